From an optimization exercise on the open Yosys and OpenROAD flow, aimed at small area; shortcuts taken in it are not production practice. RTL that was checked went through simulation tests only; none was proved equivalent to the original. The runs stand in the order in which they began. Some may have run side by side, so a run need not build on the results above it, and the first need not be the original design. Not every run is shown, and edits may drop behaviour that the tests do not exercise. No functional check of the RTL was part of run 1. Power figures rest on the tool's default switching activity, not on a simulated workload.

$ cat design.v
`timescale 1ns / 1ps
module NoteA4(
    input clk,
    input reset,
    output reg ClkRedu  
    );
	reg [24:0] conteo;  
	always @ (posedge clk, posedge reset)
		begin
		if(reset)
			begin
				conteo <= 0;
				ClkRedu <= 0;
			end
		else
			begin
				conteo <= conteo + 1;
			if(conteo == 25000000/440) 
				begin
					ClkRedu <= ClkRedu + 1;
					conteo <= 0;
				end
			end
		end
endmodule
`timescale 1ns / 1ps
module NoteA5(
    input clk,
    input reset,
    output reg ClkRedu  
    );
	reg [24:0] conteo;  
	always @ (posedge clk, posedge reset)
		begin
		if(reset)
			begin
				conteo <= 0;
				ClkRedu <= 0;
			end
		else
			begin
				conteo <= conteo + 1;
			if(conteo == 25000000/880) 
				begin
					ClkRedu <= ClkRedu + 1;
					conteo <= 0;
				end
			end
		end
endmodule
`timescale 1ns / 1ps
module NoteAS4(
    input clk,
    input reset,
    output reg ClkRedu  
    );
	reg [24:0] conteo;  
	always @ (posedge clk, posedge reset)
		begin
		if(reset)
			begin
				conteo <= 0;
				ClkRedu <= 0;
			end
		else
			begin
				conteo <= conteo + 1;
			if(conteo == 25000000/466) 
				begin
					ClkRedu <= ClkRedu + 1;
					conteo <= 0;
				end
			end
		end
endmodule
`timescale 1ns / 1ps
module NoteAS5(
    input clk,
    input reset,
    output reg ClkRedu  
    );
	reg [24:0] conteo;  
	always @ (posedge clk, posedge reset)
		begin
		if(reset)
			begin
				conteo <= 0;
				ClkRedu <= 0;
			end
		else
			begin
				conteo <= conteo + 1;
			if(conteo == 25000000/932) 
				begin
					ClkRedu <= ClkRedu + 1;
					conteo <= 0;
				end
			end
		end
endmodule
`timescale 1ns / 1ps
module NoteB4(
    input clk,
    input reset,
    output reg ClkRedu  
    );
	reg [24:0] conteo;  
	always @ (posedge clk, posedge reset)
		begin
		if(reset)
			begin
				conteo <= 0;
				ClkRedu <= 0;
			end
		else
			begin
				conteo <= conteo + 1;
			if(conteo == 25000000/494) 
				begin
					ClkRedu <= ClkRedu + 1;
					conteo <= 0;
				end
			end
		end
endmodule
`timescale 1ns / 1ps
module NoteB5(
    input clk,
    input reset,
    output reg ClkRedu  
    );
	reg [24:0] conteo;  
	always @ (posedge clk, posedge reset)
		begin
		if(reset)
			begin
				conteo <= 0;
				ClkRedu <= 0;
			end
		else
			begin
				conteo <= conteo + 1;
			if(conteo == 25000000/988) 
				begin
					ClkRedu <= ClkRedu + 1;
					conteo <= 0;
				end
			end
		end
endmodule
`timescale 1ns / 1ps
module NoteC4(
    input clk,
    input reset,
    output reg ClkRedu  
    );
	reg [24:0] conteo;  
	always @ (posedge clk, posedge reset)
		begin
		if(reset)
			begin
				conteo <= 0;
				ClkRedu <= 0;
			end
		else
			begin
				conteo <= conteo + 1;
			if(conteo == 25000000/262) 
				begin
					ClkRedu <= ClkRedu + 1;
					conteo <= 0;
				end
			end
		end
endmodule
`timescale 1ns / 1ps
module NoteC5(
    input clk,
    input reset,
    output reg ClkRedu  
    );
	reg [24:0] conteo;  
	always @ (posedge clk, posedge reset)
		begin
		if(reset)
			begin
				conteo <= 0;
				ClkRedu <= 0;
			end
		else
			begin
				conteo <= conteo + 1;
			if(conteo == 25000000/523) 
				begin
					ClkRedu <= ClkRedu + 1;
					conteo <= 0;
				end
			end
		end
endmodule
`timescale 1ns / 1ps
module NoteC6(
    input clk,
    input reset,
    output reg ClkRedu  
    );
	reg [24:0] conteo;  
	always @ (posedge clk, posedge reset)
		begin
		if(reset)
			begin
				conteo <= 0;
				ClkRedu <= 0;
			end
		else
			begin
				conteo <= conteo + 1;
			if(conteo == 25000000/1047) 
				begin
					ClkRedu <= ClkRedu + 1;
					conteo <= 0;
				end
			end
		end
endmodule
`timescale 1ns / 1ps
module NoteCS4(
    input clk,
    input reset,
    output reg ClkRedu  
    );
	reg [24:0] conteo;  
	always @ (posedge clk, posedge reset)
		begin
		if(reset)
			begin
				conteo <= 0;
				ClkRedu <= 0;
			end
		else
			begin
				conteo <= conteo + 1;
			if(conteo == 25000000/277) 
				begin
					ClkRedu <= ClkRedu + 1;
					conteo <= 0;
				end
			end
		end
endmodule
`timescale 1ns / 1ps
module NoteCS5(
    input clk,
    input reset,
    output reg ClkRedu  
    );
	reg [24:0] conteo;  
	always @ (posedge clk, posedge reset)
		begin
		if(reset)
			begin
				conteo <= 0;
				ClkRedu <= 0;
			end
		else
			begin
				conteo <= conteo + 1;
			if(conteo == 25000000/554) 
				begin
					ClkRedu <= ClkRedu + 1;
					conteo <= 0;
				end
			end
		end
endmodule
`timescale 1ns / 1ps
module NoteCS6(
    input clk,
    input reset,
    output reg ClkRedu  
    );
	reg [24:0] conteo;  
	always @ (posedge clk, posedge reset)
		begin
		if(reset)
			begin
				conteo <= 0;
				ClkRedu <= 0;
			end
		else
			begin
				conteo <= conteo + 1;
			if(conteo == 25000000/1109) 
				begin
					ClkRedu <= ClkRedu + 1;
					conteo <= 0;
				end
			end
		end
endmodule
`timescale 1ns / 1ps
module NoteD4(
    input clk,
    input reset,
    output reg ClkRedu  
    );
	reg [24:0] conteo;  
	always @ (posedge clk, posedge reset)
		begin
		if(reset)
			begin
				conteo <= 0;
				ClkRedu <= 0;
			end
		else
			begin
				conteo <= conteo + 1;
			if(conteo == 25000000/294) 
				begin
					ClkRedu <= ClkRedu + 1;
					conteo <= 0;
				end
			end
		end
endmodule
`timescale 1ns / 1ps
module NoteD5(
    input clk,
    input reset,
    output reg ClkRedu  
    );
	reg [24:0] conteo;  
	always @ (posedge clk, posedge reset)
		begin
		if(reset)
			begin
				conteo <= 0;
				ClkRedu <= 0;
			end
		else
			begin
				conteo <= conteo + 1;
			if(conteo == 25000000/587) 
				begin
					ClkRedu <= ClkRedu + 1;
					conteo <= 0;
				end
			end
		end
endmodule
`timescale 1ns / 1ps
module NoteD6(
    input clk,
    input reset,
    output reg ClkRedu  
    );
	reg [24:0] conteo;  
	always @ (posedge clk, posedge reset)
		begin
		if(reset)
			begin
				conteo <= 0;
				ClkRedu <= 0;
			end
		else
			begin
				conteo <= conteo + 1;
			if(conteo == 25000000/1175) 
				begin
					ClkRedu <= ClkRedu + 1;
					conteo <= 0;
				end
			end
		end
endmodule
`timescale 1ns / 1ps
module NoteDS4(
    input clk,
    input reset,
    output reg ClkRedu  
    );
	reg [24:0] conteo;  
	always @ (posedge clk, posedge reset)
		begin
		if(reset)
			begin
				conteo <= 0;
				ClkRedu <= 0;
			end
		else
			begin
				conteo <= conteo + 1;
			if(conteo == 25000000/311) 
				begin
					ClkRedu <= ClkRedu + 1;
					conteo <= 0;
				end
			end
		end
endmodule
`timescale 1ns / 1ps
module NoteDS5(
    input clk,
    input reset,
    output reg ClkRedu  
    );
	reg [24:0] conteo;  
	always @ (posedge clk, posedge reset)
		begin
		if(reset)
			begin
				conteo <= 0;
				ClkRedu <= 0;
			end
		else
			begin
				conteo <= conteo + 1;
			if(conteo == 25000000/622) 
				begin
					ClkRedu <= ClkRedu + 1;
					conteo <= 0;
				end
			end
		end
endmodule
`timescale 1ns / 1ps
module NoteDS6(
    input clk,
    input reset,
    output reg ClkRedu  
    );
	reg [24:0] conteo;  
	always @ (posedge clk, posedge reset)
		begin
		if(reset)
			begin
				conteo <= 0;
				ClkRedu <= 0;
			end
		else
			begin
				conteo <= conteo + 1;
			if(conteo == 25000000/1245) 
				begin
					ClkRedu <= ClkRedu + 1;
					conteo <= 0;
				end
			end
		end
endmodule
`timescale 1ns / 1ps
module NoteE4(
    input clk,
    input reset,
    output reg ClkRedu  
    );
	reg [24:0] conteo;  
	always @ (posedge clk, posedge reset)
		begin
		if(reset)
			begin
				conteo <= 0;
				ClkRedu <= 0;
			end
		else
			begin
				conteo <= conteo + 1;
			if(conteo == 25000000/330) 
				begin
					ClkRedu <= ClkRedu + 1;
					conteo <= 0;
				end
			end
		end
endmodule
`timescale 1ns / 1ps
module NoteE5(
    input clk,
    input reset,
    output reg ClkRedu  
    );
	reg [24:0] conteo;  
	always @ (posedge clk, posedge reset)
		begin
		if(reset)
			begin
				conteo <= 0;
				ClkRedu <= 0;
			end
		else
			begin
				conteo <= conteo + 1;
			if(conteo == 25000000/659) 
				begin
					ClkRedu <= ClkRedu + 1;
					conteo <= 0;
				end
			end
		end
endmodule
`timescale 1ns / 1ps
module NoteF4(
    input clk,
    input reset,
    output reg ClkRedu  
    );
	reg [24:0] conteo;  
	always @ (posedge clk, posedge reset)
		begin
		if(reset)
			begin
				conteo <= 0;
				ClkRedu <= 0;
			end
		else
			begin
				conteo <= conteo + 1;
			if(conteo == 25000000/349) 
				begin
					ClkRedu <= ClkRedu + 1;
					conteo <= 0;
				end
			end
		end
endmodule
`timescale 1ns / 1ps
module NoteF5(
    input clk,
    input reset,
    output reg ClkRedu  
    );
	reg [24:0] conteo;  
	always @ (posedge clk, posedge reset)
		begin
		if(reset)
			begin
				conteo <= 0;
				ClkRedu <= 0;
			end
		else
			begin
				conteo <= conteo + 1;
			if(conteo == 25000000/698) 
				begin
					ClkRedu <= ClkRedu + 1;
					conteo <= 0;
				end
			end
		end
endmodule
`timescale 1ns / 1ps
module NoteFS4(
    input clk,
    input reset,
    output reg ClkRedu  
    );
	reg [24:0] conteo;  
	always @ (posedge clk, posedge reset)
		begin
		if(reset)
			begin
				conteo <= 0;
				ClkRedu <= 0;
			end
		else
			begin
				conteo <= conteo + 1;
			if(conteo == 25000000/370) 
				begin
					ClkRedu <= ClkRedu + 1;
					conteo <= 0;
				end
			end
		end
endmodule
`timescale 1ns / 1ps
module NoteFS5(
    input clk,
    input reset,
    output reg ClkRedu  
    );
	reg [24:0] conteo;  
	always @ (posedge clk, posedge reset)
		begin
		if(reset)
			begin
				conteo <= 0;
				ClkRedu <= 0;
			end
		else
			begin
				conteo <= conteo + 1;
			if(conteo == 25000000/740) 
				begin
					ClkRedu <= ClkRedu + 1;
					conteo <= 0;
				end
			end
		end
endmodule
`timescale 1ns / 1ps
module NoteG4(
    input clk,
    input reset,
    output reg ClkRedu  
    );
	reg [24:0] conteo;  
	always @ (posedge clk, posedge reset)
		begin
		if(reset)
			begin
				conteo <= 0;
				ClkRedu <= 0;
			end
		else
			begin
				conteo <= conteo + 1;
			if(conteo == 25000000/392) 
				begin
					ClkRedu <= ClkRedu + 1;
					conteo <= 0;
				end
			end
		end
endmodule
`timescale 1ns / 1ps
module NoteG5(
    input clk,
    input reset,
    output reg ClkRedu  
    );
	reg [24:0] conteo;  
	always @ (posedge clk, posedge reset)
		begin
		if(reset)
			begin
				conteo <= 0;
				ClkRedu <= 0;
			end
		else
			begin
				conteo <= conteo + 1;
			if(conteo == 25000000/784) 
				begin
					ClkRedu <= ClkRedu + 1;
					conteo <= 0;
				end
			end
		end
endmodule
`timescale 1ns / 1ps
module NoteGS4(
    input clk,
    input reset,
    output reg ClkRedu  
    );
	reg [24:0] conteo;  
	always @ (posedge clk, posedge reset)
		begin
		if(reset)
			begin
				conteo <= 0;
				ClkRedu <= 0;
			end
		else
			begin
				conteo <= conteo + 1;
			if(conteo == 25000000/415) 
				begin
					ClkRedu <= ClkRedu + 1;
					conteo <= 0;
				end
			end
		end
endmodule
`timescale 1ns / 1ps
module NoteGS5(
    input clk,
    input reset,
    output reg ClkRedu  
    );
	reg [24:0] conteo;  
	always @ (posedge clk, posedge reset)
		begin
		if(reset)
			begin
				conteo <= 0;
				ClkRedu <= 0;
			end
		else
			begin
				conteo <= conteo + 1;
			if(conteo == 25000000/830) 
				begin
					ClkRedu <= ClkRedu + 1;
					conteo <= 0;
				end
			end
		end
endmodule
`timescale 1ns / 1ps
module Bus(
	input sw1,
	input sw2,
	input sw3,
	input sw4,
	input sw5,
	input sw6,
	input sw7,
   input btn1,
   input btn2,
   input btn3,
	input btn4,
	output [6:0] swBus,
   output [3:0] noteBus
   );
	assign swBus[0] = sw7;
	assign swBus[1] = sw6;
	assign swBus[2] = sw5;
	assign swBus[3] = sw4;
	assign swBus[4] = sw3;
	assign swBus[5] = sw2;
	assign swBus[6] = sw1;
	assign noteBus[0] = btn4;
	assign noteBus[1] = btn3;
	assign noteBus[2] = btn2;
	assign noteBus[3] = btn1;
endmodule
`timescale 1ns / 1ps
module Notes(
	input clk,
	input reset,
	input [6:0] swBus,
	input [3:0] noteBus,
	output clkNote
	);
	wire notaC4, notaC5, notaC6, notaCS4, notaCS5, notaCS6, notaD4, notaD5,
	notaD6, notaDS4, notaDS5, notaDS6, notaE4, notaE5, notaF4, notaF5, notaFS4,
	notaFS5, notaG4, notaG5, notaGS4, notaGS5, notaA4, notaA5, notaAS4, notaAS5,
	notaB4, notaB5;
	NoteC4	 	NoteC4	(.clk(clk),.reset(reset),.ClkRedu(	notaC4	));
	NoteC5	 	NoteC5	(.clk(clk),.reset(reset),.ClkRedu(	notaC5	));
	NoteC6	 	NoteC6	(.clk(clk),.reset(reset),.ClkRedu(	notaC6	));
	NoteCS4	 	NoteCS4	(.clk(clk),.reset(reset),.ClkRedu(	notaCS4	));
	NoteCS5	 	NoteCS5	(.clk(clk),.reset(reset),.ClkRedu(	notaCS5	));
	NoteCS6	 	NoteCS6	(.clk(clk),.reset(reset),.ClkRedu(	notaCS6	));
	NoteD4	 	NoteD4	(.clk(clk),.reset(reset),.ClkRedu(	notaD4	));
	NoteD5	 	NoteD5	(.clk(clk),.reset(reset),.ClkRedu(	notaD5	));
	NoteD6	 	NoteD6	(.clk(clk),.reset(reset),.ClkRedu(	notaD6	));
	NoteDS4	 	NoteDS4	(.clk(clk),.reset(reset),.ClkRedu(	notaDS4	));
	NoteDS5	 	NoteDS5	(.clk(clk),.reset(reset),.ClkRedu(	notaDS5	));
	NoteDS6	 	NoteDS6	(.clk(clk),.reset(reset),.ClkRedu(	notaDS6	));
	NoteE4	 	NoteE4	(.clk(clk),.reset(reset),.ClkRedu(	notaE4	));
	NoteE5	 	NoteE5	(.clk(clk),.reset(reset),.ClkRedu(	notaE5	));
	NoteF4	 	NoteF4	(.clk(clk),.reset(reset),.ClkRedu(	notaF4	));
	NoteF5	 	NoteF5	(.clk(clk),.reset(reset),.ClkRedu(	notaF5	));
	NoteFS4	 	NoteFS4	(.clk(clk),.reset(reset),.ClkRedu(	notaFS4	));
	NoteFS5	 	NoteFS5	(.clk(clk),.reset(reset),.ClkRedu(	notaFS5	));
	NoteG4	 	NoteG4	(.clk(clk),.reset(reset),.ClkRedu(	notaG4	));
	NoteG5	 	NoteG5	(.clk(clk),.reset(reset),.ClkRedu(	notaG5	));
	NoteGS4	 	NoteGS4	(.clk(clk),.reset(reset),.ClkRedu(	notaGS4	));
	NoteGS5	 	NoteGS5	(.clk(clk),.reset(reset),.ClkRedu(	notaGS5	));
	NoteA4	 	NoteA4	(.clk(clk),.reset(reset),.ClkRedu(	notaA4	));
	NoteA5	 	NoteA5	(.clk(clk),.reset(reset),.ClkRedu(	notaA5	));
	NoteAS4	 	NoteAS4	(.clk(clk),.reset(reset),.ClkRedu(	notaAS4	));
	NoteAS5	 	NoteAS5	(.clk(clk),.reset(reset),.ClkRedu(	notaAS5	));
	NoteB4	 	NoteB4	(.clk(clk),.reset(reset),.ClkRedu(	notaB4	));
	NoteB5	 	NoteB5	(.clk(clk),.reset(reset),.ClkRedu(	notaB5	));
	assign clkNote  =
	(swBus == 	1	 && noteBus == 	1	) ? 	notaDS6	:
	(swBus == 	1	 && noteBus == 	2	) ? 	notaD6	:
	(swBus == 	1	 && noteBus == 	4	) ? 	notaCS6	:
	(swBus == 	1	 && noteBus == 	8	) ? 	notaC6	:
	(swBus == 	2	 && noteBus == 	1	) ? 	notaB5	:
	(swBus == 	2	 && noteBus == 	2	) ? 	notaAS5	:
	(swBus == 	2	 && noteBus == 	4	) ? 	notaA5	:
	(swBus == 	2	 && noteBus == 	8	) ? 	notaGS5	:
	(swBus == 	4	 && noteBus == 	1	) ? 	notaG5	:
	(swBus == 	4	 && noteBus == 	2	) ? 	notaFS5	:
	(swBus == 	4	 && noteBus == 	4	) ? 	notaF5	:
	(swBus == 	4	 && noteBus == 	8	) ? 	notaE5	:
	(swBus == 	8	 && noteBus == 	1	) ? 	notaDS5	:
	(swBus == 	8	 && noteBus == 	2	) ? 	notaD5	:
	(swBus == 	8	 && noteBus == 	4	) ? 	notaCS5	:
	(swBus == 	8	 && noteBus == 	8	) ? 	notaC5	:
	(swBus == 	16	 && noteBus == 	1	) ? 	notaB4	:
	(swBus == 	16	 && noteBus == 	2	) ? 	notaAS4	:
	(swBus == 	16	 && noteBus == 	4	) ? 	notaA4	:
	(swBus == 	16	 && noteBus == 	8	) ? 	notaGS4	:
	(swBus == 	32	 && noteBus == 	1	) ? 	notaG4	:
	(swBus == 	32	 && noteBus == 	2	) ? 	notaFS4	:
	(swBus == 	32	 && noteBus == 	4	) ? 	notaF4	:
	(swBus == 	32	 && noteBus == 	8	) ? 	notaE4	:
	(swBus == 	64	 && noteBus == 	1	) ? 	notaDS4	:
	(swBus == 	64	 && noteBus == 	2	) ? 	notaD4	:
	(swBus == 	64	 && noteBus == 	4	) ? 	notaCS4	:
	(swBus == 	64	 && noteBus == 	8	) ? 	notaC4	:
															0			;
endmodule
`timescale 1ns / 1ps
module Piano(
	input clk,
	input reset,
	input sw1,
	input sw2,
	input sw3,
	input sw4,
	input sw5,
	input sw6,
	input sw7,
	input btn1,
	input btn2,
	input btn3,
	input btn4,
	output sound
	);
	wire [6:0] swBus;
	wire [3:0] noteBus;
	Bus Bus (.sw1(sw1),.sw2(sw2),.sw3(sw3),.sw4(sw4),.sw5(sw5),.sw6(sw6),.sw7(sw7),
		.btn1(btn1),.btn2(btn2),.btn3(btn3),.btn4(btn4),
		.swBus(swBus),.noteBus(noteBus));
	Notes Notes (.clk(clk),.reset(reset),.swBus(swBus),.noteBus(noteBus),.clkNote(sound));
endmodule
$ cat run.sh
#!/bin/bash
# synth_recipe.tcl (not shown) runs the flow's synth.tcl, then flattens the netlist and writes it again
# the make line also repeats each setting of config.mk as NAME=value (left out here)
make -C /OpenROAD-flow-scripts/flow DESIGN_CONFIG=/design/flow/config.mk WORK_HOME=/design/flow/orfs CLKGATE_MAP_FILE= SYNTH_SCRIPT=/design/flow/synth_recipe.tcl finish
$ cat config.mk
export PLATFORM = sky130hd
export DESIGN_NAME = Piano
export DESIGN_NICKNAME = Piano
export VERILOG_FILES = /design/flow/design.v
export SDC_FILE = /design/flow/constraint.sdc
export NUM_CORES = 4
export LEC_CHECK = 0
export CAP_MARGIN = 20
export CORE_MARGIN = 2
export CORE_UTILIZATION = 40
export SLEW_MARGIN = 20
$ cat constraint.sdc
create_clock -name core_clock -period 6.0 [get_ports {clk}]
set_input_delay 1.2000 -clock core_clock [delete_from_list [all_inputs] [get_ports {clk}]]
set_output_delay 1.2000 -clock core_clock [all_outputs]
set_load 0.01 [all_outputs]
==> impl_metrics.ini, run 1 <==
[worst_setup_path]
crit_family = buffers and inverters
critPathBufInv = 2
slowest_stage = clkdlybuf4s50_1
worst_ep_arrival_time_ns = 4.16
worstPathCellList = clkdlybuf4s50_1 -> or4_4 -> nor4b_1 -> o311ai_0 -> o311ai_0 -> o211ai_1 -> a2bb2oi_1 -> clkdlybuf4s50_1
required_ns = 4.80
crit_fanout = 6
cpPeakStageDelay_ns = 0.60
cp-start-kind = primary input
path_class = in -> out
crit_path_end_kind = output pin

[clock_network]
root_buffer = clkbuf_16
cts_num_sinks = 728
insertion_delay_ns = 0.63
postCtsSetupBuffers = 0
clkTransAtPathRegs_ns = 0.05
cts_tree = built
cts-resized-gates = 0
cts_buffer_depth = 3
htree_levels = 3
numCtsBuffers = 80
holdBufCountCts = 0

[timing]
fmax_ghz = 0.186
worst_clock_skew_ns = 0.0244
setup_viol = 0
rsz0062_at_grt = no
min_period_ns = 5.36
tightest_slew_ns = 1.05
slew_violations = 0
finalHoldViolCount = 0
worst_slew_margin_rel_pct = 29.9
period_share_pct = 89.4

[yosys]
synthMuxAreaShare_pct = 0.0963
synthDistinctLibCells = 63
netlist_instances = 3229
syn-num-nets = 3291
yosys.area.top_type = dfrtp_1
synth_fa_ha_area_share_pct = 1.82
syn_area_mm2 = 0.0338
synth_edf_count = 0
ys_ff_latch = 728
synth_area_leaders = dfrtp_1 54%, xnor2_1 9.2%, xor2_1 7.3%, nor2_1 4.8%, nand3_1 3.8%
yosys.area_share.xor_xnor_pct = 16.5
synth-simple-area-share_pct = 24.4
ys_seq_area_share_pct = 53.9
yosysWarnings = 28
synth_top_family_by_area = simple AND/OR/NAND/NOR gates
synth_compound_area_share_pct = 1.93
ys.flop_type = dfrtp_1
synthArstFlopShare_pct = 100
syn_avg_cell_area_um2 = 10.5
yosysTopAreaCellShare_pct = 53.9

[floorplanning]
initial_core_util_pct = 40.4
core_mm2 = 0.0837
fp.dieArea_mm2 = 0.0868
die_y_um = 295
die_w_um = 295
row_count = 106
ios = 14

[cells_and_area]
fin_util_pct = 45.6
final_cell_mix = 728 x dfrtp_1, 435 x nor2_1, 353 x xnor2_1
fill_cells = 7825
area_delta_synth_final_pct = 13.1
drive_gt1_share_pct = 5.52
final_common_cell = dfrtp_1
nNetsFinal = 3372
final_cell_count_no_fill = 4508
stdcell_area_mm2 = 0.0382

[routing]
num_vias = 22400
drtAntennaViolNets = 0
viasPerCell = 4.97
wl_um = 61100
wl_per_cell_um = 13.6
drtIter0Drc = 1342
first_pass_iters = 5
drc_errors = 0

[global_routing]
grt.overflow.total = 0
antenna_found_initial = 0
grtUsageTotal_pct = 14.5
grt_max_degree = 163
grt_pass1_vias = 22100
grt_first_pass_wirelength_um = 107000

[placed_design]
post-place-cells = 4361
placed_area_mm2 = 0.0355
numPortBuffers = 13
gp_congestion = 0.807
dpl.hpwl_um = 40300

[power]
vdd_drop_max_mv = 0.161
p_leak_uw = 0.0170
p_per_area_mw_per_mm2 = 263

[run]
maxCapViolations = 0

[status]
outcome = finished clean

[min_path]
min_path_type = reg -> reg
-- report_power, final --
part           internal [uW]  leakage, uW  switching [uW]
Sequential              4910      0.00977               0
Combinational           24.9      0.00595             115
Clock                   2980      0.00132            2020
Total                   7910       0.0170            2140
-- path summary, 6_finish.rpt --
path | depth (start not counted) | from | slack (ns) | end
hold / removal | 1 | Notes.NoteG5.conteo[24] | 0.46 | Notes.NoteG5.conteo[24]
max in group asynchronous | 3 | reset | 3.70 | Notes.NoteFS5.conteo[6]
setup / recovery | 8 | sw6 | 0.64 | sound
setup reg to reg | 8 | Notes.NoteAS4.conteo[0] | 3.48 | Notes.NoteAS4.conteo[15]
min in group asynchronous | 2 | reset | 1.02 | Notes.NoteCS4.conteo[13]
hold reg to reg | 1 | Notes.NoteG5.conteo[24] | 0.46 | Notes.NoteG5.conteo[24]
-- cells by family after synthesis --
kind of cell	count (synthesis)
compound gates	112
xor+xnor	635
fa+ha+maj	49
buf+inv	120
flops	728
mux	3
simple gates	1582
-- synthesized netlist by cell type (all sizes together) (41+ instances only) --
cell type	count
dfrtp	728
nor2	436
xnor2	353
xor2	282
nand2	266
nand3	256
nand4	147
and3	114
inv	77
nor4	71
nor3	67
o21ai	56
ha	49
and4	42
nor4b	41
-- per-layer routing --
metal	vias to the layer above	GRT usage (%)	wire length [um]
met5	-	0	0
met4	0	4.21	1210
met3	86	2.28	1920
met2	185	22.0	26300
met1	10900	21.3	31700
li1	11300	-	-
-- stage by stage --
stage | power [uW] | setup slack [ns] | hold slack (ns) | setup TNS (ns)
floorplan | 5100 | -5.17 | 0.425 | -3766.40
global placement | 5150 | 0.699 | 0.451 | 0
detailed placement | 5150 | 0.717 | 0.458 | 0
CTS | 10200 | 0.705 | 0.466 | 0
global route | 10400 | 0.525 | 0.475 | 0
finish | 10100 | 0.636 | 0.462 | 0
-- layout make-up --
cell class              count  area (um2)  area share, %
clock inverters            27         375          0.983
well taps                1134        1420           3.72
diodes                      2        5.00         0.0131
repair buffers             41         388           1.02
multi-input cells        2381       15200           39.7
clock buffers             117        2330           6.11
flip-flops and latches    728       18200           47.7
inverters                  78         297          0.776
==> run 2, diff against run 1 <==
==> design.v (replaced) <==
module Piano(
	input clk,
	input reset,
	input sw1,
	input sw2,
	input sw3,
	input sw4,
	input sw5,
	input sw6,
	input sw7,
	input btn1,
	input btn2,
	input btn3,
	input btn4,
	output sound
	);
	reg [4:0] bin;
	always @(posedge clk or posedge reset)
		if (reset) bin <= 0; else bin <= bin + 1'b1;
	wire tc2 = &bin[0:0];
	wire tc4 = &bin[1:0];
	wire tc8 = &bin[2:0];
	wire tc16 = &bin[3:0];
	wire tc32 = &bin[4:0];
	reg [1:0] q3;
	wire tc3 = q3[1];
	always @(posedge clk or posedge reset)
		if (reset) q3 <= 2'd0; else q3 <= {q3[0], ~(q3[1] ^ q3[0])};
	reg [2:0] q5;
	wire tc5 = ~q5[0] & q5[1];
	always @(posedge clk or posedge reset)
		if (reset) q5 <= 3'd4; else q5 <= {q5[1:0], q5[2] ^ q5[0] ^ tc5};
	reg [2:0] q7;
	wire tc7 = ~q7[0] & ~q7[2];
	always @(posedge clk or posedge reset)
		if (reset) q7 <= 3'd4; else q7 <= {q7[1:0], q7[2] ^ q7[0]};
	reg [3:0] q13;
	wire tc13 = ~q13[0] & q13[1] & ~q13[2];
	always @(posedge clk or posedge reset)
		if (reset) q13 <= 4'd4; else q13 <= {q13[2:0], ~(q13[3] ^ q13[0]) ^ tc13};
	reg [8:0] q331;
	wire tc331 = ~q331[0] & ~q331[1] & ~q331[2] & q331[3] & q331[4] & q331[5] & ~q331[7];
	always @(posedge clk or posedge reset)
		if (reset) q331 <= 9'd112; else q331 <= {q331[7:0], q331[8] ^ q331[3] ^ tc331};
	reg [8:0] q367;
	wire tc367 = ~q367[0] & ~q367[1] & ~q367[3] & ~q367[4] & q367[5] & q367[6] & ~q367[7];
	always @(posedge clk or posedge reset)
		if (reset) q367 <= 9'd192; else q367 <= {q367[7:0], ~(q367[8] ^ q367[4]) ^ tc367};
	reg [9:0] q947;
	wire tc947 = ~q947[0] & ~q947[1] & ~q947[2] & ~q947[3] & ~q947[4] & ~q947[5] & ~q947[6] & ~q947[7] & q947[8];
	always @(posedge clk or posedge reset)
		if (reset) q947 <= 10'd512; else q947 <= {q947[8:0], q947[9] ^ q947[2] ^ tc947};
	reg [10:0] q1993;
	wire tc1993 = q1993[0] & q1993[1] & ~q1993[2] & ~q1993[3] & q1993[4] & ~q1993[5] & ~q1993[6] & ~q1993[7] & q1993[8] & ~q1993[9];
	always @(posedge clk or posedge reset)
		if (reset) q1993 <= 11'd550; else q1993 <= {q1993[9:0], ~(q1993[10] ^ q1993[8]) ^ tc1993};
	reg [11:0] q3163;
	wire tc3163 = ~q3163[0] & ~q3163[1] & ~q3163[2] & ~q3163[3] & q3163[4] & ~q3163[5] & ~q3163[6] & ~q3163[7] & q3163[8] & ~q3163[9] & ~q3163[10];
	always @(posedge clk or posedge reset)
		if (reset) q3163 <= 12'd544; else q3163 <= {q3163[10:0], q3163[11] ^ q3163[0] ^ tc3163};
	reg [12:0] q4223;
	wire tc4223 = ~q4223[0] & ~q4223[1] & ~q4223[2] & ~q4223[3] & ~q4223[4] & ~q4223[6] & q4223[7] & ~q4223[8] & ~q4223[9] & ~q4223[10] & ~q4223[11];
	always @(posedge clk or posedge reset)
		if (reset) q4223 <= 13'd256; else q4223 <= {q4223[11:0], ~(q4223[12] ^ q4223[3]) ^ tc4223};
	reg [12:0] q4259;
	wire tc4259 = ~q4259[0] & q4259[1] & ~q4259[2] & q4259[3] & ~q4259[4] & ~q4259[5] & ~q4259[7] & ~q4259[8] & ~q4259[9] & ~q4259[10] & ~q4259[12];
	always @(posedge clk or posedge reset)
		if (reset) q4259 <= 13'd4244; else q4259 <= {q4259[11:0], ~(q4259[12] ^ q4259[2]) ^ tc4259};
	reg [12:0] q5669;
	wire tc5669 = ~q5669[0] & q5669[1] & ~q5669[2] & q5669[4] & ~q5669[5] & q5669[6] & ~q5669[7] & ~q5669[8] & ~q5669[9] & ~q5669[10] & ~q5669[12];
	always @(posedge clk or posedge reset)
		if (reset) q5669 <= 13'd180; else q5669 <= {q5669[11:0], ~(q5669[12] ^ q5669[8]) ^ tc5669};
	reg [12:0] q7967;
	wire tc7967 = q7967[0] & ~q7967[1] & ~q7967[2] & ~q7967[3] & q7967[4] & ~q7967[5] & ~q7967[6] & ~q7967[7] & ~q7967[8] & ~q7967[9] & ~q7967[10] & q7967[11];
	always @(posedge clk or posedge reset)
		if (reset) q7967 <= 13'd4130; else q7967 <= {q7967[11:0], ~(q7967[12] ^ q7967[2]) ^ tc7967};
	reg [13:0] q8117;
	wire tc8117 = ~q8117[0] & ~q8117[1] & q8117[2] & q8117[3] & ~q8117[4] & ~q8117[5] & q8117[6] & ~q8117[7] & ~q8117[8] & q8117[9] & ~q8117[10] & ~q8117[12];
	always @(posedge clk or posedge reset)
		if (reset) q8117 <= 14'd5272; else q8117 <= {q8117[12:0], q8117[13] ^ q8117[0] ^ tc8117};
	reg [14:0] q11939;
	wire tc11939 = q11939[0] & q11939[1] & q11939[2] & ~q11939[3] & ~q11939[5] & ~q11939[7] & ~q11939[8] & ~q11939[9] & ~q11939[10] & q11939[11] & ~q11939[13] & q11939[14];
	always @(posedge clk or posedge reset)
		if (reset) q11939 <= 15'd12430; else q11939 <= {q11939[13:0], q11939[14] ^ q11939[7] ^ tc11939};
	reg [14:0] q20081;
	wire tc20081 = ~q20081[0] & q20081[1] & q20081[2] & q20081[3] & ~q20081[5] & ~q20081[6] & ~q20081[7] & q20081[8] & ~q20081[9] & ~q20081[10] & ~q20081[11] & q20081[12] & q20081[13];
	always @(posedge clk or posedge reset)
		if (reset) q20081 <= 15'd25117; else q20081 <= {q20081[13:0], q20081[14] ^ q20081[3] ^ tc20081};
	reg [14:0] q21277;
	wire tc21277 = ~q21277[0] & ~q21277[1] & q21277[2] & ~q21277[3] & q21277[5] & ~q21277[6] & ~q21277[7] & q21277[8] & ~q21277[9] & ~q21277[10] & ~q21277[11] & ~q21277[12] & q21277[13];
	always @(posedge clk or posedge reset)
		if (reset) q21277 <= 15'd16969; else q21277 <= {q21277[13:0], ~(q21277[14] ^ q21277[13]) ^ tc21277};
	reg [14:0] q22543;
	wire tc22543 = q22543[0] & q22543[1] & ~q22543[2] & q22543[3] & q22543[4] & ~q22543[5] & ~q22543[6] & ~q22543[7] & ~q22543[8] & ~q22543[10] & ~q22543[11] & q22543[13] & q22543[14];
	always @(posedge clk or posedge reset)
		if (reset) q22543 <= 15'd17462; else q22543 <= {q22543[13:0], ~(q22543[14] ^ q22543[0]) ^ tc22543};
	reg [14:0] q26825;
	wire tc26825 = ~q26825[0] & ~q26825[1] & ~q26825[2] & ~q26825[3] & ~q26825[4] & ~q26825[5] & q26825[6] & q26825[7] & q26825[8] & ~q26825[9] & ~q26825[10] & ~q26825[11] & q26825[13];
	always @(posedge clk or posedge reset)
		if (reset) q26825 <= 15'd17281; else q26825 <= {q26825[13:0], ~(q26825[14] ^ q26825[3]) ^ tc26825};
	reg [15:0] q37879;
	wire tc37879 = ~q37879[0] & ~q37879[1] & ~q37879[2] & q37879[3] & ~q37879[4] & ~q37879[5] & ~q37879[6] & ~q37879[7] & q37879[8] & ~q37879[9] & ~q37879[10] & ~q37879[11] & ~q37879[13] & ~q37879[15];
	always @(posedge clk or posedge reset)
		if (reset) q37879 <= 16'd8721; else q37879 <= {q37879[14:0], q37879[15] ^ q37879[2] ^ tc37879};
	reg [15:0] q37937;
	wire tc37937 = q37937[0] & q37937[1] & ~q37937[2] & q37937[3] & q37937[4] & q37937[5] & q37937[6] & ~q37937[7] & ~q37937[8] & ~q37937[9] & q37937[10] & ~q37937[11] & ~q37937[13] & ~q37937[14];
	always @(posedge clk or posedge reset)
		if (reset) q37937 <= 16'd2294; else q37937 <= {q37937[14:0], q37937[15] ^ q37937[2] ^ tc37937};
	reg [15:0] q40193;
	wire tc40193 = q40193[0] & ~q40193[1] & ~q40193[2] & ~q40193[3] & q40193[4] & ~q40193[5] & q40193[6] & q40193[7] & ~q40193[8] & ~q40193[9] & q40193[11] & q40193[12] & ~q40193[13] & q40193[14];
	always @(posedge clk or posedge reset)
		if (reset) q40193 <= 16'd47522; else q40193 <= {q40193[14:0], q40193[15] ^ q40193[2] ^ tc40193};
	reg [15:0] q45127;
	wire tc45127 = ~q45127[0] & ~q45127[1] & q45127[2] & q45127[3] & ~q45127[4] & ~q45127[5] & q45127[6] & ~q45127[7] & q45127[8] & ~q45127[9] & q45127[10] & q45127[11] & ~q45127[12] & ~q45127[13] & q45127[14];
	always @(posedge clk or posedge reset)
		if (reset) q45127 <= 16'd39577; else q45127 <= {q45127[14:0], q45127[15] ^ q45127[2] ^ tc45127};
	reg [15:0] q53649;
	wire tc53649 = q53649[0] & ~q53649[1] & ~q53649[2] & q53649[3] & ~q53649[5] & q53649[6] & ~q53649[7] & q53649[8] & ~q53649[9] & ~q53649[10] & q53649[12] & q53649[13] & ~q53649[14] & q53649[15];
	always @(posedge clk or posedge reset)
		if (reset) q53649 <= 16'd29331; else q53649 <= {q53649[14:0], q53649[15] ^ q53649[6] ^ tc53649};
	reg [15:0] q60241;
	wire tc60241 = ~q60241[0] & q60241[1] & ~q60241[2] & q60241[3] & ~q60241[4] & q60241[5] & q60241[6] & ~q60241[7] & ~q60241[8] & ~q60241[9] & q60241[10] & ~q60241[11] & ~q60241[12] & q60241[13] & ~q60241[15];
	always @(posedge clk or posedge reset)
		if (reset) q60241 <= 16'd51412; else q60241 <= {q60241[14:0], q60241[15] ^ q60241[6] ^ tc60241};
	reg [16:0] q90253;
	wire tc90253 = ~q90253[0] & ~q90253[1] & ~q90253[2] & ~q90253[3] & ~q90253[5] & q90253[6] & ~q90253[7] & ~q90253[8] & q90253[9] & q90253[10] & ~q90253[11] & q90253[12] & ~q90253[13] & q90253[14] & ~q90253[15];
	always @(posedge clk or posedge reset)
		if (reset) q90253 <= 17'd44160; else q90253 <= {q90253[15:0], q90253[16] ^ q90253[13] ^ tc90253};
	reg wC4;  
	always @(posedge clk or posedge reset)
		if (reset) wC4 <= 1'b0; else if (tc4 & tc5 & tc13 & tc367) wC4 <= ~wC4;
	reg wCS4;  
	always @(posedge clk or posedge reset)
		if (reset) wCS4 <= 1'b0; else if (tc90253) wCS4 <= ~wCS4;
	reg wD4;  
	always @(posedge clk or posedge reset)
		if (reset) wD4 <= 1'b0; else if (tc3 & tc5 & tc5669) wD4 <= ~wD4;
	reg wDS4;  
	always @(posedge clk or posedge reset)
		if (reset) wDS4 <= 1'b0; else if (tc2 & tc40193) wDS4 <= ~wDS4;
	reg wE4;  
	always @(posedge clk or posedge reset)
		if (reset) wE4 <= 1'b0; else if (tc2 & tc37879) wE4 <= ~wE4;
	reg wF4;  
	always @(posedge clk or posedge reset)
		if (reset) wF4 <= 1'b0; else if (tc2 & tc3 & tc11939) wF4 <= ~wF4;
	reg wFS4;  
	always @(posedge clk or posedge reset)
		if (reset) wFS4 <= 1'b0; else if (tc16 & tc4223) wFS4 <= ~wFS4;
	reg wG4;  
	always @(posedge clk or posedge reset)
		if (reset) wG4 <= 1'b0; else if (tc32 & tc1993) wG4 <= ~wG4;
	reg wGS4;  
	always @(posedge clk or posedge reset)
		if (reset) wGS4 <= 1'b0; else if (tc60241) wGS4 <= ~wGS4;
	reg wA4;  
	always @(posedge clk or posedge reset)
		if (reset) wA4 <= 1'b0; else if (tc7 & tc8117) wA4 <= ~wA4;
	reg wAS4;  
	always @(posedge clk or posedge reset)
		if (reset) wAS4 <= 1'b0; else if (tc53649) wAS4 <= ~wAS4;
	reg wB4;  
	always @(posedge clk or posedge reset)
		if (reset) wB4 <= 1'b0; else if (tc16 & tc3163) wB4 <= ~wB4;
	reg wC5;  
	always @(posedge clk or posedge reset)
		if (reset) wC5 <= 1'b0; else if (tc2 & tc3 & tc7967) wC5 <= ~wC5;
	reg wCS5;  
	always @(posedge clk or posedge reset)
		if (reset) wCS5 <= 1'b0; else if (tc45127) wCS5 <= ~wCS5;
	reg wD5;  
	always @(posedge clk or posedge reset)
		if (reset) wD5 <= 1'b0; else if (tc2 & tc5 & tc4259) wD5 <= ~wD5;
	reg wDS5;  
	always @(posedge clk or posedge reset)
		if (reset) wDS5 <= 1'b0; else if (tc40193) wDS5 <= ~wDS5;
	reg wE5;  
	always @(posedge clk or posedge reset)
		if (reset) wE5 <= 1'b0; else if (tc37937) wE5 <= ~wE5;
	reg wF5;  
	always @(posedge clk or posedge reset)
		if (reset) wF5 <= 1'b0; else if (tc3 & tc11939) wF5 <= ~wF5;
	reg wFS5;  
	always @(posedge clk or posedge reset)
		if (reset) wFS5 <= 1'b0; else if (tc8 & tc4223) wFS5 <= ~wFS5;
	reg wG5;  
	always @(posedge clk or posedge reset)
		if (reset) wG5 <= 1'b0; else if (tc16 & tc1993) wG5 <= ~wG5;
	reg wGS5;  
	always @(posedge clk or posedge reset)
		if (reset) wGS5 <= 1'b0; else if (tc7 & tc13 & tc331) wGS5 <= ~wGS5;
	reg wA5;  
	always @(posedge clk or posedge reset)
		if (reset) wA5 <= 1'b0; else if (tc2 & tc3 & tc5 & tc947) wA5 <= ~wA5;
	reg wAS5;  
	always @(posedge clk or posedge reset)
		if (reset) wAS5 <= 1'b0; else if (tc26825) wAS5 <= ~wAS5;
	reg wB5;  
	always @(posedge clk or posedge reset)
		if (reset) wB5 <= 1'b0; else if (tc8 & tc3163) wB5 <= ~wB5;
	reg wC6;  
	always @(posedge clk or posedge reset)
		if (reset) wC6 <= 1'b0; else if (tc2 & tc11939) wC6 <= ~wC6;
	reg wCS6;  
	always @(posedge clk or posedge reset)
		if (reset) wCS6 <= 1'b0; else if (tc22543) wCS6 <= ~wCS6;
	reg wD6;  
	always @(posedge clk or posedge reset)
		if (reset) wD6 <= 1'b0; else if (tc21277) wD6 <= ~wD6;
	reg wDS6;  
	always @(posedge clk or posedge reset)
		if (reset) wDS6 <= 1'b0; else if (tc20081) wDS6 <= ~wDS6;
	wire [6:0] sw = {sw7, sw6, sw5, sw4, sw3, sw2, sw1};
	wire [3:0] btn = {btn4, btn3, btn2, btn1};
	wire sw_one = (sw != 7'd0) && ((sw & (sw - 7'd1)) == 7'd0);
	wire btn_one = (btn != 4'd0) && ((btn & (btn - 4'd1)) == 4'd0);
	assign sound = sw_one & btn_one & (
		(sw1 & ((btn1 & wC4) | (btn2 & wCS4) | (btn3 & wD4) | (btn4 & wDS4))) |
		(sw2 & ((btn1 & wE4) | (btn2 & wF4) | (btn3 & wFS4) | (btn4 & wG4))) |
		(sw3 & ((btn1 & wGS4) | (btn2 & wA4) | (btn3 & wAS4) | (btn4 & wB4))) |
		(sw4 & ((btn1 & wC5) | (btn2 & wCS5) | (btn3 & wD5) | (btn4 & wDS5))) |
		(sw5 & ((btn1 & wE5) | (btn2 & wF5) | (btn3 & wFS5) | (btn4 & wG5))) |
		(sw6 & ((btn1 & wGS5) | (btn2 & wA5) | (btn3 & wAS5) | (btn4 & wB5))) |
		(sw7 & ((btn1 & wC6) | (btn2 & wCS6) | (btn3 & wD6) | (btn4 & wDS6))));
endmodule
==> run 2 against run 1 <==
Still clean. Clock skew is 0.011 ns lower. Via count decreased by 78%. Area after synthesis fell by 68%. Count of clock-buffer cells in the layout is 66 lower. Sequential share of layout area up 24 points. Maximum frequency grew 17%. Register-to-register slack improved by 0.89 ns. Critical path type unchanged.
==> impl_metrics.ini, run 2 <==
[clock_network]
cts_buffer_depth = 3
cts-resized-gates = 0
holdBufCountCts = 0
cts_num_sinks = 350
clkTransAtPathRegs_ns = 0.06
htree_levels = 2
insertion_delay_ns = 0.50
postCtsSetupBuffers = 0
numCtsBuffers = 34
root_buffer = clkbuf_16
cts_tree = built

[global_routing]
antenna_found_initial = 3
grt.overflow.total = 0
grt_pass1_vias = 5352
grtUsageTotal_pct = 12.2
grt_first_pass_wirelength_um = 27900
grt_max_degree = 187

[power]
vdd_drop_max_mv = 0.261
p_per_area_mw_per_mm2 = 364
finalPower_uw = 4520
p_leak_uw = 0.00548

[yosys]
synthTopCellsByCount = 242 x dfrtp_1, 108 x dfstp_2, 47 x xnor2_1, 22 x xor2_1, 18 x nor4bb_1
ys_ff_latch = 350
syn_area_mm2 = 0.0107
yosysTopAreaCellShare_pct = 56.5
synthMostInstantiatedCell = dfrtp_1
netlist_instances = 597
ys.flop_type = dfrtp_1
syn_avg_cell_area_um2 = 18.0
yosysWarnings = 1
yosys.area.top_type = dfrtp_1
ys_seq_area_share_pct = 83.0
synthArstFlopShare_pct = 100
synthDistinctLibCells = 43
syn-num-nets = 614
synth_edf_count = 0
synth_area_leaders = dfrtp_1 56%, dfstp_2 26%, xnor2_1 3.8%, xor2_1 1.8%, nor4bb_1 1.7%

[timing]
worst_slew_margin_rel_pct = 37.4
finalSetupTns_ns = 0
min_period_ns = 4.57
slew_violations = 0
period_share_pct = 76.2
rsz0062_at_grt = no
fmax_ghz = 0.219
setup_viol = 0
tightest_slew_ns = 0.939
worst_clock_skew_ns = 0.0139
finalHoldViolCount = 0

[cells_and_area]
fill_cells = 2187
largest_register_ffs = 17
area_delta_synth_final_pct = 15.9
nNetsFinal = 662
drive_gt1_share_pct = 24.9
final_common_cell = dfrtp_1
final_cell_count_no_fill = 1007
multi_input_area_mm2 = 0.00178
final-seq-area_mm2 = 0.00889
fin_util_pct = 47.4
regMostFlops = q90253
final_cell_mix = 242 x dfrtp_1, 108 x dfstp_2, 47 x xnor2_1

[routing]
drtIter0Drc = 352
first_pass_iters = 5
wl_per_cell_um = 15.9
drtAntennaViolNets = 0
viasPerCell = 4.80
wl_um = 16000
drc_errors = 0
num_vias = 4832

[min_path]
min_path_type = reg -> reg
holdPathEnd = q22543[13]
hold_path_depth = 0
hp-start = q22543[12]

[status]
outcome = finished clean

[worst_setup_path]
cpPeakStageDelay_ns = 0.67
crit_fanout = 10
critPathBufInv = 2
slowest_stage = clkdlybuf4s50_1
worst_ep_arrival_time_ns = 3.37
crit_family = buffers and inverters
r2r_start = q1993[3]
r2r-end = wG4
worstPathCellList = clkdlybuf4s50_1 -> or3b_2 -> o21ai_0 -> o221ai_1 -> a211oi_1 -> clkdlybuf4s50_1
ff2ff_setup_slack_ns = 4.37
path_class = in -> out
cp-start-kind = primary input
cpMostUsedCell = clkdlybuf4s50_1
r2r_cells = 4
required_ns = 4.80
crit_path_end_kind = output pin

[placed_design]
dpl.hpwl_um = 9660
numPortBuffers = 13
post-place-cells = 944
gp_congestion = 0.825

[floorplanning]
die_w_um = 168
core_mm2 = 0.0262
fp.dieArea_mm2 = 0.0281
ios = 14
die_y_um = 168
initial_core_util_pct = 40.9
row_count = 59

[run]
maxCapViolations = 0
[run 2: cell count changes after synthesis, sizes merged, moves of 59 or more]
cell   previous run  this run
and3            114         3
dfrtp           728       242
dfstp             0       108
inv              77         7
nand2           266        17
nand3           256        11
nand4           147        10
nor2            436        10
nor3             67         8
xnor2           353        47
xor2            282        22
[run 2: final cells by class]
cell class / instances / area share (%)
flip-flops and latches: 350 / 71.6
multi-input cells: 236 / 14.4
diodes: 1 / 0.0202
well taps: 335 / 3.38
clock buffers: 51 / 8.12
clock inverters: 11 / 0.907
repair buffers: 16 / 1.36
inverters: 7 / 0.242
[run 2: worst max-delay path by stage]
stage | startpoint | endpoint | slack (ns) | cells after the start
after CTS | btn2 | sound | 1.41 | 6
after detailed placement | btn2 | sound | 1.42 | 6
after global routing | btn4 | sound | 1.20 | 6
after global placement | btn2 | sound | 1.48 | 6
final | btn2 | sound | 1.43 | 6
after floorplan | reset | bin[0] | 0.20 | 1
[run 2: metal layers]
layer  wire, um  share of wire [%]  track usage, %
met3        758                4.7            3.57
met1       7540                 47            17.4
met5         26               0.16               0
met4        374                2.3            4.46
met2       7340                 46            17.9
[run 2: power breakdown]
group / total [uW] / leakage (uW) / internal (uW) / switching (uW)
logic: 61.7 / 0.000668 / 12.4 / 49.3
clock network: 2100 / 0.000555 / 1260 / 840
registers: 2360 / 0.00426 / 2360 / 0
[run 2: through the flow]
| stage | hold WS (ns) | worst slack (ns) | cell area [um2] |
|---|---|---|---|
| final | 0.342 | 1.43 | 12400 |
| after global routing | 0.358 | 1.20 | 12400 |
| after CTS | 0.342 | 1.41 | 12400 |
| after detailed placement | 0.336 | 1.42 | 11300 |
| after global placement | 0.335 | 1.48 | 11300 |
| after floorplan | 0.331 | 0.202 | 10700 |
[run 2: kinds of logic (layout without fill, tap and decap cells)]
logic type	count (synthesis)	count (layout)	synth area share, %
AOI/OAI and AO/OA	29	29	2.00
xor gates and xnor gates	69	69	5.64
adders and majority gates	5	5	0.560
buffers and inverters	11	85	0.397
DFF	350	350	83.0
other	0	1	0
and+or+nand+nor	133	133	8.44
==> run 3, diff against run 2 <==
==> design.v (replaced) <==
module Piano(
	input clk,
	input reset,
	input sw1,
	input sw2,
	input sw3,
	input sw4,
	input sw5,
	input sw6,
	input sw7,
	input btn1,
	input btn2,
	input btn3,
	input btn4,
	output sound
	);
	reg run;
	always @(posedge clk or posedge reset)
		if (reset) run <= 1'b0; else run <= 1'b1;
	reg [4:0] bin;
	always @(posedge clk)
		if (!run) bin <= 5'd1; else bin <= bin + 1'b1;
	wire tc2 = &bin[0:0];
	wire tc4 = &bin[1:0];
	wire tc8 = &bin[2:0];
	wire tc16 = &bin[3:0];
	wire tc32 = &bin[4:0];
	reg [1:0] y3;
	wire [1:0] x3 = y3 ^ 2'd2;
	wire tc3 = ~x3[1];   
	wire fb3 = x3[1] ^ x3[0];
	always @(posedge clk)
		if (!run) y3 <= 2'd0; else y3 <= {x3[0:0], fb3} ^ 2'd2;
	reg [2:0] y5;
	wire [2:0] x5 = y5 ^ 3'd2;
	wire tc5 = ~x5[0] & x5[1];   
	wire fb5 = ~(x5[2] ^ (x5[1] & ~tc5));
	always @(posedge clk)
		if (!run) y5 <= 3'd2; else y5 <= {x5[1:0], fb5} ^ 3'd2;
	reg [2:0] y7;
	wire [2:0] x7 = y7 ^ 3'd2;
	wire tc7 = x7[1] & x7[2];   
	wire fb7 = ~(x7[2] ^ x7[1]);
	always @(posedge clk)
		if (!run) y7 <= 3'd0; else y7 <= {x7[1:0], fb7} ^ 3'd2;
	reg [3:0] y13;
	wire [3:0] x13 = y13 ^ 4'd10;
	wire tc13 = x13[0] & ~x13[1] & x13[2];   
	wire fb13 = x13[3] ^ (x13[2] & ~tc13);
	always @(posedge clk)
		if (!run) y13 <= 4'd13; else y13 <= {x13[2:0], fb13} ^ 4'd10;
	reg [8:0] y331;
	wire [8:0] x331 = y331 ^ 9'd170;
	wire tc331 = x331[0] & x331[1] & x331[2] & ~x331[3] & ~x331[4] & ~x331[5] & x331[7];   
	wire fb331 = ~(x331[8] ^ (x331[3] | tc331));
	always @(posedge clk)
		if (!run) y331 <= 9'd437; else y331 <= {x331[7:0], fb331} ^ 9'd170;
	reg [8:0] y367;
	wire [8:0] x367 = y367 ^ 9'd170;
	wire tc367 = ~x367[0] & ~x367[1] & ~x367[3] & ~x367[4] & x367[5] & x367[6] & ~x367[7];   
	wire fb367 = ~(x367[8] ^ (x367[4] | tc367));
	always @(posedge clk)
		if (!run) y367 <= 9'd299; else y367 <= {x367[7:0], fb367} ^ 9'd170;
	reg [9:0] y947;
	wire [9:0] x947 = y947 ^ 10'd682;
	wire tc947 = x947[1] & x947[2] & x947[3] & x947[4] & x947[5] & x947[6] & x947[7] & x947[8] & x947[9];   
	wire fb947 = ~(x947[9] ^ (x947[6] & ~tc947));
	always @(posedge clk)
		if (!run) y947 <= 10'd339; else y947 <= {x947[8:0], fb947} ^ 10'd682;
	reg [10:0] y1993;
	wire [10:0] x1993 = y1993 ^ 11'd682;
	wire tc1993 = x1993[0] & ~x1993[1] & x1993[2] & x1993[3] & x1993[4] & ~x1993[5] & x1993[6] & x1993[7] & ~x1993[8] & ~x1993[9];   
	wire fb1993 = x1993[10] ^ (x1993[1] | tc1993);
	always @(posedge clk)
		if (!run) y1993 <= 11'd479; else y1993 <= {x1993[9:0], fb1993} ^ 11'd682;
	reg [11:0] y3163;
	wire [11:0] x3163 = y3163 ^ 12'd2730;
	wire tc3163 = ~x3163[0] & ~x3163[1] & ~x3163[2] & ~x3163[3] & x3163[4] & ~x3163[5] & ~x3163[6] & ~x3163[7] & x3163[8] & ~x3163[9] & ~x3163[10];   
	wire fb3163 = x3163[11] ^ (x3163[0] | tc3163);
	always @(posedge clk)
		if (!run) y3163 <= 12'd3818; else y3163 <= {x3163[10:0], fb3163} ^ 12'd2730;
	reg [12:0] y4223;
	wire [12:0] x4223 = y4223 ^ 13'd2730;
	wire tc4223 = x4223[0] & ~x4223[1] & ~x4223[2] & x4223[3] & ~x4223[4] & ~x4223[5] & ~x4223[7] & x4223[8] & x4223[9] & ~x4223[10];   
	wire fb4223 = x4223[12] ^ (x4223[4] | tc4223);
	always @(posedge clk)
		if (!run) y4223 <= 13'd1935; else y4223 <= {x4223[11:0], fb4223} ^ 13'd2730;
	reg [12:0] y4259;
	wire [12:0] x4259 = y4259 ^ 13'd2730;
	wire tc4259 = ~x4259[0] & x4259[1] & x4259[2] & ~x4259[3] & ~x4259[4] & ~x4259[5] & x4259[7] & ~x4259[8] & x4259[11] & x4259[12];   
	wire fb4259 = x4259[12] ^ (x4259[3] | tc4259);
	always @(posedge clk)
		if (!run) y4259 <= 13'd4530; else y4259 <= {x4259[11:0], fb4259} ^ 13'd2730;
	reg [12:0] y5669;
	wire [12:0] x5669 = y5669 ^ 13'd2730;
	wire tc5669 = x5669[0] & ~x5669[1] & x5669[2] & ~x5669[4] & x5669[5] & ~x5669[6] & x5669[7] & x5669[8] & x5669[9] & x5669[10] & x5669[12];   
	wire fb5669 = x5669[12] ^ (x5669[8] & ~tc5669);
	always @(posedge clk)
		if (!run) y5669 <= 13'd5180; else y5669 <= {x5669[11:0], fb5669} ^ 13'd2730;
	reg [12:0] y7967;
	wire [12:0] x7967 = y7967 ^ 13'd2730;
	wire tc7967 = x7967[0] & ~x7967[1] & ~x7967[2] & ~x7967[3] & ~x7967[4] & ~x7967[5] & ~x7967[6] & x7967[7] & ~x7967[8] & ~x7967[9] & ~x7967[10] & x7967[11];   
	wire fb7967 = ~(x7967[12] ^ (x7967[9] | tc7967));
	always @(posedge clk)
		if (!run) y7967 <= 13'd2222; else y7967 <= {x7967[11:0], fb7967} ^ 13'd2730;
	reg [12:0] y8117;
	wire [12:0] x8117 = y8117 ^ 13'd2730;
	wire tc8117 = x8117[0] & ~x8117[1] & x8117[2] & ~x8117[3] & x8117[4] & x8117[5] & x8117[6] & ~x8117[7] & x8117[8] & x8117[9] & ~x8117[10] & ~x8117[11];   
	wire fb8117 = ~(x8117[12] ^ ((~x8117[5] & ~x8117[9]) | tc8117));
	always @(posedge clk)
		if (!run) y8117 <= 13'd1919; else y8117 <= {x8117[11:0], fb8117} ^ 13'd2730;
	reg [13:0] y11939;
	wire [13:0] x11939 = y11939 ^ 14'd10922;
	wire tc11939 = ~x11939[0] & ~x11939[1] & x11939[2] & x11939[3] & x11939[4] & ~x11939[5] & ~x11939[6] & ~x11939[7] & x11939[8] & ~x11939[9] & ~x11939[10] & x11939[11];   
	wire fb11939 = ~(x11939[13] ^ ((x11939[6] & ~x11939[8]) | tc11939));
	always @(posedge clk)
		if (!run) y11939 <= 14'd3802; else y11939 <= {x11939[12:0], fb11939} ^ 14'd10922;
	reg [14:0] y20081;
	wire [14:0] x20081 = y20081 ^ 15'd10922;
	wire tc20081 = ~x20081[0] & ~x20081[2] & x20081[3] & x20081[4] & x20081[5] & x20081[6] & ~x20081[7] & ~x20081[8] & x20081[9] & ~x20081[10] & x20081[12] & ~x20081[13] & ~x20081[14];   
	wire fb20081 = x20081[14] ^ (x20081[6] & ~tc20081);
	always @(posedge clk)
		if (!run) y20081 <= 15'd17219; else y20081 <= {x20081[13:0], fb20081} ^ 15'd10922;
	reg [14:0] y21277;
	wire [14:0] x21277 = y21277 ^ 15'd10922;
	wire tc21277 = ~x21277[0] & ~x21277[1] & x21277[2] & x21277[3] & x21277[4] & ~x21277[5] & ~x21277[6] & x21277[8] & x21277[9] & x21277[10] & ~x21277[11] & ~x21277[12] & ~x21277[13];   
	wire fb21277 = x21277[14] ^ (x21277[7] & ~tc21277);
	always @(posedge clk)
		if (!run) y21277 <= 15'd13528; else y21277 <= {x21277[13:0], fb21277} ^ 15'd10922;
	reg [14:0] y22543;
	wire [14:0] x22543 = y22543 ^ 15'd10922;
	wire tc22543 = x22543[0] & x22543[1] & ~x22543[2] & x22543[3] & x22543[4] & ~x22543[5] & ~x22543[6] & ~x22543[7] & ~x22543[8] & ~x22543[10] & ~x22543[11] & x22543[13] & x22543[14];   
	wire fb22543 = ~(x22543[14] ^ (x22543[0] & ~tc22543));
	always @(posedge clk)
		if (!run) y22543 <= 15'd8902; else y22543 <= {x22543[13:0], fb22543} ^ 15'd10922;
	reg [14:0] y26825;
	wire [14:0] x26825 = y26825 ^ 15'd10922;
	wire tc26825 = ~x26825[0] & ~x26825[1] & ~x26825[2] & ~x26825[3] & ~x26825[4] & ~x26825[5] & x26825[6] & x26825[7] & x26825[8] & ~x26825[9] & ~x26825[10] & ~x26825[11] & x26825[13];   
	wire fb26825 = ~(x26825[14] ^ (x26825[3] | tc26825));
	always @(posedge clk)
		if (!run) y26825 <= 15'd11688; else y26825 <= {x26825[13:0], fb26825} ^ 15'd10922;
	reg [15:0] y37879;
	wire [15:0] x37879 = y37879 ^ 16'd43690;
	wire tc37879 = ~x37879[0] & ~x37879[1] & ~x37879[2] & x37879[3] & x37879[4] & ~x37879[6] & ~x37879[7] & ~x37879[8] & ~x37879[9] & ~x37879[10] & ~x37879[11] & x37879[13] & x37879[14] & ~x37879[15];   
	wire fb37879 = x37879[15] ^ (x37879[6] | tc37879);
	always @(posedge clk)
		if (!run) y37879 <= 16'd10824; else y37879 <= {x37879[14:0], fb37879} ^ 16'd43690;
	reg [15:0] y37937;
	wire [15:0] x37937 = y37937 ^ 16'd43690;
	wire tc37937 = ~x37937[0] & ~x37937[1] & x37937[2] & ~x37937[3] & ~x37937[4] & ~x37937[5] & ~x37937[6] & x37937[7] & x37937[8] & x37937[9] & ~x37937[10] & x37937[11] & x37937[13] & x37937[14];   
	wire fb37937 = ~(x37937[15] ^ (x37937[2] & ~tc37937));
	always @(posedge clk)
		if (!run) y37937 <= 16'd17592; else y37937 <= {x37937[14:0], fb37937} ^ 16'd43690;
	reg [15:0] y40193;
	wire [15:0] x40193 = y40193 ^ 16'd43690;
	wire tc40193 = x40193[0] & ~x40193[1] & ~x40193[2] & ~x40193[3] & ~x40193[4] & ~x40193[5] & x40193[6] & x40193[7] & ~x40193[8] & x40193[9] & ~x40193[10] & x40193[11] & ~x40193[12] & x40193[13];   
	wire fb40193 = ~(x40193[15] ^ (x40193[8] | tc40193));
	always @(posedge clk)
		if (!run) y40193 <= 16'd429; else y40193 <= {x40193[14:0], fb40193} ^ 16'd43690;
	reg [15:0] y45127;
	wire [15:0] x45127 = y45127 ^ 16'd43690;
	wire tc45127 = x45127[0] & ~x45127[1] & ~x45127[2] & x45127[3] & x45127[4] & ~x45127[5] & x45127[6] & ~x45127[7] & ~x45127[9] & ~x45127[10] & x45127[11] & x45127[12] & ~x45127[13] & ~x45127[14] & x45127[15];   
	wire fb45127 = x45127[15] ^ (x45127[12] & ~tc45127);
	always @(posedge clk)
		if (!run) y45127 <= 16'd53197; else y45127 <= {x45127[14:0], fb45127} ^ 16'd43690;
	reg [15:0] y53649;
	wire [15:0] x53649 = y53649 ^ 16'd43690;
	wire tc53649 = ~x53649[0] & x53649[1] & x53649[2] & ~x53649[3] & x53649[5] & ~x53649[6] & x53649[7] & ~x53649[8] & x53649[9] & x53649[10] & ~x53649[12] & ~x53649[13] & x53649[14] & ~x53649[15];   
	wire fb53649 = ~(x53649[15] ^ (x53649[6] | tc53649));
	always @(posedge clk)
		if (!run) y53649 <= 16'd45171; else y53649 <= {x53649[14:0], fb53649} ^ 16'd43690;
	reg [15:0] y60241;
	wire [15:0] x60241 = y60241 ^ 16'd43690;
	wire tc60241 = x60241[0] & x60241[1] & ~x60241[2] & ~x60241[3] & x60241[4] & ~x60241[5] & ~x60241[6] & ~x60241[7] & x60241[8] & x60241[9] & ~x60241[10] & x60241[11] & ~x60241[12] & x60241[13] & ~x60241[14];   
	wire fb60241 = x60241[15] ^ (x60241[8] & ~tc60241);
	always @(posedge clk)
		if (!run) y60241 <= 16'd1766; else y60241 <= {x60241[14:0], fb60241} ^ 16'd43690;
	reg [16:0] y90253;
	wire [16:0] x90253 = y90253 ^ 17'd43690;
	wire tc90253 = x90253[0] & ~x90253[1] & x90253[2] & ~x90253[3] & x90253[4] & ~x90253[5] & ~x90253[6] & x90253[7] & x90253[8] & ~x90253[9] & x90253[10] & x90253[12] & x90253[13] & x90253[14] & x90253[15];   
	wire fb90253 = ~(x90253[16] ^ (x90253[2] & ~tc90253));
	always @(posedge clk)
		if (!run) y90253 <= 17'd89342; else y90253 <= {x90253[15:0], fb90253} ^ 17'd43690;
	reg wC4;  
	always @(posedge clk or posedge reset)
		if (reset) wC4 <= 1'b0; else if (run & tc4 & tc5 & tc13 & tc367) wC4 <= ~wC4;
	reg wCS4;  
	always @(posedge clk or posedge reset)
		if (reset) wCS4 <= 1'b0; else if (run & tc90253) wCS4 <= ~wCS4;
	reg wD4;  
	always @(posedge clk or posedge reset)
		if (reset) wD4 <= 1'b0; else if (run & tc3 & tc5 & tc5669) wD4 <= ~wD4;
	reg wDS4;  
	always @(posedge clk or posedge reset)
		if (reset) wDS4 <= 1'b0; else if (run & tc2 & tc40193) wDS4 <= ~wDS4;
	reg wE4;  
	always @(posedge clk or posedge reset)
		if (reset) wE4 <= 1'b0; else if (run & tc2 & tc37879) wE4 <= ~wE4;
	reg wF4;  
	always @(posedge clk or posedge reset)
		if (reset) wF4 <= 1'b0; else if (run & tc2 & tc3 & tc11939) wF4 <= ~wF4;
	reg wFS4;  
	always @(posedge clk or posedge reset)
		if (reset) wFS4 <= 1'b0; else if (run & tc16 & tc4223) wFS4 <= ~wFS4;
	reg wG4;  
	always @(posedge clk or posedge reset)
		if (reset) wG4 <= 1'b0; else if (run & tc32 & tc1993) wG4 <= ~wG4;
	reg wGS4;  
	always @(posedge clk or posedge reset)
		if (reset) wGS4 <= 1'b0; else if (run & tc60241) wGS4 <= ~wGS4;
	reg wA4;  
	always @(posedge clk or posedge reset)
		if (reset) wA4 <= 1'b0; else if (run & tc7 & tc8117) wA4 <= ~wA4;
	reg wAS4;  
	always @(posedge clk or posedge reset)
		if (reset) wAS4 <= 1'b0; else if (run & tc53649) wAS4 <= ~wAS4;
	reg wB4;  
	always @(posedge clk or posedge reset)
		if (reset) wB4 <= 1'b0; else if (run & tc16 & tc3163) wB4 <= ~wB4;
	reg wC5;  
	always @(posedge clk or posedge reset)
		if (reset) wC5 <= 1'b0; else if (run & tc2 & tc3 & tc7967) wC5 <= ~wC5;
	reg wCS5;  
	always @(posedge clk or posedge reset)
		if (reset) wCS5 <= 1'b0; else if (run & tc45127) wCS5 <= ~wCS5;
	reg wD5;  
	always @(posedge clk or posedge reset)
		if (reset) wD5 <= 1'b0; else if (run & tc2 & tc5 & tc4259) wD5 <= ~wD5;
	reg wDS5;  
	always @(posedge clk or posedge reset)
		if (reset) wDS5 <= 1'b0; else if (run & tc40193) wDS5 <= ~wDS5;
	reg wE5;  
	always @(posedge clk or posedge reset)
		if (reset) wE5 <= 1'b0; else if (run & tc37937) wE5 <= ~wE5;
	reg wF5;  
	always @(posedge clk or posedge reset)
		if (reset) wF5 <= 1'b0; else if (run & tc3 & tc11939) wF5 <= ~wF5;
	reg wFS5;  
	always @(posedge clk or posedge reset)
		if (reset) wFS5 <= 1'b0; else if (run & tc8 & tc4223) wFS5 <= ~wFS5;
	reg wG5;  
	always @(posedge clk or posedge reset)
		if (reset) wG5 <= 1'b0; else if (run & tc16 & tc1993) wG5 <= ~wG5;
	reg wGS5;  
	always @(posedge clk or posedge reset)
		if (reset) wGS5 <= 1'b0; else if (run & tc7 & tc13 & tc331) wGS5 <= ~wGS5;
	reg wA5;  
	always @(posedge clk or posedge reset)
		if (reset) wA5 <= 1'b0; else if (run & tc2 & tc3 & tc5 & tc947) wA5 <= ~wA5;
	reg wAS5;  
	always @(posedge clk or posedge reset)
		if (reset) wAS5 <= 1'b0; else if (run & tc26825) wAS5 <= ~wAS5;
	reg wB5;  
	always @(posedge clk or posedge reset)
		if (reset) wB5 <= 1'b0; else if (run & tc8 & tc3163) wB5 <= ~wB5;
	reg wC6;  
	always @(posedge clk or posedge reset)
		if (reset) wC6 <= 1'b0; else if (run & tc2 & tc11939) wC6 <= ~wC6;
	reg wCS6;  
	always @(posedge clk or posedge reset)
		if (reset) wCS6 <= 1'b0; else if (run & tc22543) wCS6 <= ~wCS6;
	reg wD6;  
	always @(posedge clk or posedge reset)
		if (reset) wD6 <= 1'b0; else if (run & tc21277) wD6 <= ~wD6;
	reg wDS6;  
	always @(posedge clk or posedge reset)
		if (reset) wDS6 <= 1'b0; else if (run & tc20081) wDS6 <= ~wDS6;
	wire [6:0] sw = {sw7, sw6, sw5, sw4, sw3, sw2, sw1};
	wire [3:0] btn = {btn4, btn3, btn2, btn1};
	wire sw_one = (sw != 7'd0) && ((sw & (sw - 7'd1)) == 7'd0);
	wire btn_one = (btn != 4'd0) && ((btn & (btn - 4'd1)) == 4'd0);
	assign sound = sw_one & btn_one & (
		(sw1 & ((btn1 & wC4) | (btn2 & wCS4) | (btn3 & wD4) | (btn4 & wDS4))) |
		(sw2 & ((btn1 & wE4) | (btn2 & wF4) | (btn3 & wFS4) | (btn4 & wG4))) |
		(sw3 & ((btn1 & wGS4) | (btn2 & wA4) | (btn3 & wAS4) | (btn4 & wB4))) |
		(sw4 & ((btn1 & wC5) | (btn2 & wCS5) | (btn3 & wD5) | (btn4 & wDS5))) |
		(sw5 & ((btn1 & wE5) | (btn2 & wF5) | (btn3 & wFS5) | (btn4 & wG5))) |
		(sw6 & ((btn1 & wGS5) | (btn2 & wA5) | (btn3 & wAS5) | (btn4 & wB5))) |
		(sw7 & ((btn1 & wC6) | (btn2 & wCS6) | (btn3 & wD6) | (btn4 & wDS6))));
endmodule
==> run 3 against run 2 <==
Count of clock-buffer cells in the layout rose by 4. Sequential share of layout area decreased by 11 points. Critical path depth rose by 1. Area after synthesis decreased by 3.6%. Setup slack improved by 0.20 ns. Utilization fell by 0.44 points. Sequential cell count down 1. Die area down 3.5%. Final area down 4.5%. Synthesized cell count increased by 63%. Final cell count up 33%. Sequential power is 7% higher. Critical endpoint unchanged.
==> impl_metrics.ini, run 3 <==
[yosys]
yosysWarnings = 1
netlist_instances = 975
syn_area_mm2 = 0.0103
syn-num-nets = 992
synthMuxAreaShare_pct = 0.109
synth_area_leaders = dfxtp_1 62%, dfrtp_1 7.0%, nand2_1 6.8%, nor2_1 6.4%, xnor2_1 1.9%
ys.flop_type = dfxtp_1
yosys.area.top_type = dfxtp_1
synthMostInstantiatedCell = dfxtp_1
synthArstFlopShare_pct = 8.31
synth_compound_area_share_pct = 2.94
synth_edf_count = 0
yosys.area_share.xor_xnor_pct = 3.56
synth_fa_ha_area_share_pct = 0.484
syn_avg_cell_area_um2 = 10.6
synth-simple-area-share_pct = 22.0
ys_ff_latch = 349
synthDistinctLibCells = 48
synth_top_family_by_area = simple AND/OR/NAND/NOR gates
synthTopCellsByCount = 320 x dfxtp_1, 186 x nand2_1, 177 x nor2_1, 37 x clkbuf_1, 29 x dfrtp_1
yosysTopAreaCellShare_pct = 62.0
ys_seq_area_share_pct = 69.0

[clock_network]
holdBufCountCts = 0
htree_levels = 2
cts_tree = built
cts_num_sinks = 349
postCtsSetupBuffers = 0
insertion_delay_ns = 0.50
cts_buffer_depth = 3
cts-resized-gates = 0
numCtsBuffers = 35
clkTransAtPathRegs_ns = 0.06
root_buffer = clkbuf_16

[cells_and_area]
final_cell_mix = 320 x dfxtp_1, 186 x nand2_1, 177 x nor2_1
final_common_cell = dfxtp_1
drive_gt1_share_pct = 6.51
fin_util_pct = 46.9
largest_register_ffs = 17
diodes = 0
nNetsFinal = 1006
area_delta_synth_final_pct = 14.7
regMostFlops = y90253
stdcell_area_mm2 = 0.0119

[placed_design]
gp_congestion = 0.757
numPortBuffers = 13
dpl.hpwl_um = 10500
placed_area_mm2 = 0.0108

[routing]
wl_per_cell_um = 12.7
drc_errors = 0
wl_um = 17000
first_pass_iters = 4
viasPerCell = 4.65
num_vias = 6250
drtIter0Drc = 382
drtAntennaViolNets = 0

[floorplanning]
row_count = 58
initial_core_util_pct = 40.9
fp.dieArea_mm2 = 0.0271
die_y_um = 165
core_mm2 = 0.0253
ios = 14
die_w_um = 165

[timing]
rsz0062_at_grt = no
worst_clock_skew_ns = 0.0179
tightest_slew_ns = 0.713
finalSetupTns_ns = 0
period_share_pct = 72.8
setup_viol = 0
slew_violations = 0
min_period_ns = 4.37
worst_slew_margin_rel_pct = 52.5
fmax_ghz = 0.229
finalHoldViolCount = 0

[run]
maxCapViolations = 0

[global_routing]
grtUsageTotal_pct = 13.2
antenna_found_initial = 0
grt.overflow.total = 0
grt_max_degree = 75
grt_pass1_vias = 6118
grt_first_pass_wirelength_um = 29500

[power]
vdd_drop_max_mv = 0.228
p_per_area_mw_per_mm2 = 398
p_leak_uw = 0.00498

[worst_setup_path]
worst_ep_arrival_time_ns = 3.17
crit_path_end_kind = output pin
path_class = in -> out
required_ns = 4.80
crit_fanout = 9
cp-start-kind = primary input

[min_path]
min_path_type = reg -> reg

[status]
outcome = finished clean
==> run 3: changes by cell type after synthesis, moves of 5 or more <==
cell	before	now
nor4bb_1	18	2
nand4b_1	6	16
or4_1	0	5
nand2_1	17	186
clkbuf_1	2	37
dfstp_2	108	0
dfxtp_1	0	320
o21ai_0	1	12
nor2_1	10	177
xnor2_1	47	23
dfrtp_1	242	29
==> run 3: area by class of cell <==
cell class | count | area, um2
repair buffers | 18 | 168
clock inverters | 7 | 41.3
flip-flops and latches | 349 | 7140
clock buffers | 55 | 1050
fillers | 2363 | 13400
multi-input cells | 576 | 3010
well taps | 330 | 413
inverters | 9 | 36.3
==> run 3: metal layers <==
metal  global-route usage, %  part of all wire, %
met5                       0                    0
met4                    4.58                  2.0
met3                    2.86                  3.1
met2                    20.0                   41
met1                    18.6                   54
==> run 3: logic make-up (layout without fill, tap and decap cells) <==
logic type | count (synthesis) | after routing
other cells | 1 | 1
mux | 1 | 1
simple gates | 483 | 483
compound gates | 45 | 45
buf+inv | 50 | 89
xor+xnor | 42 | 42
flops | 349 | 349
fa+ha+maj | 4 | 4
==> run 3: power breakdown <==
group	leakage, uW	total [uW]	switching, uW	internal, uW
Clock	0.000537	2050	841	1210
Combinational	0.00139	149	84.3	64.9
Sequential	0.00305	2520	70.5	2450
==> run 3: final timing paths <==
check,start,to,slack [ns],cells after the start
setup / recovery,btn3,sound,1.63,7
hold / removal,y45127[8],y45127[9],0.36,1
setup reg to reg,run,wA5,3.69,4
hold reg to reg,y45127[8],y45127[9],0.36,1
max in group asynchronous,reset,run,4.62,3
min in group asynchronous,reset,wB4,1.07,3
==> run 3: critical path, stage by stage <==
cell and delay [ns]:
clkdlybuf4s50_1 0.58, a22oi_1 0.27, nand2_1 0.07, a222oi_1 0.32
nand3_1 0.11, and4_1 0.15, clkdlybuf4s50_1 0.47
==> run 3: per-stage QoR <==
step	cells	setup WS, ns	total power (uW)	hold WS (ns)
global placement	1282	1.63	2720	0.345
CTS	1344	1.61	4780	0.366
detailed placement	1282	1.61	2720	0.352
global route	1344	1.49	4910	0.372
finish	1344	1.63	4720	0.361
floorplan	975	2.59	2670	0.343
==> run 4, diff against run 3 <==
--- a/config.mk
+++ b/config.mk
@@ -8,4 +8,7 @@
 export CAP_MARGIN = 20
 export CORE_MARGIN = 2
 export CORE_UTILIZATION = 40
+export CTS_BUF_LIST = sky130_fd_sc_hd__clkbuf_4 sky130_fd_sc_hd__clkbuf_8
+export CTS_CLUSTER_DIAMETER = 50
+export CTS_CLUSTER_SIZE = 16
 export SLEW_MARGIN = 20
==> run 4 against run 3 <==
Critical path type unchanged. Final area decreased by 4.3%. Combinational power about the same. Critical endpoint unchanged. Still clean on timing, DRC and antenna. Final cell count is 1.0% lower. Sequential cell count unchanged. Routed wire length is 2.6% lower. Setup slack worse by 0.0020 ns. Clock power decreased by 36%. Highest routed layer unchanged.
==> impl_metrics.ini, run 4 <==
[status]
outcome = finished clean

[worst_setup_path]
crit_family = buffers and inverters
crit_fanout = 9
cp-start-kind = primary input
path_class = in -> out
worst_ep_arrival_time_ns = 3.17
ff2ff_setup_slack_ns = 3.66
r2r_start = run
startpoint = btn3
crit_path_end_kind = output pin
critPathBufInv = 2
required_ns = 4.80
cpMostUsedCell = clkdlybuf4s50_1
cpPeakStageDelay_ns = 0.58
slowest_stage = clkdlybuf4s50_1
worstPathCellList = clkdlybuf4s50_1 -> a22oi_1 -> nand2_1 -> a222oi_1 -> nand3_1 -> and4_1 -> clkdlybuf4s50_1

[yosys]
yosysWarnings = 1
syn_area_mm2 = 0.0103
ys_seq_area_share_pct = 69.0
synth_edf_count = 0
synthDistinctLibCells = 48
ys_ff_latch = 349
syn-num-nets = 992
ys.flop_type = dfxtp_1
synthArstFlopShare_pct = 8.31
netlist_instances = 975
yosysTopAreaCellShare_pct = 62.0
synthTopCellsByCount = 320 x dfxtp_1, 186 x nand2_1, 177 x nor2_1, 37 x clkbuf_1, 29 x dfrtp_1
synth_area_leaders = dfxtp_1 62%, dfrtp_1 7.0%, nand2_1 6.8%, nor2_1 6.4%, xnor2_1 1.9%
synthMostInstantiatedCell = dfxtp_1
yosys.area.top_type = dfxtp_1
syn_avg_cell_area_um2 = 10.6

[min_path]
min_path_type = reg -> reg
hp-start = y90253[11]

[cells_and_area]
fill_cells = 2420
final_common_cell = dfxtp_1
final_cell_mix = 320 x dfxtp_1, 186 x nand2_1, 177 x nor2_1
drive_gt1_share_pct = 6.40
diodes = 0
fin_util_pct = 44.9
area_delta_synth_final_pct = 9.78
regMostFlops = y90253
largest_register_ffs = 17
nNetsFinal = 1001

[global_routing]
antenna_found_initial = 0
grt_use_met3_pct = 2.41
grt.overflow.total = 0
grt_pass1_vias = 5983
top_usage_layer = met2
grt_max_degree = 75
grt_use_met1_pct = 18.3
use_met2_pct = 19.6
grtUsageTotal_pct = 12.7
grt_first_pass_wirelength_um = 28800

[timing]
rsz0062_at_grt = no
min_period_ns = 4.37
finalSetupTns_ns = 0
period_share_pct = 72.9
worst_clock_skew_ns = 0.0258
worst_slew_margin_rel_pct = 53.0
tightest_slew_ns = 0.705
fmax_ghz = 0.229
setup_ws_ns = 1.63
slew_violations = 0
setup_viol = 0
finalHoldViolCount = 0

[floorplanning]
row_count = 58
ios = 14
initial_core_util_pct = 40.9
fp.dieArea_mm2 = 0.0271
core_mm2 = 0.0253
die_y_um = 165
die_w_um = 165

[routing]
drtIter0Drc = 384
viasPerCell = 4.66
first_pass_iters = 4
wl_um = 16600
drc_errors = 0
drtAntennaViolNets = 0
wl_per_cell_um = 12.5
num_vias = 6194

[clock_network]
cts-resized-gates = 0
insertion_delay_ns = 0.59
holdBufCountCts = 0
postCtsSetupBuffers = 0
numCtsBuffers = 30
cts_tree = built
root_buffer = clkbuf_8
cts_num_sinks = 349
clkTransAtPathRegs_ns = 0.09
cts_buffer_depth = 3
htree_levels = 1

[placed_design]
pre_cts_slack_ns = 1.61
numPortBuffers = 13
gp_congestion = 0.757
dpl.hpwl_um = 10500

[power]
p_per_area_mw_per_mm2 = 351
vdd_drop_max_mv = 0.185
p_leak_uw = 0.00472

[run]
maxCapViolations = 0
==> run 4: cell count changes in the layout (fill, tap and decap cells not counted), moves of 2 or more <==
cell	change
clkbuf_8	+24
clkinv_2	-3
clkbuf_1	-12
clkinv_4	+2
clkbuf_16	-37
clkbuf_4	+2
clkinvlp_4	+5
==> run 4: worst paths after layout <==
kind,cells past startpoint,endpoint
setup / recovery,7,sound
hold / removal,1,y90253[12]
setup reg to reg,4,wA5
hold reg to reg,1,y90253[12]
max in group asynchronous,3,run
min in group asynchronous,3,wD4
==> run 4: per-layer routing <==
metal  vias up  share of wire, %
met2        62                41
met1      2897                53
met5         -                 0
met4         0               2.2
met3        32               3.5
li1       3203                 -
==> run 4: area by class of cell <==
| cell class | count | area (um2) | area share [%] |
|---|---|---|---|
| multi-input combinational | 576 | 3010 | 26.5 |
| clock inverter | 16 | 154 | 1.36 |
| clock buffer | 32 | 428 | 3.77 |
| sequential | 349 | 7140 | 62.9 |
| tap | 330 | 413 | 3.64 |
| inverter | 9 | 36.3 | 0.320 |
| timing repair buffer | 18 | 168 | 1.48 |
==> run 4: logic make-up (layout without fill, tap and decap cells) <==
group           Yosys count  after routing  synth area share [%]
compound gates           45             45                  2.94
xor+xnor                 42             42                  3.56
fa+ha+maj                 4              4                 0.484
buf+inv                  50             75                  1.85
flops                   349            349                  69.0
mux                       1              1                 0.109
other cells               1              1                0.0363
simple gates            483            483                  22.0
==> run 4: metrics by stage <==
| stage | hold WS, ns | cell area, um2 | total power [uW] | instances |
|---|---|---|---|---|
| after floorplan | 0.343 | 10300 | 2670 | 975 |
| after global placement | 0.345 | 10800 | 2720 | 1282 |
| after detailed placement | 0.352 | 10800 | 2720 | 1282 |
| after CTS | 0.363 | 11300 | 4040 | 1330 |
| after global routing | 0.373 | 11300 | 4170 | 1330 |
| final | 0.362 | 11300 | 3980 | 1330 |
==> run 4: report_power, final <==
part / switching [uW] / internal [uW]
Sequential: 70.1 / 2450
Combinational: 83.5 / 64.8
Clock: 771 / 544
Total: 925 / 3050
==> run 5, diff against run 4 <==
--- a/config.mk
+++ b/config.mk
@@ -9,6 +9,6 @@
 export CORE_MARGIN = 2
 export CORE_UTILIZATION = 40
 export CTS_BUF_LIST = sky130_fd_sc_hd__clkbuf_4 sky130_fd_sc_hd__clkbuf_8
-export CTS_CLUSTER_DIAMETER = 50
-export CTS_CLUSTER_SIZE = 16
+export CTS_CLUSTER_DIAMETER = 60
+export CTS_CLUSTER_SIZE = 22
 export SLEW_MARGIN = 20
==> run 5 against run 4 <==
Critical path type unchanged. Sequential cell count stayed put. Die area stayed put. Final cell count is 0.90% lower. Clock power is 11% lower. Setup slack hardly changed. First-iteration DRC count stayed put. Critical endpoint unchanged. Still clean on timing, DRC and antenna. Largest power group unchanged. Hold slack worse by 0.0047 ns.
==> impl_metrics.ini, run 5 <==
[placed_design]
dpl.hpwl_um = 10500
pre_cts_slack_ns = 1.61
gp_congestion = 0.757
numPortBuffers = 13

[cells_and_area]
largest_register_ffs = 17
final_common_cell = dfxtp_1
fill_cells = 2416
drive_gt1_share_pct = 5.26
area_delta_synth_final_pct = 8.57
final_cell_mix = 320 x dfxtp_1, 186 x nand2_1, 177 x nor2_1
final-seq-area_mm2 = 0.00714
diodes = 0
regMostFlops = y90253
nNetsFinal = 993
multi_input_area_mm2 = 0.00301

[clock_network]
root_buffer = clkbuf_8
holdBufCountCts = 0
htree_levels = 1
numCtsBuffers = 22
insertion_delay_ns = 0.56
postCtsSetupBuffers = 0
cts_buffer_depth = 3
clkTransAtPathRegs_ns = 0.12
cts_num_sinks = 349
cts-resized-gates = 0
cts_tree = built

[yosys]
synthMostInstantiatedCell = dfxtp_1
synthDistinctLibCells = 48
synthArstFlopShare_pct = 8.31
synth_edf_count = 0
ys_seq_area_share_pct = 69.0
netlist_instances = 975
yosysWarnings = 1
yosys.area.top_type = dfxtp_1
yosysTopAreaCellShare_pct = 62.0
ys.flop_type = dfxtp_1
synthTopCellsByCount = 320 x dfxtp_1, 186 x nand2_1, 177 x nor2_1, 37 x clkbuf_1, 29 x dfrtp_1
synth_area_leaders = dfxtp_1 62%, dfrtp_1 7.0%, nand2_1 6.8%, nor2_1 6.4%, xnor2_1 1.9%
ys_ff_latch = 349
syn_avg_cell_area_um2 = 10.6
syn_area_mm2 = 0.0103
syn-num-nets = 992

[routing]
drc_errors = 0
drtIter0Drc = 384
num_vias = 6139
wl_um = 16500
viasPerCell = 4.66
drtAntennaViolNets = 0
wl_per_cell_um = 12.5
first_pass_iters = 5

[worst_setup_path]
r2r_start = run
cp-start-kind = primary input
crit_path_end_kind = output pin
r2r-end = wA5
crit_fanout = 9
path_class = in -> out
required_ns = 4.80
ff2ff_setup_slack_ns = 3.65
r2r_cells = 4
worst_ep_arrival_time_ns = 3.17
startpoint = btn3

[global_routing]
grt_max_degree = 75
grt_pass1_vias = 5933
grtUsageTotal_pct = 12.6
grt.overflow.total = 0
antenna_found_initial = 0
grt_first_pass_wirelength_um = 28400

[floorplanning]
core_mm2 = 0.0253
fp.dieArea_mm2 = 0.0271
die_w_um = 165
row_count = 58
ios = 14
die_y_um = 165
initial_core_util_pct = 40.9

[timing]
finalSetupTns_ns = 0
slew_violations = 0
rsz0062_at_grt = no
worst_clock_skew_ns = 0.0276
finalHoldViolCount = 0
worst_slew_margin_rel_pct = 52.1
fmax_ghz = 0.229
min_period_ns = 4.37
tightest_slew_ns = 0.718
setup_ws_ns = 1.63
setup_viol = 0
period_share_pct = 72.9

[run]
maxCapViolations = 0

[power]
finalPower_uw = 3840
p_leak_uw = 0.00468
vdd_drop_max_mv = 0.199
p_per_area_mw_per_mm2 = 342

[status]
outcome = finished clean

[min_path]
hp-start = y53649[4]
min_path_type = reg -> reg
hold_path_depth = 1
holdPathEnd = y53649[5]
run 5: changes by cell type in the layout (fill, tap and decap cells not counted):
cell        delta
inv_12         +1
clkinvlp_4     -6
inv_4          -1
inv_6          +1
clkinv_4       -2
clkbuf_8       -7
clkbuf_4       +2
run 5: final cells by class:
type                       instances  share of cell area (%)
tap                              330                    3.68
sequential                       349                    63.6
inverter                           9                   0.323
clock buffer                      27                    3.09
multi-input combinational        576                    26.8
clock inverter                     9                   0.981
timing repair buffer              18                    1.49
run 5: worst max path at each step:
stage                  to  slack [ns]
floorplan           sound        2.59
global placement    sound        1.63
detailed placement  sound        1.61
CTS                 sound        1.61
global route        sound        1.49
finish              sound        1.63
run 5: power by group:
group          switching [uW]  internal [uW]  leakage (uW)
combinational            83.7           64.8       0.00139
clock                     724            450      0.000239
sequential               70.0           2450       0.00305
total                     877           2960       0.00468
run 5: per-layer routing:
metal	GRT usage, %	vias to the layer above	wire (um)
li1	-	3175	-
met1	18.3	2900	8910
met2	19.4	48	6780
met3	2.44	16	544
met4	2.96	0	216
met5	0	-	0
run 5: worst max-delay path, stage by stage:
cell and delay [ns]:
clkdlybuf4s50_1 0.58, a22oi_1 0.27, nand2_1 0.07, a222oi_1 0.32
nand3_1 0.11, and4_1 0.15, clkdlybuf4s50_1 0.47
run 5: kinds of logic (layout without fill, tap and decap cells):
kind of cell             Yosys count  after routing  share of synthesized area, %
adder cells (fa/ha/maj)            4              4                         0.484
other                              1              1                        0.0363
multiplexers                       1              1                         0.109
AO/OA/AOI/OAI                     45             45                          2.94
AND/OR/NAND/NOR                  483            483                          22.0
flip-flops                       349            349                          69.0
XOR/XNOR                          42             42                          3.56
buffers and inverters             50             63                          1.85
run 5: per-stage QoR:
step | std cells | util [%] | cell area, um2 | hold slack, ns
after detailed placement | 1282 | 42.6 | 10800 | 0.352
after floorplan | 975 | - | 10300 | 0.343
final | 1318 | 44.4 | 11200 | 0.357
after global placement | 1282 | 42.6 | 10800 | 0.345
after CTS | 1318 | 44.4 | 11200 | 0.364
after global routing | 1318 | 44.4 | 11200 | 0.370
==> run 6, diff against run 5 <==
==> design.v (replaced) <==
module Piano(
	input clk,
	input reset,
	input sw1,
	input sw2,
	input sw3,
	input sw4,
	input sw5,
	input sw6,
	input sw7,
	input btn1,
	input btn2,
	input btn3,
	input btn4,
	output sound
	);
	reg [4:0] bin;
	always @(posedge clk or posedge reset)
		if (reset) bin <= 5'd0; else bin <= bin + 1'b1;
	wire tc2 = &bin[0:0];
	wire tc4 = &bin[1:0];
	wire tc8 = &bin[2:0];
	wire tc16 = &bin[3:0];
	wire tc32 = &bin[4:0];
	reg done;
	always @(posedge clk or posedge reset)
		if (reset) done <= 1'b0; else done <= done | tc16;
	reg [1:0] x3;
	wire tc3 = x3[0];   
	wire fb3 = ~(x3[1] ^ x3[0]);
	wire [15:0] init3 = 16'h0000;   
	wire in3 = done ? fb3 : init3[bin[3:0]];
	always @(posedge clk)
		x3 <= {x3[0:0], in3};
	reg [2:0] x5;
	wire tc5 = ~x5[0] & x5[1];   
	wire fb5 = ~(x5[2] ^ (x5[1] & ~tc5));
	wire [15:0] init5 = 16'h0000;   
	wire in5 = done ? fb5 : init5[bin[3:0]];
	always @(posedge clk)
		x5 <= {x5[1:0], in5};
	reg [2:0] x7;
	wire tc7 = ~x7[0] & ~x7[2];   
	wire fb7 = x7[2] ^ x7[1];
	wire [15:0] init7 = 16'hffff;   
	wire in7 = done ? fb7 : init7[bin[3:0]];
	always @(posedge clk)
		x7 <= {x7[1:0], in7};
	reg [3:0] x13;
	wire tc13 = ~x13[0] & x13[2] & ~x13[3];   
	wire fb13 = ~(x13[3] ^ (x13[0] & ~x13[1]));
	wire [15:0] init13 = 16'hffff;   
	wire in13 = done ? fb13 : init13[bin[3:0]];
	always @(posedge clk)
		x13 <= {x13[2:0], in13};
	reg [8:0] x331;
	wire tc331 = x331[0] & ~x331[1] & ~x331[2] & ~x331[3] & ~x331[4] & ~x331[5] & x331[6] & ~x331[7];   
	wire fb331 = x331[8] ^ (x331[1] | tc331);
	wire [15:0] init331 = 16'h8888;   
	wire in331 = done ? fb331 : init331[bin[3:0]];
	always @(posedge clk)
		x331 <= {x331[7:0], in331};
	reg [8:0] x367;
	wire tc367 = x367[0] & ~x367[1] & ~x367[2] & x367[3] & x367[4] & x367[5] & ~x367[6] & x367[7];   
	wire fb367 = x367[8] ^ (x367[1] | tc367);
	wire [15:0] init367 = 16'h03ff;   
	wire in367 = done ? fb367 : init367[bin[3:0]];
	always @(posedge clk)
		x367 <= {x367[7:0], in367};
	reg [9:0] x947;
	wire tc947 = ~x947[1] & ~x947[2] & ~x947[3] & ~x947[4] & ~x947[5] & ~x947[6] & ~x947[7] & ~x947[8] & ~x947[9];   
	wire fb947 = x947[9] ^ (x947[6] | tc947);
	wire [15:0] init947 = 16'h3377;   
	wire in947 = done ? fb947 : init947[bin[3:0]];
	always @(posedge clk)
		x947 <= {x947[8:0], in947};
	reg [10:0] x1993;
	wire tc1993 = ~x1993[0] & ~x1993[1] & x1993[2] & x1993[3] & ~x1993[4] & x1993[5] & x1993[6] & x1993[7] & ~x1993[8] & x1993[9];   
	wire fb1993 = x1993[10] ^ (x1993[8] | tc1993);
	wire [15:0] init1993 = 16'h81ff;   
	wire in1993 = done ? fb1993 : init1993[bin[3:0]];
	always @(posedge clk)
		x1993 <= {x1993[9:0], in1993};
	reg [11:0] x3163;
	wire tc3163 = ~x3163[0] & ~x3163[1] & ~x3163[2] & ~x3163[3] & x3163[4] & ~x3163[5] & ~x3163[6] & ~x3163[7] & x3163[8] & ~x3163[9] & ~x3163[10];   
	wire fb3163 = x3163[11] ^ (x3163[0] | tc3163);
	wire [15:0] init3163 = 16'h4033;   
	wire in3163 = done ? fb3163 : init3163[bin[3:0]];
	always @(posedge clk)
		x3163 <= {x3163[10:0], in3163};
	reg [12:0] x4223;
	wire tc4223 = ~x4223[0] & ~x4223[1] & x4223[2] & x4223[3] & x4223[4] & ~x4223[6] & x4223[7] & ~x4223[8] & x4223[10] & ~x4223[11];   
	wire fb4223 = ~(x4223[12] ^ ((~x4223[5] & ~x4223[9]) | tc4223));
	wire [15:0] init4223 = 16'h0cae;   
	wire in4223 = done ? fb4223 : init4223[bin[3:0]];
	always @(posedge clk)
		x4223 <= {x4223[11:0], in4223};
	reg [12:0] x4259;
	wire tc4259 = ~x4259[1] & ~x4259[2] & ~x4259[4] & ~x4259[5] & x4259[6] & x4259[7] & x4259[8] & x4259[11] & x4259[12];   
	wire fb4259 = x4259[12] ^ ((~x4259[2] & ~x4259[8]) | tc4259);
	wire [15:0] init4259 = 16'h00aa;   
	wire in4259 = done ? fb4259 : init4259[bin[3:0]];
	always @(posedge clk)
		x4259 <= {x4259[11:0], in4259};
	reg [12:0] x5669;
	wire tc5669 = ~x5669[0] & x5669[1] & ~x5669[2] & x5669[4] & ~x5669[5] & x5669[6] & ~x5669[7] & ~x5669[8] & ~x5669[9] & ~x5669[10] & ~x5669[12];   
	wire fb5669 = ~(x5669[12] ^ (x5669[8] | tc5669));
	wire [15:0] init5669 = 16'h5000;   
	wire in5669 = done ? fb5669 : init5669[bin[3:0]];
	always @(posedge clk)
		x5669 <= {x5669[11:0], in5669};
	reg [12:0] x7967;
	wire tc7967 = ~x7967[0] & x7967[1] & x7967[2] & x7967[3] & x7967[4] & x7967[5] & x7967[6] & ~x7967[7] & x7967[8] & x7967[9] & x7967[10] & ~x7967[11];   
	wire fb7967 = x7967[12] ^ (x7967[9] & ~tc7967);
	wire [15:0] init7967 = 16'h3911;   
	wire in7967 = done ? fb7967 : init7967[bin[3:0]];
	always @(posedge clk)
		x7967 <= {x7967[11:0], in7967};
	reg [12:0] x8117;
	wire tc8117 = ~x8117[0] & ~x8117[1] & ~x8117[2] & x8117[3] & ~x8117[4] & x8117[5] & ~x8117[6] & ~x8117[7] & ~x8117[8] & x8117[9] & x8117[10] & x8117[11] & ~x8117[12];   
	wire fb8117 = ~(x8117[12] ^ ((x8117[2] & x8117[6]) | tc8117));
	wire [15:0] init8117 = 16'haabb;   
	wire in8117 = done ? fb8117 : init8117[bin[3:0]];
	always @(posedge clk)
		x8117 <= {x8117[11:0], in8117};
	reg [13:0] x11939;
	wire tc11939 = ~x11939[0] & ~x11939[1] & ~x11939[2] & ~x11939[4] & x11939[5] & x11939[6] & ~x11939[7] & ~x11939[8] & x11939[9] & x11939[10] & ~x11939[11] & ~x11939[12] & ~x11939[13];   
	wire fb11939 = ~(x11939[13] ^ ((~x11939[0] & ~x11939[5]) | tc11939));
	wire [15:0] init11939 = 16'hff44;   
	wire in11939 = done ? fb11939 : init11939[bin[3:0]];
	always @(posedge clk)
		x11939 <= {x11939[12:0], in11939};
	reg [14:0] x20081;
	wire tc20081 = ~x20081[0] & ~x20081[1] & ~x20081[2] & ~x20081[3] & ~x20081[4] & ~x20081[5] & ~x20081[7] & ~x20081[8] & ~x20081[9] & x20081[11] & x20081[12] & x20081[13] & ~x20081[14];   
	wire fb20081 = ~(x20081[14] ^ ((~x20081[1] & x20081[10]) | tc20081));
	wire [15:0] init20081 = 16'hfff8;   
	wire in20081 = done ? fb20081 : init20081[bin[3:0]];
	always @(posedge clk)
		x20081 <= {x20081[13:0], in20081};
	reg [14:0] x21277;
	wire tc21277 = ~x21277[0] & ~x21277[1] & x21277[2] & x21277[3] & x21277[4] & ~x21277[5] & ~x21277[6] & x21277[8] & x21277[9] & x21277[10] & ~x21277[11] & ~x21277[12] & ~x21277[13];   
	wire fb21277 = x21277[14] ^ (x21277[7] & ~tc21277);
	wire [15:0] init21277 = 16'haae4;   
	wire in21277 = done ? fb21277 : init21277[bin[3:0]];
	always @(posedge clk)
		x21277 <= {x21277[13:0], in21277};
	reg [14:0] x22543;
	wire tc22543 = x22543[0] & ~x22543[1] & x22543[2] & ~x22543[3] & x22543[4] & ~x22543[5] & ~x22543[6] & x22543[8] & ~x22543[9] & ~x22543[10] & ~x22543[11] & x22543[13] & ~x22543[14];   
	wire fb22543 = ~(x22543[14] ^ ((~x22543[0] & ~x22543[7]) | tc22543));
	wire [15:0] init22543 = 16'h55dd;   
	wire in22543 = done ? fb22543 : init22543[bin[3:0]];
	always @(posedge clk)
		x22543 <= {x22543[13:0], in22543};
	reg [14:0] x26825;
	wire tc26825 = x26825[0] & ~x26825[1] & ~x26825[2] & ~x26825[3] & ~x26825[4] & x26825[5] & x26825[6] & x26825[7] & ~x26825[8] & ~x26825[10] & ~x26825[11] & ~x26825[13] & x26825[14];   
	wire fb26825 = ~(x26825[14] ^ (x26825[10] | tc26825));
	wire [15:0] init26825 = 16'h0022;   
	wire in26825 = done ? fb26825 : init26825[bin[3:0]];
	always @(posedge clk)
		x26825 <= {x26825[13:0], in26825};
	reg [15:0] x37879;
	wire tc37879 = ~x37879[0] & x37879[1] & x37879[2] & x37879[3] & ~x37879[5] & x37879[6] & x37879[7] & x37879[8] & ~x37879[9] & x37879[11] & x37879[12] & ~x37879[13] & ~x37879[14];   
	wire fb37879 = ~(x37879[15] ^ ((x37879[2] & ~x37879[5]) & ~tc37879));
	wire [15:0] init37879 = 16'h7722;   
	wire in37879 = done ? fb37879 : init37879[bin[3:0]];
	always @(posedge clk)
		x37879 <= {x37879[14:0], in37879};
	reg [15:0] x37937;
	wire tc37937 = x37937[0] & x37937[1] & x37937[2] & x37937[3] & x37937[4] & ~x37937[5] & ~x37937[6] & x37937[7] & x37937[9] & x37937[10] & ~x37937[11] & ~x37937[12] & ~x37937[14] & ~x37937[15];   
	wire fb37937 = ~(x37937[15] ^ ((x37937[0] & ~x37937[5]) & ~tc37937));
	wire [15:0] init37937 = 16'h0f4f;   
	wire in37937 = done ? fb37937 : init37937[bin[3:0]];
	always @(posedge clk)
		x37937 <= {x37937[14:0], in37937};
	reg [15:0] x40193;
	wire tc40193 = x40193[0] & x40193[1] & ~x40193[3] & x40193[4] & x40193[6] & x40193[7] & ~x40193[8] & x40193[9] & x40193[10] & ~x40193[11] & x40193[12] & ~x40193[13] & ~x40193[15];   
	wire fb40193 = ~(x40193[15] ^ ((~x40193[0] & ~x40193[12]) | tc40193));
	wire [15:0] init40193 = 16'h0b03;   
	wire in40193 = done ? fb40193 : init40193[bin[3:0]];
	always @(posedge clk)
		x40193 <= {x40193[14:0], in40193};
	reg [15:0] x45127;
	wire tc45127 = x45127[0] & x45127[1] & ~x45127[2] & ~x45127[3] & x45127[4] & x45127[5] & ~x45127[6] & x45127[7] & ~x45127[8] & x45127[9] & ~x45127[10] & ~x45127[11] & x45127[12] & x45127[13] & ~x45127[14];   
	wire fb45127 = ~(x45127[15] ^ (x45127[2] | tc45127));
	wire [15:0] init45127 = 16'h110a;   
	wire in45127 = done ? fb45127 : init45127[bin[3:0]];
	always @(posedge clk)
		x45127 <= {x45127[14:0], in45127};
	reg [15:0] x53649;
	wire tc53649 = ~x53649[0] & x53649[1] & x53649[2] & x53649[3] & ~x53649[4] & ~x53649[5] & x53649[6] & ~x53649[7] & x53649[8] & ~x53649[9] & ~x53649[10] & x53649[11] & ~x53649[12] & ~x53649[13] & x53649[14] & x53649[15];   
	wire fb53649 = x53649[15] ^ (x53649[8] & ~tc53649);
	wire [15:0] init53649 = 16'hce3b;   
	wire in53649 = done ? fb53649 : init53649[bin[3:0]];
	always @(posedge clk)
		x53649 <= {x53649[14:0], in53649};
	reg [15:0] x60241;
	wire tc60241 = x60241[0] & x60241[1] & ~x60241[2] & x60241[3] & x60241[4] & x60241[5] & x60241[6] & x60241[7] & x60241[8] & x60241[9] & ~x60241[10] & ~x60241[11] & x60241[12] & x60241[13] & ~x60241[14] & x60241[15];   
	wire fb60241 = ~(x60241[15] ^ ((~x60241[0] & x60241[10]) | tc60241));
	wire [15:0] init60241 = 16'h555d;   
	wire in60241 = done ? fb60241 : init60241[bin[3:0]];
	always @(posedge clk)
		x60241 <= {x60241[14:0], in60241};
	reg [16:0] x90253;
	wire tc90253 = x90253[0] & ~x90253[1] & x90253[2] & ~x90253[3] & x90253[4] & ~x90253[5] & ~x90253[6] & x90253[7] & x90253[8] & ~x90253[9] & x90253[10] & x90253[12] & x90253[13] & x90253[14] & x90253[15];   
	wire fb90253 = ~(x90253[16] ^ (x90253[2] & ~tc90253));
	wire [15:0] init90253 = 16'hd0d2;   
	wire in90253 = done ? fb90253 : init90253[bin[3:0]];
	always @(posedge clk)
		x90253 <= {done ? x90253[15] : 1'b0, x90253[14:0], in90253};
	reg wC4;  
	always @(posedge clk)
		wC4 <= done & (wC4 ^ (tc4 & tc5 & tc13 & tc367));
	reg wCS4;  
	always @(posedge clk)
		wCS4 <= done & (wCS4 ^ (tc90253));
	reg wD4;  
	always @(posedge clk)
		wD4 <= done & (wD4 ^ (tc3 & tc5 & tc5669));
	reg wDS4;  
	always @(posedge clk)
		wDS4 <= done & (wDS4 ^ (tc2 & tc40193));
	reg wE4;  
	always @(posedge clk)
		wE4 <= done & (wE4 ^ (tc2 & tc37879));
	reg wF4;  
	always @(posedge clk)
		wF4 <= done & (wF4 ^ (tc2 & tc3 & tc11939));
	reg wFS4;  
	always @(posedge clk)
		wFS4 <= done & (wFS4 ^ (tc16 & tc4223));
	reg wG4;  
	always @(posedge clk)
		wG4 <= done & (wG4 ^ (tc32 & tc1993));
	reg wGS4;  
	always @(posedge clk)
		wGS4 <= done & (wGS4 ^ (tc60241));
	reg wA4;  
	always @(posedge clk)
		wA4 <= done & (wA4 ^ (tc7 & tc8117));
	reg wAS4;  
	always @(posedge clk)
		wAS4 <= done & (wAS4 ^ (tc53649));
	reg wB4;  
	always @(posedge clk)
		wB4 <= done & (wB4 ^ (tc16 & tc3163));
	reg wC5;  
	always @(posedge clk)
		wC5 <= done & (wC5 ^ (tc2 & tc3 & tc7967));
	reg wCS5;  
	always @(posedge clk)
		wCS5 <= done & (wCS5 ^ (tc45127));
	reg wD5;  
	always @(posedge clk)
		wD5 <= done & (wD5 ^ (tc2 & tc5 & tc4259));
	reg wDS5;  
	always @(posedge clk)
		wDS5 <= done & (wDS5 ^ (tc40193));
	reg wE5;  
	always @(posedge clk)
		wE5 <= done & (wE5 ^ (tc37937));
	reg wF5;  
	always @(posedge clk)
		wF5 <= done & (wF5 ^ (tc3 & tc11939));
	reg wFS5;  
	always @(posedge clk)
		wFS5 <= done & (wFS5 ^ (tc8 & tc4223));
	reg wG5;  
	always @(posedge clk)
		wG5 <= done & (wG5 ^ (tc16 & tc1993));
	reg wGS5;  
	always @(posedge clk)
		wGS5 <= done & (wGS5 ^ (tc7 & tc13 & tc331));
	reg wA5;  
	always @(posedge clk)
		wA5 <= done & (wA5 ^ (tc2 & tc3 & tc5 & tc947));
	reg wAS5;  
	always @(posedge clk)
		wAS5 <= done & (wAS5 ^ (tc26825));
	reg wB5;  
	always @(posedge clk)
		wB5 <= done & (wB5 ^ (tc8 & tc3163));
	reg wC6;  
	always @(posedge clk)
		wC6 <= done & (wC6 ^ (tc2 & tc11939));
	reg wCS6;  
	always @(posedge clk)
		wCS6 <= done & (wCS6 ^ (tc22543));
	reg wD6;  
	always @(posedge clk)
		wD6 <= done & (wD6 ^ (tc21277));
	reg wDS6;  
	always @(posedge clk)
		wDS6 <= done & (wDS6 ^ (tc20081));
	wire [6:0] sw = {sw7, sw6, sw5, sw4, sw3, sw2, sw1};
	wire [3:0] btn = {btn4, btn3, btn2, btn1};
	wire sw_one = (sw != 7'd0) && ((sw & (sw - 7'd1)) == 7'd0);
	wire btn_one = (btn != 4'd0) && ((btn & (btn - 4'd1)) == 4'd0);
	assign sound = done & sw_one & btn_one & (
		(sw1 & ((btn1 & wC4) | (btn2 & wCS4) | (btn3 & wD4) | (btn4 & wDS4))) |
		(sw2 & ((btn1 & wE4) | (btn2 & wF4) | (btn3 & wFS4) | (btn4 & wG4))) |
		(sw3 & ((btn1 & wGS4) | (btn2 & wA4) | (btn3 & wAS4) | (btn4 & wB4))) |
		(sw4 & ((btn1 & wC5) | (btn2 & wCS5) | (btn3 & wD5) | (btn4 & wDS5))) |
		(sw5 & ((btn1 & wE5) | (btn2 & wF5) | (btn3 & wFS5) | (btn4 & wG5))) |
		(sw6 & ((btn1 & wGS5) | (btn2 & wA5) | (btn3 & wAS5) | (btn4 & wB5))) |
		(sw7 & ((btn1 & wC6) | (btn2 & wCS6) | (btn3 & wD6) | (btn4 & wDS6))));
endmodule
--- a/config.mk
+++ b/config.mk
@@ -9,6 +9,6 @@
 export CORE_MARGIN = 2
 export CORE_UTILIZATION = 40
 export CTS_BUF_LIST = sky130_fd_sc_hd__clkbuf_4 sky130_fd_sc_hd__clkbuf_8
-export CTS_CLUSTER_DIAMETER = 60
-export CTS_CLUSTER_SIZE = 22
+export CTS_CLUSTER_DIAMETER = 50
+export CTS_CLUSTER_SIZE = 16
 export SLEW_MARGIN = 20
==> run 6 against run 5 <==
Highest routed layer is now met5. Critical path depth unchanged. Sequential cell count stayed put. Critical endpoint unchanged. Routed wire length shrank 7.7%. Clock skew increased by 0.022 ns. Still clean. Final area shrank 5.5%. Maximum frequency down 7.6%. Register-to-register slack got worse by 0.08 ns. Utilization increased by 0.73 points.
==> impl_metrics.ini, run 6 <==
[status]
outcome = finished clean

[timing]
fmax_ghz = 0.211
whs_ns = 0.309
rsz0062_at_grt = no
finalHoldViolCount = 0
min_period_ns = 4.73
period_share_pct = 78.9
setup_viol = 0
slew_violations = 0
worst_slew_margin_rel_pct = 44.0
finalSetupTns_ns = 0
tightest_slew_ns = 0.829
worst_clock_skew_ns = 0.0497

[routing]
wl_per_cell_um = 13.9
num_vias = 5040
drc_errors = 0
wl_um = 15200
drtIter0Drc = 265
first_pass_iters = 4
viasPerCell = 4.60
drtAntennaViolNets = 0

[yosys]
synthMostInstantiatedCell = dfxtp_1
netlist_instances = 736
yosysTopAreaCellShare_pct = 71.7
synthArstFlopShare_pct = 1.72
syn_area_mm2 = 0.00958
synthDistinctLibCells = 53
synthTopCellsByCount = 343 x dfxtp_1, 39 x nand2_1, 32 x xnor2_1, 30 x nor2_1, 29 x and2_1
ys_seq_area_share_pct = 73.3
syn_avg_cell_area_um2 = 13.0
synth_area_leaders = dfxtp_1 72%, xnor2_1 2.9%, and2_1 1.9%, dfrtp_1 1.6%, xor2_1 1.6%
ys.flop_type = dfxtp_1
ys_ff_latch = 349
syn-num-nets = 758
yosysWarnings = 1
synth_edf_count = 0
yosys.area.top_type = dfxtp_1

[cells_and_area]
regMostFlops = x90253
final_common_cell = dfxtp_1
nNetsFinal = 786
diodes = 0
fin_util_pct = 45.1
stdcell_area_mm2 = 0.0106
final_cell_mix = 343 x dfxtp_1, 39 x nand2_1, 32 x xnor2_1
drive_gt1_share_pct = 7.85
multi_input_area_mm2 = 0.00246
final-seq-area_mm2 = 0.00702
fill_cells = 2123
largest_register_ffs = 17
area_delta_synth_final_pct = 10.6

[clock_network]
numCtsBuffers = 29
clkTransAtPathRegs_ns = 0.10
cts_buffer_depth = 3
htree_levels = 1
cts_tree = built
cts-resized-gates = 0
root_buffer = clkbuf_8
insertion_delay_ns = 0.59
postCtsSetupBuffers = 0
holdBufCountCts = 0
cts_num_sinks = 349

[global_routing]
grt_pass1_vias = 4935
antenna_found_initial = 1
grtUsageTotal_pct = 12.1
grt_max_degree = 76
grt_first_pass_wirelength_um = 25300
grt.overflow.total = 0

[floorplanning]
die_y_um = 159
fp.dieArea_mm2 = 0.0252
initial_core_util_pct = 40.8
die_w_um = 159
core_mm2 = 0.0235
ios = 14
row_count = 56

[run]
maxCapViolations = 0

[min_path]
hold_path_depth = 0
min_path_type = reg -> reg

[worst_setup_path]
cp-start-kind = primary input
crit_fanout = 10
r2r_cells = 7
path_class = in -> out
worst_ep_arrival_time_ns = 3.53
required_ns = 4.80
crit_path_end_kind = output pin

[placed_design]
numPortBuffers = 13
dpl.hpwl_um = 9930
gp_congestion = 0.813
placed_area_mm2 = 0.0100
==> run 6: final cells by class <==
| type | instances | share of cell area, % |
|---|---|---|
| Clock buffer | 32 | 4.04 |
| Clock inverter | 12 | 1.16 |
| Inverter | 8 | 0.283 |
| Multi-Input combinational cell | 362 | 23.2 |
| Sequential cell | 349 | 66.2 |
| Tap cell | 319 | 3.77 |
| Timing Repair Buffer | 14 | 1.30 |
==> run 6: layer usage <==
metal,GRT usage (%),wire [um],up-vias
met5,0,13,-
met3,3.21,675,29
met4,3.38,306,2
met1,18.1,8170,2341
met2,17.0,6020,66
li1,-,-,2602
==> run 6: logic make-up after synthesis <==
| logic type | count (synthesis) | synth area share [%] |
|---|---|---|
| multiplexers | 6 | 0.653 |
| buffers and inverters | 25 | 1.03 |
| AO/OA/AOI/OAI | 80 | 5.49 |
| AND/OR/NAND/NOR | 218 | 13.9 |
| XOR/XNOR | 49 | 4.48 |
| flip-flops | 349 | 73.3 |
| adder cells (fa/ha/maj) | 9 | 1.18 |
==> run 6: critical path: stages <==
cell             delay, ns
clkdlybuf4s50_1       0.68
or3b_2                0.47
o21ai_0               0.09
o2111ai_1             0.14
a31o_2                0.23
a31oi_1               0.15
clkdlybuf4s50_1       0.57
==> run 6: path summary, 6_finish.rpt <==
path | start | endpoint | slack, ns
max in group asynchronous | reset | done | 4.86
min reg2reg | x367[6] | x367[7] | 0.31
min in group asynchronous | reset | bin[3] | 0.90
min | x367[6] | x367[7] | 0.31
max | btn2 | sound | 1.27
max reg2reg | bin[0] | wG4 | 3.57
==> run 6: per-stage QoR <==
stage | cells | setup WS (ns)
finish | 1096 | 1.27
global route | 1096 | 1.12
CTS | 1096 | 1.26
detailed placement | 1052 | 1.27
global placement | 1052 | 1.32
floorplan | 736 | 2.37
Power of run 6 is not shown: the default activity estimate is doubtful for this run.
==> run 7, diff against run 6 <==
==> flow/run.sh (new file) <==
#!/bin/bash
# Own flow: the standard layout (standard.sh, unchanged synthesis), with two CTS and
# port-buffer options that ORFS only takes from the environment:
#  - clock tree from clkbuf_4/clkbuf_8 with sink clusters of 16 within 50 um, and no dummy
#    loads (cells CTS adds only to balance the tree's load)
#  - port buffers of the smallest buffer, buf_1
# Each tool's output goes to standard.log here; ORFS's own logs stay under orfs/logs.
set -euo pipefail
export CTS_ARGS="-sink_clustering_enable -repair_clock_nets -sink_clustering_size 16 -sink_clustering_max_diameter 50 -buf_list {sky130_fd_sc_hd__clkbuf_4 sky130_fd_sc_hd__clkbuf_8} -dont_use_dummy_load"
export BUFFER_PORTS_ARGS="-buffer_cell sky130_fd_sc_hd__buf_1"
bash standard.sh > standard.log 2>&1
==> standard.sh (new file) <==
#!/bin/bash
# synth_recipe.tcl (not shown) runs the flow's synth.tcl, then flattens the netlist and writes it again
# the make line also repeats each setting of config.mk as NAME=value (left out here)
make -C /OpenROAD-flow-scripts/flow DESIGN_CONFIG=/design/flow/config.mk WORK_HOME=/design/flow/orfs CLKGATE_MAP_FILE= SYNTH_SCRIPT=/design/flow/synth_recipe.tcl "${@:-finish}"
removed: run.sh
==> run 7 against run 6 <==
Clock skew rose by 0.041 ns. Maximum frequency rose by 20%. Die area stayed put. Final area is 2.0% lower. Critical endpoint unchanged. Setup slack gained 0.78 ns. Count of clock-buffer cells in the layout shrank 2. Still clean.
==> impl_metrics.ini, run 7 <==
[worst_setup_path]
crit_path_end_kind = output pin
ff2ff_setup_slack_ns = 3.76
crit_family = compound AO/OA/AOI/OAI gates
crit_fanout = 10
critPathBufInv = 2
worstPathCellList = buf_1 -> or3b_2 -> o21ai_0 -> o2111ai_1 -> a31o_2 -> a31oi_1 -> buf_1
required_ns = 4.80
path_class = in -> out
cp-start-kind = primary input
cp_num_cells = 7
r2r-end = wG4
r2r_cells = 6
worst_ep_arrival_time_ns = 2.76
r2r_start = bin[3]
slowest_stage = or3b_2
cpPeakStageDelay_ns = 0.47
cpMostUsedCell = buf_1

[timing]
setup_viol = 0
period_share_pct = 65.9
worst_slew_margin_rel_pct = 47.6
slew_violations = 0
fmax_ghz = 0.253
worst_clock_skew_ns = 0.0908
tightest_slew_ns = 0.779
finalHoldViolCount = 0
rsz0062_at_grt = no
min_period_ns = 3.96
finalSetupTns_ns = 0

[clock_network]
holdBufCountCts = 0
clkTransAtPathRegs_ns = 0.09
cts_num_sinks = 349
insertion_delay_ns = 0.60
cts-resized-gates = 0
htree_levels = 1
postCtsSetupBuffers = 0
root_buffer = clkbuf_8
numCtsBuffers = 30
cts_tree = built
cts_buffer_depth = 3

[routing]
wl_um = 14700
drtIter0Drc = 234
first_pass_iters = 4
num_vias = 5007
viasPerCell = 4.62
wl_per_cell_um = 13.6
drc_errors = 0
drtAntennaViolNets = 0

[yosys]
yosys.area.top_type = dfxtp_1
synthDistinctLibCells = 53
netlist_instances = 736
synthTopCellsByCount = 343 x dfxtp_1, 39 x nand2_1, 32 x xnor2_1, 30 x nor2_1, 29 x and2_1
syn_area_mm2 = 0.00958
syn_avg_cell_area_um2 = 13.0
ys_ff_latch = 349
syn-num-nets = 758
ys_seq_area_share_pct = 73.3
yosysWarnings = 1
ys.flop_type = dfxtp_1
synth_edf_count = 0
synth_area_leaders = dfxtp_1 72%, xnor2_1 2.9%, and2_1 1.9%, dfrtp_1 1.6%, xor2_1 1.6%
yosysTopAreaCellShare_pct = 71.7
synthMostInstantiatedCell = dfxtp_1
synthArstFlopShare_pct = 1.72

[cells_and_area]
multi_input_area_mm2 = 0.00246
final_cell_count_no_fill = 1083
nNetsFinal = 788
final_common_cell = dfxtp_1
final-seq-area_mm2 = 0.00702
drive_gt1_share_pct = 6.28
area_delta_synth_final_pct = 8.44
largest_register_ffs = 17
final_cell_mix = 343 x dfxtp_1, 39 x nand2_1, 32 x xnor2_1
diodes = 0
fill_cells = 2160
regMostFlops = x90253

[min_path]
hp-start = x45127[5]
hold_path_depth = 0
min_path_type = reg -> reg
holdPathEnd = x45127[6]

[floorplanning]
ios = 14
die_w_um = 159
row_count = 56
core_mm2 = 0.0235
die_y_um = 159
fp.dieArea_mm2 = 0.0252
initial_core_util_pct = 40.8

[placed_design]
post-place-cells = 1053
dpl.hpwl_um = 9820
gp_congestion = 0.758
numPortBuffers = 13

[global_routing]
grt.overflow.total = 0
grt_max_degree = 76
antenna_found_initial = 1
grtUsageTotal_pct = 11.8
grt_pass1_vias = 4991
grt_first_pass_wirelength_um = 24600

[run]
maxCapViolations = 0

[status]
outcome = finished clean
## run 7: cell types whose count changed in the layout (fill, tap and decap cells not counted), moves of 3 or more
| cell | delta |
|---|---|
| inv_8 | -3 |
| clkinvlp_4 | -3 |
| buf_1 | +13 |
| clkdlybuf4s50_1 | -13 |
| inv_6 | -3 |
## run 7: how the worst max path moves through the flow
stage,endpoint,from
2_1_floorplan,sound,btn4
3_3_place_gp,sound,btn2
3_5_place_dp,sound,btn2
4_1_cts,sound,btn2
5_1_grt,sound,btn2
6_report,sound,btn2
## run 7: through the flow
stage / hold slack [ns] / area [um2] / util (%) / worst slack [ns]
after floorplan: 0.310 / 9580 / - / 2.37
after global placement: 0.310 / 9970 / 42.5 / 2.05
after detailed placement: 0.312 / 9970 / 42.5 / 2.06
after CTS: 0.255 / 10400 / 44.2 / 2.06
after global routing: 0.261 / 10400 / 44.2 / 1.90
final: 0.245 / 10400 / 44.2 / 2.04
## run 7: kinds of logic (layout without fill, tap and decap cells)
family,after synthesis,in the layout,share of synthesized area (%)
flip-flops,349,349,73.3
AND/OR/NAND/NOR,218,218,13.9
AO/OA/AOI/OAI,80,80,5.49
XOR/XNOR,49,49,4.48
buffers and inverters,25,53,1.03
adder cells (fa/ha/maj),9,9,1.18
multiplexers,6,6,0.653
## run 7: layer usage
metal / routed length, um / track usage [%] / up-vias
met4: 447 / 3.92 / 2
met2: 5640 / 16.8 / 72
met3: 664 / 3.03 / 39
li1: - / - / 2597
met1: 7940 / 17.4 / 2297
met5: 13 / 0 / -
## run 7: layout make-up
cell class              instances  area share (%)
well taps                     319            3.84
repair buffers                 15           0.614
inverters                       8           0.289
flip-flops and latches        349            67.6
clock buffers                  30            3.98
multi-input cells             362            23.7
## run 7: worst register-to-register path, cell delays in order (launching register included)
cell and delay [ns]:
dfrtp_1 0.74, inv_1 0.36, nor3_1 0.51, ha_1 0.24, nand2_1 0.06, xnor2_1 0.15, and2_1 0.14
Power of run 7 is not shown: the default activity estimate is doubtful for this run.
==> run 8, diff against run 7 <==
--- a/design.v
+++ b/design.v
@@ -15,13 +15,13 @@
 	output sound
 	);
 	reg [4:0] bin;
-	always @(posedge clk or posedge reset)
-		if (reset) bin <= 5'd0; else bin <= bin + 1'b1;
 	wire tc2 = &bin[0:0];
 	wire tc4 = &bin[1:0];
 	wire tc8 = &bin[2:0];
 	wire tc16 = &bin[3:0];
 	wire tc32 = &bin[4:0];
+	always @(posedge clk or posedge reset)
+		if (reset) bin <= 5'd0; else bin <= {bin[4] ^ tc16, bin[3] ^ tc8, bin[2] ^ tc4, bin[1] ^ tc2, ~bin[0]};
 	reg done;
 	always @(posedge clk or posedge reset)
 		if (reset) done <= 1'b0; else done <= done | tc16;
@@ -293,8 +293,15 @@
 		wDS6 <= done & (wDS6 ^ (tc20081));
 	wire [6:0] sw = {sw7, sw6, sw5, sw4, sw3, sw2, sw1};
 	wire [3:0] btn = {btn4, btn3, btn2, btn1};
-	wire sw_one = (sw != 7'd0) && ((sw & (sw - 7'd1)) == 7'd0);
-	wire btn_one = (btn != 4'd0) && ((btn & (btn - 4'd1)) == 4'd0);
+	wire [6:0] sw_a, sw_m;
+	assign sw_a[0] = sw[0]; assign sw_m[0] = 1'b0;
+	genvar gi;
+	generate for (gi = 1; gi < 7; gi = gi + 1) begin : sw_scan
+		assign sw_a[gi] = sw_a[gi-1] | sw[gi];
+		assign sw_m[gi] = sw_m[gi-1] | (sw_a[gi-1] & sw[gi]);
+	end endgenerate
+	wire sw_one = sw_a[6] & ~sw_m[6];
+	wire btn_one = (btn == 4'b0001) | (btn == 4'b0010) | (btn == 4'b0100) | (btn == 4'b1000);
 	assign sound = done & sw_one & btn_one & (
 		(sw1 & ((btn1 & wC4) | (btn2 & wCS4) | (btn3 & wD4) | (btn4 & wDS4))) |
 		(sw2 & ((btn1 & wE4) | (btn2 & wF4) | (btn3 & wFS4) | (btn4 & wG4))) |
--- a/config.mk
+++ b/config.mk
@@ -7,7 +7,7 @@
 export LEC_CHECK = 0
 export CAP_MARGIN = 20
 export CORE_MARGIN = 2
-export CORE_UTILIZATION = 40
+export CORE_UTILIZATION = 55
 export CTS_BUF_LIST = sky130_fd_sc_hd__clkbuf_4 sky130_fd_sc_hd__clkbuf_8
 export CTS_CLUSTER_DIAMETER = 50
 export CTS_CLUSTER_SIZE = 16
==> run 8 against run 7 <==
Synthesized cell count decreased by 0.54%. Non-clock buffer count unchanged. Global-route usage grew 5.8 points. Setup slack better by 0.18 ns. Clock skew down 0.049 ns. Sequential cell count is the same. Sequential share of layout area up 1.7 points. Critical path type unchanged. Still clean. Final area shrank 2.5%. Highest routed layer is now met4. First-iteration DRC count decreased by 0.85%. Utilization up 16 points. Register-to-register slack worse by 0.31 ns. Critical path depth decreased by 1.
==> impl_metrics.ini, run 8 <==
[status]
outcome = finished clean

[cells_and_area]
diodes = 0
final_cell_mix = 343 x dfxtp_1, 56 x nor2_1, 38 x nand2_1
nNetsFinal = 782
regMostFlops = x90253
largest_register_ffs = 17
area_delta_synth_final_pct = 6.97
drive_gt1_share_pct = 5.01
final_common_cell = dfxtp_1

[timing]
tightest_slew_ns = 0.774
min_period_ns = 3.78
period_share_pct = 63.0
rsz0062_at_grt = no
slew_violations = 0
finalSetupTns_ns = 0
worst_slew_margin_rel_pct = 47.7
fmax_ghz = 0.265
finalHoldViolCount = 0
worst_clock_skew_ns = 0.0416
setup_viol = 0

[routing]
drtAntennaViolNets = 0
wl_per_cell_um = 15.8
viasPerCell = 5.16
num_vias = 5044
wl_um = 15500
drtIter0Drc = 232
first_pass_iters = 6
drc_errors = 0

[worst_setup_path]
cpMostUsedCell = buf_1
crit_fanout = 9
r2r-end = wG4
slowest_stage = or4b_2
worst_ep_arrival_time_ns = 2.58
crit_path_end_kind = output pin
path_class = in -> out
required_ns = 4.80
ff2ff_setup_slack_ns = 3.45
worstPathCellList = buf_1 -> or4b_2 -> o21ai_0 -> nand4_1 -> nor2_1 -> buf_1
r2r_cells = 6
r2r_start = bin[3]
cpPeakStageDelay_ns = 0.62
cp-start-kind = primary input

[min_path]
min_path_type = reg -> reg
hp-start = x13[2]
holdPathEnd = x13[3]
hold_path_depth = 0

[yosys]
syn_avg_cell_area_um2 = 12.9
synthArstFlopShare_pct = 1.72
synthDistinctLibCells = 52
yosys.area.top_type = dfxtp_1
netlist_instances = 732
syn_area_mm2 = 0.00947
syn-num-nets = 754
ys_seq_area_share_pct = 74.1
synthMostInstantiatedCell = dfxtp_1
synth_edf_count = 0
yosysTopAreaCellShare_pct = 72.5
synth_area_leaders = dfxtp_1 73%, xor2_1 3.3%, nor2_1 2.2%, dfrtp_1 1.6%, xnor2_1 1.6%
yosysWarnings = 1
ys_ff_latch = 349
synthTopCellsByCount = 343 x dfxtp_1, 56 x nor2_1, 38 x nand2_1, 36 x xor2_1, 19 x a21oi_1
ys.flop_type = dfxtp_1

[global_routing]
grtUsageTotal_pct = 17.6
grt_pass1_vias = 5216
grt.overflow.total = 0
antenna_found_initial = 0
grt_max_degree = 39
grt_first_pass_wirelength_um = 25900

[clock_network]
root_buffer = clkbuf_8
cts_tree = built
cts_buffer_depth = 3
postCtsSetupBuffers = 0
insertion_delay_ns = 0.58
htree_levels = 1
cts-resized-gates = 0
clkTransAtPathRegs_ns = 0.09
cts_num_sinks = 349
holdBufCountCts = 0
numCtsBuffers = 28

[floorplanning]
die_w_um = 135
row_count = 47
initial_core_util_pct = 56.7
fp.dieArea_mm2 = 0.0183
die_y_um = 135
ios = 14
core_mm2 = 0.0167

[placed_design]
dpl.hpwl_um = 10400
gp_congestion = 0.783
numPortBuffers = 13

[run]
maxCapViolations = 0
-- run 8: cell types whose count changed after synthesis, moves of 5 or more --
cell,change
and2_1,-27
nor2_1,+26
xor2_1,+19
xnor2_1,-15
clkbuf_1,+5
-- run 8: cell families after synthesis --
| family | share of synthesized area, % |
|---|---|
| flops | 74.1 |
| simple gates | 12.9 |
| compound gates | 5.21 |
| xor+xnor | 4.90 |
| buf+inv | 1.12 |
| fa+ha+maj | 1.30 |
| mux | 0.436 |
-- run 8: metal layers --
| layer | wire [um] | share of wire [%] | track usage (%) |
|---|---|---|---|
| met1 | 7790 | 50 | 25.3 |
| met2 | 6950 | 45 | 27.5 |
| met3 | 464 | 3.0 | 3.22 |
| met4 | 257 | 1.7 | 5.21 |
| met5 | 0 | 0 | 0 |
-- run 8: final cells by class --
| class | count | area (um2) |
|---|---|---|
| fill | 1365 | 6580 |
| timing repair buffer | 15 | 63.8 |
| clock buffer | 28 | 385 |
| tap | 220 | 275 |
| multi-input combinational | 355 | 2340 |
| sequential | 349 | 7020 |
| inverter | 11 | 41.3 |
-- run 8: worst max-delay path by stage --
stage | startpoint | slack [ns] | cells past startpoint | end
after floorplan | btn1 | 2.41 | 5 | sound
after global placement | btn3 | 2.28 | 6 | sound
after detailed placement | btn3 | 2.24 | 6 | sound
after CTS | btn3 | 2.24 | 6 | sound
after global routing | sw2 | 2.07 | 7 | sound
final | btn3 | 2.22 | 6 | sound
-- run 8: worst max-delay path: cells and delay by family --
| family | cells | cell delay, ns |
|---|---|---|
| AND/OR/NAND/NOR | 3 | 0.83 |
| buffers and inverters | 2 | 0.45 |
| AO/OA/AOI/OAI | 1 | 0.11 |
-- run 8: through the flow --
step	setup WS (ns)	instance area, um2	hold slack (ns)	cells	util, %
after floorplan	2.41	9470	0.310	732	-
after global placement	2.28	9740	0.312	950	58.3
after detailed placement	2.24	9740	0.312	950	58.3
after CTS	2.24	10100	0.319	978	60.6
after global routing	2.07	10100	0.326	978	60.6
final	2.22	10100	0.317	978	60.6
Power of run 8 is not shown: the default activity estimate is doubtful for this run.
==> run 9, diff against run 8 <==
--- a/flow/run.sh
+++ b/flow/run.sh
@@ -6,6 +6,6 @@
 #  - port buffers of the smallest buffer, buf_1
 # Each tool's output goes to standard.log here; ORFS's own logs stay under orfs/logs.
 set -euo pipefail
-export CTS_ARGS="-sink_clustering_enable -repair_clock_nets -sink_clustering_size 16 -sink_clustering_max_diameter 50 -buf_list {sky130_fd_sc_hd__clkbuf_4 sky130_fd_sc_hd__clkbuf_8} -dont_use_dummy_load"
+export CTS_ARGS="-sink_clustering_enable -repair_clock_nets -sink_clustering_size 12 -sink_clustering_max_diameter 40 -buf_list {sky130_fd_sc_hd__clkbuf_2 sky130_fd_sc_hd__clkbuf_4} -dont_use_dummy_load"
 export BUFFER_PORTS_ARGS="-buffer_cell sky130_fd_sc_hd__buf_1"
 bash standard.sh > standard.log 2>&1
==> run 9 against run 8 <==
Area after synthesis unchanged. Global-route usage is 0.26 points higher. First-iteration DRC count shrank 27%. Non-clock buffer count stayed put. Maximum frequency about the same. Hold slack worse by 0.015 ns. Synthesized cell count unchanged. Register-to-register slack hardly changed.
==> impl_metrics.ini, run 9 <==
[yosys]
syn_avg_cell_area_um2 = 12.9
synth_fa_ha_area_share_pct = 1.30
yosysWarnings = 1
synth-simple-area-share_pct = 12.9
yosys.area_share.xor_xnor_pct = 4.90
syn_area_mm2 = 0.00947
synth_area_leaders = dfxtp_1 73%, xor2_1 3.3%, nor2_1 2.2%, dfrtp_1 1.6%, xnor2_1 1.6%
yosys.area.top_type = dfxtp_1
netlist_instances = 732
synthMostInstantiatedCell = dfxtp_1
ys_ff_latch = 349
synthTopCellsByCount = 343 x dfxtp_1, 56 x nor2_1, 38 x nand2_1, 36 x xor2_1, 19 x a21oi_1
synth_compound_area_share_pct = 5.21
yosysTopAreaCellShare_pct = 72.5
synthDistinctLibCells = 52
synthArstFlopShare_pct = 1.72
synth_top_family_by_area = simple AND/OR/NAND/NOR gates
synthMuxAreaShare_pct = 0.436
ys.flop_type = dfxtp_1
syn-num-nets = 754
ys_seq_area_share_pct = 74.1
synth_edf_count = 0

[timing]
finalSetupTns_ns = 0
worst_slew_margin_rel_pct = 46.2
finalHoldViolCount = 0
whs_ns = 0.303
slew_violations = 0
worst_clock_skew_ns = 0.0580
rsz0062_at_grt = no
period_share_pct = 63.0
min_period_ns = 3.78
setup_ws_ns = 2.22
setup_viol = 0
tightest_slew_ns = 0.796
fmax_ghz = 0.265

[clock_network]
insertion_delay_ns = 0.63
cts-resized-gates = 0
cts_buffer_depth = 3
cts_tree = built
root_buffer = clkbuf_4
postCtsSetupBuffers = 0
cts_num_sinks = 349
numCtsBuffers = 37
htree_levels = 2
holdBufCountCts = 0
clkTransAtPathRegs_ns = 0.11

[placed_design]
pre_cts_slack_ns = 2.24
post-place-cells = 950
gp_congestion = 0.783
dpl.hpwl_um = 10400
numPortBuffers = 13

[min_path]
min_path_type = reg -> reg
hold_path_depth = 0
holdPathEnd = x5669[12]
hp-start = x5669[11]

[worst_setup_path]
worst_ep_arrival_time_ns = 2.58
ff2ff_setup_slack_ns = 3.45
path_class = in -> out
cp-start-kind = primary input
r2r_cells = 6
crit_fanout = 9
r2r_start = bin[3]
required_ns = 4.80
r2r-end = wG4
crit_path_end_kind = output pin

[cells_and_area]
final-seq-area_mm2 = 0.00702
nNetsFinal = 791
multi_input_area_mm2 = 0.00234
drive_gt1_share_pct = 6.13
final_common_cell = dfxtp_1
area_delta_synth_final_pct = 5.86
final_cell_mix = 343 x dfxtp_1, 56 x nor2_1, 38 x nand2_1
fill_cells = 1381
final_cell_count_no_fill = 988
regMostFlops = x90253
largest_register_ffs = 17

[status]
outcome = finished clean

[floorplanning]
ios = 14
core_mm2 = 0.0167
initial_core_util_pct = 56.7
row_count = 47
fp.dieArea_mm2 = 0.0183
die_y_um = 135
die_w_um = 135

[global_routing]
grt_max_degree = 39
grt_pass1_vias = 5318
grt.overflow.total = 0
grtUsageTotal_pct = 17.9
grt_first_pass_wirelength_um = 26000
antenna_found_initial = 1

[run]
maxCapViolations = 0

[routing]
drtAntennaViolNets = 0
drtIter0Drc = 169
wl_um = 15400
viasPerCell = 5.16
drc_errors = 0
num_vias = 5101
wl_per_cell_um = 15.6
first_pass_iters = 4
==> run 9: cell counts after synthesis <==
No cell type changed its count.
==> run 9: cell families after synthesis <==
family / count (synthesis)
buffers and inverters: 28
adders and majority gates: 10
and+or+nand+nor: 212
muxes: 4
xor gates and xnor gates: 53
AOI/OAI and AO/OA: 76
DFF: 349
==> run 9: worst max-delay path by stage <==
| stage | start | end | slack, ns | depth (start not counted) |
|---|---|---|---|---|
| 4_1_cts | btn3 | sound | 2.24 | 6 |
| 2_1_floorplan | btn1 | sound | 2.41 | 5 |
| 5_1_grt | sw2 | sound | 2.07 | 7 |
| 3_3_place_gp | btn3 | sound | 2.28 | 6 |
| 3_5_place_dp | btn3 | sound | 2.24 | 6 |
| 6_report | btn3 | sound | 2.22 | 6 |
==> run 9: layer usage <==
layer | GRT usage (%) | vias up | share of wire, %
met1 | 25.0 | 2407 | 49
li1 | - | 2582 | -
met3 | 3.85 | 27 | 5.1
met2 | 27.6 | 85 | 44
met4 | 6.71 | 0 | 1.8
met5 | 0 | - | 0
==> run 9: cell type report <==
class / count / area share (%)
Multi-Input combinational cell: 355 / 23.4
Sequential cell: 349 / 70.0
Inverter: 11 / 0.412
Antenna cell: 1 / 0.0250
Clock buffer: 37 / 2.77
Tap cell: 220 / 2.75
Timing Repair Buffer: 15 / 0.637
==> run 9: metrics by stage <==
stage | utilization, % | instance area, um2
after floorplan | - | 9470
after global placement | 58.3 | 9740
after detailed placement | 58.3 | 9740
after CTS | 60.0 | 10000
after global routing | 60.0 | 10000
final | 60.0 | 10000
==> run 9: worst max-delay path, cell delays in order <==
cell	delay [ns]
buf_1	0.29
or4b_2	0.62
o21ai_0	0.11
nand4_1	0.11
nor2_1	0.09
buf_1	0.16
Power of run 9 is not shown: the default activity estimate is doubtful for this run.
==> run 10, diff against run 9 <==
--- a/flow/run.sh
+++ b/flow/run.sh
@@ -6,6 +6,6 @@
 #  - port buffers of the smallest buffer, buf_1
 # Each tool's output goes to standard.log here; ORFS's own logs stay under orfs/logs.
 set -euo pipefail
-export CTS_ARGS="-sink_clustering_enable -repair_clock_nets -sink_clustering_size 12 -sink_clustering_max_diameter 40 -buf_list {sky130_fd_sc_hd__clkbuf_2 sky130_fd_sc_hd__clkbuf_4} -dont_use_dummy_load"
+export CTS_ARGS="-sink_clustering_enable -repair_clock_nets -sink_clustering_size 14 -sink_clustering_max_diameter 45 -buf_list {sky130_fd_sc_hd__clkbuf_4 sky130_fd_sc_hd__clkbuf_8} -dont_use_dummy_load"
 export BUFFER_PORTS_ARGS="-buffer_cell sky130_fd_sc_hd__buf_1"
 bash standard.sh > standard.log 2>&1
==> run 10 against run 9 <==
Register-to-register slack is essentially flat. Setup slack gained 0.0063 ns. Via count fell by 0.73%. Non-clock buffer count is the same. Routed wire length is 0.53% higher. Final area grew 1.5%. Final cell count is 0.71% lower. First-iteration DRC count is 8.3% higher. Critical path depth unchanged. Count of clock-buffer cells in the layout shrank 6.
==> impl_metrics.ini, run 10 <==
[status]
outcome = finished clean

[clock_network]
htree_levels = 1
holdBufCountCts = 0
root_buffer = clkbuf_8
cts-resized-gates = 0
insertion_delay_ns = 0.59
cts_buffer_depth = 3
clkTransAtPathRegs_ns = 0.07
postCtsSetupBuffers = 0
cts_tree = built
cts_num_sinks = 349
numCtsBuffers = 31

[cells_and_area]
largest_register_ffs = 17
final_common_cell = dfxtp_1
regMostFlops = x90253
nNetsFinal = 785
area_delta_synth_final_pct = 7.40
diodes = 0
drive_gt1_share_pct = 5.39
final_cell_mix = 343 x dfxtp_1, 56 x nor2_1, 38 x nand2_1

[yosys]
synth_edf_count = 0
synthMostInstantiatedCell = dfxtp_1
syn_avg_cell_area_um2 = 12.9
synth_compound_area_share_pct = 5.21
synth_top_family_by_area = simple AND/OR/NAND/NOR gates
syn_area_mm2 = 0.00947
synth_area_leaders = dfxtp_1 73%, xor2_1 3.3%, nor2_1 2.2%, dfrtp_1 1.6%, xnor2_1 1.6%
synth_fa_ha_area_share_pct = 1.30
ys_ff_latch = 349
netlist_instances = 732
syn-num-nets = 754
synthArstFlopShare_pct = 1.72
synth-simple-area-share_pct = 12.9
yosysWarnings = 1
synthTopCellsByCount = 343 x dfxtp_1, 56 x nor2_1, 38 x nand2_1, 36 x xor2_1, 19 x a21oi_1
yosys.area_share.xor_xnor_pct = 4.90
ys.flop_type = dfxtp_1
yosys.area.top_type = dfxtp_1
ys_seq_area_share_pct = 74.1
yosysTopAreaCellShare_pct = 72.5
synthMuxAreaShare_pct = 0.436
synthDistinctLibCells = 52

[global_routing]
grt.overflow.total = 0
grt_max_degree = 39
antenna_found_initial = 0
grt_first_pass_wirelength_um = 26100
grtUsageTotal_pct = 17.6
grt_pass1_vias = 5246

[placed_design]
numPortBuffers = 13
gp_congestion = 0.783
dpl.hpwl_um = 10400
pre_cts_slack_ns = 2.24

[routing]
drc_errors = 0
wl_per_cell_um = 15.8
first_pass_iters = 5
num_vias = 5064
wl_um = 15500
drtIter0Drc = 183
drtAntennaViolNets = 0
viasPerCell = 5.16

[floorplanning]
ios = 14
die_y_um = 135
row_count = 47
fp.dieArea_mm2 = 0.0183
initial_core_util_pct = 56.7
core_mm2 = 0.0167
die_w_um = 135

[min_path]
min_path_type = reg -> reg

[worst_setup_path]
crit_fanout = 9
worst_ep_arrival_time_ns = 2.57
path_class = in -> out
crit_path_end_kind = output pin
required_ns = 4.80
cp-start-kind = primary input

[timing]
finalHoldViolCount = 0
whs_ns = 0.313
finalSetupTns_ns = 0
setup_ws_ns = 2.23
setup_viol = 0
slew_violations = 0
rsz0062_at_grt = no
period_share_pct = 62.9
tightest_slew_ns = 0.731
worst_slew_margin_rel_pct = 50.8
worst_clock_skew_ns = 0.0555
min_period_ns = 3.77
fmax_ghz = 0.265

[run]
maxCapViolations = 0
## run 10: cell types whose count changed in the layout (fill, tap and decap cells not counted)
cell | before | now
clkbuf_4 | 37 | 0
clkbuf_8 | 0 | 31
diode_2 | 1 | 0
## run 10: critical path: stages
cell and delay [ns]:
buf_1 0.29, or4b_2 0.62, o21ai_0 0.11, nand4_1 0.11, nor2_1 0.09, buf_1 0.16
## run 10: final cells by class
| cell class | instances | area, um2 |
|---|---|---|
| clock buffer | 31 | 427 |
| fill | 1355 | 6530 |
| inverter | 11 | 41.3 |
| multi-input combinational | 355 | 2340 |
| sequential | 349 | 7020 |
| tap | 220 | 275 |
| timing repair buffer | 15 | 63.8 |
## run 10: worst paths after layout
path	startpoint	to	slack (ns)	cells after the start
max	btn3	sound	2.23	6
min	x3163[6]	x3163[7]	0.31	0
max reg2reg	bin[3]	wG4	3.44	6
min reg2reg	x3163[6]	x3163[7]	0.31	0
max in group asynchronous	reset	bin[4]	5.20	2
min in group asynchronous	reset	bin[3]	0.54	2
## run 10: stage by stage
step                instance area [um2]  util [%]  cells
finish                            10200      60.9    981
global route                      10200      60.9    981
CTS                               10200      60.9    981
detailed placement                 9740      58.3    950
global placement                   9740      58.3    950
floorplan                          9470         -    732
## run 10: metal layers
| metal | GRT usage [%] | vias up | share of wire (%) |
|---|---|---|---|
| met4 | 4.75 | 0 | 2.3 |
| met5 | 0 | - | 0 |
| met2 | 27.4 | 85 | 43 |
| met3 | 3.67 | 36 | 4.1 |
| li1 | - | 2553 | - |
| met1 | 25.3 | 2390 | 51 |
## run 10: kinds of logic (layout without fill, tap and decap cells)
| group | Yosys count | in the layout |
|---|---|---|
| adder cells (fa/ha/maj) | 10 | 10 |
| flip-flops | 349 | 349 |
| AND/OR/NAND/NOR | 212 | 212 |
| multiplexers | 4 | 4 |
| AO/OA/AOI/OAI | 76 | 76 |
| buffers and inverters | 28 | 57 |
| XOR/XNOR | 53 | 53 |
Power of run 10 is not shown: the default activity estimate is doubtful for this run.
==> run 11, diff against run 10 <==
--- a/flow/run.sh
+++ b/flow/run.sh
@@ -6,6 +6,6 @@
 #  - port buffers of the smallest buffer, buf_1
 # Each tool's output goes to standard.log here; ORFS's own logs stay under orfs/logs.
 set -euo pipefail
-export CTS_ARGS="-sink_clustering_enable -repair_clock_nets -sink_clustering_size 14 -sink_clustering_max_diameter 45 -buf_list {sky130_fd_sc_hd__clkbuf_4 sky130_fd_sc_hd__clkbuf_8} -dont_use_dummy_load"
+export CTS_ARGS="-sink_clustering_enable -repair_clock_nets -sink_clustering_size 10 -sink_clustering_max_diameter 35 -buf_list {sky130_fd_sc_hd__clkbuf_2 sky130_fd_sc_hd__clkbuf_4} -dont_use_dummy_load"
 export BUFFER_PORTS_ARGS="-buffer_cell sky130_fd_sc_hd__buf_1"
 bash standard.sh > standard.log 2>&1
==> run 11 against run 10 <==
Still clean on timing, DRC and antenna. Count of clock-buffer cells in the layout increased by 13. Critical path depth unchanged. Die area unchanged. Final cell count increased by 1.4%. Utilization decreased by 0.56 points. Via count increased by 1.6%. First-iteration DRC count increased by 2.2%. Area after synthesis unchanged. Setup slack got worse by 0.019 ns. Maximum frequency decreased by 0.50%. Hold slack got worse by 0.0011 ns.
==> impl_metrics.ini, run 11 <==
[routing]
first_pass_iters = 5
drtAntennaViolNets = 0
drtIter0Drc = 187
num_vias = 5144
wl_per_cell_um = 15.8
viasPerCell = 5.17
wl_um = 15700
drc_errors = 0

[cells_and_area]
area_delta_synth_final_pct = 6.41
drive_gt1_share_pct = 6.98
nNetsFinal = 798
final_common_cell = dfxtp_1
largest_register_ffs = 17
regMostFlops = x90253
fill_cells = 1374
multi_input_area_mm2 = 0.00234
final_cell_mix = 343 x dfxtp_1, 56 x nor2_1, 44 x clkbuf_4
final-seq-area_mm2 = 0.00702

[yosys]
syn-num-nets = 754
yosysWarnings = 1
synthArstFlopShare_pct = 1.72
syn_area_mm2 = 0.00947
synth_area_leaders = dfxtp_1 73%, xor2_1 3.3%, nor2_1 2.2%, dfrtp_1 1.6%, xnor2_1 1.6%
syn_avg_cell_area_um2 = 12.9
ys_ff_latch = 349
synthDistinctLibCells = 52
netlist_instances = 732
synthMostInstantiatedCell = dfxtp_1
synthTopCellsByCount = 343 x dfxtp_1, 56 x nor2_1, 38 x nand2_1, 36 x xor2_1, 19 x a21oi_1
ys.flop_type = dfxtp_1
ys_seq_area_share_pct = 74.1
yosysTopAreaCellShare_pct = 72.5
synth_edf_count = 0
yosys.area.top_type = dfxtp_1

[status]
outcome = finished clean

[placed_design]
dpl.hpwl_um = 10400
gp_congestion = 0.783
numPortBuffers = 13

[clock_network]
holdBufCountCts = 0
clkTransAtPathRegs_ns = 0.09
cts-resized-gates = 0
cts_tree = built
numCtsBuffers = 44
root_buffer = clkbuf_4
htree_levels = 2
cts_buffer_depth = 3
cts_num_sinks = 349
postCtsSetupBuffers = 0
insertion_delay_ns = 0.64

[floorplanning]
row_count = 47
ios = 14
die_w_um = 135
initial_core_util_pct = 56.7
die_y_um = 135
core_mm2 = 0.0167
fp.dieArea_mm2 = 0.0183

[timing]
fmax_ghz = 0.264
finalHoldViolCount = 0
min_period_ns = 3.79
slew_violations = 0
period_share_pct = 63.2
rsz0062_at_grt = no
setup_viol = 0
worst_slew_margin_rel_pct = 46.2
finalSetupTns_ns = 0
tightest_slew_ns = 0.796
worst_clock_skew_ns = 0.0570

[global_routing]
grt_use_met1_pct = 25.0
grt.overflow.total = 0
grt_pass1_vias = 5392
grt_use_met3_pct = 3.85
top_usage_layer = met2
grt_first_pass_wirelength_um = 26300
grt_max_degree = 39
grtUsageTotal_pct = 18.1
antenna_found_initial = 1
use_met2_pct = 27.9

[worst_setup_path]
worst_ep_arrival_time_ns = 2.59
cpPeakStageDelay_ns = 0.62
slowest_stage = or4b_2
required_ns = 4.80
cp-start-kind = primary input
worstPathCellList = buf_1 -> or4b_2 -> o21ai_0 -> nand4_1 -> nor2_1 -> buf_1
path_class = in -> out
cpMostUsedCell = buf_1
crit_fanout = 9
crit_path_end_kind = output pin

[min_path]
min_path_type = reg -> reg

[run]
maxCapViolations = 0
## run 11: cell counts after synthesis
No cell type changed its count.
## run 11: final timing paths
path                            startpoint         to  slack (ns)  depth (start not counted)
worst max-delay path                  btn3      sound        2.21                          6
worst min-delay path             x5669[11]  x5669[12]        0.31                          0
worst max register to register      bin[3]        wG4        3.42                          6
worst min register to register   x5669[11]  x5669[12]        0.31                          0
max in group asynchronous            reset     bin[4]        5.25                          2
min in group asynchronous            reset     bin[1]        0.46                          2
## run 11: area by class of cell
| cell class | instances | share of cell area (%) |
|---|---|---|
| antenna | 1 | 0.0248 |
| clock buffer | 44 | 3.28 |
| inverter | 11 | 0.410 |
| multi-input combinational | 355 | 23.3 |
| sequential | 349 | 69.7 |
| tap | 220 | 2.73 |
| timing repair buffer | 15 | 0.633 |
## run 11: through the flow
step | util (%) | setup WS, ns | hold slack, ns | cells | instance area, um2
final | 60.3 | 2.21 | 0.312 | 995 | 10100
after global routing | 60.3 | 2.07 | 0.310 | 995 | 10100
after CTS | 60.3 | 2.24 | 0.315 | 994 | 10100
after detailed placement | 58.3 | 2.24 | 0.312 | 950 | 9740
after global placement | 58.3 | 2.28 | 0.312 | 950 | 9740
after floorplan | - | 2.41 | 0.310 | 732 | 9470
## run 11: critical path: cells and delay by family
family	cells	cell delay [ns]
AOI/OAI and AO/OA	1	0.11
and+or+nand+nor	3	0.82
buffers and inverters	2	0.46
## run 11: cells by family after synthesis
family,share of synthesized area [%]
fa+ha+maj,1.30
flops,74.1
buf+inv,1.12
xor+xnor,4.90
simple gates,12.9
compound gates,5.21
mux,0.436
## run 11: layer usage
layer | up-vias | share of wire (%)
met5 | - | 0
met4 | 0 | 2.2
met3 | 34 | 5.1
met2 | 96 | 44
met1 | 2419 | 48
li1 | 2595 | -
Power of run 11 is not shown: the default activity estimate is doubtful for this run.
==> run 12, diff against run 11 <==
--- a/config.mk
+++ b/config.mk
@@ -7,8 +7,9 @@
 export LEC_CHECK = 0
 export CAP_MARGIN = 20
 export CORE_MARGIN = 2
-export CORE_UTILIZATION = 55
+export CORE_UTILIZATION = 70
 export CTS_BUF_LIST = sky130_fd_sc_hd__clkbuf_4 sky130_fd_sc_hd__clkbuf_8
 export CTS_CLUSTER_DIAMETER = 50
 export CTS_CLUSTER_SIZE = 16
+export PLACE_DENSITY = 0.8
 export SLEW_MARGIN = 20
==> run 12 against run 11 <==
Clock skew fell by 0.018 ns. Utilization is 15 points higher. Count of clock-buffer cells in the layout fell by 1. Via count increased by 1.1%. Setup slack got worse by 0.060 ns. Still clean. First-iteration DRC count rose by 86%. Highest routed layer unchanged. Sequential share of layout area is 0.45 points higher. Critical path depth did not move. Non-clock buffer count is the same.
==> impl_metrics.ini, run 12 <==
[status]
outcome = finished clean

[floorplanning]
row_count = 42
ios = 14
die_y_um = 120
initial_core_util_pct = 71.5
die_w_um = 120
fp.dieArea_mm2 = 0.0145
core_mm2 = 0.0132

[cells_and_area]
regMostFlops = x90253
final_common_cell = dfxtp_1
drive_gt1_share_pct = 6.86
multi_input_area_mm2 = 0.00234
nNetsFinal = 797
stdcell_area_mm2 = 0.0100
final_cell_mix = 343 x dfxtp_1, 56 x nor2_1, 43 x clkbuf_4
diodes = 0
area_delta_synth_final_pct = 5.72
fin_util_pct = 75.6
final-seq-area_mm2 = 0.00702
fill_cells = 870
largest_register_ffs = 17

[worst_setup_path]
worstPathCellList = buf_1 -> or4b_2 -> o21ai_0 -> nand4_1 -> nor2_1 -> buf_1
path_class = in -> out
worst_ep_arrival_time_ns = 2.65
required_ns = 4.80
cp-start-kind = primary input
cpPeakStageDelay_ns = 0.62
cpMostUsedCell = buf_1
crit_path_end_kind = output pin
slowest_stage = or4b_2
crit_fanout = 9

[routing]
drc_errors = 0
wl_per_cell_um = 16.3
first_pass_iters = 4
num_vias = 5201
drtAntennaViolNets = 0
wl_um = 15400
viasPerCell = 5.48
drtIter0Drc = 348

[clock_network]
numCtsBuffers = 43
cts-resized-gates = 0
cts_num_sinks = 349
postCtsSetupBuffers = 0
insertion_delay_ns = 0.63
cts_tree = built
clkTransAtPathRegs_ns = 0.10
root_buffer = clkbuf_4
htree_levels = 2
holdBufCountCts = 0
cts_buffer_depth = 3

[global_routing]
grt_first_pass_wirelength_um = 26200
grt_max_degree = 39
grt_pass1_vias = 5539
grt.overflow.total = 0
grtUsageTotal_pct = 22.7
antenna_found_initial = 0

[timing]
setup_viol = 0
slew_violations = 0
finalSetupTns_ns = 0
finalHoldViolCount = 0
whs_ns = 0.320
worst_slew_margin_rel_pct = 48.3
rsz0062_at_grt = no
worst_clock_skew_ns = 0.0390
fmax_ghz = 0.260
period_share_pct = 64.2
tightest_slew_ns = 0.768
min_period_ns = 3.85

[yosys]
yosysTopAreaCellShare_pct = 72.5
synthDistinctLibCells = 52
syn_avg_cell_area_um2 = 12.9
ys_seq_area_share_pct = 74.1
yosys.area.top_type = dfxtp_1
synthMostInstantiatedCell = dfxtp_1
synthArstFlopShare_pct = 1.72
yosysWarnings = 1
ys.flop_type = dfxtp_1
syn-num-nets = 754
ys_ff_latch = 349
synthTopCellsByCount = 343 x dfxtp_1, 56 x nor2_1, 38 x nand2_1, 36 x xor2_1, 19 x a21oi_1
synth_area_leaders = dfxtp_1 73%, xor2_1 3.3%, nor2_1 2.2%, dfrtp_1 1.6%, xnor2_1 1.6%
synth_edf_count = 0
netlist_instances = 732
syn_area_mm2 = 0.00947

[placed_design]
placed_area_mm2 = 0.00969
numPortBuffers = 13
dpl.hpwl_um = 10600
gp_congestion = 0.854

[run]
maxCapViolations = 0

[min_path]
min_path_type = reg -> reg
==> run 12: changes by cell type in the layout (fill, tap and decap cells not counted), sizes merged <==
cell	change
clkbuf	-1
diode	-1
==> run 12: final timing paths <==
check                      cells past startpoint    start  endpoint  slack [ns]
setup / recovery                               6     btn3     sound        2.15
hold / removal                                 0  x947[7]   x947[8]        0.32
setup reg to reg                               6   bin[3]       wG4        3.63
hold reg to reg                                0  x947[7]   x947[8]        0.32
max in group asynchronous                      2    reset    bin[3]        5.31
min in group asynchronous                      2    reset    bin[0]        0.51
==> run 12: worst max-delay path, delay by kind of cell <==
kind                   cells  cell delay (ns)
AOI/OAI and AO/OA          1             0.09
buffers and inverters      2             0.48
and+or+nand+nor            3             0.87
==> run 12: kinds of logic (layout without fill, tap and decap cells) <==
group,count (synthesis),after routing,share of synthesized area [%]
flops,349,349,74.1
simple gates,212,212,12.9
compound gates,76,76,5.21
xor+xnor,53,53,4.90
buf+inv,28,69,1.12
fa+ha+maj,10,10,1.30
mux,4,4,0.436
==> run 12: metal layers <==
layer | wire length (um) | up-vias | share of wire [%] | GRT usage [%]
met5 | 0 | - | 0 | 0
met4 | 393 | 0 | 2.5 | 10.0
met3 | 585 | 31 | 3.8 | 4.91
met2 | 7400 | 96 | 48 | 37.4
met1 | 7060 | 2477 | 46 | 29.2
li1 | - | 2597 | - | -
==> run 12: layout make-up <==
type                            count  share of cell area [%]
Clock buffer                       43                    3.23
Inverter                           11                   0.413
Tap cell                          176                    2.20
Timing Repair Buffer               15                   0.638
Sequential cell                   349                    70.1
Multi-Input combinational cell    355                    23.4
==> run 12: through the flow <==
stage	setup WS [ns]	cells
after floorplan	2.41	732
after global placement	2.19	906
after detailed placement	2.14	906
after CTS	2.15	949
after global routing	2.03	949
final	2.15	949
Power of run 12 is not shown: the default activity estimate is doubtful for this run.
==> run 13, diff against run 12 <==
--- a/design.v
+++ b/design.v
@@ -293,21 +293,11 @@
 		wDS6 <= done & (wDS6 ^ (tc20081));
 	wire [6:0] sw = {sw7, sw6, sw5, sw4, sw3, sw2, sw1};
 	wire [3:0] btn = {btn4, btn3, btn2, btn1};
-	wire [6:0] sw_a, sw_m;
-	assign sw_a[0] = sw[0]; assign sw_m[0] = 1'b0;
-	genvar gi;
-	generate for (gi = 1; gi < 7; gi = gi + 1) begin : sw_scan
-		assign sw_a[gi] = sw_a[gi-1] | sw[gi];
-		assign sw_m[gi] = sw_m[gi-1] | (sw_a[gi-1] & sw[gi]);
-	end endgenerate
-	wire sw_one = sw_a[6] & ~sw_m[6];
-	wire btn_one = (btn == 4'b0001) | (btn == 4'b0010) | (btn == 4'b0100) | (btn == 4'b1000);
+	wire sw_one = ~(|(sw[6:1] & sw[5:0]) | (sw[0] & |sw[6:2]) | (sw[1] & |sw[6:3]) | (sw[2] & |sw[6:4]) | (sw[3] & |sw[6:5]) | (sw[4] & sw[6]));
+	wire btn_one = ~((btn[0] & (btn[1] | btn[2] | btn[3])) | (btn[1] & (btn[2] | btn[3])) | (btn[2] & btn[3]));
 	assign sound = done & sw_one & btn_one & (
-		(sw1 & ((btn1 & wC4) | (btn2 & wCS4) | (btn3 & wD4) | (btn4 & wDS4))) |
-		(sw2 & ((btn1 & wE4) | (btn2 & wF4) | (btn3 & wFS4) | (btn4 & wG4))) |
-		(sw3 & ((btn1 & wGS4) | (btn2 & wA4) | (btn3 & wAS4) | (btn4 & wB4))) |
-		(sw4 & ((btn1 & wC5) | (btn2 & wCS5) | (btn3 & wD5) | (btn4 & wDS5))) |
-		(sw5 & ((btn1 & wE5) | (btn2 & wF5) | (btn3 & wFS5) | (btn4 & wG5))) |
-		(sw6 & ((btn1 & wGS5) | (btn2 & wA5) | (btn3 & wAS5) | (btn4 & wB5))) |
-		(sw7 & ((btn1 & wC6) | (btn2 & wCS6) | (btn3 & wD6) | (btn4 & wDS6))));
+		(btn1 & ((sw1 & wC4) | (sw2 & wE4) | (sw3 & wGS4) | (sw4 & wC5) | (sw5 & wE5) | (sw6 & wGS5) | (sw7 & wC6))) |
+		(btn2 & ((sw1 & wCS4) | (sw2 & wF4) | (sw3 & wA4) | (sw4 & wCS5) | (sw5 & wF5) | (sw6 & wA5) | (sw7 & wCS6))) |
+		(btn3 & ((sw1 & wD4) | (sw2 & wFS4) | (sw3 & wAS4) | (sw4 & wD5) | (sw5 & wFS5) | (sw6 & wAS5) | (sw7 & wD6))) |
+		(btn4 & ((sw1 & wDS4) | (sw2 & wG4) | (sw3 & wB4) | (sw4 & wDS5) | (sw5 & wG5) | (sw6 & wB5) | (sw7 & wDS6))));
 endmodule
--- a/config.mk
+++ b/config.mk
@@ -7,9 +7,8 @@
 export LEC_CHECK = 0
 export CAP_MARGIN = 20
 export CORE_MARGIN = 2
-export CORE_UTILIZATION = 70
+export CORE_UTILIZATION = 55
 export CTS_BUF_LIST = sky130_fd_sc_hd__clkbuf_4 sky130_fd_sc_hd__clkbuf_8
 export CTS_CLUSTER_DIAMETER = 50
 export CTS_CLUSTER_SIZE = 16
-export PLACE_DENSITY = 0.8
 export SLEW_MARGIN = 20
==> run 13 against run 12 <==
Area after synthesis decreased by 0.79%. Non-clock buffer count is the same. Hold slack got worse by 0.0072 ns. Register-to-register slack lost 0.07 ns. Synthesized cell count decreased by 2.2%. Global-route usage decreased by 4.8 points. Still clean on timing, DRC and antenna. Clock skew is 0.0064 ns higher. Die area increased by 25%. Final area hardly changed.
==> impl_metrics.ini, run 13 <==
[yosys]
ys.flop_type = dfxtp_1
syn-num-nets = 738
syn_area_mm2 = 0.00939
netlist_instances = 716
synthTopCellsByCount = 343 x dfxtp_1, 55 x nor2_1, 34 x xor2_1, 32 x nand2_1, 19 x a21oi_1
synthArstFlopShare_pct = 1.72
yosysWarnings = 1
synth_edf_count = 0
ys_seq_area_share_pct = 74.7
yosysTopAreaCellShare_pct = 73.1
syn_avg_cell_area_um2 = 13.1
ys_ff_latch = 349
synthMostInstantiatedCell = dfxtp_1
synth_area_leaders = dfxtp_1 73%, xor2_1 3.2%, nor2_1 2.2%, dfrtp_1 1.6%, xnor2_1 1.6%
synthDistinctLibCells = 52
yosys.area.top_type = dfxtp_1

[timing]
fmax_ghz = 0.265
setup_viol = 0
finalHoldViolCount = 0
period_share_pct = 62.9
tightest_slew_ns = 0.767
worst_slew_margin_rel_pct = 48.4
slew_violations = 0
min_period_ns = 3.77
worst_clock_skew_ns = 0.0453
rsz0062_at_grt = no
finalSetupTns_ns = 0

[routing]
drtIter0Drc = 220
wl_per_cell_um = 15.8
viasPerCell = 5.20
met1Wirelength_um = 7680
top_layer_used = met4
first_pass_iters = 7
num_vias = 5108
drc_errors = 0
wl_met2_um = 6700
wl_um = 15500
dr_wl_met3_um = 701
drtAntennaViolNets = 0

[clock_network]
insertion_delay_ns = 0.65
htree_levels = 2
clkTransAtPathRegs_ns = 0.10
cts-resized-gates = 0
numCtsBuffers = 43
postCtsSetupBuffers = 0
holdBufCountCts = 0
cts_tree = built
cts_buffer_depth = 3
cts_num_sinks = 349
root_buffer = clkbuf_4

[cells_and_area]
largest_register_ffs = 17
final-seq-area_mm2 = 0.00702
area_delta_synth_final_pct = 6.54
final_common_cell = dfxtp_1
regMostFlops = x90253
nNetsFinal = 785
final_cell_mix = 343 x dfxtp_1, 55 x nor2_1, 43 x clkbuf_4
drive_gt1_share_pct = 6.83
multi_input_area_mm2 = 0.00228
fill_cells = 1377

[global_routing]
antenna_found_initial = 1
grt_max_degree = 41
grt_pass1_vias = 5363
grt_first_pass_wirelength_um = 26000
grt.overflow.total = 0
grtUsageTotal_pct = 18.0

[floorplanning]
ios = 14
initial_core_util_pct = 56.4
row_count = 47
fp.dieArea_mm2 = 0.0181
die_w_um = 135
die_y_um = 135
core_mm2 = 0.0166

[worst_setup_path]
slowest_stage = or4_1
path_class = in -> out
worst_ep_arrival_time_ns = 2.57
critPathBufInv = 2
crit_family = simple AND/OR/NAND/NOR gates
worstPathCellList = buf_1 -> or4_1 -> o22ai_1 -> nand4_1 -> a221oi_1 -> buf_1
cpPeakStageDelay_ns = 0.57
cpMostUsedCell = buf_1
required_ns = 4.80
cp-start-kind = primary input
r2r_start = bin[3]
crit_path_end_kind = output pin
startpoint = sw5
crit_fanout = 8

[placed_design]
dpl.hpwl_um = 10400
gp_congestion = 0.859
numPortBuffers = 13

[min_path]
hp-start = x4259[3]
min_path_type = reg -> reg

[run]
maxCapViolations = 0

[status]
outcome = finished clean
==> run 13: changes by cell type after synthesis, moves of 2 or more <==
cell	change
clkbuf_1	-5
nor3b_1	-2
nand2_1	-6
a22oi_1	-6
o21ai_0	-3
nand3_1	+4
a222oi_1	+3
xor2_1	-2
==> run 13: cell type report <==
| cell class | count | share of cell area (%) |
|---|---|---|
| multi-input cells | 343 | 22.8 |
| diodes | 1 | 0.0250 |
| flip-flops and latches | 349 | 70.1 |
| repair buffers | 15 | 0.638 |
| clock buffers | 43 | 3.23 |
| inverters | 11 | 0.413 |
| well taps | 220 | 2.75 |
==> run 13: metrics by stage <==
step / cells / area (um2) / utilization, % / hold slack (ns) / setup slack (ns)
floorplan: 716 / 9390 / - / 0.310 / 2.51
global placement: 938 / 9680 / 58.2 / 0.310 / 2.30
detailed placement: 938 / 9680 / 58.2 / 0.312 / 2.27
CTS: 981 / 10000 / 60.1 / 0.319 / 2.27
global route: 982 / 10000 / 60.1 / 0.317 / 2.10
finish: 982 / 10000 / 60.1 / 0.313 / 2.23
==> run 13: logic make-up (layout without fill, tap and decap cells) <==
logic type,count (synthesis),in the layout,share of synthesized area (%)
compound gates,75,75,5.36
xor+xnor,51,51,4.76
fa+ha+maj,9,9,1.20
buf+inv,24,69,0.973
flops,349,349,74.7
mux,4,4,0.440
other cells,0,1,0
simple gates,204,204,12.6
==> run 13: metal layers <==
layer,track usage (%),vias up
met5,0,-
met4,8.07,0
met3,3.87,36
met2,27.1,99
met1,25.0,2401
li1,-,2572
==> run 13: final timing paths <==
path	to	cells after the start	slack, ns
worst max-delay path	sound	6	2.23
min in group asynchronous	bin[3]	2	0.47
worst min-delay path	x4259[4]	0	0.31
worst max register to register	wG4	6	3.56
max in group asynchronous	bin[2]	2	5.26
worst min register to register	x4259[4]	0	0.31
Power of run 13 is not shown: the default activity estimate is doubtful for this run.
==> run 14, diff against run 13 <==
--- a/flow/run.sh
+++ b/flow/run.sh
@@ -6,6 +6,6 @@
 #  - port buffers of the smallest buffer, buf_1
 # Each tool's output goes to standard.log here; ORFS's own logs stay under orfs/logs.
 set -euo pipefail
-export CTS_ARGS="-sink_clustering_enable -repair_clock_nets -sink_clustering_size 10 -sink_clustering_max_diameter 35 -buf_list {sky130_fd_sc_hd__clkbuf_2 sky130_fd_sc_hd__clkbuf_4} -dont_use_dummy_load"
+export CTS_ARGS="-sink_clustering_enable -repair_clock_nets -sink_clustering_size 12 -sink_clustering_max_diameter 38 -buf_list {sky130_fd_sc_hd__clkbuf_2 sky130_fd_sc_hd__clkbuf_4} -dont_use_dummy_load"
 export BUFFER_PORTS_ARGS="-buffer_cell sky130_fd_sc_hd__buf_1"
 bash standard.sh > standard.log 2>&1
==> run 14 against run 13 <==
Still clean on timing, DRC and antenna. Count of clock-buffer cells in the layout is 4 lower. Die area stayed put. Critical path depth stayed put. Hold slack worse by 0.0077 ns. Global-route usage hardly changed. Maximum frequency is 0.73% higher. Via count is 0.47% lower. Routed wire length is 0.28% higher. Critical path type unchanged. Critical endpoint unchanged.
==> impl_metrics.ini, run 14 <==
[timing]
slew_violations = 0
rsz0062_at_grt = no
period_share_pct = 62.4
worst_clock_skew_ns = 0.0548
finalSetupTns_ns = 0
fmax_ghz = 0.267
worst_slew_margin_rel_pct = 46.1
min_period_ns = 3.75
tightest_slew_ns = 0.798
finalHoldViolCount = 0
setup_viol = 0

[worst_setup_path]
worstPathCellList = buf_1 -> or4_1 -> o22ai_1 -> nand4_1 -> a221oi_1 -> buf_1
r2r_start = bin[3]
crit_family = simple AND/OR/NAND/NOR gates
required_ns = 4.80
crit_end = sound
r2r-end = wG4
cpMostUsedCell = buf_1
critPathBufInv = 2
worst_ep_arrival_time_ns = 2.55
ff2ff_setup_slack_ns = 3.59
crit_fanout = 8
cpPeakStageDelay_ns = 0.57
startpoint = sw5
cp-start-kind = primary input
r2r_cells = 6
slowest_stage = or4_1
crit_path_end_kind = output pin
cp_num_cells = 6
path_class = in -> out

[routing]
wl_per_cell_um = 15.9
drc_errors = 0
wl_um = 15500
num_vias = 5084
drtAntennaViolNets = 0
drtIter0Drc = 241
viasPerCell = 5.20
first_pass_iters = 5

[clock_network]
holdBufCountCts = 0
numCtsBuffers = 39
htree_levels = 2
cts_buffer_depth = 3
clkTransAtPathRegs_ns = 0.10
insertion_delay_ns = 0.63
cts-resized-gates = 0
cts_tree = built
root_buffer = clkbuf_4
postCtsSetupBuffers = 0
cts_num_sinks = 349

[yosys]
yosys.area.top_type = dfxtp_1
netlist_instances = 716
ys.flop_type = dfxtp_1
ys_ff_latch = 349
yosysWarnings = 1
synth_edf_count = 0
syn_avg_cell_area_um2 = 13.1
synthDistinctLibCells = 52
synthArstFlopShare_pct = 1.72
syn_area_mm2 = 0.00939
syn-num-nets = 738
yosysTopAreaCellShare_pct = 73.1
synth_area_leaders = dfxtp_1 73%, xor2_1 3.2%, nor2_1 2.2%, dfrtp_1 1.6%, xnor2_1 1.6%
synthTopCellsByCount = 343 x dfxtp_1, 55 x nor2_1, 34 x xor2_1, 32 x nand2_1, 19 x a21oi_1
synthMostInstantiatedCell = dfxtp_1
ys_seq_area_share_pct = 74.7

[cells_and_area]
largest_register_ffs = 17
fin_util_pct = 59.9
drive_gt1_share_pct = 6.34
final_cell_mix = 343 x dfxtp_1, 55 x nor2_1, 39 x clkbuf_4
final_common_cell = dfxtp_1
area_delta_synth_final_pct = 6.22
nNetsFinal = 781
stdcell_area_mm2 = 0.00998
regMostFlops = x90253
fill_cells = 1380

[floorplanning]
die_w_um = 135
fp.dieArea_mm2 = 0.0181
die_y_um = 135
ios = 14
initial_core_util_pct = 56.4
core_mm2 = 0.0166
row_count = 47

[placed_design]
dpl.hpwl_um = 10400
gp_congestion = 0.859
placed_area_mm2 = 0.00968
numPortBuffers = 13

[global_routing]
grtUsageTotal_pct = 18.0
grt.overflow.total = 0
antenna_found_initial = 1
grt_pass1_vias = 5321
grt_first_pass_wirelength_um = 26000
grt_max_degree = 41

[min_path]
min_path_type = reg -> reg

[run]
maxCapViolations = 0

[status]
outcome = finished clean
==> run 14: worst min path at each step <==
stage / startpoint / to / slack [ns] / depth (start not counted)
2_1_floorplan: x11939[3] / x11939[4] / 0.31 / 0
3_3_place_gp: x40193[5] / x40193[6] / 0.31 / 0
3_5_place_dp: x5669[3] / x5669[4] / 0.31 / 0
4_1_cts: x4223[4] / x4223[5] / 0.30 / 0
5_1_grt: x4223[4] / x4223[5] / 0.30 / 0
6_report: x4223[4] / x4223[5] / 0.30 / 0
==> run 14: metal layers <==
metal	share of wire [%]	wire length, um	vias to the layer above	track usage [%]
li1	-	-	2566	-
met1	50	7830	2405	25.3
met2	43	6710	90	27.0
met3	4.5	694	23	4.24
met4	1.8	276	0	7.02
met5	0	0	-	0
==> run 14: stage by stage <==
step	hold slack [ns]	std cells	setup WS, ns
after floorplan	0.310	716	2.51
after global placement	0.310	938	2.30
after detailed placement	0.312	938	2.27
after CTS	0.303	977	2.27
after global routing	0.297	978	2.10
final	0.305	978	2.25
==> run 14: cell type report <==
class	count	area, um2	share of cell area [%]
Sequential cell	349	7020	70.3
Multi-Input combinational cell	343	2280	22.9
Clock buffer	39	293	2.93
Tap cell	220	275	2.76
Timing Repair Buffer	15	63.8	0.640
Inverter	11	41.3	0.414
Antenna cell	1	2.50	0.0251
==> run 14: kinds of logic after synthesis <==
group | Yosys count | share of synthesized area [%]
compound gates | 75 | 5.36
xor+xnor | 51 | 4.76
fa+ha+maj | 9 | 1.20
buf+inv | 24 | 0.973
flops | 349 | 74.7
mux | 4 | 0.440
simple gates | 204 | 12.6
Power of run 14 is not shown: the default activity estimate is doubtful for this run.
==> run 15, diff against run 14 <==
--- a/flow/run.sh
+++ b/flow/run.sh
@@ -6,6 +6,6 @@
 #  - port buffers of the smallest buffer, buf_1
 # Each tool's output goes to standard.log here; ORFS's own logs stay under orfs/logs.
 set -euo pipefail
-export CTS_ARGS="-sink_clustering_enable -repair_clock_nets -sink_clustering_size 12 -sink_clustering_max_diameter 38 -buf_list {sky130_fd_sc_hd__clkbuf_2 sky130_fd_sc_hd__clkbuf_4} -dont_use_dummy_load"
+export CTS_ARGS="-sink_clustering_enable -repair_clock_nets -sink_clustering_size 24 -sink_clustering_max_diameter 45 -buf_list {sky130_fd_sc_hd__clkbuf_8 sky130_fd_sc_hd__clkbuf_16} -dont_use_dummy_load"
 export BUFFER_PORTS_ARGS="-buffer_cell sky130_fd_sc_hd__buf_1"
 bash standard.sh > standard.log 2>&1
==> run 15 against run 14 <==
Still clean on timing, DRC and antenna. Die area did not move. Utilization rose by 2.6 points. Synthesized cell count did not move. Routed wire length rose by 0.14%. Clock skew fell by 0.022 ns. Count of clock-buffer cells in the layout fell by 10. Critical path depth did not move. Setup slack got worse by 0.0079 ns. Largest cell class unchanged. Highest routed layer unchanged.
==> impl_metrics.ini, run 15 <==
[yosys]
synthMostInstantiatedCell = dfxtp_1
synthDistinctLibCells = 52
yosysTopAreaCellShare_pct = 73.1
synth_edf_count = 0
synthTopCellsByCount = 343 x dfxtp_1, 55 x nor2_1, 34 x xor2_1, 32 x nand2_1, 19 x a21oi_1
ys.flop_type = dfxtp_1
ys_ff_latch = 349
ys_seq_area_share_pct = 74.7
yosysWarnings = 1
netlist_instances = 716
synthArstFlopShare_pct = 1.72
yosys.area.top_type = dfxtp_1
syn-num-nets = 738
syn_avg_cell_area_um2 = 13.1
synth_area_leaders = dfxtp_1 73%, xor2_1 3.2%, nor2_1 2.2%, dfrtp_1 1.6%, xnor2_1 1.6%
syn_area_mm2 = 0.00939

[worst_setup_path]
r2r_cells = 6
crit_path_end_kind = output pin
critPathBufInv = 2
worst_ep_arrival_time_ns = 2.55
cp-start-kind = primary input
cpPeakStageDelay_ns = 0.57
worstPathCellList = buf_1 -> or4_1 -> o22ai_1 -> nand4_1 -> a221oi_1 -> buf_1
crit_family = simple AND/OR/NAND/NOR gates
path_class = in -> out
required_ns = 4.80
crit_fanout = 8
cpMostUsedCell = buf_1
slowest_stage = or4_1
cp_num_cells = 6

[floorplanning]
initial_core_util_pct = 56.4
die_y_um = 135
row_count = 47
core_mm2 = 0.0166
fp.dieArea_mm2 = 0.0181
die_w_um = 135
ios = 14

[clock_network]
numCtsBuffers = 29
cts_buffer_depth = 3
clkTransAtPathRegs_ns = 0.08
insertion_delay_ns = 0.54
cts-resized-gates = 0
root_buffer = clkbuf_16
cts_tree = built
holdBufCountCts = 0
postCtsSetupBuffers = 0
htree_levels = 1
cts_num_sinks = 349

[routing]
drc_errors = 0
wl_per_cell_um = 16.1
num_vias = 5116
drtIter0Drc = 203
drtAntennaViolNets = 0
viasPerCell = 5.29
wl_um = 15500
first_pass_iters = 5

[timing]
whs_ns = 0.312
fmax_ghz = 0.266
worst_clock_skew_ns = 0.0323
min_period_ns = 3.75
finalHoldViolCount = 0
tightest_slew_ns = 0.762
finalSetupTns_ns = 0
slew_violations = 0
rsz0062_at_grt = no
period_share_pct = 62.6
worst_slew_margin_rel_pct = 48.7
setup_viol = 0

[placed_design]
gp_congestion = 0.859
dpl.hpwl_um = 10400
post-place-cells = 938
numPortBuffers = 13

[cells_and_area]
drive_gt1_share_pct = 5.09
diodes = 0
largest_register_ffs = 17
final_cell_count_no_fill = 967
area_delta_synth_final_pct = 10.8
final_common_cell = dfxtp_1
nNetsFinal = 771
regMostFlops = x90253
final_cell_mix = 343 x dfxtp_1, 55 x nor2_1, 34 x xor2_1

[global_routing]
grt.overflow.total = 0
grt_first_pass_wirelength_um = 26200
grt_pass1_vias = 5304
antenna_found_initial = 0
grt_max_degree = 41
grtUsageTotal_pct = 17.9

[status]
outcome = finished clean

[run]
maxCapViolations = 0

[min_path]
min_path_type = reg -> reg
hold_path_depth = 0
run 15: layout make-up:
class / count / area [um2]
flip-flops and latches: 349 / 7020
fillers: 1302 / 6240
multi-input cells: 343 / 2280
clock buffers: 29 / 726
well taps: 220 / 275
repair buffers: 15 / 63.8
inverters: 11 / 41.3
run 15: final timing paths:
path	start	slack (ns)	endpoint
max	sw5	2.25	sound
min	x7967[4]	0.31	x7967[5]
max reg2reg	bin[3]	3.61	wG4
min reg2reg	x7967[4]	0.31	x7967[5]
max in group asynchronous	reset	5.18	bin[1]
min in group asynchronous	reset	0.57	bin[2]
run 15: worst register-to-register path, stage by stage (launching register included):
cell      delay, ns
dfrtp_1        0.75
clkinv_1       0.44
nor3_1         0.56
ha_1           0.25
nand2_1        0.06
xor2_1         0.16
nor2_1         0.05
run 15: metal layers:
| layer | vias up | GRT usage (%) | wire length [um] |
|---|---|---|---|
| met5 | - | 0 | 0 |
| met4 | 0 | 5.38 | 297 |
| met3 | 32 | 3.27 | 576 |
| met2 | 95 | 27.7 | 6720 |
| met1 | 2446 | 25.6 | 7940 |
| li1 | 2543 | - | - |
run 15: kinds of logic (layout without fill, tap and decap cells):
kind of cell / count (synthesis) / in the layout / share of synthesized area [%]
and+or+nand+nor: 204 / 204 / 12.6
DFF: 349 / 349 / 74.7
buffers and inverters: 24 / 55 / 0.973
muxes: 4 / 4 / 0.440
xor gates and xnor gates: 51 / 51 / 4.76
AOI/OAI and AO/OA: 75 / 75 / 5.36
adders and majority gates: 9 / 9 / 1.20
run 15: stage by stage:
| stage | util, % | cell area [um2] | setup slack, ns |
|---|---|---|---|
| after floorplan | - | 9390 | 2.51 |
| after global placement | 58.2 | 9680 | 2.30 |
| after detailed placement | 58.2 | 9680 | 2.27 |
| after CTS | 62.5 | 10400 | 2.27 |
| after global routing | 62.5 | 10400 | 2.09 |
| final | 62.5 | 10400 | 2.25 |
Power of run 15 is not shown: the default activity estimate is doubtful for this run.
==> run 16, diff against run 15 <==
--- a/flow/run.sh
+++ b/flow/run.sh
@@ -6,6 +6,6 @@
 #  - port buffers of the smallest buffer, buf_1
 # Each tool's output goes to standard.log here; ORFS's own logs stay under orfs/logs.
 set -euo pipefail
-export CTS_ARGS="-sink_clustering_enable -repair_clock_nets -sink_clustering_size 24 -sink_clustering_max_diameter 45 -buf_list {sky130_fd_sc_hd__clkbuf_8 sky130_fd_sc_hd__clkbuf_16} -dont_use_dummy_load"
+export CTS_ARGS="-sink_clustering_enable -repair_clock_nets -sink_clustering_size 16 -sink_clustering_max_diameter 40 -buf_list {sky130_fd_sc_hd__clkbuf_4 sky130_fd_sc_hd__clkbuf_8} -dont_use_dummy_load"
 export BUFFER_PORTS_ARGS="-buffer_cell sky130_fd_sc_hd__buf_1"
 bash standard.sh > standard.log 2>&1
==> run 16 against run 15 <==
Final area down 2.3%. Routed wire length hardly changed. Register-to-register slack worse by 0.08 ns. Die area stayed put. Area after synthesis stayed put. Critical path depth stayed put. Utilization shrank 1.5 points.
==> impl_metrics.ini, run 16 <==
[status]
outcome = finished clean

[worst_setup_path]
cp-start-kind = primary input
crit_path_end_kind = output pin
worst_ep_arrival_time_ns = 2.55
crit_fanout = 8
path_class = in -> out
required_ns = 4.80

[routing]
num_vias = 5097
drc_errors = 0
first_pass_iters = 5
wl_per_cell_um = 16.0
drtIter0Drc = 206
drtAntennaViolNets = 0
viasPerCell = 5.24
wl_um = 15500

[timing]
setup_ws_ns = 2.25
min_period_ns = 3.75
finalHoldViolCount = 0
fmax_ghz = 0.266
finalSetupTns_ns = 0
rsz0062_at_grt = no
period_share_pct = 62.6
worst_slew_margin_rel_pct = 47.0
worst_clock_skew_ns = 0.0442
tightest_slew_ns = 0.785
slew_violations = 0
setup_viol = 0

[floorplanning]
core_mm2 = 0.0166
initial_core_util_pct = 56.4
ios = 14
row_count = 47
die_y_um = 135
die_w_um = 135
fp.dieArea_mm2 = 0.0181

[cells_and_area]
final_cell_mix = 343 x dfxtp_1, 55 x nor2_1, 35 x clkbuf_8
final_common_cell = dfxtp_1
drive_gt1_share_pct = 5.84
nNetsFinal = 777
diodes = 0
largest_register_ffs = 17
area_delta_synth_final_pct = 8.21
fill_cells = 1340
stdcell_area_mm2 = 0.0102
final_cell_count_no_fill = 973
regMostFlops = x90253

[yosys]
synth_area_leaders = dfxtp_1 73%, xor2_1 3.2%, nor2_1 2.2%, dfrtp_1 1.6%, xnor2_1 1.6%
synthDistinctLibCells = 52
synth-simple-area-share_pct = 12.6
synthTopCellsByCount = 343 x dfxtp_1, 55 x nor2_1, 34 x xor2_1, 32 x nand2_1, 19 x a21oi_1
syn_area_mm2 = 0.00939
yosys.area.top_type = dfxtp_1
netlist_instances = 716
syn-num-nets = 738
synthMostInstantiatedCell = dfxtp_1
yosysWarnings = 1
synthArstFlopShare_pct = 1.72
synthMuxAreaShare_pct = 0.440
synth_edf_count = 0
synth_fa_ha_area_share_pct = 1.20
yosysTopAreaCellShare_pct = 73.1
ys.flop_type = dfxtp_1
syn_avg_cell_area_um2 = 13.1
yosys.area_share.xor_xnor_pct = 4.76
synth_top_family_by_area = simple AND/OR/NAND/NOR gates
ys_seq_area_share_pct = 74.7
ys_ff_latch = 349
synth_compound_area_share_pct = 5.36

[clock_network]
postCtsSetupBuffers = 0
cts-resized-gates = 0
root_buffer = clkbuf_8
cts_num_sinks = 349
cts_buffer_depth = 3
insertion_delay_ns = 0.53
htree_levels = 2
cts_tree = built
clkTransAtPathRegs_ns = 0.07
holdBufCountCts = 0
numCtsBuffers = 35

[global_routing]
antenna_found_initial = 0
grt_first_pass_wirelength_um = 26000
grt.overflow.total = 0
grt_max_degree = 41
grt_pass1_vias = 5285
grtUsageTotal_pct = 17.9

[min_path]
min_path_type = reg -> reg

[placed_design]
gp_congestion = 0.859
dpl.hpwl_um = 10400
post-place-cells = 938
placed_area_mm2 = 0.00968
numPortBuffers = 13
pre_cts_slack_ns = 2.27

[run]
maxCapViolations = 0
## run 16: cell type report
type,instances,area (um2),area share [%]
well taps,220,275,2.71
inverters,11,41.3,0.406
clock buffers,35,482,4.74
repair buffers,15,63.8,0.628
multi-input cells,343,2280,22.5
flip-flops and latches,349,7020,69.0
## run 16: worst paths after layout
kind / cells past startpoint / startpoint / slack, ns / endpoint
max: 6 / sw5 / 2.25 / sound
min: 0 / x4259[10] / 0.31 / x4259[11]
max reg2reg: 6 / bin[3] / 3.53 / wG4
min reg2reg: 0 / x4259[10] / 0.31 / x4259[11]
max in group asynchronous: 2 / reset / 5.16 / bin[1]
min in group asynchronous: 2 / reset / 0.59 / bin[2]
## run 16: cell families after synthesis
| logic type | count (synthesis) |
|---|---|
| AO/OA/AOI/OAI | 75 |
| XOR/XNOR | 51 |
| adder cells (fa/ha/maj) | 9 |
| buffers and inverters | 24 |
| flip-flops | 349 |
| multiplexers | 4 |
| AND/OR/NAND/NOR | 204 |
## run 16: metal layers
metal	wire length [um]	vias up	part of all wire, %	track usage (%)
li1	-	2548	-	-
met1	7820	2423	50	25.3
met2	6630	83	43	27.0
met3	619	43	4.0	3.90
met4	443	0	2.9	7.49
met5	0	-	0	0
## run 16: per-stage QoR
step	utilization, %	hold slack [ns]
global route	61.1	0.308
global placement	58.2	0.310
finish	61.1	0.305
CTS	61.1	0.306
floorplan	-	0.310
detailed placement	58.2	0.312
## run 16: critical path, stage by stage
cell and delay [ns]:
buf_1 0.16, or4_1 0.57, o22ai_1 0.14, nand4_1 0.09, a221oi_1 0.21, buf_1 0.18
Power of run 16 is not shown: the default activity estimate is doubtful for this run.
==> run 17, diff against run 16 <==
==> flow/run.sh (replaced) <==
#!/bin/bash
# Own flow: the standard layout (standard.sh, unchanged synthesis), with two CTS and
# port-buffer options that ORFS only takes from the environment:
#  - clock tree from clkbuf_2/clkbuf_4 with sink clusters of at most 12 within 38 um, and
#    no dummy loads (cells CTS adds only to balance the tree's load)
#  - port buffers of the smallest buffer, buf_1
# make's output (yosys and openroad for every step) goes to standard.log here; ORFS also
# keeps each step's log under orfs/logs.
set -euo pipefail
export CTS_ARGS="-sink_clustering_enable -repair_clock_nets -sink_clustering_size 12 -sink_clustering_max_diameter 38 -buf_list {sky130_fd_sc_hd__clkbuf_2 sky130_fd_sc_hd__clkbuf_4} -dont_use_dummy_load"
export BUFFER_PORTS_ARGS="-buffer_cell sky130_fd_sc_hd__buf_1"
bash standard.sh > standard.log 2>&1
--- a/config.mk
+++ b/config.mk
@@ -8,7 +8,4 @@
 export CAP_MARGIN = 20
 export CORE_MARGIN = 2
 export CORE_UTILIZATION = 55
-export CTS_BUF_LIST = sky130_fd_sc_hd__clkbuf_4 sky130_fd_sc_hd__clkbuf_8
-export CTS_CLUSTER_DIAMETER = 50
-export CTS_CLUSTER_SIZE = 16
 export SLEW_MARGIN = 20
==> run 17 against run 16 <==
Sequential share of layout area is 1.3 points higher. Die area stayed put. Hold slack about the same. Final cell count increased by 0.51%. First-iteration DRC count up 17%. Area after synthesis unchanged.
==> impl_metrics.ini, run 17 <==
[yosys]
yosysWarnings = 1
synth_top_family_by_area = simple AND/OR/NAND/NOR gates
yosys.area.top_type = dfxtp_1
syn_avg_cell_area_um2 = 13.1
synth_edf_count = 0
synthTopCellsByCount = 343 x dfxtp_1, 55 x nor2_1, 34 x xor2_1, 32 x nand2_1, 19 x a21oi_1
syn_area_mm2 = 0.00939
synth_compound_area_share_pct = 5.36
synthDistinctLibCells = 52
ys_ff_latch = 349
synthArstFlopShare_pct = 1.72
synthMostInstantiatedCell = dfxtp_1
synthMuxAreaShare_pct = 0.440
synth-simple-area-share_pct = 12.6
netlist_instances = 716
yosysTopAreaCellShare_pct = 73.1
syn-num-nets = 738
ys_seq_area_share_pct = 74.7
synth_fa_ha_area_share_pct = 1.20
synth_area_leaders = dfxtp_1 73%, xor2_1 3.2%, nor2_1 2.2%, dfrtp_1 1.6%, xnor2_1 1.6%
yosys.area_share.xor_xnor_pct = 4.76
ys.flop_type = dfxtp_1

[clock_network]
clkTransAtPathRegs_ns = 0.10
postCtsSetupBuffers = 0
cts_tree = built
root_buffer = clkbuf_4
htree_levels = 2
insertion_delay_ns = 0.63
cts_num_sinks = 349
numCtsBuffers = 39
cts_buffer_depth = 3
holdBufCountCts = 0
cts-resized-gates = 0

[routing]
wl_um = 15500
drtAntennaViolNets = 0
drc_errors = 0
viasPerCell = 5.20
num_vias = 5084
wl_per_cell_um = 15.9
first_pass_iters = 5
drtIter0Drc = 241

[cells_and_area]
final_cell_mix = 343 x dfxtp_1, 55 x nor2_1, 39 x clkbuf_4
nNetsFinal = 781
drive_gt1_share_pct = 6.34
final_common_cell = dfxtp_1
largest_register_ffs = 17
area_delta_synth_final_pct = 6.22
final_cell_count_no_fill = 978
regMostFlops = x90253

[worst_setup_path]
required_ns = 4.80
cp-start-kind = primary input
path_class = in -> out
crit_fanout = 8
crit_path_end_kind = output pin
r2r-end = wG4
r2r_cells = 6
r2r_start = bin[3]
worst_ep_arrival_time_ns = 2.55
ff2ff_setup_slack_ns = 3.59

[placed_design]
numPortBuffers = 13
post-place-cells = 938
dpl.hpwl_um = 10400
gp_congestion = 0.859

[global_routing]
grt_pass1_vias = 5321
grtUsageTotal_pct = 18.0
grt_first_pass_wirelength_um = 26000
antenna_found_initial = 1
grt.overflow.total = 0
grt_max_degree = 41

[floorplanning]
die_y_um = 135
core_mm2 = 0.0166
ios = 14
fp.dieArea_mm2 = 0.0181
row_count = 47
die_w_um = 135
initial_core_util_pct = 56.4

[timing]
whs_ns = 0.305
worst_clock_skew_ns = 0.0548
fmax_ghz = 0.267
slew_violations = 0
finalSetupTns_ns = 0
period_share_pct = 62.4
rsz0062_at_grt = no
min_period_ns = 3.75
setup_viol = 0
worst_slew_margin_rel_pct = 46.1
finalHoldViolCount = 0
tightest_slew_ns = 0.798

[min_path]
hp-start = x4223[4]
hold_path_depth = 0
min_path_type = reg -> reg
holdPathEnd = x4223[5]

[status]
outcome = finished clean

[run]
maxCapViolations = 0
[run 17: cell counts after synthesis]
No cell type changed its count.
[run 17: cells by family after synthesis]
logic type      count (synthesis)
compound gates                 75
xor+xnor                       51
fa+ha+maj                       9
buf+inv                        24
flops                         349
mux                             4
simple gates                  204
[run 17: metal layers]
layer | vias to the layer above | share of wire, % | track usage, %
met5 | - | 0 | 0
met4 | 0 | 1.8 | 7.02
met3 | 23 | 4.5 | 4.24
met2 | 90 | 43 | 27.0
met1 | 2405 | 50 | 25.3
li1 | 2566 | - | -
[run 17: worst max path at each step]
stage	cells past startpoint	endpoint	slack, ns	start
4_1_cts	6	sound	2.27	sw5
2_1_floorplan	4	sound	2.51	sw3
3_3_place_gp	7	sound	2.30	sw5
5_1_grt	6	sound	2.10	sw5
3_5_place_dp	6	sound	2.27	sw5
6_report	6	sound	2.25	sw5
[run 17: critical path: stages]
cell and delay, ns:
buf_1 0.16, or4_1 0.57, o22ai_1 0.14, nand4_1 0.09, a221oi_1 0.21, buf_1 0.18
[run 17: area by class of cell]
| class | instances | area, um2 |
|---|---|---|
| Clock buffer | 39 | 293 |
| Inverter | 11 | 41.3 |
| Sequential cell | 349 | 7020 |
| Fill cell | 1380 | 6670 |
| Tap cell | 220 | 275 |
| Antenna cell | 1 | 2.50 |
| Timing Repair Buffer | 15 | 63.8 |
| Multi-Input combinational cell | 343 | 2280 |
[run 17: stage by stage]
stage,area [um2],worst slack (ns),util (%)
after floorplan,9390,2.51,-
after global placement,9680,2.30,58.2
after detailed placement,9680,2.27,58.2
after CTS,9970,2.27,59.9
after global routing,9980,2.10,59.9
final,9980,2.25,59.9
Power of run 17 is not shown: the default activity estimate is doubtful for this run.

what the ideal ports hide:
In the flow no input, the clock included, has a driving cell. The finished layouts below were timed again as built, in two steps.
Step 1 assumes that a clkbuf_16 drives the clock port and a buf_2 every other input.
Step 2 times the ports against the registers' clock, not the clock port: input delays grow and output delays shrink by t, the midpoint of the rising clock arrivals with the driver on.
a / b / c = ideal ports / drivers / drivers and shift; a / b = the first two.
| run | t (ns) | setup WS [ns] | worst hold slack (ns) | pins driven straight from the clock port |
|---|---|---|---|---|
| run 1 | 0.677 | 0.636 / 0.598 / 0.598 | 0.462 / 0.462 / 0.462 | 1 |
| run 2 | 0.540 | 1.426 / 1.349 / 1.349 | 0.342 / 0.342 / 0.342 | 1 |
| run 3 | 0.538 | 1.630 / 1.605 / 1.605 | 0.361 / 0.361 / 0.361 | 1 |
| run 4 | 0.620 | 1.628 / 1.604 / 1.604 | 0.362 / 0.362 / 0.362 | 1 |
| run 5 | 0.585 | 1.628 / 1.601 / 1.601 | 0.357 / 0.357 / 0.357 | 1 |
| run 6 | 0.609 | 1.269 / 1.240 / 1.240 | 0.309 / 0.309 / 0.309 | 1 |
| run 7 | 0.595 | 2.044 / 2.016 / 2.016 | 0.245 / 0.245 / 0.245 | 1 |
| run 8 | 0.587 | 2.221 / 2.154 / 2.154 | 0.317 / 0.317 / 0.317 | 1 |
| run 9 | 0.639 | 2.220 / 2.154 / 2.154 | 0.303 / 0.303 / 0.303 | 1 |
| run 10 | 0.603 | 2.226 / 2.161 / 2.161 | 0.313 / 0.313 / 0.313 | 1 |
| run 11 | 0.647 | 2.207 / 2.141 / 2.141 | 0.312 / 0.312 / 0.312 | 1 |
| run 12 | 0.646 | 2.147 / 2.103 / 2.103 | 0.320 / 0.320 / 0.320 | 1 |
| run 13 | 0.662 | 2.227 / 2.205 / 2.205 | 0.313 / 0.313 / 0.313 | 1 |
| run 14 | 0.639 | 2.255 / 2.233 / 2.233 | 0.305 / 0.305 / 0.305 | 1 |
| run 15 | 0.567 | 2.247 / 2.225 / 2.225 | 0.312 / 0.312 / 0.312 | 1 |
| run 16 | 0.549 | 2.246 / 2.224 / 2.224 | 0.305 / 0.305 / 0.305 | 1 |
| run 17 | 0.639 | 2.255 / 2.233 / 2.233 | 0.305 / 0.305 / 0.305 | 1 |
After both steps every run listed still meets setup and hold. For run 2, which loses most, drivers alone change the setup slack by -0.077 ns; drivers and shift together by -0.077 ns.
